Background: an optimization exercise with open tools, aiming at small area, a short achievable clock period and few clock cycles. Do not read the settings as production practice.
Only simulation tests tie the RTL to the original design; equivalence was not proved.
Order is by start time. A run may have started before the one above it ended, and the first run may already hold edits.
Some runs may be left out. An edit can pass the tests and still lose a function that they never use.
Power is estimated from default activity; no workload was simulated.

`flow/run.sh`:
```
#!/bin/bash
# synth_recipe.tcl (not shown) runs the flow's synth.tcl, then flattens the netlist and writes it again
# the make line also repeats each setting of config.mk as NAME=value (left out here)
make -C /OpenROAD-flow-scripts/flow DESIGN_CONFIG=/design/flow/config.mk WORK_HOME=/design/flow/orfs CLKGATE_MAP_FILE= SYNTH_SCRIPT=/design/flow/synth_recipe.tcl finish
```
`flow/config.mk`:
```
export PLATFORM = sky130hd
export DESIGN_NAME = riscv_core
export DESIGN_NICKNAME = riscv_core
export VERILOG_FILES = /design/flow/design.v
export SDC_FILE = /design/flow/constraint.sdc
export NUM_CORES = 8
export LEC_CHECK = 0
export CAP_MARGIN = 20
export CORE_MARGIN = 2
export CORE_UTILIZATION = 40
export SETUP_SLACK_MARGIN = 0.3
export SLEW_MARGIN = 20
```
`flow/constraint.sdc`:
```
create_clock -name core_clock -period 10.0 [get_ports {clk_i}]
set_input_delay 2.0000 -clock core_clock [delete_from_list [all_inputs] [get_ports {clk_i}]]
set_output_delay 2.0000 -clock core_clock [all_outputs]
set_load 0.01 [all_outputs]
```
`flow/design.v`:
```
`timescale 1ns / 1ps
module reg_file (
    input  logic        clk_i,
    input  logic        reset_i,
    input  logic [4:0]  ra1_i,
    input  logic [4:0]  ra2_i,
    output logic [31:0] rd1_o,
    output logic [31:0] rd2_o,
    input  logic        we_i,
    input  logic [4:0]  wa_i,
    input  logic [31:0] wd_i
);
    logic [31:1][31:0] regs;
    logic [31:0]       wd_g;
    assign wd_g = reset_i ? 32'd0 : wd_i;
    genvar i;
    generate
        for (i = 1; i < 32; i = i + 1) begin : g_reg
            logic en;
            assign en = reset_i | (we_i & (wa_i == i));
            always_ff @(posedge clk_i) begin
                if (en) regs[i] <= wd_g;
            end
        end
    endgenerate
    always_comb begin
        rd1_o = 32'd0;
        rd2_o = 32'd0;
        for (int k = 1; k < 32; k = k + 1) begin
            rd1_o = rd1_o | (regs[k] & {32{ra1_i == k[4:0]}});
            rd2_o = rd2_o | (regs[k] & {32{ra2_i == k[4:0]}});
        end
    end
endmodule
`timescale 1ns / 1ps
module riscv_core (
    input  logic        clk_i,
    input  logic        reset_i,
    output logic [31:0] pc_fi_o,
    input  logic [31:0] instr_fi_i,
    output logic [31:0] alu_result_mem_o,
    output logic [31:0] write_data_mem_o,
    output logic [2:0]  width_src_mem_o,
    output logic        mem_write_mem_o,
    input  logic [31:0] read_data_mem_i
);
    logic [31:2] pc_q;
    logic        ex_valid_q;
    logic [31:0] ex_a_q;
    logic [31:0] ex_b_q;
    logic [11:0] ex_imm_q;
    logic [31:2] ex_alt_q;       
    logic [4:0]  ex_rd_q;
    logic        ex_we_q;        
    logic        ex_fa_q;        
    logic        ex_fb_q;        
    logic        ex_use_imm_q;
    logic [2:0]  ex_alu_f3_q;
    logic        ex_sub_q;
    logic        ex_sra_q;
    logic        ex_sel_alt_q;
    logic        ex_csr_q;
    logic        ex_csr_300_q;
    logic        ex_csr_7c0_q;
    logic        ex_br_q;
    logic        ex_pred_q;
    logic        ex_jalr_q;
    logic        ex_load_q;
    logic        ex_store_q;
    logic [2:0]  ex_f3_q;
    logic [31:0] mem_res_q;
    logic [31:0] mem_sd_q;
    logic [2:0]  mem_f3_q;
    logic        mem_store_q;
    logic        mem_load_q;
    logic        mem_we_q;
    logic [4:0]  mem_rd_q;
    logic [31:0] csr_300_q;
    logic [31:0] csr_7c0_q;
    logic [31:0] ld_data;
    logic [31:0] wb_data;
    assign alu_result_mem_o = mem_res_q;
    assign write_data_mem_o = mem_sd_q;
    assign width_src_mem_o  = {mem_f3_q[2], mem_f3_q[0], ~mem_f3_q[1] & ~mem_f3_q[0]};
    assign mem_write_mem_o  = mem_store_q;
    always_comb begin
        ld_data = read_data_mem_i;
        if (~mem_f3_q[2]) begin
            if (mem_f3_q[1:0] == 2'b00)      ld_data[31:8]  = {24{read_data_mem_i[7]}};
            else if (mem_f3_q[1:0] == 2'b01) ld_data[31:16] = {16{read_data_mem_i[15]}};
        end
    end
    assign wb_data = mem_load_q ? ld_data : mem_res_q;
    logic [31:0] ins;
    assign ins = instr_fi_i;
    assign pc_fi_o = {pc_q, 2'b00};
    logic b6, b5, b4, b3, b2;
    assign {b6, b5, b4, b3, b2} = ins[6:2];
    logic d_sys, d_jal, d_jalr, d_br, d_lui, d_auipc, d_load, d_store, d_opimm, d_op;
    assign d_sys   =  b6 &  b4;
    assign d_jal   =  b6 &  b3;
    assign d_jalr  =  b6 & ~b3 &  b2;
    assign d_br    =  b6 & ~b4 & ~b2;
    assign d_lui   = ~b6 &  b2 &  b5;
    assign d_auipc = ~b6 &  b2 & ~b5;
    assign d_load  = ~b6 & ~b4 & ~b5;
    assign d_store = ~b6 & ~b4 &  b5;
    assign d_opimm = ~b6 &  b4 & ~b2 & ~b5;
    assign d_op    = ~b6 &  b4 & ~b2 &  b5;
    logic [4:0] rs1, rs2, rd;
    logic [2:0] f3;
    assign rs1 = ins[19:15];
    assign rs2 = ins[24:20];
    assign rd  = ins[11:7];
    assign f3  = ins[14:12];
    logic uses_rs1, uses_rs2, writes_rd;
    assign uses_rs1  = d_jalr | d_br | d_load | d_store | d_opimm | d_op | (d_sys & ~f3[2]);
    assign uses_rs2  = d_br | d_store | d_op;
    assign writes_rd = ~(d_br | d_store) & (rd != 5'd0);
    logic [31:2] timm;
    logic [31:2] target;
    logic [31:2] pc_plus4;
    logic        pred;
    always_comb begin
        if (~b6)        timm = ins[31:12] << 10;                                         
        else if (b3)    timm = {{11{ins[31]}}, ins[31], ins[19:12], ins[20], ins[30:22]};  
        else            timm = {{19{ins[31]}}, ins[31], ins[7], ins[30:25], ins[11:9]};    
    end
    assign target   = pc_q + timm;
    assign pc_plus4 = pc_q + 30'd1;
    assign pred     = d_jal | (d_br & ins[31]);
    logic [31:0] rf_rd1, rf_rd2;
    reg_file u_reg_file (
        .clk_i   (clk_i),
        .reset_i (reset_i),
        .ra1_i   (rs1),
        .ra2_i   (rs2),
        .rd1_o   (rf_rd1),
        .rd2_o   (rf_rd2),
        .we_i    (mem_we_q),
        .wa_i    (mem_rd_q),
        .wd_i    (wb_data)
    );
    logic [31:0] op_a, op_b;
    assign op_a = (mem_we_q && mem_rd_q == rs1) ? wb_data : rf_rd1;
    assign op_b = (mem_we_q && mem_rd_q == rs2) ? wb_data : rf_rd2;
    logic stall;
    assign stall = ex_valid_q & ex_load_q & ex_we_q &
                   ((uses_rs1 & (ex_rd_q == rs1)) | (uses_rs2 & (ex_rd_q == rs2)));
    logic [31:0] a, b, opb;
    assign a   = ex_fa_q ? mem_res_q : ex_a_q;
    assign b   = ex_fb_q ? mem_res_q : ex_b_q;
    assign opb = ex_use_imm_q ? {{20{ex_imm_q[11]}}, ex_imm_q} : b;
    logic [32:0] sum;
    assign sum = {1'b0, a} + {1'b0, opb ^ {32{ex_sub_q}}} + {32'd0, ex_sub_q};
    logic lt, ltu, eq;
    assign ltu = ~sum[32];
    assign lt  = (a[31] ^ opb[31]) ? a[31] : sum[31];
    assign eq  = (a == opb);
    logic [31:0] sh_in, sh_r, sh_out;
    logic        sh_left;
    assign sh_left = ~ex_alu_f3_q[2];
    always_comb begin
        for (int k = 0; k < 32; k = k + 1) sh_in[k] = sh_left ? a[31-k] : a[k];
    end
    logic [32:0] sh_x;
    assign sh_x = $signed({ex_sra_q & a[31], sh_in}) >>> opb[4:0];
    assign sh_r = sh_x[31:0];
    always_comb begin
        for (int k = 0; k < 32; k = k + 1) sh_out[k] = sh_left ? sh_r[31-k] : sh_r[k];
    end
    logic [31:0] alu_out;
    always_comb begin
        case (ex_alu_f3_q)
            3'b000:  alu_out = sum[31:0];
            3'b001:  alu_out = sh_out;
            3'b010:  alu_out = {31'd0, lt};
            3'b011:  alu_out = {31'd0, ltu};
            3'b100:  alu_out = a ^ opb;
            3'b101:  alu_out = sh_out;
            3'b110:  alu_out = a | opb;
            default: alu_out = a & opb;
        endcase
    end
    logic [31:0] csr_old, csr_src, csr_new;
    assign csr_old = ({32{ex_csr_300_q}} & csr_300_q) | ({32{ex_csr_7c0_q}} & csr_7c0_q);
    assign csr_src = ex_f3_q[2] ? {27'd0, ex_imm_q[4:0]} : a;
    always_comb begin
        case (ex_f3_q[1:0])
            2'b01:   csr_new = csr_src;
            2'b10:   csr_new = csr_old | csr_src;
            default: csr_new = csr_old & ~csr_src;
        endcase
    end
    always_ff @(posedge clk_i) begin
        if (reset_i) begin
            csr_300_q <= 32'd0;
            csr_7c0_q <= 32'd0;
        end else if (ex_valid_q & ex_csr_q) begin
            if (ex_csr_300_q) csr_300_q <= csr_new;
            if (ex_csr_7c0_q) csr_7c0_q <= csr_new;
        end
    end
    logic [31:0] ex_res;
    always_comb begin
        if (ex_sel_alt_q)  ex_res = {ex_alt_q, 2'b00};
        else if (ex_csr_q) ex_res = csr_old;
        else               ex_res = alu_out;
    end
    logic cond, taken, redirect;
    logic [31:2] redirect_pc;
    assign cond        = ex_f3_q[2] ? (ex_f3_q[1] ? ltu : lt) : eq;
    assign taken       = cond ^ ex_f3_q[0];
    assign redirect    = ex_valid_q & (ex_jalr_q | (ex_br_q & (taken ^ ex_pred_q)));
    assign redirect_pc = ex_jalr_q ? sum[31:2] : ex_alt_q;
    always_ff @(posedge clk_i) begin
        if (reset_i)       pc_q <= 30'd0;
        else if (redirect) pc_q <= redirect_pc;
        else if (stall)    pc_q <= pc_q;
        else if (pred)     pc_q <= target;
        else               pc_q <= pc_plus4;
    end
    logic fd_go;
    assign fd_go = ~redirect & ~stall;
    always_ff @(posedge clk_i) begin
        if (reset_i) ex_valid_q <= 1'b0;
        else         ex_valid_q <= fd_go;
    end
    always_ff @(posedge clk_i) begin
        ex_a_q       <= op_a;
        ex_b_q       <= op_b;
        ex_imm_q     <= d_sys   ? {7'd0, rs1} :
                        d_store ? {ins[31:25], ins[11:7]} : ins[31:20];
        ex_alt_q     <= d_lui ? ins[31:12] << 10 :
                        (d_auipc | (d_br & ~ins[31])) ? target : pc_plus4;
        ex_rd_q      <= rd;
        ex_we_q      <= writes_rd;
        ex_fa_q      <= ex_valid_q & ex_we_q & (ex_rd_q == rs1);
        ex_fb_q      <= ex_valid_q & ex_we_q & (ex_rd_q == rs2);
        ex_use_imm_q <= ~(d_op | d_br);
        ex_alu_f3_q  <= (d_op | d_opimm) ? f3 : 3'b000;
        ex_sub_q     <= d_br | ((d_op | d_opimm) & (f3 == 3'b010 || f3 == 3'b011)) |
                        (d_op & ins[30] & (f3 == 3'b000));
        ex_sra_q     <= ins[30];
        ex_sel_alt_q <= d_jal | d_jalr | d_lui | d_auipc;
        ex_csr_q     <= d_sys;
        ex_csr_300_q <= d_sys & (ins[31:20] == 12'h300);
        ex_csr_7c0_q <= d_sys & (ins[31:20] == 12'h7C0);
        ex_br_q      <= d_br;
        ex_pred_q    <= pred;
        ex_jalr_q    <= d_jalr;
        ex_load_q    <= d_load;
        ex_store_q   <= d_store;
        ex_f3_q      <= f3;
    end
    always_ff @(posedge clk_i) begin
        if (reset_i) begin
            mem_store_q <= 1'b0;
            mem_we_q    <= 1'b0;
        end else begin
            mem_store_q <= ex_valid_q & ex_store_q;
            mem_we_q    <= ex_valid_q & ex_we_q;
        end
    end
    always_ff @(posedge clk_i) begin
        mem_res_q  <= ex_res;
        mem_sd_q   <= b;
        mem_f3_q   <= ex_f3_q;
        mem_load_q <= ex_load_q;
        mem_rd_q   <= ex_rd_q;
    end
endmodule
```
==> flow_summary.yaml, run 1 <==
finish:
  n_fill_cell: 14008
  drive_gt1_share_pct: 12.6
  area_delta_synth_final_pct: 15.8
  nNetsFinal: 5742
  fin_util_pct: 46.6
  most-common-layout-cells: "edfxtp_1 (992), a22oi_1 (429), nand2_1 (356)"
  layoutNonFillerInstCount: 7724
  final_common_cell: "edfxtp_1"
timing:
  slew_viol_final: 0
  finalHoldViolCount: 0
  rsz0062_at_grt: "false"
  fin_tns_setup_ns: 0
  max-slew-margin-rel_pct: 12.9
  fin_crit_sh_pct: 61.4
  worst_pin_slew_ns: 1.30
  fmaxAchievable_ghz: 0.163
  setup_viol: 0
  finClkSkew_ns: 0.0559
  min_period_ns: 6.14
route:
  first_pass_iters: 13
  drt_iter0_drc: 12287
  drc: 0
  wl_per_cell_um: 42.0
  vias: 56587
  drt_wl_total_um: 325000
  ant_nets: 0
  avgViaCountPerCell: 7.33
power_and_ir_drop:
  leakage_nw: 25.9
  ir_drop_v: 0.000192
  power.density_nw_per_um2: 227
setup_path:
  start_kind: "flop"
  critPathMaxFanout: 32
  end_kind: "flop"
  crit_chain: "buf_4, mux2i_1, inv_1, ha_1, and3_1, and2_1, a221oi_1, o211ai_2, a31oi_2, o32a_1, a211oi_2, a21o_1, o21ai_2, o221ai_1"
  cp.required_ns: 10.65
  criticalPathCategory: "flop to flop"
  crit_arrival_ns: 6.79
  max_stage_delay_ns: 1.02
  slowest_stage: "mux2i_1"
place:
  routabilityCongestion: 1.05
  port-buffer-count: 161
  dpl.cell_count: 7459
  hpwl_um: 196000
yosys:
  syn_avg_cell_area_um2: 11.6
  synth_warnings: 2
  synth_edf_count: 992
  synthArstFlopShare_pct: 0
  ys.flop_type: "edfxtp_1"
  synth_cell_types: 95
  syn_inst: 5422
  synth_seq_cells: 1294
  synth.cell_area_um2: 62900
  yosysSeqAreaShare_pct: 56.9
global_route:
  grt_max_degree: 86
  grt_pass1_vias: 52585
  track_usage_pct: 38.9
  grt-ovfl-total: 0
  grt_pass1_wl_um: 436000
  antenna_found_initial: 8
status:
  status: "complete, no violations"
cts:
  root_buffer: "clkbuf_16"
  cts_setup_buffers: 0
  post_cts_resized: 0
  hold_buffers: 0
  clk_latency_ns: 0.82
  cts_tree: "built"
  cts_buffers: 143
  cts_max_level: 4
  clockBufferDepth: 3
  clk_pin_slew_worst_paths_ns: 0.06
  clock-sinks: 1294
floorplanning:
  core_area_um2: 156000
  die_x_um: 401
  ios: 166
  fp.dieArea_um2: 161000
  die_y_um: 401
  row_count: 145
  start_util_pct: 40.3
flow_run:
  drv_cap: 0
hold_path:
  hold_path.class: "flop to flop"
state kept, by name, summed over array words and instances, names as in the netlist, 5 cells and up:
register,cells
u_reg_file.regs,992
ex_alt_q,30
mem_sd_q,32
ex_b_q,32
csr_7c0_q,32
pc_q,30
ex_imm_q,12
ex_a_q,32
mem_res_q,32
ex_rd_q,5
mem_rd_q,5
csr_300_q,32
synth_stat cells, drive strengths merged, types with 85 or more instances:
| cell | n | area share, % |
|---|---|---|
| edfxtp | 992 | 47 |
| inv | 127 | 0.76 |
| nor3 | 96 | 0.76 |
| clkbuf | 330 | 2.0 |
| nor2 | 392 | 2.3 |
| a22o | 263 | 3.7 |
| nand3 | 110 | 0.87 |
| nand2 | 356 | 2.1 |
| ha | 127 | 2.5 |
| xnor2 | 85 | 1.2 |
| a221oi | 276 | 3.8 |
| a21oi | 312 | 2.5 |
| o21ai | 169 | 1.4 |
| nand4 | 145 | 1.4 |
| a22oi | 429 | 5.1 |
| mux2i | 134 | 2.2 |
| dfxtp | 302 | 9.6 |
cell families (layout without fill, tap and decap cells):
logic type	Yosys count	count (layout)	synth area share (%)
xor gates and xnor gates	130	130	1.81
AOI/OAI and AO/OA	1831	1831	21.5
and+or+nand+nor	1273	1273	9.36
other	1	10	0.00596
DFF	1294	1294	56.9
muxes	236	236	4.54
adders and majority gates	129	129	2.59
buffers and inverters	528	763	3.23
where the power goes:
| group | internal [mW] | switching [mW] |
|---|---|---|
| Sequential | 6.68 | 0.615 |
| Clock | 3.08 | 2.36 |
| Combinational | 1.18 | 2.63 |
path summary, 6_finish.rpt:
kind,slack (ns),depth (start not counted),to,startpoint
worst max-delay path,3.86,14,pc_q[2],ex_fa_q
worst max register to register,3.86,14,pc_q[2],ex_fa_q
worst min register to register,0.35,0,mem_load_q,ex_load_q
worst min-delay path,0.35,0,mem_load_q,ex_load_q
through the flow:
step | hold slack, ns | total power, mW | worst slack, ns | instance area (um^2)
after floorplan | 0.332 | 8.95 | 4.56 | 62900
after global placement | 0.343 | 10.9 | 3.47 | 68000
after detailed placement | 0.340 | 10.9 | 3.41 | 68000
after CTS | 0.348 | 16.3 | 4.06 | 72700
after global routing | 0.355 | 16.9 | 3.66 | 72800
final | 0.352 | 16.5 | 3.86 | 72900
worst max-delay path, delay by kind of cell (launching register included):
kind,cells,cell delay (ns)
muxes,1,1.02
and+or+nand+nor,2,0.37
DFF,1,0.32
buffers and inverters,2,0.86
adders and majority gates,1,0.44
AOI/OAI and AO/OA,8,2.96
per-layer routing:
| metal | routed length [um] | vias to the layer above | track usage, % |
|---|---|---|---|
| met1 | 108000 | 27183 | 46.3 |
| met3 | 49600 | 1721 | 15.0 |
| li1 | - | 21845 | - |
| met2 | 134000 | 5822 | 56.7 |
| met4 | 32100 | 16 | 29.7 |
| met5 | 214 | - | 0.446 |
layout make-up:
| type | count | area [um^2] | share of cell area, % |
|---|---|---|---|
| multi-input combinational | 3601 | 25900 | 35.6 |
| clock buffer | 175 | 3880 | 5.33 |
| sequential | 1294 | 35800 | 49.2 |
| clock inverter | 81 | 875 | 1.20 |
| inverter | 130 | 490 | 0.673 |
| timing repair buffer | 377 | 3230 | 4.43 |
| tap | 2058 | 2570 | 3.53 |
| antenna | 8 | 20.0 | 0.0275 |
Testbench counts, summed over its fixed seeds: cycles 65,971.
==> inputs of run 2 (changes only) <==
==> flow/design.v (replaced) <==
`timescale 1ns / 1ps
module reg_file (
    input  logic        clk_i,
    input  logic        reset_i,
    input  logic [4:0]  ra1_i,
    input  logic [4:0]  ra2_i,
    output logic [31:0] rd1_o,
    output logic [31:0] rd2_o,
    input  logic        we_i,
    input  logic [4:0]  wa_i,
    input  logic [31:0] wd_i
);
    logic [31:1][31:0] regs;
    logic [31:0]       wd_g;
    assign wd_g = reset_i ? 32'd0 : wd_i;
    genvar i;
    generate
        for (i = 1; i < 32; i = i + 1) begin : g_reg
            logic en;
            assign en = reset_i | (we_i & (wa_i == i));
            always_ff @(posedge clk_i) begin
                if (en) regs[i] <= wd_g;
            end
        end
    endgenerate
    always_comb begin
        rd1_o = 32'd0;
        rd2_o = 32'd0;
        for (int k = 1; k < 32; k = k + 1) begin
            rd1_o = rd1_o | (regs[k] & {32{ra1_i == k[4:0]}});
            rd2_o = rd2_o | (regs[k] & {32{ra2_i == k[4:0]}});
        end
    end
endmodule
`timescale 1ns / 1ps
module riscv_core (
    input  logic        clk_i,
    input  logic        reset_i,
    output logic [31:0] pc_fi_o,
    input  logic [31:0] instr_fi_i,
    output logic [31:0] alu_result_mem_o,
    output logic [31:0] write_data_mem_o,
    output logic [2:0]  width_src_mem_o,
    output logic        mem_write_mem_o,
    input  logic [31:0] read_data_mem_i
);
    logic [31:2] pc_q;
    logic        ex_valid_q;
    logic [31:0] ex_a_q;         
    logic [31:0] ex_b_q;         
    logic [31:0] ex_sd_q;        
    logic [31:2] ex_alt_q;       
    logic        ex_adj_p1_q;    
    logic        ex_adj_m1_q;    
    logic [4:0]  ex_rd_q;
    logic        ex_we_q;        
    logic        ex_sub_q;
    logic        ex_sra_q;
    logic        ex_shl_q;       
    logic        ex_csr_q;
    logic        ex_csr_300_q;
    logic        ex_csr_7c0_q;
    logic        ex_br_q;
    logic        ex_pred_q;
    logic        ex_jump_q;      
    logic        ex_load_q;
    logic        ex_store_q;
    logic [2:0]  ex_f3_q;
    logic        ex_r_sum_q, ex_r_sh_q, ex_r_slt_q, ex_r_sltu_q;
    logic        ex_r_xor_q, ex_r_or_q, ex_r_and_q, ex_r_alt_q, ex_r_csr_q;
    logic [31:0] mem_res_q;
    logic [31:0] mem_sd_q;
    logic [2:0]  mem_f3_q;
    logic        mem_store_q;
    logic        mem_load_q;
    logic        mem_we_q;
    logic [4:0]  mem_rd_q;
    logic [31:0] csr_300_q;
    logic [31:0] csr_7c0_q;
    logic [31:0] ld_data;
    logic [31:0] wb_data;
    assign alu_result_mem_o = mem_res_q;
    assign write_data_mem_o = mem_sd_q;
    assign width_src_mem_o  = {mem_f3_q[2], mem_f3_q[0], ~mem_f3_q[1] & ~mem_f3_q[0]};
    assign mem_write_mem_o  = mem_store_q;
    always_comb begin
        ld_data = read_data_mem_i;
        if (~mem_f3_q[2]) begin
            if (mem_f3_q[1:0] == 2'b00)      ld_data[31:8]  = {24{read_data_mem_i[7]}};
            else if (mem_f3_q[1:0] == 2'b01) ld_data[31:16] = {16{read_data_mem_i[15]}};
        end
    end
    assign wb_data = mem_load_q ? ld_data : mem_res_q;
    logic [31:0] a, b;
    assign a = ex_a_q;
    assign b = ex_b_q;
    logic [32:0] sum;
    assign sum = {1'b0, a} + {1'b0, b ^ {32{ex_sub_q}}} + {32'd0, ex_sub_q};
    logic lt, ltu, eq, lt_low;
    assign lt_low = a[30:0] < b[30:0];
    assign ltu    = (a[31] ^ b[31]) ? b[31] : lt_low;
    assign lt     = (a[31] ^ b[31]) ? a[31] : lt_low;
    assign eq     = (a == b);
    logic [31:0] sh_in, sh_r, sh_out;
    logic [32:0] sh_x;
    always_comb begin
        for (int k = 0; k < 32; k = k + 1) sh_in[k] = ex_shl_q ? a[31-k] : a[k];
    end
    assign sh_x = $signed({ex_sra_q & a[31], sh_in}) >>> b[4:0];
    assign sh_r = sh_x[31:0];
    always_comb begin
        for (int k = 0; k < 32; k = k + 1) sh_out[k] = ex_shl_q ? sh_r[31-k] : sh_r[k];
    end
    logic [31:0] csr_old, csr_src, csr_new, csr_wd;
    logic        csr_we;
    assign csr_old = ({32{ex_csr_300_q}} & csr_300_q) | ({32{ex_csr_7c0_q}} & csr_7c0_q);
    assign csr_src = ex_f3_q[2] ? b : a;
    always_comb begin
        case (ex_f3_q[1:0])
            2'b01:   csr_new = csr_src;
            2'b10:   csr_new = csr_old | csr_src;
            default: csr_new = csr_old & ~csr_src;
        endcase
    end
    assign csr_wd = reset_i ? 32'd0 : csr_new;
    assign csr_we = ex_valid_q & ex_csr_q;
    always_ff @(posedge clk_i) begin
        if (reset_i | (csr_we & ex_csr_300_q)) csr_300_q <= csr_wd;
    end
    always_ff @(posedge clk_i) begin
        if (reset_i | (csr_we & ex_csr_7c0_q)) csr_7c0_q <= csr_wd;
    end
    logic [31:0] ex_res;
    assign ex_res = ({32{ex_r_sum_q}}  & sum[31:0])          |
                    ({32{ex_r_sh_q}}   & sh_out)             |
                    ({32{ex_r_slt_q}}  & {31'd0, lt})        |
                    ({32{ex_r_sltu_q}} & {31'd0, ltu})       |
                    ({32{ex_r_xor_q}}  & (a ^ b))            |
                    ({32{ex_r_or_q}}   & (a | b))            |
                    ({32{ex_r_and_q}}  & (a & b))            |
                    ({32{ex_r_alt_q}}  & {ex_alt_q, 2'b00})  |
                    ({32{ex_r_csr_q}}  & csr_old);
    logic cond, taken, redirect;
    logic [31:2] redirect_pc;
    assign cond        = ex_f3_q[2] ? (ex_f3_q[1] ? ltu : lt) : eq;
    assign taken       = cond ^ ex_f3_q[0];
    assign redirect    = ex_valid_q & (ex_jump_q | (ex_br_q & (taken ^ ex_pred_q)));
    logic [31:12] alt_hi_p1, alt_hi_m1;
    logic [31:2]  alt_full;
    assign alt_hi_p1 = ex_alt_q[31:12] + 20'd1;
    assign alt_hi_m1 = ex_alt_q[31:12] - 20'd1;
    assign alt_full  = {({20{ex_adj_p1_q}} & alt_hi_p1) |
                        ({20{ex_adj_m1_q}} & alt_hi_m1) |
                        ({20{~ex_adj_p1_q & ~ex_adj_m1_q}} & ex_alt_q[31:12]),
                        ex_alt_q[11:2]};
    assign redirect_pc = ex_jump_q ? sum[31:2] : alt_full;
    logic [31:0] ins;
    assign ins = instr_fi_i;
    assign pc_fi_o = {pc_q, 2'b00};
    logic b6, b5, b4, b3, b2;
    assign {b6, b5, b4, b3, b2} = ins[6:2];
    logic d_sys, d_jal, d_jalr, d_br, d_lui, d_auipc, d_load, d_store, d_opimm, d_op;
    assign d_sys   =  b6 &  b4;
    assign d_jal   =  b6 &  b3;
    assign d_jalr  =  b6 & ~b3 &  b2;
    assign d_br    =  b6 & ~b4 & ~b2;
    assign d_lui   = ~b6 &  b2 &  b5;
    assign d_auipc = ~b6 &  b2 & ~b5;
    assign d_load  = ~b6 & ~b4 & ~b5;
    assign d_store = ~b6 & ~b4 &  b5;
    assign d_opimm = ~b6 &  b4 & ~b2 & ~b5;
    assign d_op    = ~b6 &  b4 & ~b2 &  b5;
    logic [4:0] rs1, rs2, rd;
    logic [2:0] f3;
    assign rs1 = ins[19:15];
    assign rs2 = ins[24:20];
    assign rd  = ins[11:7];
    assign f3  = ins[14:12];
    logic uses_rs1, uses_rs2, b_is_rs2, writes_rd;
    assign uses_rs1  = d_jalr | d_br | d_load | d_store | d_opimm | d_op | (d_sys & ~f3[2]);
    assign uses_rs2  = d_br | d_store | d_op;
    assign b_is_rs2  = d_br | d_op;
    assign writes_rd = ~(d_br | d_store) & (rd != 5'd0);
    logic        s, c;
    logic [11:2] imm_lo;
    logic [10:0] t_lo;
    logic        jal_short, near;
    assign s         = ins[31];
    assign imm_lo    = ins[3] ? {ins[20], ins[30:22]} : {ins[7], ins[30:25], ins[11:9]};
    assign t_lo      = {1'b0, pc_q[11:2]} + {1'b0, imm_lo};
    assign c         = t_lo[10];
    assign jal_short = (ins[19:12] == {8{s}});
    assign near      = (c == s);
    logic [31:2] target_near;
    logic [31:2] pc_plus4;
    assign target_near = {pc_q[31:12], t_lo[9:0]};
    assign pc_plus4    = pc_q + 30'd1;
    logic pred_br, pred;
    assign pred_br = ins[31] | ins[12];
    assign pred    = near & ((d_jal & jal_short) | (d_br & pred_br));
    logic [31:0] rf_rd1, rf_rd2;
    reg_file u_reg_file (
        .clk_i   (clk_i),
        .reset_i (reset_i),
        .ra1_i   (rs1),
        .ra2_i   (rs2),
        .rd1_o   (rf_rd1),
        .rd2_o   (rf_rd2),
        .we_i    (mem_we_q),
        .wa_i    (mem_rd_q),
        .wd_i    (wb_data)
    );
    logic [31:0] imm_b;
    always_comb begin
        if (d_lui | d_auipc) imm_b = {ins[31:12], 12'd0};
        else if (d_jal)      imm_b = {{12{ins[31]}}, ins[19:12], ins[20], ins[30:21], 1'b0};
        else if (d_store)    imm_b = {{20{ins[31]}}, ins[31:25], ins[11:7]};
        else if (d_sys)      imm_b = {27'd0, rs1};
        else                 imm_b = {{20{ins[31]}}, ins[31:20]};
    end
    logic ex_fwd_ok;
    assign ex_fwd_ok = ex_valid_q & ex_we_q;
    logic sa_ex, sa_mem, sa_rf, sa_pc;
    logic sb_ex, sb_mem, sb_rf, sb_imm;
    logic sd_ex, sd_mem, sd_rf;
    logic m_ex1, m_ex2, m_mem1, m_mem2;
    assign m_ex1  = ex_fwd_ok & (ex_rd_q == rs1);
    assign m_ex2  = ex_fwd_ok & (ex_rd_q == rs2);
    assign m_mem1 = mem_we_q & (mem_rd_q == rs1);
    assign m_mem2 = mem_we_q & (mem_rd_q == rs2);
    logic a_is_rs1;
    assign a_is_rs1 = ~(d_lui | d_auipc | d_jal);
    assign sa_pc  = d_auipc | d_jal;
    assign sa_ex  = a_is_rs1 & m_ex1;
    assign sa_mem = a_is_rs1 & ~m_ex1 & m_mem1;
    assign sa_rf  = a_is_rs1 & ~m_ex1 & ~m_mem1;
    assign sb_imm = ~b_is_rs2;
    assign sb_ex  = b_is_rs2 & m_ex2;
    assign sb_mem = b_is_rs2 & ~m_ex2 & m_mem2;
    assign sb_rf  = b_is_rs2 & ~m_ex2 & ~m_mem2;
    assign sd_ex  = m_ex2;
    assign sd_mem = ~m_ex2 & m_mem2;
    assign sd_rf  = ~m_ex2 & ~m_mem2;
    logic [31:0] op_a, op_b, op_sd;
    assign op_a  = ({32{sa_ex}}  & ex_res)  | ({32{sa_mem}} & wb_data) |
                   ({32{sa_rf}}  & rf_rd1)  | ({32{sa_pc}}  & {pc_q, 2'b00});
    assign op_b  = ({32{sb_ex}}  & ex_res)  | ({32{sb_mem}} & wb_data) |
                   ({32{sb_rf}}  & rf_rd2)  | ({32{sb_imm}} & imm_b);
    assign op_sd = ({32{sd_ex}}  & ex_res)  | ({32{sd_mem}} & wb_data) |
                   ({32{sd_rf}}  & rf_rd2);
    logic stall;
    assign stall = ex_valid_q & ex_load_q & ex_we_q &
                   ((uses_rs1 & (ex_rd_q == rs1)) | (uses_rs2 & (ex_rd_q == rs2)));
    logic        take_target;
    logic [31:2] pc_other;
    assign take_target = pred & ~stall & ~redirect & ~reset_i;
    always_comb begin
        if (reset_i)       pc_other = 30'd0;
        else if (redirect) pc_other = redirect_pc;
        else if (stall)    pc_other = pc_q;
        else               pc_other = pc_plus4;
    end
    always_ff @(posedge clk_i) begin
        pc_q <= take_target ? target_near : pc_other;
    end
    always_ff @(posedge clk_i) begin
        if (reset_i) ex_valid_q <= 1'b0;
        else         ex_valid_q <= ~redirect & ~stall;
    end
    always_ff @(posedge clk_i) begin
        ex_a_q       <= op_a;
        ex_b_q       <= op_b;
        ex_sd_q      <= op_sd;
        ex_alt_q     <= (d_br & ~pred) ? target_near : pc_plus4;
        ex_adj_p1_q  <= d_br & ~pred & ~s &  c;
        ex_adj_m1_q  <= d_br & ~pred &  s & ~c;
        ex_rd_q      <= rd;
        ex_we_q      <= writes_rd;
        ex_sub_q     <= d_op & ins[30] & (f3 == 3'b000);
        ex_sra_q     <= ins[30];
        ex_shl_q     <= ~f3[2];
        ex_r_sum_q   <= ~(d_op | d_opimm) ? ~(d_jal | d_jalr | d_sys) : (f3 == 3'b000);
        ex_r_sh_q    <= (d_op | d_opimm) & (f3[1:0] == 2'b01);
        ex_r_slt_q   <= (d_op | d_opimm) & (f3 == 3'b010);
        ex_r_sltu_q  <= (d_op | d_opimm) & (f3 == 3'b011);
        ex_r_xor_q   <= (d_op | d_opimm) & (f3 == 3'b100);
        ex_r_or_q    <= (d_op | d_opimm) & (f3 == 3'b110);
        ex_r_and_q   <= (d_op | d_opimm) & (f3 == 3'b111);
        ex_r_alt_q   <= d_jal | d_jalr;
        ex_r_csr_q   <= d_sys;
        ex_csr_q     <= d_sys;
        ex_csr_300_q <= d_sys & (ins[31:20] == 12'h300);
        ex_csr_7c0_q <= d_sys & (ins[31:20] == 12'h7C0);
        ex_br_q      <= d_br;
        ex_pred_q    <= pred;
        ex_jump_q    <= d_jalr | (d_jal & ~pred);
        ex_load_q    <= d_load;
        ex_store_q   <= d_store;
        ex_f3_q      <= f3;
    end
    always_ff @(posedge clk_i) begin
        if (reset_i) begin
            mem_store_q <= 1'b0;
            mem_we_q    <= 1'b0;
        end else begin
            mem_store_q <= ex_valid_q & ex_store_q;
            mem_we_q    <= ex_valid_q & ex_we_q;
        end
    end
    always_ff @(posedge clk_i) begin
        mem_res_q  <= ex_res;
        mem_sd_q   <= ex_sd_q;
        mem_f3_q   <= ex_f3_q;
        mem_load_q <= ex_load_q;
        mem_rd_q   <= ex_rd_q;
    end
endmodule
==> flow/flow/run.sh (new file) <==
#!/bin/bash
# Layout flow: the standard synthesis unchanged, then the standard ORFS
# steps with two differences: the port buffers are buf_4 cells (the default
# choice, clkdlybuf4s50_1, is a slow delay cell), and timing repair aims for
# 6 ns of setup slack at the design's 10 ns clock.
set -euo pipefail
bash standard.sh synth > synth.log 2>&1
bash standard.sh SETUP_SLACK_MARGIN=6 \
    "BUFFER_PORTS_ARGS=-buffer_cell sky130_fd_sc_hd__buf_4" \
    finish > layout.log 2>&1
==> flow/standard.sh (new file) <==
#!/bin/bash
# synth_recipe.tcl (not shown) runs the flow's synth.tcl, then flattens the netlist and writes it again
# the make line also repeats each setting of config.mk as NAME=value (left out here)
make -C /OpenROAD-flow-scripts/flow DESIGN_CONFIG=/design/flow/config.mk WORK_HOME=/design/flow/orfs CLKGATE_MAP_FILE= SYNTH_SCRIPT=/design/flow/synth_recipe.tcl "${@:-finish}"
--- a/flow/config.mk
+++ b/flow/config.mk
@@ -8,5 +8,5 @@
 export CAP_MARGIN = 20
 export CORE_MARGIN = 2
-export CORE_UTILIZATION = 40
-export SETUP_SLACK_MARGIN = 0.3
+export CORE_UTILIZATION = 70
+export SETUP_SLACK_MARGIN = 5
 export SLEW_MARGIN = 20
removed: flow/run.sh
==> flow_summary.yaml, run 2 <==
place:
  routabilityCongestion: 1.11
  placed_cell_area_um2: 67400
  hpwl_um: 186000
  port-buffer-count: 161
  dpl.cell_count: 6449
yosys:
  yosys.area.top_type_share_pct: 50.9
  yosysSeqAreaShare_pct: 58.2
  synth_warnings: 2
  synth_cell_types: 93
  syn_avg_cell_area_um2: 12.1
  ys.flop_type: "edfxtp_1"
  netlist_top_cells_area: "edfxtp_1 (51%), a22oi_1 (7.8%), dfxtp_1 (7.3%), ha_1 (2.8%), a221oi_1 (2.4%)"
  synth_seq_cells: 1318
  synth.cell_area_um2: 64000
  synth_edf_count: 1086
  syn_inst: 5312
  yosysTopAreaCell: "edfxtp_1"
  synth.most_common_cell: "edfxtp_1"
  synth_common_cells: "edfxtp_1 (1,086), a22oi_1 (662), nand2_1 (347), clkbuf_1 (323), nor2_1 (312)"
  synthArstFlopShare_pct: 0
floorplanning:
  ios: 166
  die_x_um: 306
  start_util_pct: 70.9
  row_count: 110
  die_y_um: 306
cts:
  clock-sinks: 1318
  hold_buffers: 0
  root_buffer: "clkbuf_16"
  cts_max_level: 4
  clockBufferDepth: 3
  cts_buffers: 130
global_route:
  grt_max_degree: 60
  track_usage_pct: 85.1
  grt-ovfl-total: 197
status:
  first-error: "[ERROR GRT-0232] Routing congestion too high. Check the congestion heatmap in the GUI."
  haltStage: "global routing (5_1_grt)"
  status: "aborted with a tool error"
==> run 2: power groups by stage <==
stage	sequential, mW	clock, mW	combinational (mW)
after floorplan	7.27	0	1.47
after global placement	7.47	0	2.66
after detailed placement	7.52	0	2.70
after CTS	7.46	4.82	2.85
==> run 2: repair_timing <==
item | CTS
pin swaps | 54
buffers inserted | 117
cloned | 7
setup endpoints to repair | 511
gates resized for setup | 318
==> run 2: per-layer routing <==
metal  GRT overflow  global-route usage (%)
met3             11                    76.7
met5              2                    54.8
met2             70                    94.9
met4             88                    84.1
met1             26                    85.1
==> run 2: cell families after synthesis <==
group	after synthesis	synth area share, %
buf+inv	539	3.41
flops	1318	58.2
simple gates	1198	8.87
other cells	1	0.00586
xor+xnor	137	1.87
fa+ha+maj	143	2.82
mux	171	3.63
compound gates	1805	21.2
==> run 2: how the worst min path moves through the flow <==
stage / end / start / cells after the start / slack (ns)
floorplan: mem_sd_q[0] / ex_sd_q[0] / 0 / 0.31
global placement: mem_sd_q[18] / ex_sd_q[18] / 0 / 0.31
detailed placement: mem_sd_q[15] / ex_sd_q[15] / 0 / 0.31
CTS: mem_sd_q[30] / ex_sd_q[30] / 0 / 0.31
==> run 2: per-stage QoR <==
step                      hold slack (ns)  worst slack (ns)
after global placement              0.312              3.74
after CTS                           0.314              5.58
after detailed placement            0.313              3.65
after floorplan                     0.310              5.04
Testbench counts for the RTL of run 2, summed over its fixed seeds: cycles 64,714.
==> inputs of run 3 (changes only) <==
--- a/flow/config.mk
+++ b/flow/config.mk
@@ -8,5 +8,5 @@
 export CAP_MARGIN = 20
 export CORE_MARGIN = 2
-export CORE_UTILIZATION = 70
+export CORE_UTILIZATION = 50
 export SETUP_SLACK_MARGIN = 5
 export SLEW_MARGIN = 20
==> flow_summary.yaml, run 3 <==
yosys:
  yosys.area.top_type_share_pct: 50.9
  synth_warnings: 2
  yosysTopAreaCell: "edfxtp_1"
  synth_cell_types: 93
  synthArstFlopShare_pct: 0
  yosys.area_share.simple_pct: 8.87
  synth_xor_area_share_pct: 1.87
  synth.cell_area_um2: 64000
  synth_seq_cells: 1318
  netlist_top_cells_area: "edfxtp_1 (51%), a22oi_1 (7.8%), dfxtp_1 (7.3%), ha_1 (2.8%), a221oi_1 (2.4%)"
  syn_avg_cell_area_um2: 12.1
  synth_edf_count: 1086
  synth_top_family_by_area: "compound AO/OA/AOI/OAI gates"
  syn_inst: 5312
  synth.most_common_cell: "edfxtp_1"
  yosys.area_share.adder_pct: 2.82
  yosysSeqAreaShare_pct: 58.2
  muxShareOfSynthArea_pct: 3.63
  synth_compound_area_share_pct: 21.2
  ys.flop_type: "edfxtp_1"
  synth_common_cells: "edfxtp_1 (1,086), a22oi_1 (662), nand2_1 (347), clkbuf_1 (323), nor2_1 (312)"
route:
  wl_per_cell_um: 46.3
  drc: 0
  first_pass_iters: 12
  ant_nets: 0
  avgViaCountPerCell: 7.90
  drt_iter0_drc: 12977
  drt_wl_total_um: 341000
  vias: 58107
hold_path:
  hold_depth: 0
  hold_path.class: "flop to flop"
  hold-path-endpoint: "mem_sd_q[27]"
  hp-start: "ex_sd_q[27]"
setup_path:
  rrSetupSlack_ns: 5.92
  end_kind: "flop"
  start_kind: "primary input"
  r2r-end: "ex_b_q[4]"
  rr_startpoint: "ex_b_q[1]"
  crit_arrival_ns: 4.95
  cp.required_ns: 10.52
  criticalPathCategory: "primary input to flop"
  critPathMaxFanout: 4
  r2r_cells: 9
global_route:
  grt-ovfl-total: 0
  track_usage_pct: 50.8
  antenna_found_initial: 21
  grt_pass1_vias: 53569
  grt_max_degree: 65
  grt_pass1_wl_um: 452000
timing:
  min_period_ns: 4.43
  worst_pin_slew_ns: 1.32
  max-slew-margin-rel_pct: 11.2
  rsz0062_at_grt: "true"
  fin_tns_setup_ns: 0
  fin_crit_sh_pct: 44.3
  finClkSkew_ns: 0.0412
  setup_ws_ns: 5.57
  fmaxAchievable_ghz: 0.226
  finalHoldViolCount: 0
  slew_viol_final: 0
  setup_viol: 0
finish:
  area_delta_synth_final_pct: 18.4
  most-common-layout-cells: "edfxtp_1 (1,086), a22oi_1 (661), buf_4 (378)"
  seq_area_um2: 37300
  finalInstanceArea_um2: 75800
  multiInputGateArea_um2: 26400
  regMostFlops: "u_reg_file.regs"
  n_fill_cell: 10257
  final_common_cell: "edfxtp_1"
  largest_reg_flops: 992
  nNetsFinal: 5767
  drive_gt1_share_pct: 19.3
  fin_util_pct: 59.5
  layoutNonFillerInstCount: 7357
cts:
  root_buffer: "clkbuf_16"
  cts_buffers: 140
  cts_max_level: 4
  hold_buffers: 0
  cts_tree: "built"
  clk_pin_slew_worst_paths_ns: 0.06
  clock-sinks: 1318
  clockBufferDepth: 3
  clk_latency_ns: 0.82
floorplanning:
  core_area_um2: 127000
  ios: 166
  row_count: 131
  start_util_pct: 50.3
  fp.dieArea_um2: 131000
  die_x_um: 362
  die_y_um: 362
place:
  port-buffer-count: 161
  placed_cell_area_um2: 68200
  hpwl_um: 202000
  post-place-ws_ns: 3.83
  dpl.cell_count: 6947
  routabilityCongestion: 1.04
status:
  status: "complete, no violations"
power_and_ir_drop:
  leakage_nw: 28.2
  ir_drop_v: 0.000192
  power.density_nw_per_um2: 211
flow_run:
  drv_cap: 0
[run 3: how the worst max path moves through the flow]
| stage | startpoint | endpoint | slack [ns] |
|---|---|---|---|
| floorplan | instr_fi_i[3] | pc_q[12] | 5.04 |
| global placement | instr_fi_i[3] | pc_q[6] | 3.81 |
| detailed placement | instr_fi_i[3] | pc_q[6] | 3.83 |
| CTS | instr_fi_i[3] | pc_q[11] | 5.68 |
| global route | instr_fi_i[3] | pc_q[11] | 5.49 |
| finish | instr_fi_i[3] | pc_q[11] | 5.57 |
[run 3: cell families after synthesis]
kind of cell / Yosys count
AOI/OAI and AO/OA: 1805
xor gates and xnor gates: 137
adders and majority gates: 143
buffers and inverters: 539
DFF: 1318
muxes: 171
other: 1
and+or+nand+nor: 1198
[run 3: repair_timing]
item,4_1_cts,5_1_grt
pin swaps,36,45
setup buffers,59,60
endpoints found under the setup margin,204,161
gates cloned,4,7
resized for setup,190,225
[run 3: power breakdown]
group	switching, mW	total (mW)	internal [mW]
Clock	2.32	5.30	2.98
Sequential	0.615	7.45	6.83
Combinational	2.24	3.24	0.996
[run 3: cell type report]
type                    instances  area share (%)
inverters                     149           0.756
repair buffers                493            6.28
diodes                         21          0.0693
clock buffers                 172            4.99
well taps                    1662            2.74
multi-input cells            3456            34.9
clock inverters                86            1.07
flip-flops and latches       1318            49.2
[run 3: critical path: stages]
cell and delay [ns]:
buf_12 0.12, mux2_4 0.27, ha_4 0.15, inv_2 0.04, fa_2 0.38, nor2b_4 0.14, o2111ai_2 0.13, and3_4 0.21
o31a_1 0.29, xnor2_2 0.18, nor3b_4 0.30, buf_6 0.16, buf_16 0.11, mux2_4 0.29, nand4_1 0.08, o41ai_1 0.09
[run 3: layer usage]
layer	up-vias	GRT usage, %	part of all wire [%]
li1	21922	-	-
met1	27928	58.2	32
met2	6232	72.8	41
met3	2001	21.9	16
met4	24	43.3	11
met5	-	0.740	0.14
[run 3: stage by stage]
step                hold slack (ns)  power (mW)
floorplan                     0.310        8.74
global placement              0.312        10.3
detailed placement            0.312        10.3
CTS                           0.327        15.6
global route                  0.327        16.3
finish                        0.326        16.0
==> inputs of run 4 (changes only) <==
--- a/flow/design.v
+++ b/flow/design.v
@@ -53,4 +53,5 @@
     logic        ex_adj_p1_q;    
     logic        ex_adj_m1_q;    
+    logic        ex_cross_q;     
     logic [4:0]  ex_rd_q;
     logic        ex_we_q;        
@@ -145,14 +146,16 @@
     assign cond        = ex_f3_q[2] ? (ex_f3_q[1] ? ltu : lt) : eq;
     assign taken       = cond ^ ex_f3_q[0];
-    assign redirect    = ex_valid_q & (ex_jump_q | (ex_br_q & (taken ^ ex_pred_q)));
-    logic [31:12] alt_hi_p1, alt_hi_m1;
-    logic [31:2]  alt_full;
-    assign alt_hi_p1 = ex_alt_q[31:12] + 20'd1;
-    assign alt_hi_m1 = ex_alt_q[31:12] - 20'd1;
-    assign alt_full  = {({20{ex_adj_p1_q}} & alt_hi_p1) |
-                        ({20{ex_adj_m1_q}} & alt_hi_m1) |
-                        ({20{~ex_adj_p1_q & ~ex_adj_m1_q}} & ex_alt_q[31:12]),
-                        ex_alt_q[11:2]};
-    assign redirect_pc = ex_jump_q ? sum[31:2] : alt_full;
+    assign redirect    = ex_valid_q & (ex_jump_q | (ex_br_q & (ex_pred_q ? (~taken | ex_cross_q) : taken)));
+    logic [31:2]  tgt_base;
+    logic [31:12] tgt_hi_p1, tgt_hi_m1;
+    logic [31:2]  tgt_full;
+    assign tgt_base  = ex_pred_q ? pc_q : ex_alt_q;
+    assign tgt_hi_p1 = tgt_base[31:12] + 20'd1;
+    assign tgt_hi_m1 = tgt_base[31:12] - 20'd1;
+    assign tgt_full  = {({20{ex_adj_p1_q}} & tgt_hi_p1) |
+                        ({20{ex_adj_m1_q}} & tgt_hi_m1) |
+                        ({20{~ex_adj_p1_q & ~ex_adj_m1_q}} & tgt_base[31:12]),
+                        tgt_base[11:2]};
+    assign redirect_pc = ex_jump_q ? sum[31:2] : (ex_pred_q & ~taken) ? ex_alt_q : tgt_full;
     logic [31:0] ins;
     assign ins = instr_fi_i;
@@ -185,5 +188,5 @@
     logic [11:2] imm_lo;
     logic [10:0] t_lo;
-    logic        jal_short, near;
+    logic        jal_short, pg_cross;
     assign s         = ins[31];
     assign imm_lo    = ins[3] ? {ins[20], ins[30:22]} : {ins[7], ins[30:25], ins[11:9]};
@@ -191,5 +194,5 @@
     assign c         = t_lo[10];
     assign jal_short = (ins[19:12] == {8{s}});
-    assign near      = (c == s);
+    assign pg_cross     = (c != s);
     logic [31:2] target_near;
     logic [31:2] pc_plus4;
@@ -198,5 +201,5 @@
     logic pred_br, pred;
     assign pred_br = ins[31] | ins[12];
-    assign pred    = near & ((d_jal & jal_short) | (d_br & pred_br));
+    assign pred    = (d_jal & jal_short) | (d_br & pred_br);
     logic [31:0] rf_rd1, rf_rd2;
     reg_file u_reg_file (
@@ -253,14 +256,14 @@
                    ((uses_rs1 & (ex_rd_q == rs1)) | (uses_rs2 & (ex_rd_q == rs2)));
     logic        take_target;
-    logic [31:2] pc_other;
+    logic sel_red, sel_hold, sel_seq;
     assign take_target = pred & ~stall & ~redirect & ~reset_i;
-    always_comb begin
-        if (reset_i)       pc_other = 30'd0;
-        else if (redirect) pc_other = redirect_pc;
-        else if (stall)    pc_other = pc_q;
-        else               pc_other = pc_plus4;
-    end
+    assign sel_red  = ~reset_i & redirect;
+    assign sel_hold = ~reset_i & ~redirect & stall;
+    assign sel_seq  = ~reset_i & ~redirect & ~stall & ~pred;
     always_ff @(posedge clk_i) begin
-        pc_q <= take_target ? target_near : pc_other;
+        pc_q <= ({30{sel_red}}     & redirect_pc) |
+                ({30{sel_hold}}    & pc_q)        |
+                ({30{take_target}} & target_near) |
+                ({30{sel_seq}}     & pc_plus4);
     end
     always_ff @(posedge clk_i) begin
@@ -273,6 +276,7 @@
         ex_sd_q      <= op_sd;
         ex_alt_q     <= (d_br & ~pred) ? target_near : pc_plus4;
-        ex_adj_p1_q  <= d_br & ~pred & ~s &  c;
-        ex_adj_m1_q  <= d_br & ~pred &  s & ~c;
+        ex_adj_p1_q  <= ~s &  c;
+        ex_adj_m1_q  <=  s & ~c;
+        ex_cross_q   <= pg_cross;
         ex_rd_q      <= rd;
         ex_we_q      <= writes_rd;
@@ -294,5 +298,5 @@
         ex_br_q      <= d_br;
         ex_pred_q    <= pred;
-        ex_jump_q    <= d_jalr | (d_jal & ~pred);
+        ex_jump_q    <= d_jalr | (d_jal & ~(jal_short & ~pg_cross));
         ex_load_q    <= d_load;
         ex_store_q   <= d_store;
--- a/flow/config.mk
+++ b/flow/config.mk
@@ -8,5 +8,6 @@
 export CAP_MARGIN = 20
 export CORE_MARGIN = 2
-export CORE_UTILIZATION = 50
+export CORE_UTILIZATION = 60
+export CTS_BUF_LIST = sky130_fd_sc_hd__clkbuf_8
 export SETUP_SLACK_MARGIN = 5
 export SLEW_MARGIN = 20
==> flow_summary.yaml, run 4 <==
status:
  status: "complete, no violations"
setup_path:
  start_kind: "primary input"
  slowest_stage: "nor2_4"
  crit_chain: "buf_4, or3_4, nor2_4, buf_4, a22o_1, a221oi_1, nand4_1, o21ai_1, o211ai_1"
  cp_common_cell: "buf_4"
  criticalPathCategory: "primary input to flop"
  cp.required_ns: 10.83
  crit_arrival_ns: 5.05
  critPathMaxFanout: 21
  end_kind: "flop"
  max_stage_delay_ns: 0.65
timing:
  min_period_ns: 4.21
  setup_viol: 0
  rsz0062_at_grt: "true"
  fin_crit_sh_pct: 42.1
  holdWs_ns: 0.322
  finalHoldViolCount: 0
  fmaxAchievable_ghz: 0.237
  finClkSkew_ns: 0.0921
  worst_pin_slew_ns: 1.32
  fin_tns_setup_ns: 0
  max-slew-margin-rel_pct: 12.2
  slew_viol_final: 0
global_route:
  grt_max_degree: 63
  grt-ovfl-total: 0
  track_usage_pct: 55.2
  grt_pass1_vias: 55051
  grt_pass1_wl_um: 425000
  antenna_found_initial: 22
yosys:
  synth_common_cells: "edfxtp_1 (1,056), a22oi_1 (671), nand2_1 (357), clkbuf_1 (333), nor2_1 (283)"
  synth.cell_area_um2: 64700
  synthArstFlopShare_pct: 0
  synth.most_common_cell: "edfxtp_1"
  netlist_top_cells_area: "edfxtp_1 (49%), dfxtp_1 (8.1%), a22oi_1 (7.8%), ha_1 (2.8%), a221oi_1 (2.5%)"
  ys.flop_type: "edfxtp_1"
  yosysSeqAreaShare_pct: 57.1
  synth_warnings: 2
  yosys.area.top_type_share_pct: 49.0
  yosysTopAreaCell: "edfxtp_1"
  synth_cell_types: 92
  syn_inst: 5481
  syn_avg_cell_area_um2: 11.8
  synth_seq_cells: 1319
  synth_edf_count: 1056
floorplanning:
  die_y_um: 332
  core_area_um2: 107000
  ios: 166
  start_util_pct: 60.4
  fp.dieArea_um2: 110000
  row_count: 120
  die_x_um: 332
finish:
  fin_util_pct: 69.2
  most-common-layout-cells: "edfxtp_1 (1,056), a22oi_1 (671), buf_4 (346)"
  largest_reg_flops: 992
  nNetsFinal: 5907
  drive_gt1_share_pct: 17.8
  final_common_cell: "edfxtp_1"
  regMostFlops: "u_reg_file.regs"
  area_delta_synth_final_pct: 14.5
route:
  avgViaCountPerCell: 8.26
  drt_iter0_drc: 14329
  ant_nets: 0
  vias: 60209
  drc: 0
  first_pass_iters: 13
  drt_wl_total_um: 315000
  wl_per_cell_um: 43.2
cts:
  root_buffer: "clkbuf_8"
  cts_tree: "built"
  cts_buffers: 204
  clk_latency_ns: 0.97
  hold_buffers: 0
  cts_max_level: 4
  clock-sinks: 1319
  clk_pin_slew_worst_paths_ns: 0.06
  clockBufferDepth: 3
power_and_ir_drop:
  leakage_nw: 27.9
  ir_drop_v: 0.000169
  power.density_nw_per_um2: 209
hold_path:
  hold_path.class: "flop to flop"
flow_run:
  drv_cap: 0
place:
  routabilityCongestion: 1.03
  port-buffer-count: 161
  hpwl_um: 180000
==> run 4: where the power goes <==
| part | switching [mW] | internal (mW) |
|---|---|---|
| Clock | 2.29 | 2.44 |
| Sequential | 0.615 | 6.87 |
| Combinational | 2.23 | 1.01 |
| Total | 5.13 | 10.3 |
==> run 4: cell families after synthesis <==
kind of cell    share of synthesized area [%]
compound gates                           21.3
mux                                      4.10
buf+inv                                  3.40
other cells                           0.00580
xor+xnor                                 2.06
fa+ha+maj                                2.83
simple gates                             9.20
flops                                    57.1
==> run 4: final timing paths <==
path	cells past startpoint	slack [ns]	start	to
min	0	0.32	ex_sd_q[15]	mem_sd_q[15]
min reg2reg	0	0.32	ex_sd_q[15]	mem_sd_q[15]
max reg2reg	12	5.94	ex_a_q[29]	pc_q[15]
max	9	5.79	instr_fi_i[17]	ex_a_q[29]
==> run 4: area by class of cell <==
cell class | count | area [um^2]
diodes | 15 | 37.5
clock buffers | 221 | 3040
clock inverters | 159 | 1140
fillers | 7750 | 33000
inverters | 158 | 603
multi-input cells | 3597 | 26900
flip-flops and latches | 1319 | 37000
well taps | 1403 | 1760
repair buffers | 416 | 3570
==> run 4: layer usage <==
metal	vias up	track usage, %	routed length, um
met1	28236	63.7	96200
met5	-	1.22	774
li1	22396	-	-
met3	2370	29.0	58200
met2	7171	75.5	124000
met4	36	46.2	36300
==> run 4: through the flow <==
| step | cell area [um^2] | total power [mW] | instances | setup slack (ns) |
|---|---|---|---|---|
| after detailed placement | 68300 | 10.4 | 6821 | 4.35 |
| final | 74100 | 15.5 | 7288 | 5.79 |
| after global placement | 68300 | 10.4 | 6819 | 4.34 |
| after CTS | 73300 | 15.1 | 7243 | 5.91 |
| after global routing | 74000 | 15.7 | 7275 | 5.85 |
| after floorplan | 65000 | 8.92 | 5482 | 5.59 |
==> run 4: timing repair <==
| item | 4_1_cts | 5_1_grt |
|---|---|---|
| endpoints found under the hold margin | 0 | 0 |
| buffers inserted | 42 | 29 |
| gates resized for setup | 110 | 124 |
| setup endpoints to repair | 365 | 661 |
| pin swaps | 20 | 11 |
==> run 4: worst max-delay path: cells and delay by family <==
kind,cells,cell delay [ns]
compound gates,4,0.86
buf+inv,2,0.81
simple gates,3,1.30
Testbench counts for the RTL of run 4, summed over its fixed seeds: cycles 64,714.
==> inputs of run 5 (changes only) <==
--- a/flow/design.v
+++ b/flow/design.v
@@ -85,11 +85,11 @@
     assign width_src_mem_o  = {mem_f3_q[2], mem_f3_q[0], ~mem_f3_q[1] & ~mem_f3_q[0]};
     assign mem_write_mem_o  = mem_store_q;
-    always_comb begin
-        ld_data = read_data_mem_i;
-        if (~mem_f3_q[2]) begin
-            if (mem_f3_q[1:0] == 2'b00)      ld_data[31:8]  = {24{read_data_mem_i[7]}};
-            else if (mem_f3_q[1:0] == 2'b01) ld_data[31:16] = {16{read_data_mem_i[15]}};
-        end
-    end
+    logic ld_byte, ld_half, ld_sign;
+    assign ld_byte = ~mem_f3_q[1] & ~mem_f3_q[0];
+    assign ld_half = ~mem_f3_q[1] &  mem_f3_q[0];
+    assign ld_sign = ~mem_f3_q[2] & (mem_f3_q[0] ? read_data_mem_i[15] : read_data_mem_i[7]);
+    assign ld_data[7:0]   = read_data_mem_i[7:0];
+    assign ld_data[15:8]  = ld_byte ? {8{ld_sign}} : read_data_mem_i[15:8];
+    assign ld_data[31:16] = (ld_byte | ld_half) ? {16{ld_sign}} : read_data_mem_i[31:16];
     assign wb_data = mem_load_q ? ld_data : mem_res_q;
     logic [31:0] a, b;
@@ -185,18 +185,20 @@
     assign b_is_rs2  = d_br | d_op;
     assign writes_rd = ~(d_br | d_store) & (rd != 5'd0);
-    logic        s, c;
-    logic [11:2] imm_lo;
-    logic [10:0] t_lo;
+    logic        s, c, c_b, c_j;
+    logic [10:0] t_lo_b, t_lo_j;
     logic        jal_short, pg_cross;
     assign s         = ins[31];
-    assign imm_lo    = ins[3] ? {ins[20], ins[30:22]} : {ins[7], ins[30:25], ins[11:9]};
-    assign t_lo      = {1'b0, pc_q[11:2]} + {1'b0, imm_lo};
-    assign c         = t_lo[10];
+    assign t_lo_b    = {1'b0, pc_q[11:2]} + {1'b0, ins[7], ins[30:25], ins[11:9]};
+    assign t_lo_j    = {1'b0, pc_q[11:2]} + {1'b0, ins[20], ins[30:22]};
+    assign c_b       = t_lo_b[10];
+    assign c_j       = t_lo_j[10];
+    assign c         = ins[3] ? c_j : c_b;
     assign jal_short = (ins[19:12] == {8{s}});
-    assign pg_cross     = (c != s);
-    logic [31:2] target_near;
+    assign pg_cross  = (c != s);
+    logic [31:2] target_b, target_j;
     logic [31:2] pc_plus4;
-    assign target_near = {pc_q[31:12], t_lo[9:0]};
-    assign pc_plus4    = pc_q + 30'd1;
+    assign target_b = {pc_q[31:12], t_lo_b[9:0]};
+    assign target_j = {pc_q[31:12], t_lo_j[9:0]};
+    assign pc_plus4 = pc_q + 30'd1;
     logic pred_br, pred;
     assign pred_br = ins[31] | ins[12];
@@ -256,13 +258,16 @@
                    ((uses_rs1 & (ex_rd_q == rs1)) | (uses_rs2 & (ex_rd_q == rs2)));
     logic        take_target;
-    logic sel_red, sel_hold, sel_seq;
+    logic sel_red, sel_hold, sel_seq, sel_tgt_b, sel_tgt_j;
     assign take_target = pred & ~stall & ~redirect & ~reset_i;
     assign sel_red  = ~reset_i & redirect;
     assign sel_hold = ~reset_i & ~redirect & stall;
     assign sel_seq  = ~reset_i & ~redirect & ~stall & ~pred;
+    assign sel_tgt_b = take_target & ~ins[3];
+    assign sel_tgt_j = take_target &  ins[3];
     always_ff @(posedge clk_i) begin
         pc_q <= ({30{sel_red}}     & redirect_pc) |
                 ({30{sel_hold}}    & pc_q)        |
-                ({30{take_target}} & target_near) |
+                ({30{sel_tgt_b}}   & target_b)    |
+                ({30{sel_tgt_j}}   & target_j)    |
                 ({30{sel_seq}}     & pc_plus4);
     end
@@ -275,5 +280,5 @@
         ex_b_q       <= op_b;
         ex_sd_q      <= op_sd;
-        ex_alt_q     <= (d_br & ~pred) ? target_near : pc_plus4;
+        ex_alt_q     <= (d_br & ~pred) ? target_b : pc_plus4;
         ex_adj_p1_q  <= ~s &  c;
         ex_adj_m1_q  <=  s & ~c;
==> flow/flow/run.sh (replaced) <==
#!/bin/bash
# Layout flow: the standard synthesis unchanged, then the standard ORFS
# steps with two differences: the port buffers are buf_4 cells (the default
# choice, clkdlybuf4s50_1, is a slow delay cell), and timing repair aims for
# 6.25 ns of setup slack at the design's 10 ns clock.
set -euo pipefail
bash standard.sh synth > synth.log 2>&1
bash standard.sh SETUP_SLACK_MARGIN=6.25 \
    "BUFFER_PORTS_ARGS=-buffer_cell sky130_fd_sc_hd__buf_4" \
    finish > layout.log 2>&1
--- a/flow/config.mk
+++ b/flow/config.mk
@@ -8,6 +8,8 @@
 export CAP_MARGIN = 20
 export CORE_MARGIN = 2
-export CORE_UTILIZATION = 60
-export CTS_BUF_LIST = sky130_fd_sc_hd__clkbuf_8
+export CORE_UTILIZATION = 55
+export CTS_CLUSTER_DIAMETER = 90
+export CTS_CLUSTER_SIZE = 22
 export SETUP_SLACK_MARGIN = 5
 export SLEW_MARGIN = 20
+export TNS_END_PERCENT = 0
==> flow_summary.yaml, run 5 <==
cts:
  clockBufferDepth: 3
  cts_max_level: 3
  cts_tree: "built"
  clk_latency_ns: 0.74
  hold_buffers: 0
  cts_buffers: 74
  root_buffer: "clkbuf_16"
  clk_pin_slew_worst_paths_ns: 0.09
  clock-sinks: 1319
route:
  drc: 0
  first_pass_iters: 11
  ant_nets: 0
  avgViaCountPerCell: 8.11
  vias: 58219
  wl_per_cell_um: 44.7
  drt_wl_total_um: 321000
  drt_iter0_drc: 12444
setup_path:
  cp.required_ns: 10.66
  criticalPathCategory: "primary input to flop"
  start_kind: "primary input"
  critPathMaxFanout: 25
  end_kind: "flop"
  crit_arrival_ns: 4.82
yosys:
  synth_seq_cells: 1319
  syn_avg_cell_area_um2: 11.8
  netlist_top_cells_area: "edfxtp_1 (49%), dfxtp_1 (8.2%), a22oi_1 (8.0%), ha_1 (2.9%), a221oi_1 (2.1%)"
  syn_inst: 5449
  yosysSeqAreaShare_pct: 57.4
  synth_common_cells: "edfxtp_1 (1,056), a22oi_1 (691), nand2_1 (358), clkbuf_1 (333), nor2_1 (310)"
  synthArstFlopShare_pct: 0
  synth.most_common_cell: "edfxtp_1"
  synth_warnings: 2
  synth_edf_count: 1056
  synth.cell_area_um2: 64500
  yosys.area.top_type_share_pct: 49.2
  yosysTopAreaCell: "edfxtp_1"
  synth_cell_types: 94
  ys.flop_type: "edfxtp_1"
timing:
  setup_ws_ns: 5.83
  slew_viol_final: 0
  max-slew-margin-rel_pct: 16.5
  worst_pin_slew_ns: 1.24
  finalHoldViolCount: 0
  fin_crit_sh_pct: 41.7
  rsz0062_at_grt: "true"
  fin_tns_setup_ns: 0
  finClkSkew_ns: 0.0318
  setup_viol: 0
  min_period_ns: 4.17
  holdWs_ns: 0.332
  fmaxAchievable_ghz: 0.240
floorplanning:
  fp.dieArea_um2: 120000
  start_util_pct: 55.5
  core_area_um2: 116000
  ios: 166
  die_y_um: 346
  die_x_um: 346
  row_count: 125
finish:
  n_fill_cell: 9279
  final_common_cell: "edfxtp_1"
  nNetsFinal: 5823
  area_delta_synth_final_pct: 13.6
  most-common-layout-cells: "edfxtp_1 (1,056), a22oi_1 (690), buf_4 (385)"
  drive_gt1_share_pct: 17.1
  regMostFlops: "u_reg_file.regs"
  largest_reg_flops: 992
status:
  status: "complete, no violations"
global_route:
  grt_max_degree: 66
  grt_pass1_wl_um: 430000
  track_usage_pct: 51.8
  grt_pass1_vias: 53465
  grt-ovfl-total: 0
  antenna_found_initial: 12
flow_run:
  drv_cap: 0
power_and_ir_drop:
  leakage_nw: 26.8
  ir_drop_v: 0.000210
  power.density_nw_per_um2: 191
place:
  hpwl_um: 194000
  post-place-ws_ns: 4.18
  routabilityCongestion: 1.05
  port-buffer-count: 161
hold_path:
  hold_path.class: "flop to flop"
==> run 5: worst max-delay path: stages <==
cell      delay (ns)
buf_8           0.15
nand2b_4        0.22
nor2_4          0.43
buf_4           0.70
a22o_1          0.27
a221oi_1        0.06
nand4_1         0.17
nor3_1          0.09
mux2_2          0.28
nor2_1          0.25
a221o_1         0.16
==> run 5: repair_timing <==
item	in CTS	in global routing
pin swaps	51	32
resized for setup	248	117
gates cloned	5	3
setup endpoints to repair	951	549
buffers inserted	91	21
==> run 5: cells by family after synthesis <==
logic type                 Yosys count  share of synthesized area, %
AOI/OAI and AO/OA                 1833                          21.1
xor gates and xnor gates           165                          2.24
adders and majority gates          150                          2.95
buffers and inverters              548                          3.30
DFF                               1319                          57.4
muxes                              221                          4.14
other                                1                       0.00582
and+or+nand+nor                   1212                          8.90
==> run 5: metal layers <==
layer  track usage, %  wire [um]  vias to the layer above
met2             73.2     131000                     6301
met3             22.7      53200                     1931
met5            0.320        263                        -
met4             41.6      34100                       19
li1                 -          -                    22023
met1             61.1     102000                    27945
==> run 5: worst paths after layout <==
check / slack, ns / to / startpoint / cells past startpoint
hold reg to reg: 0.33 / mem_sd_q[13] / ex_sd_q[13] / 0
setup / recovery: 5.83 / ex_a_q[30] / instr_fi_i[16] / 11
setup reg to reg: 5.88 / ex_sd_q[14] / ex_sub_q / 14
hold / removal: 0.33 / mem_sd_q[13] / ex_sd_q[13] / 0
==> run 5: report_power, final <==
| part | switching, mW | internal [mW] | total, mW | leakage, nW |
|---|---|---|---|---|
| sequential | 0.608 | 6.83 | 7.44 | 13.0 |
| combinational | 2.21 | 1.03 | 3.24 | 12.7 |
| clock | 1.93 | 1.40 | 3.33 | 1.05 |
| total | 4.75 | 9.27 | 14.0 | 26.8 |
==> run 5: final cells by class <==
cell class                      instances  area (um^2)  area share [%]
Tap cell                             1524         1910            2.60
Timing Repair Buffer                  489         4560            6.23
Antenna cell                           17         42.5          0.0581
Inverter                              139          556           0.758
Sequential cell                      1319        37100            50.6
Multi-Input combinational cell       3584        27000            36.8
Clock buffer                           86         1900            2.59
Clock inverter                         18          262           0.357
==> run 5: metrics by stage <==
step / instances / cell area, um^2 / utilization [%] / total power, mW
after detailed placement: 6932 / 68300 / 58.8 / 10.4
after global routing: 7159 / 73200 / 63.0 / 14.3
final: 7176 / 73200 / 63.0 / 14.0
after floorplan: 5450 / 64500 / - / 8.80
after CTS: 7132 / 72400 / 62.3 / 13.7
after global placement: 6930 / 68300 / 58.7 / 10.3
Testbench counts for the RTL of run 5, summed over its fixed seeds: cycles 64,714.
==> inputs of run 6 (changes only) <==
--- a/flow/design.v
+++ b/flow/design.v
@@ -202,5 +202,8 @@
     assign pc_plus4 = pc_q + 30'd1;
     logic pred_br, pred;
-    assign pred_br = ins[31] | ins[12];
+    logic same_rs;
+    assign same_rs = (rs1 == rs2);
+    assign pred_br = same_rs ? (f3 == 3'b000 || f3 == 3'b101 || f3 == 3'b111)
+                             : (ins[31] | ins[12]);
     assign pred    = (d_jal & jal_short) | (d_br & pred_br);
     logic [31:0] rf_rd1, rf_rd2;
==> flow_summary.yaml, run 6 <==
status:
  status: "complete, no violations"
finish:
  most-common-layout-cells: "edfxtp_1 (1,056), a22oi_1 (697), nand2_1 (357)"
  multiInputGateArea_um2: 27000
  drive_gt1_share_pct: 15.7
  seq_area_um2: 37000
  layoutNonFillerInstCount: 7128
  finalInstanceArea_um2: 72400
  n_fill_cell: 9305
  area_delta_synth_final_pct: 11.9
  fin_util_pct: 62.2
  regMostFlops: "u_reg_file.regs"
  largest_reg_flops: 992
  final_common_cell: "edfxtp_1"
  nNetsFinal: 5781
route:
  drt_wl_total_um: 318000
  vias: 57597
  drt_iter0_drc: 12257
  wl_per_cell_um: 44.6
  avgViaCountPerCell: 8.08
  drc: 0
  first_pass_iters: 11
  ant_nets: 0
place:
  placed_cell_area_um2: 68500
  routabilityCongestion: 1.08
  dpl.cell_count: 6932
  port-buffer-count: 161
  post-place-ws_ns: 4.32
  hpwl_um: 181000
yosys:
  yosys.area.top_type_share_pct: 49.0
  netlist_top_cells_area: "edfxtp_1 (49%), dfxtp_1 (8.1%), a22oi_1 (8.1%), ha_1 (2.8%), nand2_1 (2.1%)"
  yosysSeqAreaShare_pct: 57.1
  syn_avg_cell_area_um2: 11.8
  ys.flop_type: "edfxtp_1"
  synth.most_common_cell: "edfxtp_1"
  syn_inst: 5470
  synth.cell_area_um2: 64700
  synth_seq_cells: 1319
  synth_cell_types: 82
  yosysTopAreaCell: "edfxtp_1"
  synthArstFlopShare_pct: 0
  synth_edf_count: 1056
  synth_warnings: 2
  synth_common_cells: "edfxtp_1 (1,056), a22oi_1 (698), nand2_1 (365), clkbuf_1 (325), nor2_1 (272)"
timing:
  setup_viol: 0
  max-slew-margin-rel_pct: 14.7
  fin_tns_setup_ns: 0
  finClkSkew_ns: 0.0338
  rsz0062_at_grt: "true"
  finalHoldViolCount: 0
  fmaxAchievable_ghz: 0.239
  fin_crit_sh_pct: 41.9
  holdWs_ns: 0.333
  worst_pin_slew_ns: 1.28
  slew_viol_final: 0
  setup_ws_ns: 5.81
  min_period_ns: 4.19
floorplanning:
  fp.dieArea_um2: 120000
  die_x_um: 347
  row_count: 125
  start_util_pct: 55.5
  die_y_um: 347
  ios: 166
  core_area_um2: 117000
power_and_ir_drop:
  ir_drop_v: 0.000164
  power_mw: 13.8
  leakage_nw: 26.1
  power.density_nw_per_um2: 190
setup_path:
  criticalPathCategory: "primary input to flop"
  end_kind: "flop"
  start_kind: "primary input"
  cp.required_ns: 10.54
  rrSetupSlack_ns: 5.92
  r2r-end: "ex_sd_q[24]"
  crit_arrival_ns: 4.73
  critPathMaxFanout: 32
  r2r_cells: 12
  rr_startpoint: "ex_b_q[1]"
  startpoint: "instr_fi_i[20]"
cts:
  cts_max_level: 3
  cts_buffers: 72
  clockBufferDepth: 3
  clock-sinks: 1319
  root_buffer: "clkbuf_16"
  clk_pin_slew_worst_paths_ns: 0.09
  clk_latency_ns: 0.71
  cts_tree: "built"
global_route:
  grt_pass1_wl_um: 428000
  antenna_found_initial: 13
  grt_pass1_vias: 53045
  track_usage_pct: 51.2
  grt-ovfl-total: 0
  grt_max_degree: 59
hold_path:
  hp-start: "ex_sd_q[5]"
  hold_path.class: "flop to flop"
  hold-path-endpoint: "mem_sd_q[5]"
  hold_depth: 0
flow_run:
  drv_cap: 0
## run 6: worst max path at each step
stage | slack [ns] | to | cells after the start
global route | 5.84 | ex_a_q[9] | 11
detailed placement | 4.32 | ex_alt_q[26] | 11
CTS | 6.06 | ex_jump_q | 15
global placement | 4.34 | ex_alt_q[26] | 11
floorplan | 5.82 | ex_jump_q | 14
finish | 5.81 | ex_b_q[7] | 11
## run 6: cell families after synthesis
family,share of synthesized area [%]
multiplexers,3.96
other,0.00579
buffers and inverters,3.37
adder cells (fa/ha/maj),2.93
flip-flops,57.1
AO/OA/AOI/OAI,21.1
XOR/XNOR,2.14
AND/OR/NAND/NOR,9.31
## run 6: metal layers
layer	part of all wire, %	routed length (um)	track usage [%]
met3	17	55600	22.3
met4	11	33500	40.2
met5	0.15	477	1.16
met2	40	127000	71.4
met1	32	101000	61.9
## run 6: layout make-up
cell class	count	area share [%]
Clock buffer	89	2.68
Timing Repair Buffer	428	5.31
Antenna cell	10	0.0345
Sequential cell	1319	51.1
Clock inverter	14	0.264
Multi-Input combinational cell	3594	37.2
Inverter	150	0.784
Tap cell	1524	2.63
## run 6: where the power goes
part	total, mW	switching [mW]	internal, mW
clock network	3.33	1.89	1.44
logic	3.08	2.11	0.973
registers	7.34	0.533	6.81
## run 6: timing repair
action | 4_1_cts | 5_1_grt
buffers inserted | 69 | 8
gates cloned | 4 | 1
hold endpoints to repair | 0 | 0
setup endpoints to repair | 344 | 554
hold buffers | 0 | 0
gates resized for setup | 227 | 20
pin swaps | 39 | 6
## run 6: worst max-delay path, cell delays in order
cell and delay (ns):
buf_6 0.22, nand2b_4 0.25, buf_12 0.15, nor2_4 0.04, buf_6 0.31, a22oi_1 0.27, and3_1 0.19, nand4_1 0.10
or4_4 0.53, a222oi_1 0.48, nand2_1 0.15
Testbench counts for the RTL of run 6, summed over its fixed seeds: cycles 64,162.
==> inputs of run 7 (changes only) <==
--- a/flow/design.v
+++ b/flow/design.v
@@ -202,8 +202,15 @@
     assign pc_plus4 = pc_q + 30'd1;
     logic pred_br, pred;
-    logic same_rs;
-    assign same_rs = (rs1 == rs2);
-    assign pred_br = same_rs ? (f3 == 3'b000 || f3 == 3'b101 || f3 == 3'b111)
-                             : (ins[31] | ins[12]);
+    logic        sum_zero;
+    logic [31:0] zt;
+    assign zt       = (ex_a_q ^ ex_b_q) ^ {ex_a_q[30:0] | ex_b_q[30:0], 1'b0};
+    assign sum_zero = ~|zt;
+    logic same_rs, early_ok;
+    assign same_rs  = (rs1 == rs2);
+    assign early_ok = ~f3[2] & ~f3[1] & (rs2 == 5'd0) & (ex_rd_q == rs1) &
+                      ex_valid_q & ex_we_q & ex_r_sum_q & ~ex_sub_q & ~ex_load_q;
+    assign pred_br  = early_ok ? (sum_zero ^ f3[0]) :
+                      same_rs  ? (f3 == 3'b000 || f3 == 3'b101 || f3 == 3'b111) :
+                                 (ins[31] | ins[12]);
     assign pred    = (d_jal & jal_short) | (d_br & pred_br);
     logic [31:0] rf_rd1, rf_rd2;
==> flow_summary.yaml, run 7 <==
setup_path:
  path_buf_inv: 2
  max_stage_delay_ns: 0.78
  cp_common_cell: "buf_4"
  crit_arrival_ns: 4.97
  criticalPathCategory: "primary input to flop"
  end_kind: "flop"
  cpLargestDelayFamily: "buffers and inverters"
  slowest_stage: "buf_4"
  crit_chain: "buf_4, nand3b_1, nor2_4, buf_4, a22oi_1, nand4_1, nor3_1, nand2_1, nor2_1, a211oi_1, a21o_1"
  cp.required_ns: 10.61
  start_kind: "primary input"
  critPathMaxFanout: 32
finish:
  final_common_cell: "edfxtp_1"
  n_fill_cell: 9293
  nNetsFinal: 5856
  drive_gt1_share_pct: 15.5
  area_delta_synth_final_pct: 12.5
  largest_reg_flops: 992
  most-common-layout-cells: "edfxtp_1 (1,056), a22oi_1 (624), buf_4 (348)"
  regMostFlops: "u_reg_file.regs"
hold_path:
  hold_path.class: "flop to flop"
timing:
  fmaxAchievable_ghz: 0.230
  setup_ws_ns: 5.64
  fin_crit_sh_pct: 43.6
  max-slew-margin-rel_pct: 7.63
  fin_tns_setup_ns: 0
  min_period_ns: 4.36
  setup_viol: 0
  finClkSkew_ns: 0.0316
  worst_pin_slew_ns: 1.37
  rsz0062_at_grt: "true"
  finalHoldViolCount: 0
  slew_viol_final: 0
yosys:
  ys.flop_type: "edfxtp_1"
  yosysSeqAreaShare_pct: 56.8
  synthArstFlopShare_pct: 0
  synth_edf_count: 1056
  syn_inst: 5525
  syn_avg_cell_area_um2: 11.8
  yosysTopAreaCell: "edfxtp_1"
  synth_warnings: 2
  synth_cell_types: 86
  synth_common_cells: "edfxtp_1 (1,056), a22oi_1 (625), nand2_1 (344), nor2_1 (330), clkbuf_1 (329)"
  netlist_top_cells_area: "edfxtp_1 (49%), dfxtp_1 (8.1%), a22oi_1 (7.2%), ha_1 (2.8%), a221oi_1 (2.5%)"
  synth.cell_area_um2: 65100
  yosys.area.top_type_share_pct: 48.7
  synth.most_common_cell: "edfxtp_1"
  synth_seq_cells: 1319
floorplanning:
  die_x_um: 348
  start_util_pct: 55.3
  die_y_um: 348
  core_area_um2: 118000
  fp.dieArea_um2: 121000
  ios: 166
  row_count: 126
place:
  port-buffer-count: 161
  routabilityCongestion: 1.09
  post-place-ws_ns: 4.21
  hpwl_um: 187000
global_route:
  met2_usage_pct: 73.6
  grt_use_met1_pct: 62.4
  grt-ovfl-total: 0
  grt_max_degree: 54
  grt_pass1_vias: 53359
  top_usage_layer: "met2"
  grt_pass1_wl_um: 433000
  grt_use_met3_pct: 21.1
  track_usage_pct: 51.8
  antenna_found_initial: 20
power_and_ir_drop:
  power.density_nw_per_um2: 192
  leakage_nw: 26.8
  ir_drop_v: 0.000180
route:
  vias: 58486
  drt_iter0_drc: 12453
  wl_per_cell_um: 45.2
  first_pass_iters: 13
  drt_wl_total_um: 326000
  drc: 0
  avgViaCountPerCell: 8.10
  ant_nets: 0
cts:
  clk_pin_slew_worst_paths_ns: 0.10
  cts_max_level: 3
  cts_buffers: 73
  cts_tree: "built"
  clockBufferDepth: 3
  clk_latency_ns: 0.72
  clock-sinks: 1319
  root_buffer: "clkbuf_16"
  hold_buffers: 0
status:
  status: "complete, no violations"
flow_run:
  drv_cap: 0
run 7: timing repair:
| action | 4_1_cts | 5_1_grt |
|---|---|---|
| resized for setup | 156 | 153 |
| setup buffers | 58 | 38 |
| setup endpoints to repair | 1394 | 1324 |
| pin swaps | 27 | 26 |
| cloned | 0 | 5 |
run 7: logic make-up after synthesis:
| group | after synthesis | share of synthesized area, % |
|---|---|---|
| AOI/OAI and AO/OA | 1844 | 21.1 |
| buffers and inverters | 563 | 3.33 |
| xor gates and xnor gates | 195 | 2.62 |
| muxes | 191 | 3.98 |
| adders and majority gates | 150 | 2.92 |
| and+or+nand+nor | 1262 | 9.27 |
| DFF | 1319 | 56.8 |
| other | 1 | 0.00576 |
run 7: final timing paths:
path	end	slack [ns]	depth (start not counted)	from
setup reg to reg	pc_q[9]	5.76	13	ex_a_q[29]
hold reg to reg	mem_sd_q[23]	0.32	0	ex_sd_q[23]
hold / removal	mem_sd_q[23]	0.32	0	ex_sd_q[23]
setup / recovery	ex_sd_q[23]	5.64	11	instr_fi_i[24]
run 7: where the power goes:
group / switching [mW] / leakage [nW] / internal (mW)
Sequential: 0.562 / 13.0 / 6.83
Clock: 1.89 / 1.03 / 1.40
Combinational: 2.33 / 12.8 / 1.07
Total: 4.78 / 26.8 / 9.30
run 7: through the flow:
stage	hold WS, ns	utilization [%]	power [mW]	std cells	cell area (um^2)
after floorplan	0.310	-	8.89	5526	65100
after global placement	0.312	58.5	10.5	7000	68800
after detailed placement	0.312	58.5	10.5	7000	68800
after CTS	0.327	61.3	13.7	7159	72200
after global routing	0.325	62.1	14.3	7205	73200
final	0.321	62.2	14.1	7217	73200
run 7: final cells by class:
type                    count  area, um^2  share of cell area, %
diodes                     15        37.5                 0.0513
flip-flops and latches   1319       37000                   50.6
repair buffers            447        3980                   5.43
clock inverters            14         196                  0.268
clock buffers              87        1910                   2.61
well taps                1536        1920                   2.63
multi-input cells        3644       27500                   37.6
inverters                 155         601                  0.820
run 7: metal layers:
layer / share of wire (%) / up-vias
met2: 40 / 6444
met5: 0.31 / -
met4: 11 / 32
met1: 32 / 27902
met3: 17 / 1896
li1: - / 22212
Testbench counts for the RTL of run 7, summed over its fixed seeds: cycles 63,155.
==> inputs of run 8 (changes only) <==
--- a/flow/design.v
+++ b/flow/design.v
@@ -65,4 +65,8 @@
     logic        ex_pred_q;
     logic        ex_jump_q;      
+    logic        ex_bht_upd_q;   
+    logic [1:0]  ex_bht_idx_q;
+    logic [1:0]  ex_bht_cnt_q;
+    logic        ex_static_q;
     logic        ex_load_q;
     logic        ex_store_q;
@@ -210,7 +214,11 @@
     assign early_ok = ~f3[2] & ~f3[1] & (rs2 == 5'd0) & (ex_rd_q == rs1) &
                       ex_valid_q & ex_we_q & ex_r_sum_q & ~ex_sub_q & ~ex_load_q;
-    assign pred_br  = early_ok ? (sum_zero ^ f3[0]) :
-                      same_rs  ? (f3 == 3'b000 || f3 == 3'b101 || f3 == 3'b111) :
-                                 (ins[31] | ins[12]);
+    logic [3:0][1:0] bht;
+    logic [1:0]      bht_cnt;
+    logic            static_br;
+    assign bht_cnt   = bht[pc_q[3:2]];
+    assign static_br = same_rs ? (f3 == 3'b000 || f3 == 3'b101 || f3 == 3'b111)
+                               : (ins[31] | ins[12]);
+    assign pred_br   = early_ok ? (sum_zero ^ f3[0]) : (static_br ^ bht_cnt[1]);
     assign pred    = (d_jal & jal_short) | (d_br & pred_br);
     logic [31:0] rf_rd1, rf_rd2;
@@ -282,4 +290,18 @@
                 ({30{sel_seq}}     & pc_plus4);
     end
+    logic [1:0] bht_new, bht_wd;
+    logic       bht_up;
+    assign bht_up  = taken ^ ex_static_q;
+    assign bht_new = bht_up ? ((ex_bht_cnt_q == 2'b11) ? 2'b11 : ex_bht_cnt_q + 2'd1)
+                            : ((ex_bht_cnt_q == 2'b00) ? 2'b00 : ex_bht_cnt_q - 2'd1);
+    assign bht_wd  = reset_i ? 2'b00 : bht_new;
+    genvar gb;
+    generate
+        for (gb = 0; gb < 4; gb = gb + 1) begin : g_bht
+            always_ff @(posedge clk_i) begin
+                if (reset_i | (ex_valid_q & ex_bht_upd_q & (ex_bht_idx_q == gb))) bht[gb] <= bht_wd;
+            end
+        end
+    endgenerate
     always_ff @(posedge clk_i) begin
         if (reset_i) ex_valid_q <= 1'b0;
@@ -313,4 +335,8 @@
         ex_br_q      <= d_br;
         ex_pred_q    <= pred;
+        ex_bht_upd_q <= d_br & ~early_ok;
+        ex_bht_idx_q <= pc_q[3:2];
+        ex_bht_cnt_q <= bht_cnt;
+        ex_static_q  <= static_br;
         ex_jump_q    <= d_jalr | (d_jal & ~(jal_short & ~pg_cross));
         ex_load_q    <= d_load;
==> flow_summary.yaml, run 8 <==
hold_path:
  hold-path-endpoint: "mem_sd_q[21]"
  hp-start: "ex_sd_q[21]"
  hold_depth: 0
  hold_path.class: "flop to flop"
yosys:
  synth_edf_count: 1064
  synth_cell_types: 77
  yosysSeqAreaShare_pct: 57.2
  yosys.area.top_type_share_pct: 49.0
  ys.flop_type: "edfxtp_1"
  netlist_top_cells_area: "edfxtp_1 (49%), dfxtp_1 (8.3%), a22oi_1 (5.0%), a221oi_1 (4.0%), a22o_1 (3.6%)"
  synth_warnings: 2
  synth.most_common_cell: "edfxtp_1"
  syn_avg_cell_area_um2: 11.9
  synth.cell_area_um2: 65200
  syn_inst: 5472
  yosysTopAreaCell: "edfxtp_1"
  synth_seq_cells: 1333
  synth_common_cells: "edfxtp_1 (1,064), a22oi_1 (434), clkbuf_1 (348), nor2_1 (324), a221oi_1 (300)"
  synthArstFlopShare_pct: 0
place:
  hpwl_um: 191000
  placed_cell_area_um2: 69100
  port-buffer-count: 161
  routabilityCongestion: 1.04
setup_path:
  criticalPathCategory: "flop to flop"
  crit_arrival_ns: 4.86
  cp.required_ns: 10.61
  cp.depth: 16
  end_kind: "flop"
  max_stage_delay_ns: 0.66
  r2r-end: "pc_q[6]"
  path_buf_inv: 5
  critPathMaxFanout: 9
  rr_startpoint: "ex_b_q[26]"
  slowest_stage: "nor4_4"
  rrSetupSlack_ns: 5.75
  crit_chain: "inv_2, ha_4, nor4_4, nand4_1, buf_4, nor4_4, mux2_4, a221oi_4, buf_6, and4_4, o31ai_4, buf_6, buf_12, nor2_4, nand2_1, o211ai_1"
  cpLargestDelayFamily: "simple AND/OR/NAND/NOR gates"
  start_kind: "flop"
  r2r_cells: 16
timing:
  rsz0062_at_grt: "true"
  slew_viol_final: 0
  finClkSkew_ns: 0.0398
  worst_pin_slew_ns: 1.28
  fin_tns_setup_ns: 0
  min_period_ns: 4.25
  setup_viol: 0
  fmaxAchievable_ghz: 0.235
  holdWs_ns: 0.318
  fin_crit_sh_pct: 42.5
  max-slew-margin-rel_pct: 13.7
  finalHoldViolCount: 0
global_route:
  track_usage_pct: 51.8
  top_usage_layer: "met2"
  antenna_found_initial: 22
  grt_use_met1_pct: 61.6
  grt_pass1_vias: 53522
  grt-ovfl-total: 0
  met2_usage_pct: 72.5
  grt_max_degree: 62
  grt_pass1_wl_um: 434000
  grt_use_met3_pct: 22.6
route:
  vias: 58698
  ant_nets: 0
  first_pass_iters: 14
  drt_wl_total_um: 323000
  drc: 0
  avgViaCountPerCell: 8.12
  wl_per_cell_um: 44.6
  drt_iter0_drc: 13061
floorplanning:
  die_y_um: 348
  start_util_pct: 55.3
  row_count: 126
  ios: 166
  core_area_um2: 118000
  fp.dieArea_um2: 121000
  die_x_um: 348
power_and_ir_drop:
  ir_drop_v: 0.000199
  leakage_nw: 27.3
  power_mw: 14.5
  power.density_nw_per_um2: 194
cts:
  cts_max_level: 3
  clk_latency_ns: 0.71
  cts_buffers: 73
  cts_tree: "built"
  clockBufferDepth: 3
  clock-sinks: 1333
  hold_buffers: 0
  clk_pin_slew_worst_paths_ns: 0.10
  root_buffer: "clkbuf_16"
finish:
  drive_gt1_share_pct: 18.1
  most-common-layout-cells: "edfxtp_1 (1,064), a22oi_1 (432), buf_4 (379)"
  fin_util_pct: 63.1
  regMostFlops: "u_reg_file.regs"
  finalInstanceArea_um2: 74500
  final_common_cell: "edfxtp_1"
  nNetsFinal: 5849
  largest_reg_flops: 992
  area_delta_synth_final_pct: 14.1
flow_run:
  drv_cap: 0
status:
  status: "complete, no violations"
## run 8: cell count changes after synthesis, moves of 18 or more
cell / previous run / this run
a22o_1: 171 / 266
a21oi_1: 142 / 160
a221oi_1: 188 / 300
a21o_1: 50 / 70
clkbuf_1: 329 / 348
nand2_1: 344 / 274
nand3_1: 152 / 183
nor4_1: 43 / 25
a22oi_1: 625 / 434
## run 8: power breakdown
group | internal (mW) | switching [mW] | leakage [nW]
registers | 6.93 | 0.603 | 13.2
clock network | 1.41 | 1.89 | 1.03
logic | 1.20 | 2.42 | 13.1
## run 8: per-layer routing
| metal | wire length [um] | up-vias | part of all wire (%) |
|---|---|---|---|
| met3 | 54700 | 2008 | 17 |
| met2 | 128000 | 6388 | 40 |
| met1 | 103000 | 28058 | 32 |
| li1 | - | 22226 | - |
| met4 | 36200 | 18 | 11 |
| met5 | 257 | - | 0.080 |
## run 8: repair_timing
action,CTS,global route
gates cloned,7,3
setup buffers,95,26
gates resized for setup,420,35
endpoints found under the setup margin,1173,1109
pin swaps,62,13
## run 8: cell families after synthesis
| logic type | Yosys count | synth area share, % |
|---|---|---|
| adder cells (fa/ha/maj) | 150 | 2.91 |
| XOR/XNOR | 178 | 2.39 |
| buffers and inverters | 563 | 3.31 |
| AO/OA/AOI/OAI | 1856 | 21.4 |
| multiplexers | 195 | 3.94 |
| flip-flops | 1333 | 57.2 |
| other | 1 | 0.00575 |
| AND/OR/NAND/NOR | 1196 | 8.81 |
## run 8: worst max-delay path by stage
stage                     slack, ns           start                    to
after floorplan                5.35     mem_rd_q[1]  u_reg_file.regs[544]
after global placement         4.14  instr_fi_i[20]             ex_b_q[5]
after detailed placement       4.07      ex_a_q[27]               pc_q[4]
after CTS                      6.05       ex_b_q[6]               pc_q[4]
after global routing           5.67      ex_b_q[24]               pc_q[6]
final                          5.75      ex_b_q[26]               pc_q[6]
## run 8: per-stage QoR
step | setup slack [ns] | std cells
after global placement | 4.14 | 6963
after CTS | 6.05 | 7169
after detailed placement | 4.07 | 6963
after global routing | 5.67 | 7203
after floorplan | 5.35 | 5473
final | 5.75 | 7226
## run 8: area by class of cell
| cell class | count | area (um^2) |
|---|---|---|
| clock inverters | 12 | 149 |
| fillers | 9233 | 43500 |
| flip-flops and latches | 1333 | 37500 |
| well taps | 1536 | 1920 |
| multi-input cells | 3579 | 27700 |
| clock buffers | 92 | 1960 |
| inverters | 150 | 608 |
| repair buffers | 496 | 4600 |
| diodes | 28 | 70.1 |
Testbench counts for the RTL of run 8, summed over its fixed seeds: cycles 62,146.
==> inputs of run 9 (changes only) <==
==> flow/flow/run.sh (replaced) <==
#!/bin/bash
# Layout flow: the standard synthesis unchanged, then the standard ORFS
# steps with two differences: the port buffers are buf_4 cells (the default
# choice, clkdlybuf4s50_1, is a slow delay cell), and timing repair aims for
# 6.5 ns of setup slack at the design's 10 ns clock.
set -euo pipefail
bash standard.sh synth > synth.log 2>&1
bash standard.sh SETUP_SLACK_MARGIN=6.5 \
    "BUFFER_PORTS_ARGS=-buffer_cell sky130_fd_sc_hd__buf_4" \
    finish > layout.log 2>&1
==> flow_summary.yaml, run 9 <==
status:
  status: "complete, no violations"
timing:
  rsz0062_at_grt: "true"
  min_period_ns: 4.20
  setup_viol: 0
  finalHoldViolCount: 0
  slew_viol_final: 0
  fin_tns_setup_ns: 0
  fin_crit_sh_pct: 42.0
  worst_pin_slew_ns: 1.21
  setup_ws_ns: 5.80
  finClkSkew_ns: 0.0565
  holdWs_ns: 0.325
  max-slew-margin-rel_pct: 18.8
  fmaxAchievable_ghz: 0.238
yosys:
  synth_cell_types: 77
  synthArstFlopShare_pct: 0
  synth.cell_area_um2: 65200
  ys.flop_type: "edfxtp_1"
  syn_avg_cell_area_um2: 11.9
  synth_common_cells: "edfxtp_1 (1,064), a22oi_1 (434), clkbuf_1 (348), nor2_1 (324), a221oi_1 (300)"
  synth_seq_cells: 1333
  yosysSeqAreaShare_pct: 57.2
  syn_inst: 5472
  synth_edf_count: 1064
  netlist_top_cells_area: "edfxtp_1 (49%), dfxtp_1 (8.3%), a22oi_1 (5.0%), a221oi_1 (4.0%), a22o_1 (3.6%)"
  synth_warnings: 2
  yosys.area.top_type_share_pct: 49.0
  yosysTopAreaCell: "edfxtp_1"
  synth.most_common_cell: "edfxtp_1"
global_route:
  grt_pass1_vias: 54065
  track_usage_pct: 51.7
  grt-ovfl-total: 0
  grt_max_degree: 62
  antenna_found_initial: 19
  grt_pass1_wl_um: 433000
finish:
  finalInstanceArea_um2: 74800
  multiInputGateArea_um2: 27800
  largest_reg_flops: 992
  seq_area_um2: 37500
  area_delta_synth_final_pct: 14.6
  final_common_cell: "edfxtp_1"
  nNetsFinal: 5853
  n_fill_cell: 9274
  regMostFlops: "u_reg_file.regs"
  most-common-layout-cells: "edfxtp_1 (1,064), a22oi_1 (430), buf_4 (394)"
  drive_gt1_share_pct: 18.6
hold_path:
  hold_depth: 0
  hp-start: "ex_sd_q[10]"
  hold-path-endpoint: "mem_sd_q[10]"
  hold_path.class: "flop to flop"
cts:
  cts_buffers: 75
  cts_tree: "built"
  root_buffer: "clkbuf_16"
  cts_max_level: 3
  clock-sinks: 1333
  clk_latency_ns: 0.74
  clk_pin_slew_worst_paths_ns: 0.09
  clockBufferDepth: 3
route:
  drc: 0
  wl_per_cell_um: 44.8
  dr_wl_met3_um: 55000
  highest_layer: "met5"
  drt_wl_total_um: 323000
  vias: 58747
  drt_iter0_drc: 12802
  avgViaCountPerCell: 8.14
  ant_nets: 0
  wl_met1_um: 102000
  met2WireLength_um: 131000
  first_pass_iters: 11
setup_path:
  cp.required_ns: 10.58
  rrSetupSlack_ns: 5.80
  rr_startpoint: "ex_sub_q"
  criticalPathCategory: "flop to flop"
  r2r_cells: 14
  crit_arrival_ns: 4.78
  end_kind: "flop"
  r2r-end: "ex_sd_q[21]"
  critPathMaxFanout: 32
  start_kind: "flop"
power_and_ir_drop:
  leakage_nw: 27.4
  power.density_nw_per_um2: 195
  ir_drop_v: 0.000195
place:
  port-buffer-count: 161
  post-place-ws_ns: 4.17
  routabilityCongestion: 1.09
  hpwl_um: 190000
  placed_cell_area_um2: 69200
floorplanning:
  row_count: 126
  fp.dieArea_um2: 121000
  core_area_um2: 118000
  ios: 166
  die_x_um: 348
  die_y_um: 348
  start_util_pct: 55.3
flow_run:
  drv_cap: 0
==> run 9: worst max-delay path by stage <==
stage                     slack, ns      startpoint     endpoint  cells past startpoint
after global placement         4.19  instr_fi_i[16]    ex_a_q[9]                     12
after detailed placement       4.17      ex_a_q[26]     pc_q[31]                     13
final                          5.80        ex_sub_q  ex_sd_q[21]                     14
after global routing           5.82      ex_a_q[24]      pc_q[4]                     16
after CTS                      6.10      ex_a_q[25]      pc_q[4]                     16
after floorplan                5.96  instr_fi_i[16]  ex_alt_q[2]                     12
==> run 9: logic make-up after synthesis <==
group | count (synthesis) | share of synthesized area (%)
DFF | 1333 | 57.2
and+or+nand+nor | 1196 | 8.81
xor gates and xnor gates | 178 | 2.39
AOI/OAI and AO/OA | 1856 | 21.4
other | 1 | 0.00575
muxes | 195 | 3.94
adders and majority gates | 150 | 2.91
buffers and inverters | 563 | 3.31
==> run 9: report_power, final <==
part,switching (mW),total [mW],internal [mW],leakage (nW)
Clock,1.94,3.40,1.47,1.08
Sequential,0.605,7.53,6.93,13.2
Combinational,2.45,3.67,1.22,13.2
Total,5.00,14.6,9.62,27.4
==> run 9: metal layers <==
| layer | global-route usage [%] | vias to the layer above |
|---|---|---|
| met1 | 60.9 | 28194 |
| met4 | 41.1 | 18 |
| met2 | 73.4 | 6395 |
| met5 | 0.120 | - |
| met3 | 22.9 | 1892 |
| li1 | - | 22248 |
==> run 9: layout make-up <==
class	instances	area share [%]
Sequential cell	1333	50.2
Multi-Input combinational cell	3578	37.2
Timing Repair Buffer	499	6.19
Clock buffer	87	2.61
Tap cell	1536	2.57
Inverter	150	0.837
Clock inverter	16	0.368
Antenna cell	14	0.0469
==> run 9: worst max-delay path: stages (launching register included) <==
cell      delay, ns
dfxtp_2        0.38
buf_12         0.24
xor2_1         0.11
ha_1           0.43
o21ai_0        0.13
a221oi_1       0.31
o211ai_1       0.14
buf_4          0.18
o31ai_4        0.33
buf_4          0.21
nand3_1        0.08
nand2_1        0.09
xor2_1         0.66
a221oi_2       0.32
a21oi_1        0.39
==> run 9: per-stage QoR <==
step           util, %  total power, mW  std cells
3_5_place_dp      58.7             10.7       6956
6_report          63.4             14.6       7213
4_1_cts           63.1             14.2       7181
5_1_grt           63.4             14.8       7199
3_3_place_gp      58.6             10.7       6955
2_1_floorplan        -             9.05       5473
==> run 9: what timing repair did <==
action                     CTS  global route
setup endpoints to repair  528           501
pin swaps                   74            13
resized for setup          422            40
buffers inserted           114            17
gates cloned                 8             0
hold buffers                 0             0
==> inputs of run 10 (changes only) <==
--- a/flow/design.v
+++ b/flow/design.v
@@ -221,5 +221,14 @@
                                : (ins[31] | ins[12]);
     assign pred_br   = early_ok ? (sum_zero ^ f3[0]) : (static_br ^ bht_cnt[1]);
-    assign pred    = (d_jal & jal_short) | (d_br & pred_br);
+    logic        jr_fuse, c_r, cross_r;
+    logic [10:0] t_lo_r;
+    logic [31:2] target_r;
+    assign jr_fuse  = d_jalr & m_ex1 & ex_r_sum_q & ~ex_sub_q & ~ex_load_q &
+                      (ex_b_q == 32'd0) & (ex_a_q[1:0] == 2'b00);
+    assign t_lo_r   = {1'b0, ex_a_q[11:2]} + {1'b0, ins[31:22]};
+    assign c_r      = t_lo_r[10];
+    assign cross_r  = (c_r != s);
+    assign target_r = {ex_a_q[31:12], t_lo_r[9:0]};
+    assign pred    = (d_jal & jal_short) | (d_br & pred_br) | jr_fuse;
     logic [31:0] rf_rd1, rf_rd2;
     reg_file u_reg_file (
@@ -276,10 +285,11 @@
                    ((uses_rs1 & (ex_rd_q == rs1)) | (uses_rs2 & (ex_rd_q == rs2)));
     logic        take_target;
-    logic sel_red, sel_hold, sel_seq, sel_tgt_b, sel_tgt_j;
+    logic sel_red, sel_hold, sel_seq, sel_tgt_b, sel_tgt_j, sel_tgt_r;
     assign take_target = pred & ~stall & ~redirect & ~reset_i;
     assign sel_red  = ~reset_i & redirect;
     assign sel_hold = ~reset_i & ~redirect & stall;
     assign sel_seq  = ~reset_i & ~redirect & ~stall & ~pred;
-    assign sel_tgt_b = take_target & ~ins[3];
+    assign sel_tgt_b = take_target & ~ins[3] & ~ins[2];
+    assign sel_tgt_r = take_target & ~ins[3] &  ins[2];
     assign sel_tgt_j = take_target &  ins[3];
     always_ff @(posedge clk_i) begin
@@ -288,4 +298,5 @@
                 ({30{sel_tgt_b}}   & target_b)    |
                 ({30{sel_tgt_j}}   & target_j)    |
+                ({30{sel_tgt_r}}   & target_r)    |
                 ({30{sel_seq}}     & pc_plus4);
     end
@@ -339,5 +350,5 @@
         ex_bht_cnt_q <= bht_cnt;
         ex_static_q  <= static_br;
-        ex_jump_q    <= d_jalr | (d_jal & ~(jal_short & ~pg_cross));
+        ex_jump_q    <= (d_jalr & ~(jr_fuse & ~cross_r)) | (d_jal & ~(jal_short & ~pg_cross));
         ex_load_q    <= d_load;
         ex_store_q   <= d_store;
==> flow/flow/run.sh (replaced) <==
#!/bin/bash
# Layout flow: the standard synthesis unchanged, then the standard ORFS
# steps with two differences: the port buffers are buf_4 cells (the default
# choice, clkdlybuf4s50_1, is a slow delay cell), and timing repair aims for
# 6.25 ns of setup slack at the design's 10 ns clock.
set -euo pipefail
bash standard.sh synth > synth.log 2>&1
bash standard.sh SETUP_SLACK_MARGIN=6.25 \
    "BUFFER_PORTS_ARGS=-buffer_cell sky130_fd_sc_hd__buf_4" \
    finish > layout.log 2>&1
==> flow_summary.yaml, run 10 <==
setup_path:
  r2r_cells: 10
  crit_arrival_ns: 4.87
  r2r-end: "ex_sd_q[23]"
  cp.required_ns: 10.59
  rrSetupSlack_ns: 5.75
  end_kind: "flop"
  criticalPathCategory: "primary input to flop"
  rr_startpoint: "ex_shl_q"
  critPathMaxFanout: 32
  start_kind: "primary input"
cts:
  hold_buffers: 0
  root_buffer: "clkbuf_16"
  cts_max_level: 3
  clock-sinks: 1333
  clk_pin_slew_worst_paths_ns: 0.09
  clk_latency_ns: 0.74
  cts_tree: "built"
  clockBufferDepth: 3
  cts_buffers: 74
finish:
  largest_reg_flops: 992
  fin_util_pct: 62.3
  final_common_cell: "edfxtp_1"
  area_delta_synth_final_pct: 12.4
  regMostFlops: "u_reg_file.regs"
  n_fill_cell: 9733
  nNetsFinal: 6054
  finalInstanceArea_um2: 74700
  drive_gt1_share_pct: 16.1
  most-common-layout-cells: "edfxtp_1 (1,064), a22oi_1 (653), nand2_1 (394)"
yosys:
  yosysTopAreaCell: "edfxtp_1"
  synthArstFlopShare_pct: 0
  yosysSeqAreaShare_pct: 56.2
  syn_inst: 5702
  synth_cell_types: 97
  synth_edf_count: 1064
  synth.cell_area_um2: 66400
  synth_seq_cells: 1333
  synth.most_common_cell: "edfxtp_1"
  synth_warnings: 2
  ys.flop_type: "edfxtp_1"
  netlist_top_cells_area: "edfxtp_1 (48%), dfxtp_1 (8.1%), a22oi_1 (7.4%), ha_1 (3.0%), a221oi_1 (2.6%)"
  syn_avg_cell_area_um2: 11.6
  synth_common_cells: "edfxtp_1 (1,064), a22oi_1 (655), nand2_1 (407), clkbuf_1 (351), nor2_1 (303)"
  yosys.area.top_type_share_pct: 48.1
power_and_ir_drop:
  switching_share_pct: 36.4
  ir_drop_v: 0.000149
  switchingPower_mw: 5.66
  power.internal_mw: 9.86
  combPwrFrac_pct: 28.1
  power.density_nw_per_um2: 208
  leakage_nw: 27.3
  seq_power_share_pct: 50.2
  pwr-share-clk_pct: 21.8
place:
  port-buffer-count: 161
  routabilityCongestion: 1.08
  placed_cell_area_um2: 70400
  hpwl_um: 192000
  post-place-ws_ns: 3.99
route:
  avgViaCountPerCell: 8.14
  vias: 60910
  drc: 0
  drt_iter0_drc: 14153
  ant_nets: 0
  drt_wl_total_um: 336000
  first_pass_iters: 13
  wl_per_cell_um: 44.9
timing:
  worst_pin_slew_ns: 1.43
  fmaxAchievable_ghz: 0.234
  fin_crit_sh_pct: 42.8
  setup_viol: 0
  max-slew-margin-rel_pct: 3.98
  holdWs_ns: 0.325
  slew_viol_final: 0
  rsz0062_at_grt: "true"
  finalHoldViolCount: 0
  setup_ws_ns: 5.72
  min_period_ns: 4.28
  fin_tns_setup_ns: 0
  finClkSkew_ns: 0.0317
hold_path:
  hp-start: "ex_sd_q[18]"
  hold_path.class: "flop to flop"
  hold-path-endpoint: "mem_sd_q[18]"
  hold_depth: 0
global_route:
  grt_use_met3_pct: 25.4
  met2_usage_pct: 74.9
  grt_use_met1_pct: 61.4
  grt_pass1_vias: 55996
  grt_pass1_wl_um: 451000
  top_usage_layer: "met2"
  grt-ovfl-total: 0
  antenna_found_initial: 23
  track_usage_pct: 53.3
  grt_max_degree: 71
status:
  status: "complete, no violations"
floorplanning:
  die_y_um: 352
  die_x_um: 352
  row_count: 127
  ios: 166
  fp.dieArea_um2: 124000
  start_util_pct: 55.4
  core_area_um2: 120000
flow_run:
  drv_cap: 0
==> run 10: cells by family (layout without fill, tap and decap cells) <==
family / Yosys count / after routing / share of synthesized area (%)
fa+ha+maj: 162 / 162 / 3.09
mux: 188 / 188 / 3.81
xor+xnor: 193 / 193 / 2.54
other cells: 1 / 16 / 0.00565
simple gates: 1339 / 1340 / 9.68
buf+inv: 575 / 727 / 3.37
flops: 1333 / 1333 / 56.2
compound gates: 1911 / 1911 / 21.3
==> run 10: through the flow <==
stage          cells  power [mW]
6_report        7482        15.5
5_1_grt         7470        15.8
4_1_cts         7463        15.1
3_5_place_dp    7261        11.7
3_3_place_gp    7261        11.6
2_1_floorplan   5703        9.67
==> run 10: layout make-up <==
type | instances | area [um^2] | share of cell area [%]
flip-flops and latches | 1333 | 37400 | 50.1
multi-input cells | 3796 | 28400 | 38.0
clock inverters | 17 | 268 | 0.358
clock buffers | 88 | 1930 | 2.58
repair buffers | 468 | 4030 | 5.40
well taps | 1612 | 2020 | 2.70
diodes | 14 | 35.0 | 0.0469
inverters | 154 | 594 | 0.796
==> run 10: what timing repair did <==
item,4_1_cts,5_1_grt
endpoints found under the setup margin,294,376
pin swaps,35,4
buffers inserted,94,2
gates cloned,3,2
resized for setup,260,36
==> run 10: critical path: stages <==
cell	delay, ns
buf_6	0.18
or3b_2	0.60
nor2_4	0.12
buf_6	0.50
a22oi_1	0.19
nand4_1	0.14
nor3_1	0.05
nand2_1	0.36
mux2i_1	0.21
a21oi_4	0.41
==> run 10: how the worst max path moves through the flow <==
stage / from / depth (start not counted) / slack [ns] / to
floorplan: mem_rd_q[1] / 3 / 5.35 / u_reg_file.regs[544]
global placement: instr_fi_i[2] / 11 / 3.99 / pc_q[18]
detailed placement: instr_fi_i[2] / 11 / 3.99 / pc_q[18]
CTS: instr_fi_i[20] / 11 / 5.97 / ex_sd_q[20]
global route: ex_b_q[29] / 15 / 5.76 / pc_q[6]
finish: instr_fi_i[24] / 10 / 5.72 / ex_sd_q[9]
==> run 10: power by group through the flow <==
stage	clock network [mW]	registers, mW	logic, mW
2_1_floorplan	0	7.51	2.16
3_3_place_gp	0	7.82	3.81
3_5_place_dp	0	7.83	3.85
4_1_cts	3.33	7.71	4.06
5_1_grt	3.52	7.81	4.45
6_report	3.38	7.78	4.36
==> run 10: metal layers <==
| metal | routed length [um] | up-vias |
|---|---|---|
| li1 | - | 22919 |
| met5 | 484 | - |
| met1 | 105000 | 29289 |
| met2 | 136000 | 6533 |
| met3 | 57300 | 2141 |
| met4 | 37400 | 28 |
Testbench counts for the RTL of run 10, summed over its fixed seeds: cycles 61,149.
==> inputs of run 11 (changes only) <==
--- a/flow/design.v
+++ b/flow/design.v
@@ -49,6 +49,5 @@
     logic [31:0] ex_a_q;         
     logic [31:0] ex_b_q;         
-    logic [31:0] ex_sd_q;        
-    logic [31:2] ex_alt_q;       
+    logic [31:0] ex_alt_q;       
     logic        ex_adj_p1_q;    
     logic        ex_adj_m1_q;    
@@ -120,5 +119,5 @@
     logic        csr_we;
     assign csr_old = ({32{ex_csr_300_q}} & csr_300_q) | ({32{ex_csr_7c0_q}} & csr_7c0_q);
-    assign csr_src = ex_f3_q[2] ? b : a;
+    assign csr_src = a;      
     always_comb begin
         case (ex_f3_q[1:0])
@@ -144,5 +143,5 @@
                     ({32{ex_r_or_q}}   & (a | b))            |
                     ({32{ex_r_and_q}}  & (a & b))            |
-                    ({32{ex_r_alt_q}}  & {ex_alt_q, 2'b00})  |
+                    ({32{ex_r_alt_q}}  & ex_alt_q)           |
                     ({32{ex_r_csr_q}}  & csr_old);
     logic cond, taken, redirect;
@@ -154,5 +153,5 @@
     logic [31:12] tgt_hi_p1, tgt_hi_m1;
     logic [31:2]  tgt_full;
-    assign tgt_base  = ex_pred_q ? pc_q : ex_alt_q;
+    assign tgt_base  = ex_pred_q ? pc_q : ex_alt_q[31:2];
     assign tgt_hi_p1 = tgt_base[31:12] + 20'd1;
     assign tgt_hi_m1 = tgt_base[31:12] - 20'd1;
@@ -161,5 +160,5 @@
                         ({20{~ex_adj_p1_q & ~ex_adj_m1_q}} & tgt_base[31:12]),
                         tgt_base[11:2]};
-    assign redirect_pc = ex_jump_q ? sum[31:2] : (ex_pred_q & ~taken) ? ex_alt_q : tgt_full;
+    assign redirect_pc = ex_jump_q ? sum[31:2] : (ex_pred_q & ~taken) ? ex_alt_q[31:2] : tgt_full;
     logic [31:0] ins;
     assign ins = instr_fi_i;
@@ -248,10 +247,9 @@
         else if (d_jal)      imm_b = {{12{ins[31]}}, ins[19:12], ins[20], ins[30:21], 1'b0};
         else if (d_store)    imm_b = {{20{ins[31]}}, ins[31:25], ins[11:7]};
-        else if (d_sys)      imm_b = {27'd0, rs1};
         else                 imm_b = {{20{ins[31]}}, ins[31:20]};
     end
     logic ex_fwd_ok;
     assign ex_fwd_ok = ex_valid_q & ex_we_q;
-    logic sa_ex, sa_mem, sa_rf, sa_pc;
+    logic sa_ex, sa_mem, sa_rf, sa_pc, sa_uimm;
     logic sb_ex, sb_mem, sb_rf, sb_imm;
     logic sd_ex, sd_mem, sd_rf;
@@ -262,5 +260,6 @@
     assign m_mem2 = mem_we_q & (mem_rd_q == rs2);
     logic a_is_rs1;
-    assign a_is_rs1 = ~(d_lui | d_auipc | d_jal);
+    assign a_is_rs1 = ~(d_lui | d_auipc | d_jal | (d_sys & f3[2]));
+    assign sa_uimm  = d_sys & f3[2];
     assign sa_pc  = d_auipc | d_jal;
     assign sa_ex  = a_is_rs1 & m_ex1;
@@ -276,5 +275,6 @@
     logic [31:0] op_a, op_b, op_sd;
     assign op_a  = ({32{sa_ex}}  & ex_res)  | ({32{sa_mem}} & wb_data) |
-                   ({32{sa_rf}}  & rf_rd1)  | ({32{sa_pc}}  & {pc_q, 2'b00});
+                   ({32{sa_rf}}  & rf_rd1)  | ({32{sa_pc}}  & {pc_q, 2'b00}) |
+                   ({32{sa_uimm}} & {27'd0, rs1});
     assign op_b  = ({32{sb_ex}}  & ex_res)  | ({32{sb_mem}} & wb_data) |
                    ({32{sb_rf}}  & rf_rd2)  | ({32{sb_imm}} & imm_b);
@@ -322,6 +322,5 @@
         ex_a_q       <= op_a;
         ex_b_q       <= op_b;
-        ex_sd_q      <= op_sd;
-        ex_alt_q     <= (d_br & ~pred) ? target_b : pc_plus4;
+        ex_alt_q     <= d_store ? op_sd : {((d_br & ~pred) ? target_b : pc_plus4), 2'b00};
         ex_adj_p1_q  <= ~s &  c;
         ex_adj_m1_q  <=  s & ~c;
@@ -366,5 +365,5 @@
     always_ff @(posedge clk_i) begin
         mem_res_q  <= ex_res;
-        mem_sd_q   <= ex_sd_q;
+        mem_sd_q   <= ex_alt_q;
         mem_f3_q   <= ex_f3_q;
         mem_load_q <= ex_load_q;
==> flow_summary.yaml, run 11 <==
global_route:
  grt_pass1_vias: 55036
  grt_max_degree: 67
  grt-ovfl-total: 0
  antenna_found_initial: 27
  track_usage_pct: 53.4
  grt_pass1_wl_um: 446000
floorplanning:
  start_util_pct: 55.4
  core_area_um2: 118000
  ios: 166
  die_y_um: 348
  fp.dieArea_um2: 121000
  row_count: 126
  die_x_um: 348
yosys:
  yosysSeqAreaShare_pct: 56.3
  netlist_top_cells_area: "edfxtp_1 (49%), dfxtp_1 (7.3%), a22oi_1 (6.9%), ha_1 (3.0%), a22o_1 (2.9%)"
  synth_warnings: 2
  synth_edf_count: 1064
  synth_common_cells: "edfxtp_1 (1,064), a22oi_1 (601), nand2_1 (407), nor2_1 (356), clkbuf_1 (328)"
  synth_cell_types: 98
  synth.most_common_cell: "edfxtp_1"
  syn_avg_cell_area_um2: 11.7
  syn_inst: 5579
  yosysTopAreaCell: "edfxtp_1"
  yosys.area.top_type_share_pct: 49.0
  synth_seq_cells: 1303
  synth.cell_area_um2: 65200
  ys.flop_type: "edfxtp_1"
  synthArstFlopShare_pct: 0
setup_path:
  critPathMaxFanout: 18
  cp.required_ns: 10.64
  start_kind: "primary input"
  criticalPathCategory: "primary input to flop"
  startpoint: "instr_fi_i[19]"
  end_kind: "flop"
  rrSetupSlack_ns: 5.69
  r2r_cells: 14
  endpoint: "ex_a_q[23]"
  r2r-end: "ex_alt_q[20]"
  crit_arrival_ns: 4.99
  rr_startpoint: "ex_sub_q"
timing:
  fmaxAchievable_ghz: 0.230
  max-slew-margin-rel_pct: 20.9
  worst_pin_slew_ns: 1.18
  fin_tns_setup_ns: 0
  setup_ws_ns: 5.65
  slew_viol_final: 0
  rsz0062_at_grt: "true"
  finalHoldViolCount: 0
  setup_viol: 0
  finClkSkew_ns: 0.0449
  min_period_ns: 4.35
  fin_crit_sh_pct: 43.5
power_and_ir_drop:
  ir_drop_v: 0.000194
  leakage_nw: 26.7
  power.density_nw_per_um2: 202
finish:
  drive_gt1_share_pct: 16.4
  nNetsFinal: 5954
  final_common_cell: "edfxtp_1"
  n_fill_cell: 9463
  area_delta_synth_final_pct: 13.0
  most-common-layout-cells: "edfxtp_1 (1,064), a22oi_1 (601), nand2_1 (394)"
  largest_reg_flops: 992
  regMostFlops: "u_reg_file.regs"
route:
  drt_wl_total_um: 332000
  wl_per_cell_um: 45.4
  ant_nets: 0
  highest_layer: "met5"
  met2WireLength_um: 134000
  wl_met1_um: 104000
  dr_wl_met3_um: 57200
  drc: 0
  first_pass_iters: 12
  avgViaCountPerCell: 8.17
  drt_iter0_drc: 13593
  vias: 59670
cts:
  cts_max_level: 3
  clk_pin_slew_worst_paths_ns: 0.09
  clock-sinks: 1303
  clk_latency_ns: 0.74
  root_buffer: "clkbuf_16"
  cts_buffers: 72
  clockBufferDepth: 3
  cts_tree: "built"
flow_run:
  drv_cap: 0
place:
  post-place-ws_ns: 4.10
  hpwl_um: 197000
  routabilityCongestion: 1.07
  port-buffer-count: 161
hold_path:
  hold_depth: 0
  hold_path.class: "flop to flop"
status:
  status: "complete, no violations"
==> run 11: cell types whose count changed in the layout (fill, tap and decap cells not counted), moves of 20 or more <==
cell and change:
inv_1 -20, o21ai_0 -59, o211a_1 -32, a221o_1 +32
o2111ai_1 +25, nor2_1 +61, nand3_1 -44, dfxtp_1 -21
a22o_1 +62, mux2i_1 -20, a22oi_1 -52
==> run 11: where the power goes <==
part	internal [mW]	switching, mW	total, mW
Sequential	6.86	0.730	7.59
Combinational	1.30	2.72	4.02
Clock	1.40	1.90	3.30
Total	9.56	5.36	14.9
==> run 11: area by class of cell <==
type                       count  area (um^2)  share of cell area, %
antenna                       19         47.5                 0.0645
sequential                  1303        36800                   49.9
multi-input combinational   3725        27900                   37.8
tap                         1536         1920                   2.61
clock inverter                17          253                  0.343
inverter                     136          533                  0.723
timing repair inverter         1         5.00                0.00679
clock buffer                  83         1870                   2.54
timing repair buffer         488         4420                   6.00
==> run 11: how the worst min path moves through the flow <==
stage                     slack [ns]          end   startpoint
after floorplan                 0.33  mem_sd_q[0]  ex_alt_q[0]
after global placement          0.39  mem_rd_q[1]   ex_rd_q[1]
after detailed placement        0.39  mem_rd_q[0]   ex_rd_q[0]
after CTS                       0.40  mem_rd_q[0]   ex_rd_q[0]
after global routing            0.41  mem_rd_q[0]   ex_rd_q[0]
final                           0.40  mem_rd_q[0]   ex_rd_q[0]
==> run 11: kinds of logic (layout without fill, tap and decap cells) <==
group	count (synthesis)	in the layout	share of synthesized area [%]
compound gates	1880	1880	21.6
simple gates	1329	1331	9.71
flops	1303	1303	56.3
buf+inv	554	725	3.32
xor+xnor	188	188	2.52
fa+ha+maj	162	162	3.15
mux	162	162	3.34
other cells	1	21	0.00575
==> run 11: per-stage QoR <==
stage | cell area, um^2 | cells | utilization [%] | hold WS (ns) | power, mW
floorplan | 65200 | 5580 | - | 0.331 | 9.31
global placement | 69100 | 7075 | 58.7 | 0.388 | 11.2
detailed placement | 69100 | 7076 | 58.7 | 0.388 | 11.2
CTS | 73500 | 7286 | 62.4 | 0.404 | 14.5
global route | 73700 | 7293 | 62.6 | 0.408 | 15.1
finish | 73700 | 7308 | 62.6 | 0.404 | 14.9
==> run 11: routing by layer <==
| metal | track usage (%) | vias to the layer above |
|---|---|---|
| met3 | 24.9 | 2138 |
| met4 | 43.7 | 22 |
| met1 | 61.7 | 28364 |
| li1 | - | 22532 |
| met2 | 75.5 | 6614 |
| met5 | 1.44 | - |
==> run 11: worst max-delay path: stages <==
cell       delay, ns
buf_4           0.19
nand3b_1        0.20
buf_4           0.18
nor2_4          0.90
buf_4           0.56
a22o_1          0.19
a221oi_1        0.06
nand4_1         0.14
o21ai_1         0.27
o2111ai_1       0.23
==> run 11: timing repair <==
item / 4_1_cts / 5_1_grt
buffers inserted: 103 / 2
pin swaps: 49 / 9
hold buffers: 0 / 0
endpoints found under the setup margin: 1210 / 1317
endpoints found under the hold margin: 0 / 0
resized for setup: 315 / 13
gates cloned: 7 / 0
Testbench counts for the RTL of run 11, summed over its fixed seeds: cycles 61,149.
==> inputs of run 12 (changes only) <==
--- a/flow/design.v
+++ b/flow/design.v
@@ -49,5 +49,6 @@
     logic [31:0] ex_a_q;         
     logic [31:0] ex_b_q;         
-    logic [31:0] ex_alt_q;       
+    logic [31:0] ex_sd_q;        
+    logic [31:2] ex_alt_q;       
     logic        ex_adj_p1_q;    
     logic        ex_adj_m1_q;    
@@ -143,5 +144,5 @@
                     ({32{ex_r_or_q}}   & (a | b))            |
                     ({32{ex_r_and_q}}  & (a & b))            |
-                    ({32{ex_r_alt_q}}  & ex_alt_q)           |
+                    ({32{ex_r_alt_q}}  & {ex_alt_q, 2'b00})  |
                     ({32{ex_r_csr_q}}  & csr_old);
     logic cond, taken, redirect;
@@ -153,5 +154,5 @@
     logic [31:12] tgt_hi_p1, tgt_hi_m1;
     logic [31:2]  tgt_full;
-    assign tgt_base  = ex_pred_q ? pc_q : ex_alt_q[31:2];
+    assign tgt_base  = ex_pred_q ? pc_q : ex_alt_q;
     assign tgt_hi_p1 = tgt_base[31:12] + 20'd1;
     assign tgt_hi_m1 = tgt_base[31:12] - 20'd1;
@@ -160,5 +161,5 @@
                         ({20{~ex_adj_p1_q & ~ex_adj_m1_q}} & tgt_base[31:12]),
                         tgt_base[11:2]};
-    assign redirect_pc = ex_jump_q ? sum[31:2] : (ex_pred_q & ~taken) ? ex_alt_q[31:2] : tgt_full;
+    assign redirect_pc = ex_jump_q ? sum[31:2] : (ex_pred_q & ~taken) ? ex_alt_q : tgt_full;
     logic [31:0] ins;
     assign ins = instr_fi_i;
@@ -322,5 +323,6 @@
         ex_a_q       <= op_a;
         ex_b_q       <= op_b;
-        ex_alt_q     <= d_store ? op_sd : {((d_br & ~pred) ? target_b : pc_plus4), 2'b00};
+        ex_sd_q      <= op_sd;
+        ex_alt_q     <= (d_br & ~pred) ? target_b : pc_plus4;
         ex_adj_p1_q  <= ~s &  c;
         ex_adj_m1_q  <=  s & ~c;
@@ -365,5 +367,5 @@
     always_ff @(posedge clk_i) begin
         mem_res_q  <= ex_res;
-        mem_sd_q   <= ex_alt_q;
+        mem_sd_q   <= ex_sd_q;
         mem_f3_q   <= ex_f3_q;
         mem_load_q <= ex_load_q;
==> flow/flow/run.sh (replaced) <==
#!/bin/bash
# Layout flow: the standard synthesis unchanged, then the standard ORFS
# steps with two differences: the port buffers are buf_4 cells (the default
# choice, clkdlybuf4s50_1, is a slow delay cell), and timing repair aims for
# 6.5 ns of setup slack at the design's 10 ns clock.
set -euo pipefail
bash standard.sh synth > synth.log 2>&1
bash standard.sh SETUP_SLACK_MARGIN=6.5 \
    "BUFFER_PORTS_ARGS=-buffer_cell sky130_fd_sc_hd__buf_4" \
    finish > layout.log 2>&1
==> flow_summary.yaml, run 12 <==
global_route:
  grt_max_degree: 62
  top_usage_layer: "met2"
  grt_pass1_vias: 54830
  met2_usage_pct: 74.7
  grt-ovfl-total: 0
  grt_pass1_wl_um: 442000
  grt_use_met1_pct: 61.7
  track_usage_pct: 52.6
  grt_use_met3_pct: 22.0
  antenna_found_initial: 15
floorplanning:
  fp.dieArea_um2: 123000
  ios: 166
  die_y_um: 351
  row_count: 127
  core_area_um2: 119000
  start_util_pct: 55.3
  die_x_um: 351
setup_path:
  endpoint: "ex_sd_q[13]"
  r2r_cells: 11
  rrSetupSlack_ns: 5.70
  cp.required_ns: 10.59
  criticalPathCategory: "flop to flop"
  end_kind: "flop"
  startpoint: "ex_shl_q"
  r2r-end: "ex_sd_q[13]"
  start_kind: "flop"
  rr_startpoint: "ex_shl_q"
  critPathMaxFanout: 61
  crit_arrival_ns: 4.89
timing:
  finClkSkew_ns: 0.0483
  slew_viol_final: 0
  finalHoldViolCount: 0
  min_period_ns: 4.30
  fin_crit_sh_pct: 43.0
  fin_tns_setup_ns: 0
  worst_pin_slew_ns: 1.26
  max-slew-margin-rel_pct: 15.8
  setup_viol: 0
  fmaxAchievable_ghz: 0.232
  rsz0062_at_grt: "true"
place:
  port-buffer-count: 161
  hpwl_um: 196000
  placed_cell_area_um2: 70200
  dpl.cell_count: 7235
  routabilityCongestion: 1.07
yosys:
  synth_seq_cells: 1333
  yosysTopAreaCell: "edfxtp_1"
  synth_common_cells: "edfxtp_1 (1,064), a22oi_1 (677), nand2_1 (425), nor2_1 (355), clkbuf_1 (325)"
  synth_warnings: 2
  syn_inst: 5666
  yosys.area.top_type_share_pct: 48.4
  synth_cell_types: 90
  netlist_top_cells_area: "edfxtp_1 (48%), dfxtp_1 (8.2%), a22oi_1 (7.7%), ha_1 (3.0%), a221oi_1 (2.5%)"
  synth.cell_area_um2: 66000
  synth.most_common_cell: "edfxtp_1"
  syn_avg_cell_area_um2: 11.7
  yosysSeqAreaShare_pct: 56.5
  synthArstFlopShare_pct: 0
  ys.flop_type: "edfxtp_1"
  synth_edf_count: 1064
cts:
  clock-sinks: 1333
  cts_buffers: 74
  root_buffer: "clkbuf_16"
  clockBufferDepth: 3
  cts_max_level: 3
  clk_pin_slew_worst_paths_ns: 0.09
  cts_tree: "built"
  clk_latency_ns: 0.73
power_and_ir_drop:
  power.density_nw_per_um2: 198
  leakage_nw: 27.2
  ir_drop_v: 0.000222
  power_mw: 14.8
route:
  vias: 60028
  first_pass_iters: 13
  drt_iter0_drc: 13406
  avgViaCountPerCell: 8.06
  ant_nets: 0
  drt_wl_total_um: 332000
  wl_per_cell_um: 44.6
  drc: 0
finish:
  area_delta_synth_final_pct: 13.0
  final_common_cell: "edfxtp_1"
  largest_reg_flops: 992
  most-common-layout-cells: "edfxtp_1 (1,064), a22oi_1 (676), nand2_1 (408)"
  nNetsFinal: 6022
  finalInstanceArea_um2: 74600
  regMostFlops: "u_reg_file.regs"
  layoutNonFillerInstCount: 7451
  drive_gt1_share_pct: 16.1
  fin_util_pct: 62.4
flow_run:
  drv_cap: 0
status:
  status: "complete, no violations"
hold_path:
  hold_path.class: "flop to flop"
## run 12: through the flow
| step | hold slack (ns) | setup slack [ns] |
|---|---|---|
| 5_1_grt | 0.336 | 5.77 |
| 3_3_place_gp | 0.311 | 3.70 |
| 4_1_cts | 0.328 | 5.93 |
| 2_1_floorplan | 0.310 | 5.70 |
| 6_report | 0.329 | 5.70 |
| 3_5_place_dp | 0.312 | 3.69 |
## run 12: power by group
part           total, mW  switching [mW]  internal (mW)
registers           7.61           0.650           6.96
logic               3.79            2.58           1.21
clock network       3.35            1.94           1.42
total               14.8            5.17           9.59
## run 12: cell type report
class / count / area (um^2)
fill: 9590 / 44900
sequential: 1333 / 37400
multi-input combinational: 3769 / 28300
timing repair buffer: 467 / 4180
tap: 1612 / 2020
clock buffer: 87 / 1930
inverter: 150 / 568
clock inverter: 18 / 236
antenna: 15 / 37.5
## run 12: per-layer routing
| metal | share of wire (%) | vias up |
|---|---|---|
| li1 | - | 22764 |
| met1 | 32 | 28721 |
| met2 | 40 | 6384 |
| met3 | 17 | 2132 |
| met4 | 11 | 27 |
| met5 | 0.15 | - |
## run 12: logic make-up (layout without fill, tap and decap cells)
logic type                 Yosys count  after routing  synth area share, %
muxes                              161            161                 3.39
and+or+nand+nor                   1386           1386                 10.0
adders and majority gates          163            163                 3.13
AOI/OAI and AO/OA                 1865           1865                 21.0
xor gates and xnor gates           192            192                 2.55
DFF                               1333           1333                 56.5
buffers and inverters              565            722                 3.33
other                                1             17              0.00568
## run 12: critical path: stages, from the launching register on
cell and delay (ns):
dfxtp_2 0.33, buf_6 0.41, inv_2 0.31, mux4_2 0.41, mux4_2 0.51, mux2i_1 0.16, mux2_2 0.19, nor2_1 0.04
o311ai_0 0.93, o21bai_1 0.40, nor2_1 0.08, a21oi_1 0.33
## run 12: how the worst min path moves through the flow
stage,start,end,slack [ns],depth (start not counted)
floorplan,ex_sd_q[0],mem_sd_q[0],0.31,0
global placement,ex_sd_q[6],mem_sd_q[6],0.31,0
CTS,ex_sd_q[25],mem_sd_q[25],0.33,0
global route,ex_sd_q[29],mem_sd_q[29],0.34,0
finish,ex_sd_q[25],mem_sd_q[25],0.33,0
detailed placement,ex_sd_q[30],mem_sd_q[30],0.31,0
## run 12: repair_timing
item	4_1_cts	5_1_grt
gates resized for setup	247	78
setup endpoints to repair	642	1062
setup buffers	84	7
pin swaps	42	10
gates cloned	2	2
hold buffers	0	0
Testbench counts for the RTL of run 12, summed over its fixed seeds: cycles 61,149.
==> inputs of run 13 (changes only) <==
==> flow/flow/run.sh (replaced) <==
#!/bin/bash
# Layout flow: the standard synthesis unchanged, then the standard ORFS
# steps with two differences: the port buffers are buf_4 cells (the default
# choice, clkdlybuf4s50_1, is a slow delay cell), and timing repair aims for
# 7 ns of setup slack at the design's 10 ns clock.
set -euo pipefail
bash standard.sh synth > synth.log 2>&1
bash standard.sh SETUP_SLACK_MARGIN=7 \
    "BUFFER_PORTS_ARGS=-buffer_cell sky130_fd_sc_hd__buf_4" \
    finish > layout.log 2>&1
==> flow_summary.yaml, run 13 <==
setup_path:
  start_kind: "flop"
  critPathMaxFanout: 61
  cp.depth: 11
  rrSetupSlack_ns: 5.70
  max_stage_delay_ns: 0.93
  endpoint: "ex_sd_q[13]"
  r2r_cells: 11
  crit_arrival_ns: 4.89
  cpLargestDelayFamily: "compound AO/OA/AOI/OAI gates"
  end_kind: "flop"
  cp.required_ns: 10.59
  rr_startpoint: "ex_shl_q"
  r2r-end: "ex_sd_q[13]"
  path_buf_inv: 2
  slowest_stage: "o311ai_0"
  criticalPathCategory: "flop to flop"
  crit_chain: "buf_6, inv_2, mux4_2, mux4_2, mux2i_1, mux2_2, nor2_1, o311ai_0, o21bai_1, nor2_1, a21oi_1"
  startpoint: "ex_shl_q"
cts:
  cts_max_level: 3
  clock-sinks: 1333
  hold_buffers: 0
  clockBufferDepth: 3
  clk_pin_slew_worst_paths_ns: 0.09
  cts_tree: "built"
  root_buffer: "clkbuf_16"
  cts_buffers: 74
  clk_latency_ns: 0.73
route:
  drc: 0
  wl_per_cell_um: 44.6
  ant_nets: 0
  avgViaCountPerCell: 8.06
  first_pass_iters: 13
  drt_wl_total_um: 332000
  drt_iter0_drc: 13406
  vias: 60028
yosys:
  ys.flop_type: "edfxtp_1"
  synth.cell_area_um2: 66000
  yosysSeqAreaShare_pct: 56.5
  syn_avg_cell_area_um2: 11.7
  yosysTopAreaCell: "edfxtp_1"
  synth_warnings: 2
  netlist_top_cells_area: "edfxtp_1 (48%), dfxtp_1 (8.2%), a22oi_1 (7.7%), ha_1 (3.0%), a221oi_1 (2.5%)"
  synth_common_cells: "edfxtp_1 (1,064), a22oi_1 (677), nand2_1 (425), nor2_1 (355), clkbuf_1 (325)"
  synth.most_common_cell: "edfxtp_1"
  synth_seq_cells: 1333
  yosys.area.top_type_share_pct: 48.4
  synth_cell_types: 90
  synth_edf_count: 1064
  syn_inst: 5666
  synthArstFlopShare_pct: 0
timing:
  worst_pin_slew_ns: 1.26
  fmaxAchievable_ghz: 0.232
  rsz0062_at_grt: "true"
  finClkSkew_ns: 0.0483
  holdWs_ns: 0.329
  setup_ws_ns: 5.70
  setup_viol: 0
  slew_viol_final: 0
  fin_crit_sh_pct: 43.0
  fin_tns_setup_ns: 0
  min_period_ns: 4.30
  max-slew-margin-rel_pct: 15.8
  finalHoldViolCount: 0
floorplanning:
  die_x_um: 351
  ios: 166
  die_y_um: 351
  core_area_um2: 119000
  start_util_pct: 55.3
  row_count: 127
  fp.dieArea_um2: 123000
place:
  routabilityCongestion: 1.07
  post-place-ws_ns: 3.69
  port-buffer-count: 161
  hpwl_um: 196000
finish:
  largest_reg_flops: 992
  final_common_cell: "edfxtp_1"
  area_delta_synth_final_pct: 13.0
  most-common-layout-cells: "edfxtp_1 (1,064), a22oi_1 (676), nand2_1 (408)"
  drive_gt1_share_pct: 16.1
  regMostFlops: "u_reg_file.regs"
  nNetsFinal: 6022
status:
  status: "complete, no violations"
global_route:
  grt_max_degree: 62
  antenna_found_initial: 15
  grt-ovfl-total: 0
  track_usage_pct: 52.6
  grt_pass1_wl_um: 442000
  grt_pass1_vias: 54830
hold_path:
  hold_path.class: "flop to flop"
flow_run:
  drv_cap: 0
power_and_ir_drop:
  ir_drop_v: 0.000222
  power.density_nw_per_um2: 198
  leakage_nw: 27.2
run 13: cell counts in the layout (fill, tap and decap cells not counted):
Identical to the previous run, type by type.
run 13: timing repair:
action / 4_1_cts / 5_1_grt
setup buffers: 84 / 7
gates cloned: 2 / 2
gates resized for setup: 247 / 78
pin swaps: 42 / 10
setup endpoints to repair: 1891 / 1938
run 13: worst min-delay path by stage:
stage                start  cells after the start            to  slack (ns)
4_1_cts        ex_sd_q[25]                      0  mem_sd_q[25]        0.33
2_1_floorplan   ex_sd_q[0]                      0   mem_sd_q[0]        0.31
6_report       ex_sd_q[25]                      0  mem_sd_q[25]        0.33
3_5_place_dp   ex_sd_q[30]                      0  mem_sd_q[30]        0.31
3_3_place_gp    ex_sd_q[6]                      0   mem_sd_q[6]        0.31
5_1_grt        ex_sd_q[29]                      0  mem_sd_q[29]        0.34
run 13: cell type report:
type | instances | area (um^2)
flip-flops and latches | 1333 | 37400
well taps | 1612 | 2020
repair buffers | 467 | 4180
clock buffers | 87 | 1930
clock inverters | 18 | 236
multi-input cells | 3769 | 28300
fillers | 9590 | 44900
diodes | 15 | 37.5
inverters | 150 | 568
run 13: layer usage:
metal | track usage (%) | up-vias | share of wire, %
met5 | 2.08 | - | 0.15
met4 | 43.7 | 27 | 11
met1 | 61.7 | 28721 | 32
met3 | 22.0 | 2132 | 17
li1 | - | 22764 | -
met2 | 74.7 | 6384 | 40
run 13: where the power goes:
group	internal (mW)	total [mW]	switching (mW)
Combinational	1.21	3.79	2.58
Sequential	6.96	7.61	0.650
Clock	1.42	3.35	1.94
run 13: cells by family after synthesis:
| kind of cell | share of synthesized area, % |
|---|---|
| AOI/OAI and AO/OA | 21.0 |
| and+or+nand+nor | 10.0 |
| DFF | 56.5 |
| buffers and inverters | 3.33 |
| xor gates and xnor gates | 2.55 |
| adders and majority gates | 3.13 |
| muxes | 3.39 |
| other | 0.00568 |
run 13: metrics by stage:
step                cell area [um^2]  power, mW  cells  util (%)
CTS                            74100       14.4   7426      62.0
finish                         74600       14.8   7451      62.4
global placement               70100       11.0   7232      58.7
floorplan                      66200       9.29   5667         -
detailed placement             70200       11.1   7235      58.7
global route                   74600       15.0   7438      62.4
==> inputs of run 14 (changes only) <==
==> flow/design.v: back to that of run 6 <==
==> flow/flow/run.sh (replaced) <==
#!/bin/bash
# Layout flow: the standard synthesis unchanged, then the standard ORFS
# steps with two differences: the port buffers are buf_4 cells (the default
# choice, clkdlybuf4s50_1, is a slow delay cell), and timing repair aims for
# 6.25 ns of setup slack at the design's 10 ns clock, estimating wires with
# the layer RC in rc.tcl (the platform's, scaled by 1.2).

set -euo pipefail
bash standard.sh synth > synth.log 2>&1
bash standard.sh SETUP_SLACK_MARGIN=6.25 "LAYER_PARASITICS_FILE=$(pwd)/flow/rc.tcl" \
    "BUFFER_PORTS_ARGS=-buffer_cell sky130_fd_sc_hd__buf_4" \
    finish > layout.log 2>&1
==> flow/flow/rc.tcl (new file) <==
# The platform's layer RC (setRC.tcl) with wire capacitance and resistance
# scaled by 1.20, for the estimates that placement and timing repair use.
# correlateRC.py gcd,ibex,aes,jpeg,chameleon,riscv32i,chameleon_hier
# cap units pf/um
set_layer_rc -layer li1 -capacitance 0.00017988 -resistance 0.086112
set_layer_rc -layer met1 -capacitance 0.00020685 -resistance 0.00107148
set_layer_rc -layer met2 -capacitance 0.00016348 -resistance 0.00107148
set_layer_rc -layer met3 -capacitance 0.000257954 -resistance 0.00018804
set_layer_rc -layer met4 -capacitance 0.000177754 -resistance 0.00018804
set_layer_rc -layer met5 -capacitance 0.000184904 -resistance 2.1372e-05
# end correlate

set_layer_rc -via mcon -resistance 9.249146E-3
set_layer_rc -via via -resistance 4.5E-3
set_layer_rc -via via2 -resistance 3.368786E-3
set_layer_rc -via via3 -resistance 0.376635E-3
set_layer_rc -via via4 -resistance 0.00580E-3

set_wire_rc -signal -layer met1
set_wire_rc -clock -layer met3
==> flow_summary.yaml, run 14 <==
route:
  drt_wl_total_um: 328000
  first_pass_iters: 13
  drc: 0
  avgViaCountPerCell: 8.18
  wl_per_cell_um: 45.5
  drt_iter0_drc: 13159
  vias: 58896
  ant_nets: 0
floorplanning:
  die_y_um: 347
  start_util_pct: 55.5
  row_count: 125
  ios: 166
  fp.dieArea_um2: 120000
  die_x_um: 347
  core_area_um2: 117000
timing:
  slew_viol_final: 0
  fmaxAchievable_ghz: 0.241
  fin_tns_setup_ns: 0
  min_period_ns: 4.15
  worst_pin_slew_ns: 1.14
  finalHoldViolCount: 0
  max-slew-margin-rel_pct: 23.8
  rsz0062_at_grt: "true"
  setup_viol: 0
  finClkSkew_ns: 0.0342
  fin_crit_sh_pct: 41.5
finish:
  drive_gt1_share_pct: 17.9
  seq_area_um2: 37000
  n_fill_cell: 9078
  final_common_cell: "edfxtp_1"
  area_delta_synth_final_pct: 14.4
  largest_reg_flops: 992
  finalInstanceArea_um2: 74000
  nNetsFinal: 5848
  regMostFlops: "u_reg_file.regs"
  multiInputGateArea_um2: 27600
  most-common-layout-cells: "edfxtp_1 (1,056), a22oi_1 (694), buf_4 (374)"
cts:
  cts_buffers: 73
  cts_tree: "built"
  clk_pin_slew_worst_paths_ns: 0.10
  clockBufferDepth: 3
  cts_max_level: 3
  clk_latency_ns: 0.71
  clock-sinks: 1319
  root_buffer: "clkbuf_16"
setup_path:
  cpLargestDelayFamily: "compound AO/OA/AOI/OAI gates"
  criticalPathCategory: "primary input to flop"
  rr_startpoint: "ex_sub_q"
  rrSetupSlack_ns: 6.09
  start_kind: "primary input"
  slowest_stage: "or4_1"
  max_stage_delay_ns: 0.56
  cp.required_ns: 10.56
  r2r_cells: 14
  crit_chain: "buf_8, or2_4, buf_4, nor2_4, buf_6, a22o_1, a221oi_1, nand3_1, or4_1, a21oi_1, o21ai_0"
  r2r-end: "pc_q[25]"
  crit_arrival_ns: 4.72
  path_buf_inv: 3
  critPathMaxFanout: 32
  end_kind: "flop"
hold_path:
  hold_path.class: "flop to flop"
  hold-path-endpoint: "mem_sd_q[6]"
  hold_depth: 0
  hp-start: "ex_sd_q[6]"
global_route:
  grt_max_degree: 59
  grt_pass1_wl_um: 430000
  antenna_found_initial: 17
  track_usage_pct: 51.7
  top_usage_layer: "met2"
  grt_use_met3_pct: 23.6
  grt-ovfl-total: 0
  grt_use_met1_pct: 61.7
  met2_usage_pct: 72.3
  grt_pass1_vias: 53107
place:
  routabilityCongestion: 1.06
  port-buffer-count: 161
  hpwl_um: 188000
  placed_cell_area_um2: 68600
yosys:
  synth_seq_cells: 1319
  synthArstFlopShare_pct: 0
  yosysSeqAreaShare_pct: 57.1
  synth_warnings: 2
  yosysTopAreaCell: "edfxtp_1"
  synth_edf_count: 1056
  ys.flop_type: "edfxtp_1"
  synth.cell_area_um2: 64700
  synth_cell_types: 82
  syn_inst: 5470
  syn_avg_cell_area_um2: 11.8
  synth_common_cells: "edfxtp_1 (1,056), a22oi_1 (698), nand2_1 (365), clkbuf_1 (325), nor2_1 (272)"
  synth.most_common_cell: "edfxtp_1"
  netlist_top_cells_area: "edfxtp_1 (49%), dfxtp_1 (8.1%), a22oi_1 (8.1%), ha_1 (2.8%), nand2_1 (2.1%)"
  yosys.area.top_type_share_pct: 49.0
power_and_ir_drop:
  leakage_nw: 26.7
  power_mw: 13.9
  power.density_nw_per_um2: 187
  ir_drop_v: 0.000244
flow_run:
  drv_cap: 0
status:
  status: "complete, no violations"
## run 14: timing repair
| action | CTS | global route |
|---|---|---|
| pin swaps | 39 | 38 |
| setup endpoints to repair | 1301 | 1068 |
| buffers inserted | 75 | 61 |
| hold endpoints to repair | 0 | 0 |
| cloned | 4 | 11 |
| gates resized for setup | 249 | 189 |
| hold buffers | 0 | 0 |
## run 14: per-stage QoR
step	std cells	hold WS, ns	setup slack (ns)	utilization, %
2_1_floorplan	5471	0.310	5.82	-
3_3_place_gp	6930	0.312	4.07	58.8
3_5_place_dp	6930	0.312	4.32	58.9
4_1_cts	7110	0.329	5.94	62.1
5_1_grt	7184	0.336	5.83	63.5
6_report	7203	0.330	5.85	63.5
## run 14: cell families (layout without fill, tap and decap cells)
| family | Yosys count | after routing | share of synthesized area (%) |
|---|---|---|---|
| buffers and inverters | 560 | 743 | 3.37 |
| adder cells (fa/ha/maj) | 150 | 150 | 2.93 |
| flip-flops | 1319 | 1319 | 57.1 |
| XOR/XNOR | 158 | 158 | 2.14 |
| multiplexers | 196 | 196 | 3.96 |
| AO/OA/AOI/OAI | 1845 | 1846 | 21.1 |
| AND/OR/NAND/NOR | 1241 | 1244 | 9.31 |
| other | 1 | 23 | 0.00579 |
## run 14: layout make-up
type / count / area share (%)
Sequential cell: 1319 / 50.0
Multi-Input combinational cell: 3596 / 37.2
Timing Repair Buffer: 492 / 6.55
Clock buffer: 88 / 2.60
Tap cell: 1524 / 2.58
Inverter: 150 / 0.767
Clock inverter: 13 / 0.191
Antenna cell: 21 / 0.0710
## run 14: routing by layer
layer | vias up | share of wire [%]
met4 | 22 | 10
met3 | 1964 | 18
met1 | 28250 | 32
li1 | 22159 | -
met5 | - | 0.18
met2 | 6501 | 40
## run 14: worst max path at each step
stage	cells past startpoint	endpoint	startpoint	slack [ns]
after floorplan	14	ex_jump_q	instr_fi_i[9]	5.82
after global placement	11	ex_alt_q[26]	instr_fi_i[15]	4.07
after detailed placement	11	ex_alt_q[26]	instr_fi_i[15]	4.32
after CTS	11	ex_alt_q[14]	instr_fi_i[17]	5.94
after global routing	12	ex_a_q[8]	instr_fi_i[17]	5.83
final	11	ex_a_q[28]	instr_fi_i[16]	5.85
## run 14: worst reg2reg max path, stage by stage (launching register included)
cell,delay [ns]
dfxtp_4,0.43
buf_12,0.22
xor2_1,0.18
ha_2,0.37
a21o_4,0.26
a211o_1,0.31
nor4_4,0.39
buf_4,0.22
a21oi_1,0.07
or2_2,0.36
a221oi_2,0.28
xnor2_1,0.23
buf_4,0.18
o22ai_1,0.06
o32ai_1,0.26
## run 14: report_power, final
group	internal (mW)	leakage, nW	switching [mW]	total, mW
Clock	1.39	1.00	1.90	3.29
Combinational	1.04	12.6	2.17	3.21
Sequential	6.81	13.0	0.554	7.37
Testbench counts for the RTL of run 14, summed over its fixed seeds: cycles 64,162.
==> inputs of run 15 (changes only) <==
--- a/flow/flow/run.sh
+++ b/flow/flow/run.sh
@@ -4,5 +4,5 @@
 # choice, clkdlybuf4s50_1, is a slow delay cell), and timing repair aims for
 # 6.25 ns of setup slack at the design's 10 ns clock, estimating wires with
-# the layer RC in rc.tcl (the platform's, scaled by 1.2).
+# the layer RC in rc.tcl (the platform's, scaled by 1.4).
 
 set -euo pipefail
==> flow/flow/rc.tcl (replaced) <==
# The platform's layer RC (setRC.tcl) with wire capacitance and resistance
# scaled by 1.40, for the estimates that placement and timing repair use.
# correlateRC.py gcd,ibex,aes,jpeg,chameleon,riscv32i,chameleon_hier
# cap units pf/um
set_layer_rc -layer li1 -capacitance 0.00020986 -resistance 0.100464
set_layer_rc -layer met1 -capacitance 0.000241325 -resistance 0.00125006
set_layer_rc -layer met2 -capacitance 0.000190726 -resistance 0.00125006
set_layer_rc -layer met3 -capacitance 0.000300947 -resistance 0.00021938
set_layer_rc -layer met4 -capacitance 0.000207379 -resistance 0.00021938
set_layer_rc -layer met5 -capacitance 0.000215722 -resistance 2.4934e-05
# end correlate

set_layer_rc -via mcon -resistance 9.249146E-3
set_layer_rc -via via -resistance 4.5E-3
set_layer_rc -via via2 -resistance 3.368786E-3
set_layer_rc -via via3 -resistance 0.376635E-3
set_layer_rc -via via4 -resistance 0.00580E-3

set_wire_rc -signal -layer met1
set_wire_rc -clock -layer met3
==> flow_summary.yaml, run 15 <==
status:
  status: "complete, no violations"
finish:
  most-common-layout-cells: "edfxtp_1 (1,056), a22oi_1 (693), buf_4 (459)"
  area_delta_synth_final_pct: 17.5
  regMostFlops: "u_reg_file.regs"
  seq_area_um2: 37000
  nNetsFinal: 5970
  largest_reg_flops: 992
  n_fill_cell: 8761
  final_common_cell: "edfxtp_1"
  multiInputGateArea_um2: 28100
  drive_gt1_share_pct: 20.9
floorplanning:
  start_util_pct: 55.5
  ios: 166
  die_y_um: 347
  fp.dieArea_um2: 120000
  die_x_um: 347
  core_area_um2: 117000
  row_count: 125
hold_path:
  hold_depth: 0
  hold_path.class: "flop to flop"
  hold-path-endpoint: "mem_sd_q[6]"
  hp-start: "ex_sd_q[6]"
route:
  wl_per_cell_um: 45.2
  drc: 0
  ant_nets: 0
  vias: 59788
  avgViaCountPerCell: 8.16
  first_pass_iters: 15
  drt_wl_total_um: 331000
  drt_iter0_drc: 14236
setup_path:
  max_stage_delay_ns: 0.65
  crit_chain: "buf_16, or3b_4, nor2_4, buf_12, a222oi_1, and3_1, nand4_1, or4_4, a222oi_1, nand2_1"
  slowest_stage: "or4_4"
  rr_startpoint: "ex_sub_q"
  critPathMaxFanout: 17
  start_kind: "primary input"
  r2r_cells: 12
  end_kind: "flop"
  cp.required_ns: 10.60
  criticalPathCategory: "primary input to flop"
  cp_common_cell: "a222oi_1"
  r2r-end: "ex_b_q[17]"
  rrSetupSlack_ns: 6.29
  crit_arrival_ns: 4.63
yosys:
  netlist_top_cells_area: "edfxtp_1 (49%), dfxtp_1 (8.1%), a22oi_1 (8.1%), ha_1 (2.8%), nand2_1 (2.1%)"
  synth_common_cells: "edfxtp_1 (1,056), a22oi_1 (698), nand2_1 (365), clkbuf_1 (325), nor2_1 (272)"
  ys.flop_type: "edfxtp_1"
  synth_cell_types: 82
  yosysSeqAreaShare_pct: 57.1
  synth_warnings: 2
  synth_seq_cells: 1319
  syn_avg_cell_area_um2: 11.8
  yosysTopAreaCell: "edfxtp_1"
  synthArstFlopShare_pct: 0
  syn_inst: 5470
  synth_edf_count: 1056
  synth.cell_area_um2: 64700
  yosys.area.top_type_share_pct: 49.0
  synth.most_common_cell: "edfxtp_1"
timing:
  max-slew-margin-rel_pct: 31.0
  fmaxAchievable_ghz: 0.249
  finalHoldViolCount: 0
  fin_crit_sh_pct: 40.2
  slew_viol_final: 0
  finClkSkew_ns: 0.0455
  worst_pin_slew_ns: 1.04
  fin_tns_setup_ns: 0
  min_period_ns: 4.02
  setup_viol: 0
  rsz0062_at_grt: "true"
global_route:
  grt-ovfl-total: 0
  grt_pass1_wl_um: 436000
  grt_max_degree: 59
  antenna_found_initial: 21
  track_usage_pct: 52.4
  grt_pass1_vias: 54057
cts:
  cts_tree: "built"
  clock-sinks: 1319
  root_buffer: "clkbuf_16"
  clockBufferDepth: 3
  clk_latency_ns: 0.74
  cts_buffers: 72
  clk_pin_slew_worst_paths_ns: 0.10
  cts_max_level: 3
place:
  routabilityCongestion: 1.06
  port-buffer-count: 161
  hpwl_um: 197000
power_and_ir_drop:
  leakage_nw: 27.6
  power.density_nw_per_um2: 184
  power_mw: 14.0
  ir_drop_v: 0.000223
flow_run:
  drv_cap: 0
==> run 15: layout make-up <==
class                   instances  share of cell area (%)
flip-flops and latches       1319                    48.7
multi-input cells            3595                    36.9
repair buffers                616                    8.36
well taps                    1524                    2.51
clock buffers                  85                    2.46
inverters                     150                   0.754
clock inverters                14                   0.227
diodes                         24                  0.0790
==> run 15: worst max-delay path by stage <==
stage	from	to	slack [ns]	cells after the start
6_report	instr_fi_i[22]	ex_b_q[7]	5.98	10
2_1_floorplan	instr_fi_i[9]	ex_jump_q	5.82	14
3_3_place_gp	instr_fi_i[20]	ex_sd_q[14]	3.74	12
3_5_place_dp	instr_fi_i[16]	ex_alt_q[26]	4.30	11
5_1_grt	ex_b_q[28]	pc_q[19]	5.88	12
4_1_cts	ex_sub_q	ex_sd_q[25]	5.97	13
==> run 15: cells by family after synthesis <==
kind of cell               Yosys count  synth area share (%)
AOI/OAI and AO/OA                 1845                  21.1
DFF                               1319                  57.1
and+or+nand+nor                   1241                  9.31
buffers and inverters              560                  3.37
muxes                              196                  3.96
xor gates and xnor gates           158                  2.14
adders and majority gates          150                  2.93
other                                1               0.00579
==> run 15: per-stage QoR <==
step	hold WS (ns)	setup WS (ns)	std cells	utilization [%]	area, um^2
6_report	0.318	5.98	7327	65.3	76000
5_1_grt	0.328	5.88	7305	65.2	76000
4_1_cts	0.322	5.97	7160	62.7	73100
3_5_place_dp	0.312	4.30	6968	59.2	69000
3_3_place_gp	0.313	3.74	6966	59.1	68900
2_1_floorplan	0.310	5.82	5471	-	64800
==> run 15: per-layer routing <==
metal | track usage (%) | routed length, um | up-vias
li1 | - | - | 22434
met1 | 61.8 | 103000 | 28466
met2 | 72.6 | 131000 | 6760
met3 | 26.3 | 60200 | 2098
met4 | 39.7 | 35800 | 30
met5 | 2.88 | 969 | -
==> run 15: where the power goes <==
part / internal, mW / leakage (nW) / switching [mW]
registers: 6.82 / 13.0 / 0.546
clock network: 1.36 / 0.997 / 1.89
logic: 1.11 / 13.5 / 2.24
total: 9.29 / 27.6 / 4.68
==> run 15: critical path: cells and delay by family <==
kind,cells,cell delay (ns)
and+or+nand+nor,6,1.45
buffers and inverters,2,0.32
AOI/OAI and AO/OA,2,0.83
==> run 15: timing repair <==
action                                  4_1_cts  5_1_grt
gates cloned                                  3       13
buffers inserted                             90      128
hold buffers                                  0        0
resized for setup                           312      261
pin swaps                                    54       81
endpoints found under the setup margin      698      635
==> inputs of run 16 (changes only) <==
==> flow/flow/run.sh (replaced) <==
#!/bin/bash
# Layout flow: the standard synthesis steps, then the standard ORFS
# steps, with these differences: the port buffers are buf_4 cells (the
# default choice, clkdlybuf4s50_1, is a slow delay cell); timing repair aims
# for 6.25 ns of setup slack at the design's 10 ns clock; and the cell
# a222oi_1, which has no stronger size that repair could swap in, is added to
# the platform's don't-use list (so synthesis maps those and-ors to cells
# that can be resized). Registers are unaffected.
set -euo pipefail
DONT_USE="sky130_fd_sc_hd__probe_p_8 sky130_fd_sc_hd__probec_p_8 sky130_fd_sc_hd__lpflow_bleeder_1 sky130_fd_sc_hd__lpflow_clkbufkapwr_1 sky130_fd_sc_hd__lpflow_clkbufkapwr_16 sky130_fd_sc_hd__lpflow_clkbufkapwr_2 sky130_fd_sc_hd__lpflow_clkbufkapwr_4 sky130_fd_sc_hd__lpflow_clkbufkapwr_8 sky130_fd_sc_hd__lpflow_clkinvkapwr_1 sky130_fd_sc_hd__lpflow_clkinvkapwr_16 sky130_fd_sc_hd__lpflow_clkinvkapwr_2 sky130_fd_sc_hd__lpflow_clkinvkapwr_4 sky130_fd_sc_hd__lpflow_clkinvkapwr_8 sky130_fd_sc_hd__lpflow_decapkapwr_12 sky130_fd_sc_hd__lpflow_decapkapwr_3 sky130_fd_sc_hd__lpflow_decapkapwr_4 sky130_fd_sc_hd__lpflow_decapkapwr_6 sky130_fd_sc_hd__lpflow_decapkapwr_8 sky130_fd_sc_hd__lpflow_inputiso0n_1 sky130_fd_sc_hd__lpflow_inputiso0p_1 sky130_fd_sc_hd__lpflow_inputiso1n_1 sky130_fd_sc_hd__lpflow_inputiso1p_1 sky130_fd_sc_hd__lpflow_inputisolatch_1 sky130_fd_sc_hd__lpflow_isobufsrc_1 sky130_fd_sc_hd__lpflow_isobufsrc_16 sky130_fd_sc_hd__lpflow_isobufsrc_2 sky130_fd_sc_hd__lpflow_isobufsrc_4 sky130_fd_sc_hd__lpflow_isobufsrc_8 sky130_fd_sc_hd__lpflow_isobufsrckapwr_16 sky130_fd_sc_hd__lpflow_lsbuf_lh_hl_isowell_tap_1 sky130_fd_sc_hd__lpflow_lsbuf_lh_hl_isowell_tap_2 sky130_fd_sc_hd__lpflow_lsbuf_lh_hl_isowell_tap_4 sky130_fd_sc_hd__lpflow_lsbuf_lh_isowell_4 sky130_fd_sc_hd__lpflow_lsbuf_lh_isowell_tap_1 sky130_fd_sc_hd__lpflow_lsbuf_lh_isowell_tap_2 sky130_fd_sc_hd__lpflow_lsbuf_lh_isowell_tap_4  sky130_fd_sc_hd__a222oi_1"
bash standard.sh "DONT_USE_CELLS=$DONT_USE" synth > synth.log 2>&1
bash standard.sh "DONT_USE_CELLS=$DONT_USE" SETUP_SLACK_MARGIN=6.25 \
    "BUFFER_PORTS_ARGS=-buffer_cell sky130_fd_sc_hd__buf_4" \
    finish > layout.log 2>&1
removed: flow/flow/rc.tcl
==> flow_summary.yaml, run 16 <==
global_route:
  track_usage_pct: 50.8
  grt_pass1_vias: 52890
  grt_pass1_wl_um: 424000
  grt_max_degree: 66
  grt-ovfl-total: 0
  antenna_found_initial: 9
finish:
  seq_area_um2: 37000
  final_common_cell: "edfxtp_1"
  area_delta_synth_final_pct: 11.7
  nNetsFinal: 5826
  largest_reg_flops: 992
  regMostFlops: "u_reg_file.regs"
  most-common-layout-cells: "edfxtp_1 (1,056), a22oi_1 (693), nand2_1 (411)"
  drive_gt1_share_pct: 15.5
  n_fill_cell: 9492
  multiInputGateArea_um2: 27400
setup_path:
  r2r-end: "ex_b_q[24]"
  criticalPathCategory: "primary input to flop"
  r2r_cells: 13
  rr_startpoint: "ex_sub_q"
  cp.required_ns: 10.56
  crit_arrival_ns: 4.79
  end_kind: "flop"
  rrSetupSlack_ns: 5.94
  critPathMaxFanout: 16
  start_kind: "primary input"
timing:
  rsz0062_at_grt: "true"
  fmaxAchievable_ghz: 0.237
  finClkSkew_ns: 0.0413
  setup_viol: 0
  slew_viol_final: 0
  max-slew-margin-rel_pct: 7.69
  setup_ws_ns: 5.78
  fin_crit_sh_pct: 42.2
  min_period_ns: 4.22
  finalHoldViolCount: 0
  worst_pin_slew_ns: 1.37
  fin_tns_setup_ns: 0
cts:
  cts_buffers: 74
  clk_latency_ns: 0.72
  clk_pin_slew_worst_paths_ns: 0.09
  cts_tree: "built"
  hold_buffers: 0
  cts_max_level: 3
  root_buffer: "clkbuf_16"
  clock-sinks: 1319
  clockBufferDepth: 3
floorplanning:
  start_util_pct: 55.2
  row_count: 126
  ios: 166
  die_x_um: 348
  die_y_um: 348
  fp.dieArea_um2: 121000
  core_area_um2: 118000
yosys:
  netlist_top_cells_area: "edfxtp_1 (49%), dfxtp_1 (8.1%), a22oi_1 (8.0%), ha_1 (2.8%), a22o_1 (2.6%)"
  synth_cell_types: 81
  syn_inst: 5536
  synth_edf_count: 1056
  synth_seq_cells: 1319
  syn_avg_cell_area_um2: 11.7
  ys.flop_type: "edfxtp_1"
  yosys.area.top_type_share_pct: 48.8
  synth.most_common_cell: "edfxtp_1"
  yosysTopAreaCell: "edfxtp_1"
  synth_warnings: 2
  synth.cell_area_um2: 65000
  synthArstFlopShare_pct: 0
  synth_common_cells: "edfxtp_1 (1,056), a22oi_1 (693), nand2_1 (416), clkbuf_1 (326), nor2_1 (291)"
  yosysSeqAreaShare_pct: 56.9
place:
  post-place-ws_ns: 4.46
  routabilityCongestion: 1.04
  port-buffer-count: 161
  hpwl_um: 183000
route:
  drt_wl_total_um: 317000
  vias: 57267
  avgViaCountPerCell: 7.97
  wl_per_cell_um: 44.1
  drc: 0
  ant_nets: 0
  first_pass_iters: 10
  drt_iter0_drc: 11729
power_and_ir_drop:
  seq_power_share_pct: 53.1
  power.density_nw_per_um2: 192
  combPwrFrac_pct: 22.6
  switching_share_pct: 33.5
  switchingPower_mw: 4.66
  ir_drop_v: 0.000225
  power.internal_mw: 9.25
  leakage_nw: 26.0
  pwr-share-clk_pct: 24.4
hold_path:
  hp-start: "ex_sd_q[7]"
  hold_depth: 0
  hold_path.class: "flop to flop"
  hold-path-endpoint: "mem_sd_q[7]"
flow_run:
  drv_cap: 0
status:
  status: "complete, no violations"
==> run 16: cell types whose count changed after synthesis, sizes merged, moves of 34 or more <==
cell | before | now
nand2 | 365 | 416
nand3 | 181 | 91
a22o | 152 | 191
a222oi | 77 | 0
o21ai | 232 | 197
a221oi | 134 | 173
nand4 | 96 | 178
or4 | 40 | 6
==> run 16: how the worst max path moves through the flow <==
stage | end | slack, ns | cells past startpoint | startpoint
CTS | u_reg_file.regs[24] | 5.88 | 6 | read_data_mem_i[7]
global route | ex_b_q[25] | 5.91 | 11 | instr_fi_i[23]
global placement | ex_sd_q[2] | 4.46 | 10 | instr_fi_i[21]
floorplan | ex_jump_q | 5.82 | 14 | instr_fi_i[9]
detailed placement | ex_sd_q[2] | 4.46 | 10 | instr_fi_i[21]
finish | ex_b_q[24] | 5.78 | 11 | instr_fi_i[23]
==> run 16: cell families after synthesis <==
group           share of synthesized area (%)
compound gates                           21.0
flops                                    56.9
simple gates                             9.71
buf+inv                                  3.36
mux                                      3.96
xor+xnor                                 2.12
fa+ha+maj                                2.92
other cells                           0.00577
==> run 16: critical path, cell delays in order <==
cell	delay [ns]
buf_4	0.23
or3b_2	0.61
nor2_4	0.15
buf_12	0.15
buf_4	0.47
a22oi_1	0.17
nand4_1	0.15
nor2_1	0.05
nand2_1	0.36
a21oi_2	0.18
o21ai_0	0.21
==> run 16: final cells by class <==
type	count	share of cell area (%)
clock inverters	18	0.400
flip-flops and latches	1319	51.0
diodes	9	0.0310
multi-input cells	3657	37.8
repair buffers	410	4.72
clock buffers	87	2.65
inverters	148	0.779
well taps	1536	2.65
==> run 16: routing by layer <==
layer  share of wire, %  wire [um]  up-vias  GRT usage (%)
met5               0.12        370        -           1.72
met4                 10      32600       20           37.7
met3                 17      53000     1719           21.3
met2                 41     129000     5964           72.8
met1                 32     102000    27464           61.1
li1                   -          -    22100              -
==> run 16: through the flow <==
stage / util (%) / total power, mW / hold WS [ns] / cells / instance area [um^2]
after floorplan: - / 8.75 / 0.310 / 5537 / 65000
after global placement: 58.3 / 10.3 / 0.312 / 7001 / 68600
after detailed placement: 58.4 / 10.3 / 0.312 / 7003 / 68600
after CTS: 61.0 / 13.6 / 0.326 / 7145 / 71700
after global routing: 61.7 / 14.2 / 0.336 / 7176 / 72500
final: 61.7 / 13.9 / 0.329 / 7184 / 72600
==> run 16: power by group through the flow <==
stage / registers, mW / logic [mW] / clock network, mW
global route: 7.42 / 3.21 / 3.52
global placement: 7.45 / 2.80 / 0
floorplan: 7.25 / 1.50 / 0
CTS: 7.34 / 2.90 / 3.36
detailed placement: 7.46 / 2.82 / 0
finish: 7.39 / 3.14 / 3.39
==> run 16: repair_timing <==
action                                  in CTS  in global routing
endpoints found under the setup margin     530                618
gates cloned                                 0                  1
buffers inserted                            37                 28
pin swaps                                   23                 21
gates resized for setup                    114                133
==> inputs of run 17 (changes only) <==
--- a/flow/design.v
+++ b/flow/design.v
@@ -65,4 +65,7 @@
     logic        ex_pred_q;
     logic        ex_jump_q;      
+    logic [1:0]  ex_bht_idx_q;
+    logic [1:0]  ex_bht_cnt_q;
+    logic        ex_static_q;
     logic        ex_load_q;
     logic        ex_store_q;
@@ -204,6 +207,11 @@
     logic same_rs;
     assign same_rs = (rs1 == rs2);
-    assign pred_br = same_rs ? (f3 == 3'b000 || f3 == 3'b101 || f3 == 3'b111)
-                             : (ins[31] | ins[12]);
+    logic [3:0][1:0] bht;
+    logic [1:0]      bht_cnt;
+    logic            static_br;
+    assign bht_cnt   = bht[pc_q[3:2]];
+    assign static_br = same_rs ? (f3 == 3'b000 || f3 == 3'b101 || f3 == 3'b111)
+                               : (ins[31] | ins[12]);
+    assign pred_br   = bht_cnt[1] ? ~static_br : static_br;
     assign pred    = (d_jal & jal_short) | (d_br & pred_br);
     logic [31:0] rf_rd1, rf_rd2;
@@ -275,4 +283,18 @@
                 ({30{sel_seq}}     & pc_plus4);
     end
+    logic [1:0] bht_new, bht_wd;
+    logic       bht_up;
+    assign bht_up  = taken ^ ex_static_q;
+    assign bht_new = bht_up ? ((ex_bht_cnt_q == 2'b11) ? 2'b11 : ex_bht_cnt_q + 2'd1)
+                            : ((ex_bht_cnt_q == 2'b00) ? 2'b00 : ex_bht_cnt_q - 2'd1);
+    assign bht_wd  = reset_i ? 2'b00 : bht_new;
+    genvar gb;
+    generate
+        for (gb = 0; gb < 4; gb = gb + 1) begin : g_bht
+            always_ff @(posedge clk_i) begin
+                if (reset_i | (ex_valid_q & ex_br_q & (ex_bht_idx_q == gb))) bht[gb] <= bht_wd;
+            end
+        end
+    endgenerate
     always_ff @(posedge clk_i) begin
         if (reset_i) ex_valid_q <= 1'b0;
@@ -306,4 +328,7 @@
         ex_br_q      <= d_br;
         ex_pred_q    <= pred;
+        ex_bht_idx_q <= pc_q[3:2];
+        ex_bht_cnt_q <= bht_cnt;
+        ex_static_q  <= static_br;
         ex_jump_q    <= d_jalr | (d_jal & ~(jal_short & ~pg_cross));
         ex_load_q    <= d_load;
==> flow/flow/run.sh (replaced) <==
#!/bin/bash
# Layout flow: the standard synthesis unchanged, then the standard ORFS
# steps with two differences: the port buffers are buf_4 cells (the default
# choice, clkdlybuf4s50_1, is a slow delay cell), and timing repair aims for
# 6.25 ns of setup slack at the design's 10 ns clock.
set -euo pipefail
bash standard.sh synth > synth.log 2>&1
bash standard.sh SETUP_SLACK_MARGIN=6.25 \
    "BUFFER_PORTS_ARGS=-buffer_cell sky130_fd_sc_hd__buf_4" \
    finish > layout.log 2>&1
==> flow_summary.yaml, run 17 <==
yosys:
  syn_avg_cell_area_um2: 11.9
  syn_inst: 5489
  muxShareOfSynthArea_pct: 4.08
  synth_warnings: 2
  synth_edf_count: 1064
  synth_top_family_by_area: "compound AO/OA/AOI/OAI gates"
  yosysTopAreaCell: "edfxtp_1"
  synth_seq_cells: 1332
  netlist_top_cells_area: "edfxtp_1 (49%), dfxtp_1 (8.2%), a22oi_1 (7.2%), ha_1 (2.8%), a221oi_1 (2.7%)"
  synth_xor_area_share_pct: 2.27
  synthArstFlopShare_pct: 0
  yosys.area_share.adder_pct: 2.93
  synth.cell_area_um2: 65100
  yosys.area_share.simple_pct: 8.68
  yosys.area.top_type_share_pct: 49.1
  synth.most_common_cell: "edfxtp_1"
  yosysSeqAreaShare_pct: 57.3
  ys.flop_type: "edfxtp_1"
  synth_cell_types: 98
  synth_compound_area_share_pct: 21.3
  synth_common_cells: "edfxtp_1 (1,064), a22oi_1 (622), nand2_1 (366), clkbuf_1 (306), nor2_1 (295)"
route:
  wl_per_cell_um: 45.0
  drc: 0
  ant_nets: 0
  drt_wl_total_um: 329000
  vias: 58955
  avgViaCountPerCell: 8.08
  first_pass_iters: 11
  drt_iter0_drc: 13552
global_route:
  grt-ovfl-total: 0
  grt_pass1_wl_um: 436000
  track_usage_pct: 52.4
  antenna_found_initial: 21
  grt_max_degree: 63
  grt_pass1_vias: 53710
hold_path:
  hold_depth: 0
  hold-path-endpoint: "mem_sd_q[15]"
  hold_path.class: "flop to flop"
  hp-start: "ex_sd_q[15]"
floorplanning:
  die_y_um: 348
  die_x_um: 348
  ios: 166
  start_util_pct: 55.3
  fp.dieArea_um2: 121000
  core_area_um2: 118000
  row_count: 126
flow_run:
  drv_cap: 0
timing:
  slew_viol_final: 0
  rsz0062_at_grt: "true"
  max-slew-margin-rel_pct: 6.13
  fin_tns_setup_ns: 0
  worst_pin_slew_ns: 1.39
  min_period_ns: 4.20
  fmaxAchievable_ghz: 0.238
  fin_crit_sh_pct: 42.0
  setup_ws_ns: 5.80
  setup_viol: 0
  finalHoldViolCount: 0
  finClkSkew_ns: 0.0365
setup_path:
  end_kind: "flop"
  rrSetupSlack_ns: 6.08
  r2r_cells: 15
  rr_startpoint: "ex_b_q[27]"
  path_buf_inv: 5
  crit_chain: "buf_16, buf_4, nor3_2, clkbuf_16, buf_4, buf_4, a221oi_1, nand3_1, nor2_1, nand4_1, a21oi_2, o21ai_0"
  cp.required_ns: 10.63
  critPathMaxFanout: 10
  crit_arrival_ns: 4.83
  cp_common_cell: "buf_4"
  cpLargestDelayFamily: "simple AND/OR/NAND/NOR gates"
  start_kind: "primary input"
  criticalPathCategory: "primary input to flop"
  max_stage_delay_ns: 0.76
  r2r-end: "pc_q[31]"
  slowest_stage: "nor3_2"
finish:
  most-common-layout-cells: "edfxtp_1 (1,064), a22oi_1 (614), buf_4 (432)"
  drive_gt1_share_pct: 18.5
  seq_area_um2: 37400
  area_delta_synth_final_pct: 15.3
  nNetsFinal: 5932
  final_common_cell: "edfxtp_1"
  regMostFlops: "u_reg_file.regs"
  n_fill_cell: 9179
  largest_reg_flops: 992
  fin_util_pct: 63.7
  multiInputGateArea_um2: 27500
power_and_ir_drop:
  leakage_nw: 27.7
  switching_share_pct: 34.4
  power.internal_mw: 9.53
  pwr-share-clk_pct: 22.8
  seq_power_share_pct: 52.6
  power_mw: 14.5
  combPwrFrac_pct: 24.6
  ir_drop_v: 0.000189
  switchingPower_mw: 5.00
  power.density_nw_per_um2: 194
cts:
  hold_buffers: 0
  cts_max_level: 3
  cts_tree: "built"
  clk_pin_slew_worst_paths_ns: 0.10
  root_buffer: "clkbuf_16"
  cts_buffers: 73
  clock-sinks: 1332
  clockBufferDepth: 3
  clk_latency_ns: 0.74
place:
  port-buffer-count: 161
  hpwl_um: 185000
  routabilityCongestion: 1.03
  post-place-ws_ns: 4.23
status:
  status: "complete, no violations"
-- run 17: cell count changes in the layout (fill, tap and decap cells not counted), sizes merged, moves of 29 or more --
cell	change
nand3	+61
o22a	-29
nor3	-31
a22oi	-71
a222oi	+64
nand4	-63
o211a	+33
o21ai	+132
nand2	-50
buf	+138
-- run 17: how the worst max path moves through the flow --
stage	from	endpoint	slack (ns)	cells past startpoint
after floorplan	reset_i	u_reg_file.regs[640]	5.74	5
after global placement	instr_fi_i[22]	ex_b_q[23]	4.21	10
after CTS	instr_fi_i[22]	ex_jump_q	6.13	15
final	instr_fi_i[19]	ex_a_q[30]	5.80	12
after global routing	ex_sub_q	ex_a_q[29]	5.97	14
after detailed placement	instr_fi_i[22]	ex_b_q[23]	4.23	10
-- run 17: worst reg2reg max path, delay by kind of cell, from the launching register on --
family / cells / cell delay, ns
AOI/OAI and AO/OA: 4 / 1.29
DFF: 1 / 0.40
buffers and inverters: 5 / 0.69
and+or+nand+nor: 5 / 1.08
adders and majority gates: 1 / 0.33
-- run 17: cells by family (layout without fill, tap and decap cells) --
kind of cell / count (synthesis) / count (layout)
AO/OA/AOI/OAI: 1879 / 1879
XOR/XNOR: 169 / 169
adder cells (fa/ha/maj): 151 / 151
buffers and inverters: 560 / 813
flip-flops: 1332 / 1332
multiplexers: 205 / 205
other: 1 / 23
AND/OR/NAND/NOR: 1192 / 1192
-- run 17: layout make-up --
| cell class | instances | area share (%) |
|---|---|---|
| Tap cell | 1536 | 2.56 |
| Clock buffer | 87 | 2.53 |
| Antenna cell | 21 | 0.0700 |
| Clock inverter | 15 | 0.303 |
| Multi-Input combinational cell | 3598 | 36.6 |
| Inverter | 154 | 0.792 |
| Timing Repair Buffer | 557 | 7.34 |
| Sequential cell | 1332 | 49.8 |
-- run 17: power groups by stage --
stage	logic (mW)	clock network, mW	registers, mW
floorplan	1.69	0	7.43
global placement	3.04	0	7.69
detailed placement	3.06	0	7.70
CTS	3.27	3.28	7.58
global route	3.65	3.45	7.67
finish	3.57	3.32	7.64
-- run 17: what timing repair did --
item	in CTS	in global routing
cloned	10	6
endpoints found under the setup margin	241	297
pin swaps	72	57
buffers inserted	113	71
resized for setup	350	112
-- run 17: metal layers --
metal  wire length (um)  track usage, %  vias up  part of all wire [%]
li1                   -               -    22250                     -
met1             103000            61.7    28317                    31
met2             132000            73.8     6255                    40
met3              54300            22.8     2105                    17
met4              38000            43.7       28                    12
met5                555            2.68        -                  0.17
-- run 17: stage by stage --
step	instance area, um^2	instances	hold WS [ns]
2_1_floorplan	65100	5490	0.310
3_3_place_gp	68900	6976	0.310
3_5_place_dp	68900	6976	0.312
4_1_cts	73800	7201	0.324
5_1_grt	75000	7283	0.322
6_report	75100	7300	0.317
Testbench counts for the RTL of run 17, summed over its fixed seeds: cycles 63,445.
==> inputs of run 18 (changes only) <==
--- a/flow/design.v
+++ b/flow/design.v
@@ -65,7 +65,4 @@
     logic        ex_pred_q;
     logic        ex_jump_q;      
-    logic [1:0]  ex_bht_idx_q;
-    logic [1:0]  ex_bht_cnt_q;
-    logic        ex_static_q;
     logic        ex_load_q;
     logic        ex_store_q;
@@ -207,12 +204,16 @@
     logic same_rs;
     assign same_rs = (rs1 == rs2);
-    logic [3:0][1:0] bht;
-    logic [1:0]      bht_cnt;
-    logic            static_br;
-    assign bht_cnt   = bht[pc_q[3:2]];
-    assign static_br = same_rs ? (f3 == 3'b000 || f3 == 3'b101 || f3 == 3'b111)
-                               : (ins[31] | ins[12]);
-    assign pred_br   = bht_cnt[1] ? ~static_br : static_br;
-    assign pred    = (d_jal & jal_short) | (d_br & pred_br);
+    assign pred_br = same_rs ? (f3 == 3'b000 || f3 == 3'b101 || f3 == 3'b111)
+                             : (ins[31] | ins[12]);
+    logic        jr_fuse, c_r, cross_r;
+    logic [10:0] t_lo_r;
+    logic [31:2] target_r;
+    assign jr_fuse  = d_jalr & m_ex1 & ex_r_sum_q & ~ex_sub_q & ~ex_load_q &
+                      (ex_b_q == 32'd0) & (ex_a_q[1:0] == 2'b00);
+    assign t_lo_r   = {1'b0, ex_a_q[11:2]} + {1'b0, ins[31:22]};
+    assign c_r      = t_lo_r[10];
+    assign cross_r  = (c_r != s);
+    assign target_r = {ex_a_q[31:12], t_lo_r[9:0]};
+    assign pred    = (d_jal & jal_short) | (d_br & pred_br) | jr_fuse;
     logic [31:0] rf_rd1, rf_rd2;
     reg_file u_reg_file (
@@ -269,10 +270,11 @@
                    ((uses_rs1 & (ex_rd_q == rs1)) | (uses_rs2 & (ex_rd_q == rs2)));
     logic        take_target;
-    logic sel_red, sel_hold, sel_seq, sel_tgt_b, sel_tgt_j;
+    logic sel_red, sel_hold, sel_seq, sel_tgt_b, sel_tgt_j, sel_tgt_r;
     assign take_target = pred & ~stall & ~redirect & ~reset_i;
     assign sel_red  = ~reset_i & redirect;
     assign sel_hold = ~reset_i & ~redirect & stall;
     assign sel_seq  = ~reset_i & ~redirect & ~stall & ~pred;
-    assign sel_tgt_b = take_target & ~ins[3];
+    assign sel_tgt_b = take_target & ~ins[3] & ~ins[2];
+    assign sel_tgt_r = take_target & ~ins[3] &  ins[2];
     assign sel_tgt_j = take_target &  ins[3];
     always_ff @(posedge clk_i) begin
@@ -281,20 +283,7 @@
                 ({30{sel_tgt_b}}   & target_b)    |
                 ({30{sel_tgt_j}}   & target_j)    |
+                ({30{sel_tgt_r}}   & target_r)    |
                 ({30{sel_seq}}     & pc_plus4);
     end
-    logic [1:0] bht_new, bht_wd;
-    logic       bht_up;
-    assign bht_up  = taken ^ ex_static_q;
-    assign bht_new = bht_up ? ((ex_bht_cnt_q == 2'b11) ? 2'b11 : ex_bht_cnt_q + 2'd1)
-                            : ((ex_bht_cnt_q == 2'b00) ? 2'b00 : ex_bht_cnt_q - 2'd1);
-    assign bht_wd  = reset_i ? 2'b00 : bht_new;
-    genvar gb;
-    generate
-        for (gb = 0; gb < 4; gb = gb + 1) begin : g_bht
-            always_ff @(posedge clk_i) begin
-                if (reset_i | (ex_valid_q & ex_br_q & (ex_bht_idx_q == gb))) bht[gb] <= bht_wd;
-            end
-        end
-    endgenerate
     always_ff @(posedge clk_i) begin
         if (reset_i) ex_valid_q <= 1'b0;
@@ -328,8 +317,5 @@
         ex_br_q      <= d_br;
         ex_pred_q    <= pred;
-        ex_bht_idx_q <= pc_q[3:2];
-        ex_bht_cnt_q <= bht_cnt;
-        ex_static_q  <= static_br;
-        ex_jump_q    <= d_jalr | (d_jal & ~(jal_short & ~pg_cross));
+        ex_jump_q    <= (d_jalr & ~(jr_fuse & ~cross_r)) | (d_jal & ~(jal_short & ~pg_cross));
         ex_load_q    <= d_load;
         ex_store_q   <= d_store;
==> flow_summary.yaml, run 18 <==
yosys:
  yosys.area.top_type_share_pct: 48.0
  synthArstFlopShare_pct: 0
  synth_seq_cells: 1319
  synth_edf_count: 1056
  synth_cell_types: 97
  yosysTopAreaCell: "edfxtp_1"
  synth_common_cells: "edfxtp_1 (1,056), a22oi_1 (695), nand2_1 (405), clkbuf_1 (340), nor2_1 (294)"
  synth_warnings: 2
  syn_avg_cell_area_um2: 11.6
  ys.flop_type: "edfxtp_1"
  netlist_top_cells_area: "edfxtp_1 (48%), dfxtp_1 (8.0%), a22oi_1 (7.9%), ha_1 (3.0%), nand2_1 (2.3%)"
  synth.most_common_cell: "edfxtp_1"
  yosysSeqAreaShare_pct: 56.0
  syn_inst: 5692
  synth.cell_area_um2: 66000
cts:
  clock-sinks: 1319
  cts_buffers: 74
  clk_latency_ns: 0.76
  clk_pin_slew_worst_paths_ns: 0.09
  cts_max_level: 3
  clockBufferDepth: 3
  root_buffer: "clkbuf_16"
  cts_tree: "built"
status:
  status: "complete, no violations"
finish:
  seq_area_um2: 37000
  drive_gt1_share_pct: 15.6
  largest_reg_flops: 992
  most-common-layout-cells: "edfxtp_1 (1,056), a22oi_1 (695), nand2_1 (399)"
  multiInputGateArea_um2: 28300
  nNetsFinal: 6013
  final_common_cell: "edfxtp_1"
  area_delta_synth_final_pct: 12.1
  regMostFlops: "u_reg_file.regs"
  layoutNonFillerInstCount: 7437
  n_fill_cell: 9671
setup_path:
  startpoint: "instr_fi_i[24]"
  r2r_cells: 11
  crit_arrival_ns: 4.77
  cp.required_ns: 10.56
  critPathMaxFanout: 25
  end_kind: "flop"
  rr_startpoint: "ex_b_q[10]"
  start_kind: "primary input"
  rrSetupSlack_ns: 5.89
  criticalPathCategory: "primary input to flop"
  r2r-end: "pc_q[24]"
place:
  routabilityCongestion: 1.12
  port-buffer-count: 161
  hpwl_um: 195000
  dpl.cell_count: 7238
power_and_ir_drop:
  leakage_nw: 27.2
  ir_drop_v: 0.000189
  power.density_nw_per_um2: 191
timing:
  slew_viol_final: 0
  setup_viol: 0
  holdWs_ns: 0.329
  finClkSkew_ns: 0.0536
  fmaxAchievable_ghz: 0.238
  worst_pin_slew_ns: 1.20
  rsz0062_at_grt: "true"
  max-slew-margin-rel_pct: 19.6
  finalHoldViolCount: 0
  fin_tns_setup_ns: 0
  min_period_ns: 4.21
  fin_crit_sh_pct: 42.1
floorplanning:
  fp.dieArea_um2: 123000
  ios: 166
  die_y_um: 350
  core_area_um2: 119000
  start_util_pct: 55.2
  die_x_um: 350
  row_count: 127
global_route:
  top_usage_layer: "met2"
  grt_max_degree: 53
  track_usage_pct: 52.6
  grt_use_met1_pct: 60.9
  met2_usage_pct: 74.7
  grt_pass1_vias: 55191
  grt-ovfl-total: 0
  antenna_found_initial: 25
  grt_use_met3_pct: 23.2
  grt_pass1_wl_um: 443000
route:
  drc: 0
  ant_nets: 0
  drt_iter0_drc: 13540
  first_pass_iters: 14
  avgViaCountPerCell: 8.06
  wl_per_cell_um: 44.7
  drt_wl_total_um: 333000
  vias: 59924
hold_path:
  hp-start: "ex_sd_q[6]"
  hold_path.class: "flop to flop"
  hold-path-endpoint: "mem_sd_q[6]"
  hold_depth: 0
flow_run:
  drv_cap: 0
==> run 18: changes by cell type in the layout (fill, tap and decap cells not counted), moves of 24 or more <==
cell / before / now
a21oi_1: 136 / 187
a221oi_1: 181 / 135
a222oi_1: 64 / 101
a22oi_1: 614 / 695
buf_12: 52 / 24
buf_4: 432 / 357
nand2_1: 352 / 399
nand3_1: 146 / 187
nor3_1: 61 / 85
o211a_1: 35 / 0
o21ai_0: 260 / 203
o22a_1: 2 / 35
==> run 18: cell type report <==
class,instances,share of cell area (%)
Sequential cell,1319,50.0
Multi-Input combinational cell,3796,38.2
Timing Repair Buffer,441,5.31
Tap cell,1612,2.73
Clock buffer,84,2.58
Inverter,154,0.795
Clock inverter,18,0.350
Antenna cell,13,0.0440
==> run 18: per-stage QoR <==
stage,worst slack [ns],area (um^2),total power [mW],util [%]
floorplan,5.63,66100,8.84,-
global placement,4.34,69900,10.4,58.5
detailed placement,4.35,69900,10.5,58.5
CTS,5.96,73300,13.8,61.3
global route,5.92,74000,14.4,61.9
finish,5.79,74000,14.2,61.9
==> run 18: worst max-delay path by stage <==
| stage | end | slack [ns] | cells after the start |
|---|---|---|---|
| detailed placement | ex_b_q[5] | 4.35 | 11 |
| floorplan | ex_jump_q | 5.63 | 15 |
| CTS | ex_b_q[5] | 5.96 | 12 |
| global route | ex_sd_q[7] | 5.92 | 11 |
| global placement | ex_b_q[5] | 4.34 | 11 |
| finish | ex_sd_q[13] | 5.79 | 10 |
==> run 18: report_power, final <==
group	switching (mW)	internal, mW
Combinational	2.35	1.07
Sequential	0.600	6.76
Clock	1.95	1.41
==> run 18: kinds of logic after synthesis <==
group / after synthesis / synth area share, %
compound gates: 1939 / 21.7
xor+xnor: 151 / 2.00
fa+ha+maj: 161 / 3.10
buf+inv: 579 / 3.46
flops: 1319 / 56.0
mux: 182 / 3.69
other cells: 1 / 0.00568
simple gates: 1360 / 9.99
==> run 18: critical path, cell delays in order <==
cell and delay (ns):
buf_4 0.25, or3b_2 0.63, nor2_4 0.20, buf_8 0.40, a22oi_1 0.20, nand3_1 0.14
nor2_1 0.05, nand2_1 0.20, mux2i_1 0.11, a21oi_1 0.54
==> run 18: per-layer routing <==
metal,part of all wire [%],vias to the layer above,wire [um]
li1,-,22827,-
met1,31,28657,104000
met2,40,6376,135000
met3,17,2044,55900
met4,11,20,37700
met5,0.14,-,464
==> run 18: timing repair <==
item	in CTS	in global routing
hold buffers	0	0
cloned	1	1
setup endpoints to repair	470	470
pin swaps	30	32
setup buffers	52	28
resized for setup	196	97
Testbench counts for the RTL of run 18, summed over its fixed seeds: cycles 63,165.

==> static timing again, ports no longer ideal <==
The flow's constraints put no driver on any port. The routed layouts listed below were extracted and timed again, unchanged, in two steps.
Step 1 sets driving cells, clkbuf_16 on the clock port and buf_2 on the other inputs (assumed; they add their load-dependent delay and slew).
Step 2, shift: input delay + t, output delay - t, t = (earliest + latest rising clock arrival at the registers) / 2. This alone moves slack from input paths to output paths.
a / b / c = ideal / step 1 / step 2; a / b = the first two.
run	t (ns)	setup slack, ns	worst setup path at the end	latest minus earliest clock arrival (ns)	worst data-port slew with drivers (ns)
run 1	0.879	3.861 / 3.861 / 3.188	input to register	0.060 / 0.060	0.08
run 3	0.883	5.574 / 5.600 / 4.718	input to register	0.046 / 0.045	0.17
run 4	0.997	5.787 / 5.742 / 4.745	input to register	0.096 / 0.096	0.18
run 5	0.792	5.832 / 5.817 / 5.024	input to register	0.041 / 0.041	0.16
run 6	0.764	5.811 / 5.684 / 4.920	input to register	0.035 / 0.035	0.20
run 7	0.775	5.643 / 5.671 / 4.896	input to register	0.037 / 0.036	0.12
run 8	0.770	5.747 / 5.747 / 5.043	input to register	0.045 / 0.045	0.09
run 9	0.793	5.804 / 5.780 / 4.987	input to register	0.059 / 0.060	0.14
run 10	0.801	5.720 / 5.751 / 4.957	input to register	0.041 / 0.041	0.07
run 11	0.789	5.645 / 5.687 / 4.903	input to register	0.054 / 0.054	0.15
run 12	0.787	5.696 / 5.696 / 4.917	input to register	0.063 / 0.063	0.12
run 13	0.787	5.696 / 5.696 / 4.917	input to register	0.063 / 0.063	0.12
run 14	0.775	5.846 / 5.761 / 4.986	input to register	0.040 / 0.040	0.32
run 15	0.793	5.978 / 5.878 / 5.085	input to register	0.050 / 0.051	0.27
run 16	0.776	5.775 / 5.827 / 5.050	input to register	0.049 / 0.049	0.10
run 17	0.801	5.800 / 5.692 / 4.891	input to register	0.042 / 0.041	0.30
run 18	0.810	5.792 / 5.846 / 5.035	input to register	0.054 / 0.053	0.08
After both steps setup and hold are still met in every run listed. For run 4, which loses most, drivers alone change the setup slack by -0.045 ns; drivers and shift together by -1.042 ns.
